Context: an optimization exercise on an open-source flow, tuned for small area. The choices shown serve that exercise and are no tape-out recipe.
RTL that was checked went through simulation tests only; none was proved equivalent to the original.
The runs stand in the order in which they began. Some may have run side by side, so a run need not build on the results above it, and the first need not be the original design.
Some runs may be left out. An edit can pass the tests and still lose a function that they never use.
The RTL of runs 3 and 6 was laid out without a check of its function.
Power is estimated from default activity; no workload was simulated.

==> design.v <==
module alu_exec_top (
    input  logic        clk,
    input  logic        rst,             
    input  logic [31:0] immediate,
    input  logic [31:0] operandA,
    input  logic [31:0] operandB,
    input  logic [1:0]  sourceSelect,
    input  logic [1:0]  aluControl,
    output logic [31:0] result,
    output logic [1:0]  compareResult,
    output logic        overflow
);
logic [31:0] imm_q, opa_q, opb_q;
logic [1:0]  sel_q, ctl_q;
logic [31:0] selA, selB;
logic [31:0] alu_result;
logic [1:0]  alu_compare;
logic        alu_overflow;
always_ff @(posedge clk) begin
    if (rst) begin
        imm_q <= 32'h0;
        opa_q <= 32'h0;
        opb_q <= 32'h0;
        sel_q <= 2'b00;
        ctl_q <= 2'b00;
    end else begin
        imm_q <= immediate;
        opa_q <= operandA;
        opb_q <= operandB;
        sel_q <= sourceSelect;
        ctl_q <= aluControl;
    end
end
ALUSourceSelect aluss (
    .immediate(imm_q),
    .operandA(opa_q),
    .operandB(opb_q),
    .sourceSelect(sel_q),
    .resultA(selA),
    .resultB(selB)
);
ALU alu (
    .operandA(selA),
    .operandB(selB),
    .aluControl(ctl_q),
    .result(alu_result),
    .compareResult(alu_compare),
    .overflow(alu_overflow)
);
always_ff @(posedge clk) begin
    if (rst) begin
        result        <= 32'h0;
        overflow      <= 1'b0;
        compareResult <= 2'b00;
    end else if (ctl_q == 2'b10) begin
        compareResult <= alu_compare;
    end else begin
        result        <= alu_result;
        overflow      <= alu_overflow;
    end
end
endmodule

module ALUSourceSelect(
    input logic [31:0] immediate, 
    input logic [31:0] operandA, 
    input logic [31:0] operandB, 
    input logic [1:0] sourceSelect,
    output logic [31:0] resultA, 
     output logic [31:0] resultB
);
always_comb begin
    case (sourceSelect)
        2'b00:begin
           resultA = immediate;
           resultB = immediate;
        end
        2'b01:begin
           resultA = immediate;
           resultB = operandB;
        end
        2'b10:begin
           resultA = operandA;
           resultB = immediate;
        end
        2'b11:begin
           resultA = operandA;
           resultB = operandB;
        end
      endcase
      end
endmodule
module ALU (
    input logic [31:0] operandA,  
    input logic [31:0] operandB,  
    input logic [1:0] aluControl,  
    output logic [31:0] result,  
    output logic [1:0] compareResult,  
    output logic overflow  
);
always_comb begin
    result = 32'h00000000;
    overflow = 1'b0;
    compareResult = 2'b00;
    case (aluControl)
        2'b00: begin
            result = operandA + operandB;
            if ((operandA[31] == operandB[31]) && (result[31] != operandA[31]))
                overflow = 1'b1;
            else
                overflow = 1'b0;
            end
        2'b01: begin
            result = operandA - operandB;
            if ((operandA[31] != operandB[31]) && (result[31] != operandA[31]))
                overflow = 1'b1;
            else
                overflow = 1'b0;
            end
        2'b11: begin
           result = operandA * operandB;
           overflow = 1'b0;
           end
        2'b10: begin
           if (operandA > operandB) 
              compareResult = 2'b10;
           else if (operandA < operandB)
              compareResult = 2'b01;
           else if (operandA == operandB)
              compareResult = 2'b00;
           end       
    endcase
end
endmodule
==> run.sh <==
#!/bin/bash
# synth_recipe.tcl (not shown) runs the flow's synth.tcl, then flattens the netlist and writes it again
# the make line also repeats each setting of config.mk as NAME=value (left out here)
make -C /OpenROAD-flow-scripts/flow DESIGN_CONFIG=/design/flow/config.mk WORK_HOME=/design/flow/orfs CLKGATE_MAP_FILE= SYNTH_SCRIPT=/design/flow/synth_recipe.tcl finish
==> config.mk <==
export PLATFORM = sky130hd
export DESIGN_NAME = alu_exec_top
export DESIGN_NICKNAME = alu_exec_top
export VERILOG_FILES = /design/flow/design.v
export SDC_FILE = /design/flow/constraint.sdc
export NUM_CORES = 4
export LEC_CHECK = 0
export CAP_MARGIN = 20
export CORE_MARGIN = 2
export CORE_UTILIZATION = 40
export SLEW_MARGIN = 20
==> constraint.sdc <==
create_clock -name core_clock -period 9.0 [get_ports {clk}]
set_input_delay 1.8000 -clock core_clock [delete_from_list [all_inputs] [get_ports {clk}]]
set_output_delay 1.8000 -clock core_clock [all_outputs]
set_load 0.01 [all_outputs]
==> flow_summary.toml, run 1 <==
[status]
status = "timing/DRC/antenna clean"

[drt]
wl_per_cell_um = 24.1
vias = 19803
wirelength_um = 87400
met1_length_um = 34800
drtIter0Drc = 1514
drc = 0
ant_nets = 0
dr.pass1.iters = 8
top_layer = "met4"
viasPerCell = 5.45
dr_wl_met3_um = 6690
wl_met2_um = 40000

[floorplan]
io_pins = 137
core-area_mm2 = 0.0578
fp.dieW_um = 246
rows = 88
start_util_pct = 40.6
die_h_um = 246
dieArea_mm2 = 0.0606

[sta]
setup_tns_ns = 0
fin_crit_sh_pct = 95.0
clock_skew_ns = 0.0185
period_needed_ns = 8.55
timing.final.hold_violations = 0
tightest_slew_ns = 0.894
rsz0062_at_grt = "false"
slew_viol_final = 0
fin_ws_ns = 0.448
setup_viol = 0
fmax_mhz = 117
slew_headroom_pct = 39.8

[yosys]
synth.avg_cell_area_um2 = 8.67
syn-num-nets = 3404
ys_seq_area_share_pct = 11.5
muxShareOfSynthArea_pct = 4.33
synth_area_mm2 = 0.0235
synth_top_family_by_area = "adder cells"
yosys.area_share.simple_pct = 16.7
synth_compound_area_share_pct = 8.80
synth_cell_types = 78
yosys_warnings = 3
synth_cells = 2706
synthArstFlopShare_pct = 0
synth_edf_count = 0
synthXorXnorAreaFrac_pct = 3.97
synthAdderAreaFrac_pct = 44.9
synth_seq_cells = 135
synth-main-ff-cell = "dfxtp_1"

[setup_path]
slowest_delay_ns = 0.62
cpMostUsedCell = "fa_1"
r2r_slack_ns = 0.45
worst-path-max-fanout = 15
critPathLaunchType = "flop"
arrival_ns = 8.85
critPathKind = "reg -> reg"
slowest_stage = "dfxtp_2"
reg2reg_depth = 27
cp-end-kind = "flop"
crit_family = "adder cells"
r2r_end = "result[30]$_SDFFE_PP0P_"
reg2reg_from = "sel_q[1]$_SDFF_PP0_"
crit_buf_inv = 6
required_ns = 9.30

[placed_design]
dpl_cell_area_mm2 = 0.0261
place_inst = 3602
pre_cts_slack_ns = 0.504
dp_hpwl_um = 72400
port_buffers = 136
place.gp.congestion = 1.01

[global_routing]
grt_pass1_vias = 21355
grt_pass1_wl_um = 133000
grt.total_usage_pct = 29.7
grt-ovfl-total = 0
antenna_found_initial = 2
grt_max_degree = 100

[clock_network]
clk_pin_slew_ns = 0.06
htreeDepth = 4
cts_sinks = 135
cts_buffers = 17
clk_latency_ns = 0.45
cts_hold_repair.buffers = 0
cts_buffer_depth = 2
root_buffer = "clkbuf_16"
cts_tree = "built"

[power]
p_switching_mw = 2.93
p_per_area_mw_per_mm2 = 216
p_leak_nw = 12.3
pwr-share-seq_pct = 11.9
peakVddDrop_uv = 251
internal_power_mw = 2.84
p_comb_share_pct = 75.7
switching_share_pct = 50.8
clkPwrFrac_pct = 12.4

[layout]
syn2layout_area_growth_pct = 13.8
fin_nets = 3554
fin_cells = 3634
layout-drive-gt1-share_pct = 7.11
fillers = 5687
diodes = 0
layout_common_cells = "inv_1, fa_1, nor2_1"
layout_commonest_cell = "inv_1"
final_area_mm2 = 0.0267

[hold_path]
holdPathStages = 1
hold_path_end = "compareResult[0]$_SDFFE_PP0N_"
hp-class = "reg -> reg"
hold_start = "compareResult[0]$_SDFFE_PP0N_"

[job]
drv_cap = 0
worst register-to-register path: cells and delay by family, from the launching register on:
family | cells | cell delay (ns)
muxes | 1 | 0.30
AOI/OAI and AO/OA | 8 | 1.56
and+or+nand+nor | 1 | 0.38
buffers and inverters | 6 | 1.08
xor gates and xnor gates | 1 | 0.24
adders and majority gates | 10 | 4.25
DFF | 1 | 0.62
kinds of logic (layout without fill, tap and decap cells):
| group | Yosys count | count (layout) |
|---|---|---|
| AOI/OAI and AO/OA | 314 | 314 |
| and+or+nand+nor | 888 | 888 |
| xor gates and xnor gates | 104 | 104 |
| adders and majority gates | 596 | 596 |
| DFF | 135 | 135 |
| muxes | 82 | 82 |
| buffers and inverters | 587 | 750 |
state kept, by name, indices dropped and copies added (netlist names):
name and flops:
opb_q 32, ctl_q 2, sel_q 2, imm_q 32, result 32, opa_q 32, overflow 1, compareResult 2
cells in the mapped netlist, types with 20 or more instances:
cell type | number | area share, %
ha_1 | 186 | 9.9
mux2i_1 | 45 | 1.9
dfxtp_1 | 135 | 12
nor2_1 | 397 | 6.3
fa_1 | 410 | 35
a211oi_1 | 27 | 0.86
clkbuf_1 | 85 | 1.4
a21oi_1 | 93 | 2.0
a21o_1 | 20 | 0.64
inv_1 | 453 | 7.2
o21ai_0 | 48 | 1.0
nor3_1 | 33 | 0.70
nor2b_1 | 122 | 3.3
xnor2_1 | 87 | 3.2
nand2_1 | 243 | 3.9
per-layer routing:
metal,vias up,global-route usage [%]
met4,0,17.0
met5,-,0
met1,9862,37.7
met2,958,48.0
met3,264,4.80
li1,8719,-
per-stage QoR:
stage	total power, mW	hold slack (ns)	util [%]
floorplan	3.34	0.511	-
global route	6.14	0.531	46.2
finish	5.77	0.503	46.2
detailed placement	4.97	0.497	45.1
CTS	5.71	0.505	46.2
global placement	4.94	0.487	45.1
power groups by stage:
stage	Combinational [mW]	Sequential (mW)	Clock, mW
2_1_floorplan	2.65	0.696	0
3_3_place_gp	4.24	0.697	0
3_5_place_dp	4.27	0.698	0
4_1_cts	4.30	0.686	0.725
5_1_grt	4.69	0.689	0.752
6_report	4.37	0.685	0.716
timing repair:
item | in CTS | in global routing
setup buffers | 0 | 0
resized for setup | 0 | 1
endpoints found under the setup margin | 0 | 1
how the worst max path moves through the flow:
stage,startpoint,end,slack (ns),cells past startpoint
after global placement,sel_q[1]$_SDFF_PP0_,result[30]$_SDFFE_PP0P_,0.46,27
after detailed placement,sel_q[1]$_SDFF_PP0_,result[30]$_SDFFE_PP0P_,0.50,27
after global routing,sel_q[1]$_SDFF_PP0_,result[30]$_SDFFE_PP0P_,0.06,27
final,sel_q[1]$_SDFF_PP0_,result[30]$_SDFFE_PP0P_,0.45,27
after floorplan,sel_q[0]$_SDFF_PP0_,result[31]$_SDFFE_PP0P_,0.97,31
after CTS,sel_q[1]$_SDFF_PP0_,result[30]$_SDFFE_PP0P_,0.46,27
layout make-up:
class	count	area, um^2	area share [%]
clock buffers	17	425	1.59
repair buffers	238	2140	8.00
multi-input cells	1984	18500	69.3
well taps	765	957	3.58
flip-flops and latches	135	2710	10.1
inverters	480	1810	6.76
clock inverters	15	179	0.670
==> run 2: changes to the inputs <==
==> design.v (replaced) <==
module alu_exec_top (
    input  logic        clk,
    input  logic        rst,             
    input  logic [31:0] immediate,
    input  logic [31:0] operandA,
    input  logic [31:0] operandB,
    input  logic [1:0]  sourceSelect,
    input  logic [1:0]  aluControl,
    output logic [31:0] result,
    output logic [1:0]  compareResult,
    output logic        overflow
);
logic [31:0] imm_q, opa_q, opb_q;
logic [1:0]  sel_q, ctl_q;
logic [31:0] selA, selB;
logic [31:0] alu_result;
logic [1:0]  alu_compare;
logic        alu_overflow;
always_ff @(posedge clk) begin
    if (rst) begin
        imm_q <= 32'h0;
        opa_q <= 32'h0;
        opb_q <= 32'h0;
        sel_q <= 2'b00;
        ctl_q <= 2'b00;
    end else begin
        imm_q <= immediate;
        opa_q <= operandA;
        opb_q <= operandB;
        sel_q <= sourceSelect;
        ctl_q <= aluControl;
    end
end
ALUSourceSelect aluss (
    .immediate(imm_q),
    .operandA(opa_q),
    .operandB(opb_q),
    .sourceSelect(sel_q),
    .resultA(selA),
    .resultB(selB)
);
ALU alu (
    .operandA(selA),
    .operandB(selB),
    .aluControl(ctl_q),
    .result(alu_result),
    .compareResult(alu_compare),
    .overflow(alu_overflow)
);
always_ff @(posedge clk) begin
    if (rst) begin
        result        <= 32'h0;
        overflow      <= 1'b0;
        compareResult <= 2'b00;
    end else if (ctl_q == 2'b10) begin
        compareResult <= alu_compare;
    end else begin
        result        <= alu_result;
        overflow      <= alu_overflow;
    end
end
endmodule

module ALUSourceSelect(
    input logic [31:0] immediate, 
    input logic [31:0] operandA, 
    input logic [31:0] operandB, 
    input logic [1:0] sourceSelect,
    output logic [31:0] resultA, 
     output logic [31:0] resultB
);
always_comb begin
    case (sourceSelect)
        2'b00:begin
           resultA = immediate;
           resultB = immediate;
        end
        2'b01:begin
           resultA = immediate;
           resultB = operandB;
        end
        2'b10:begin
           resultA = operandA;
           resultB = immediate;
        end
        2'b11:begin
           resultA = operandA;
           resultB = operandB;
        end
      endcase
      end
endmodule
module ALU (
    input logic [31:0] operandA,
    input logic [31:0] operandB,
    input logic [1:0] aluControl,
    output logic [31:0] result,
    output logic [1:0] compareResult,
    output logic overflow
);
logic mul, sub, zero, lt;
logic one0, two0, neg0, one1, two1, neg1, one2, two2, neg2, one3, two3, neg3, one4, two4, neg4, one5, two5, neg5, one6, two6, neg6, one7, two7, neg7, one8, two8, neg8, one9, two9, neg9, one10, two10, neg10, one11, two11, neg11, one12, two12, neg12, one13, two13, neg13, one14, two14, neg14, one15, two15, neg15;
logic p1, q2, p3, p4, p5, p6, p7, p8, p9, p10, p11, p12, p13, p14, p15, p16;
logic p17, p18, p19, p20, p21, p22, p23, p24, p25, p26, p27, p28, p29, p30, p31, p32;
logic p33, v34, p35, q36, p37, p38, p39, p40, p41, p42, p43, p44, p45, p46, p47, p48;
logic p49, p50, p51, p52, p53, p54, p55, p56, p57, p58, p59, p60, p61, p62, p63, p64;
logic p65, p66, q67, p68, p69, p70, p71, p72, p73, p74, p75, p76, p77, p78, p79, p80;
logic p81, p82, p83, p84, p85, p86, p87, p88, p89, p90, p91, p92, p93, p94, p95, q96;
logic p97, p98, p99, p100, p101, p102, p103, p104, p105, p106, p107, p108, p109, p110, p111, p112;
logic p113, p114, p115, p116, p117, p118, p119, p120, p121, p122, q123, p124, p125, p126, p127, p128;
logic p129, p130, p131, p132, p133, p134, p135, p136, p137, p138, p139, p140, p141, p142, p143, p144;
logic p145, p146, p147, q148, p149, p150, p151, p152, p153, p154, p155, p156, p157, p158, p159, p160;
logic p161, p162, p163, p164, p165, p166, p167, p168, p169, p170, q171, p172, p173, p174, p175, p176;
logic p177, p178, p179, p180, p181, p182, p183, p184, p185, p186, p187, p188, p189, p190, p191, q192;
logic p193, p194, p195, p196, p197, p198, p199, p200, p201, p202, p203, p204, p205, p206, p207, p208;
logic p209, p210, q211, p212, p213, p214, p215, p216, p217, p218, p219, p220, p221, p222, p223, p224;
logic p225, p226, p227, q228, p229, p230, p231, p232, p233, p234, p235, p236, p237, p238, p239, p240;
logic p241, p242, q243, p244, p245, p246, p247, p248, p249, p250, p251, p252, p253, p254, p255, q256;
logic p257, p258, p259, p260, p261, p262, p263, p264, p265, p266, q267, p268, p269, p270, p271, p272;
logic p273, p274, p275, q276, p277, p278, p279, p280, p281, p282, q283, p284, p285, p286, p287, q288;
logic p289, p290, q291, p292, s293, c294, s295, c296, s297, c298, s299, c300, s301, c302, s303, c304;
logic s305, c306, s307, c308, s309, c310, s311, c312, s313, c314, s315, c316, s317, c318, s319, c320;
logic s321, c322, s323, c324, s325, c326, s327, c328, s329, c330, s331, c332, s333, c334, s335, c336;
logic s337, c338, s339, c340, s341, c342, s343, c344, s345, c346, s347, c348, s349, c350, s351, c352;
logic s353, c354, s355, c356, s357, c358, s359, c360, s361, c362, s363, c364, s365, c366, s367, c368;
logic s369, c370, s371, c372, s373, c374, s375, c376, s377, c378, s379, c380, s381, c382, s383, c384;
logic s385, c386, s387, c388, s389, c390, s391, c392, s393, c394, s395, c396, s397, c398, s399, c400;
logic s401, c402, s403, c404, s405, c406, s407, c408, s409, c410, s411, c412, s413, c414, s415, c416;
logic s417, c418, s419, c420, s421, c422, s423, c424, s425, c426, s427, c428, s429, c430, s431, c432;
logic s433, c434, s435, c436, s437, c438, s439, c440, s441, c442, s443, c444, s445, c446, s447, c448;
logic s449, c450, s451, c452, s453, c454, s455, c456, s457, c458, s459, c460, s461, c462, s463, c464;
logic s465, c466, s467, c468, s469, c470, s471, c472, s473, c474, s475, c476, s477, c478, s479, c480;
logic s481, c482, s483, c484, s485, c486, s487, c488, s489, c490, s491, c492, s493, c494, s495, c496;
logic s497, c498, s499, c500, s501, c502, s503, c504, s505, c506, s507, c508, s509, c510, s511, c512;
logic s513, c514, s515, c516, s517, c518, s519, c520, s521, c522, s523, c524, s525, c526, s527, c528;
logic s529, c530, s531, c532, s533, c534, s535, c536, s537, c538, s539, c540, s541, c542, s543, c544;
logic s545, c546, s547, c548, s549, c550, s551, c552, s553, c554, s555, c556, s557, c558, s559, c560;
logic s561, c562, s563, c564, s565, c566, s567, c568, s569, c570, s571, c572, s573, c574, s575, c576;
logic s577, c578, s579, c580, s581, c582, s583, c584, s585, c586, s587, c588, s589, c590, s591, c592;
logic s593, c594, s595, c596, s597, c598, s599, c600, s601, c602, s603, c604, s605, c606, s607, c608;
logic s609, c610, s611, c612, s613, c614, s615, c616, s617, c618, s619, c620, s621, c622, s623, c624;
logic s625, c626, s627, c628, s629, c630, s631, c632, s633, c634, s635, c636, s637, c638, s639, c640;
logic s641, c642, s643, c644, s645, c646, s647, c648, s649, c650, s651, c652, s653, c654, s655, c656;
logic s657, c658, s659, c660, s661, c662, s663, c664, s665, c666, s667, c668, s669, c670, s671, c672;
logic s673, c674, s675, c676, s677, c678, s679, c680, s681, c682, s683, c684, s685, c686, s687, c688;
logic s689, c690, s691, c692, s693, c694, s695, c696, s697, c698, s699, c700, s701, c702, s703, c704;
logic s705, c706, s707, c708, s709, c710, s711, c712, s713, c714, s715, c716, s717, c718, s719, c720;
logic s721, c722, s723, c724, s725, c726, s727, c728, s729, c730, s731, c732, s733, c734, x735, x736;
logic x737, x738, x739, x740, x741, x742, x743, x744, x745, x746, x747, x748, x749, x750, x751, x752;
logic x753, x754, x755, x756, x757, x758, x759, x760, x761, x762, x763, x764, g765, h766, g767, h768;
logic g769, h770, g771, h772, g773, h774, g775, h776, g777, h778, g779, h780, g781, h782, g783, h784;
logic g785, h786, g787, h788, G789, G790, P791, G792, P793, G794, P795, G796, P797, G798, P799, G800;
logic P801, G802, P803, G804, P805, G806, P807, G808, P809, G810, G811, P812, G813, P814, G815, P816;
logic G817, P818, G819, G820, P821, G822, G823, G824, G825, G826, G827, G828, G829, G830, G831, G832;
logic G833, G834, G835, G836, G837, G838, G839, G840, r841, r842, r843, r844, r845, r846, r847, r848;
logic r849, r850, r851, r852, r853, r854, r855, r856, r857, r858, r859, r860, r861, r862, r863;
assign mul = aluControl[1] & aluControl[0];
assign sub = aluControl[1] ^ aluControl[0];
assign one0 = ~mul | operandB[0];
assign two0 = mul & operandB[1] & ~operandB[0];
assign neg0 = mul & operandB[1];
assign p1 = one0 & operandA[0];
assign q2 = neg0 & ~p1;
assign p3 = ((one0 & operandA[1]) | (two0 & operandA[0])) ^ neg0;
assign p4 = ((one0 & operandA[2]) | (two0 & operandA[1])) ^ neg0;
assign p5 = ((one0 & operandA[3]) | (two0 & operandA[2])) ^ neg0;
assign p6 = ((one0 & operandA[4]) | (two0 & operandA[3])) ^ neg0;
assign p7 = ((one0 & operandA[5]) | (two0 & operandA[4])) ^ neg0;
assign p8 = ((one0 & operandA[6]) | (two0 & operandA[5])) ^ neg0;
assign p9 = ((one0 & operandA[7]) | (two0 & operandA[6])) ^ neg0;
assign p10 = ((one0 & operandA[8]) | (two0 & operandA[7])) ^ neg0;
assign p11 = ((one0 & operandA[9]) | (two0 & operandA[8])) ^ neg0;
assign p12 = ((one0 & operandA[10]) | (two0 & operandA[9])) ^ neg0;
assign p13 = ((one0 & operandA[11]) | (two0 & operandA[10])) ^ neg0;
assign p14 = ((one0 & operandA[12]) | (two0 & operandA[11])) ^ neg0;
assign p15 = ((one0 & operandA[13]) | (two0 & operandA[12])) ^ neg0;
assign p16 = ((one0 & operandA[14]) | (two0 & operandA[13])) ^ neg0;
assign p17 = ((one0 & operandA[15]) | (two0 & operandA[14])) ^ neg0;
assign p18 = ((one0 & operandA[16]) | (two0 & operandA[15])) ^ neg0;
assign p19 = ((one0 & operandA[17]) | (two0 & operandA[16])) ^ neg0;
assign p20 = ((one0 & operandA[18]) | (two0 & operandA[17])) ^ neg0;
assign p21 = ((one0 & operandA[19]) | (two0 & operandA[18])) ^ neg0;
assign p22 = ((one0 & operandA[20]) | (two0 & operandA[19])) ^ neg0;
assign p23 = ((one0 & operandA[21]) | (two0 & operandA[20])) ^ neg0;
assign p24 = ((one0 & operandA[22]) | (two0 & operandA[21])) ^ neg0;
assign p25 = ((one0 & operandA[23]) | (two0 & operandA[22])) ^ neg0;
assign p26 = ((one0 & operandA[24]) | (two0 & operandA[23])) ^ neg0;
assign p27 = ((one0 & operandA[25]) | (two0 & operandA[24])) ^ neg0;
assign p28 = ((one0 & operandA[26]) | (two0 & operandA[25])) ^ neg0;
assign p29 = ((one0 & operandA[27]) | (two0 & operandA[26])) ^ neg0;
assign p30 = ((one0 & operandA[28]) | (two0 & operandA[27])) ^ neg0;
assign p31 = ((one0 & operandA[29]) | (two0 & operandA[28])) ^ neg0;
assign p32 = ((one0 & operandA[30]) | (two0 & operandA[29])) ^ neg0;
assign p33 = ((one0 & operandA[31]) | (two0 & operandA[30])) ^ neg0;
assign one1 = mul & (operandB[2] ^ operandB[1]);
assign two1 = mul & ((operandB[3] & ~operandB[2] & ~operandB[1]) | (~operandB[3] & operandB[2] & operandB[1]));
assign neg1 = mul & operandB[3];
assign v34 = (one1 & operandA[0]) | (two1 & 1'b0) | (~mul & operandB[2]);
assign p35 = v34 ^ sub;
assign q36 = neg1 & ~v34;
assign p37 = ((one1 & operandA[1]) | (two1 & operandA[0]) | (~mul & operandB[3])) ^ (neg1 | sub);
assign p38 = ((one1 & operandA[2]) | (two1 & operandA[1]) | (~mul & operandB[4])) ^ (neg1 | sub);
assign p39 = ((one1 & operandA[3]) | (two1 & operandA[2]) | (~mul & operandB[5])) ^ (neg1 | sub);
assign p40 = ((one1 & operandA[4]) | (two1 & operandA[3]) | (~mul & operandB[6])) ^ (neg1 | sub);
assign p41 = ((one1 & operandA[5]) | (two1 & operandA[4]) | (~mul & operandB[7])) ^ (neg1 | sub);
assign p42 = ((one1 & operandA[6]) | (two1 & operandA[5]) | (~mul & operandB[8])) ^ (neg1 | sub);
assign p43 = ((one1 & operandA[7]) | (two1 & operandA[6]) | (~mul & operandB[9])) ^ (neg1 | sub);
assign p44 = ((one1 & operandA[8]) | (two1 & operandA[7]) | (~mul & operandB[10])) ^ (neg1 | sub);
assign p45 = ((one1 & operandA[9]) | (two1 & operandA[8]) | (~mul & operandB[11])) ^ (neg1 | sub);
assign p46 = ((one1 & operandA[10]) | (two1 & operandA[9]) | (~mul & operandB[12])) ^ (neg1 | sub);
assign p47 = ((one1 & operandA[11]) | (two1 & operandA[10]) | (~mul & operandB[13])) ^ (neg1 | sub);
assign p48 = ((one1 & operandA[12]) | (two1 & operandA[11]) | (~mul & operandB[14])) ^ (neg1 | sub);
assign p49 = ((one1 & operandA[13]) | (two1 & operandA[12]) | (~mul & operandB[15])) ^ (neg1 | sub);
assign p50 = ((one1 & operandA[14]) | (two1 & operandA[13]) | (~mul & operandB[16])) ^ (neg1 | sub);
assign p51 = ((one1 & operandA[15]) | (two1 & operandA[14]) | (~mul & operandB[17])) ^ (neg1 | sub);
assign p52 = ((one1 & operandA[16]) | (two1 & operandA[15]) | (~mul & operandB[18])) ^ (neg1 | sub);
assign p53 = ((one1 & operandA[17]) | (two1 & operandA[16]) | (~mul & operandB[19])) ^ (neg1 | sub);
assign p54 = ((one1 & operandA[18]) | (two1 & operandA[17]) | (~mul & operandB[20])) ^ (neg1 | sub);
assign p55 = ((one1 & operandA[19]) | (two1 & operandA[18]) | (~mul & operandB[21])) ^ (neg1 | sub);
assign p56 = ((one1 & operandA[20]) | (two1 & operandA[19]) | (~mul & operandB[22])) ^ (neg1 | sub);
assign p57 = ((one1 & operandA[21]) | (two1 & operandA[20]) | (~mul & operandB[23])) ^ (neg1 | sub);
assign p58 = ((one1 & operandA[22]) | (two1 & operandA[21]) | (~mul & operandB[24])) ^ (neg1 | sub);
assign p59 = ((one1 & operandA[23]) | (two1 & operandA[22]) | (~mul & operandB[25])) ^ (neg1 | sub);
assign p60 = ((one1 & operandA[24]) | (two1 & operandA[23]) | (~mul & operandB[26])) ^ (neg1 | sub);
assign p61 = ((one1 & operandA[25]) | (two1 & operandA[24]) | (~mul & operandB[27])) ^ (neg1 | sub);
assign p62 = ((one1 & operandA[26]) | (two1 & operandA[25]) | (~mul & operandB[28])) ^ (neg1 | sub);
assign p63 = ((one1 & operandA[27]) | (two1 & operandA[26]) | (~mul & operandB[29])) ^ (neg1 | sub);
assign p64 = ((one1 & operandA[28]) | (two1 & operandA[27]) | (~mul & operandB[30])) ^ (neg1 | sub);
assign p65 = ((one1 & operandA[29]) | (two1 & operandA[28]) | (~mul & operandB[31])) ^ (neg1 | sub);
assign one2 = mul & (operandB[4] ^ operandB[3]);
assign two2 = mul & ((operandB[5] & ~operandB[4] & ~operandB[3]) | (~operandB[5] & operandB[4] & operandB[3]));
assign neg2 = mul & operandB[5];
assign p66 = one2 & operandA[0];
assign q67 = neg2 & ~p66;
assign p68 = ((one2 & operandA[1]) | (two2 & operandA[0])) ^ neg2;
assign p69 = ((one2 & operandA[2]) | (two2 & operandA[1])) ^ neg2;
assign p70 = ((one2 & operandA[3]) | (two2 & operandA[2])) ^ neg2;
assign p71 = ((one2 & operandA[4]) | (two2 & operandA[3])) ^ neg2;
assign p72 = ((one2 & operandA[5]) | (two2 & operandA[4])) ^ neg2;
assign p73 = ((one2 & operandA[6]) | (two2 & operandA[5])) ^ neg2;
assign p74 = ((one2 & operandA[7]) | (two2 & operandA[6])) ^ neg2;
assign p75 = ((one2 & operandA[8]) | (two2 & operandA[7])) ^ neg2;
assign p76 = ((one2 & operandA[9]) | (two2 & operandA[8])) ^ neg2;
assign p77 = ((one2 & operandA[10]) | (two2 & operandA[9])) ^ neg2;
assign p78 = ((one2 & operandA[11]) | (two2 & operandA[10])) ^ neg2;
assign p79 = ((one2 & operandA[12]) | (two2 & operandA[11])) ^ neg2;
assign p80 = ((one2 & operandA[13]) | (two2 & operandA[12])) ^ neg2;
assign p81 = ((one2 & operandA[14]) | (two2 & operandA[13])) ^ neg2;
assign p82 = ((one2 & operandA[15]) | (two2 & operandA[14])) ^ neg2;
assign p83 = ((one2 & operandA[16]) | (two2 & operandA[15])) ^ neg2;
assign p84 = ((one2 & operandA[17]) | (two2 & operandA[16])) ^ neg2;
assign p85 = ((one2 & operandA[18]) | (two2 & operandA[17])) ^ neg2;
assign p86 = ((one2 & operandA[19]) | (two2 & operandA[18])) ^ neg2;
assign p87 = ((one2 & operandA[20]) | (two2 & operandA[19])) ^ neg2;
assign p88 = ((one2 & operandA[21]) | (two2 & operandA[20])) ^ neg2;
assign p89 = ((one2 & operandA[22]) | (two2 & operandA[21])) ^ neg2;
assign p90 = ((one2 & operandA[23]) | (two2 & operandA[22])) ^ neg2;
assign p91 = ((one2 & operandA[24]) | (two2 & operandA[23])) ^ neg2;
assign p92 = ((one2 & operandA[25]) | (two2 & operandA[24])) ^ neg2;
assign p93 = ((one2 & operandA[26]) | (two2 & operandA[25])) ^ neg2;
assign p94 = ((one2 & operandA[27]) | (two2 & operandA[26])) ^ neg2;
assign one3 = mul & (operandB[6] ^ operandB[5]);
assign two3 = mul & ((operandB[7] & ~operandB[6] & ~operandB[5]) | (~operandB[7] & operandB[6] & operandB[5]));
assign neg3 = mul & operandB[7];
assign p95 = one3 & operandA[0];
assign q96 = neg3 & ~p95;
assign p97 = ((one3 & operandA[1]) | (two3 & operandA[0])) ^ neg3;
assign p98 = ((one3 & operandA[2]) | (two3 & operandA[1])) ^ neg3;
assign p99 = ((one3 & operandA[3]) | (two3 & operandA[2])) ^ neg3;
assign p100 = ((one3 & operandA[4]) | (two3 & operandA[3])) ^ neg3;
assign p101 = ((one3 & operandA[5]) | (two3 & operandA[4])) ^ neg3;
assign p102 = ((one3 & operandA[6]) | (two3 & operandA[5])) ^ neg3;
assign p103 = ((one3 & operandA[7]) | (two3 & operandA[6])) ^ neg3;
assign p104 = ((one3 & operandA[8]) | (two3 & operandA[7])) ^ neg3;
assign p105 = ((one3 & operandA[9]) | (two3 & operandA[8])) ^ neg3;
assign p106 = ((one3 & operandA[10]) | (two3 & operandA[9])) ^ neg3;
assign p107 = ((one3 & operandA[11]) | (two3 & operandA[10])) ^ neg3;
assign p108 = ((one3 & operandA[12]) | (two3 & operandA[11])) ^ neg3;
assign p109 = ((one3 & operandA[13]) | (two3 & operandA[12])) ^ neg3;
assign p110 = ((one3 & operandA[14]) | (two3 & operandA[13])) ^ neg3;
assign p111 = ((one3 & operandA[15]) | (two3 & operandA[14])) ^ neg3;
assign p112 = ((one3 & operandA[16]) | (two3 & operandA[15])) ^ neg3;
assign p113 = ((one3 & operandA[17]) | (two3 & operandA[16])) ^ neg3;
assign p114 = ((one3 & operandA[18]) | (two3 & operandA[17])) ^ neg3;
assign p115 = ((one3 & operandA[19]) | (two3 & operandA[18])) ^ neg3;
assign p116 = ((one3 & operandA[20]) | (two3 & operandA[19])) ^ neg3;
assign p117 = ((one3 & operandA[21]) | (two3 & operandA[20])) ^ neg3;
assign p118 = ((one3 & operandA[22]) | (two3 & operandA[21])) ^ neg3;
assign p119 = ((one3 & operandA[23]) | (two3 & operandA[22])) ^ neg3;
assign p120 = ((one3 & operandA[24]) | (two3 & operandA[23])) ^ neg3;
assign p121 = ((one3 & operandA[25]) | (two3 & operandA[24])) ^ neg3;
assign one4 = mul & (operandB[8] ^ operandB[7]);
assign two4 = mul & ((operandB[9] & ~operandB[8] & ~operandB[7]) | (~operandB[9] & operandB[8] & operandB[7]));
assign neg4 = mul & operandB[9];
assign p122 = one4 & operandA[0];
assign q123 = neg4 & ~p122;
assign p124 = ((one4 & operandA[1]) | (two4 & operandA[0])) ^ neg4;
assign p125 = ((one4 & operandA[2]) | (two4 & operandA[1])) ^ neg4;
assign p126 = ((one4 & operandA[3]) | (two4 & operandA[2])) ^ neg4;
assign p127 = ((one4 & operandA[4]) | (two4 & operandA[3])) ^ neg4;
assign p128 = ((one4 & operandA[5]) | (two4 & operandA[4])) ^ neg4;
assign p129 = ((one4 & operandA[6]) | (two4 & operandA[5])) ^ neg4;
assign p130 = ((one4 & operandA[7]) | (two4 & operandA[6])) ^ neg4;
assign p131 = ((one4 & operandA[8]) | (two4 & operandA[7])) ^ neg4;
assign p132 = ((one4 & operandA[9]) | (two4 & operandA[8])) ^ neg4;
assign p133 = ((one4 & operandA[10]) | (two4 & operandA[9])) ^ neg4;
assign p134 = ((one4 & operandA[11]) | (two4 & operandA[10])) ^ neg4;
assign p135 = ((one4 & operandA[12]) | (two4 & operandA[11])) ^ neg4;
assign p136 = ((one4 & operandA[13]) | (two4 & operandA[12])) ^ neg4;
assign p137 = ((one4 & operandA[14]) | (two4 & operandA[13])) ^ neg4;
assign p138 = ((one4 & operandA[15]) | (two4 & operandA[14])) ^ neg4;
assign p139 = ((one4 & operandA[16]) | (two4 & operandA[15])) ^ neg4;
assign p140 = ((one4 & operandA[17]) | (two4 & operandA[16])) ^ neg4;
assign p141 = ((one4 & operandA[18]) | (two4 & operandA[17])) ^ neg4;
assign p142 = ((one4 & operandA[19]) | (two4 & operandA[18])) ^ neg4;
assign p143 = ((one4 & operandA[20]) | (two4 & operandA[19])) ^ neg4;
assign p144 = ((one4 & operandA[21]) | (two4 & operandA[20])) ^ neg4;
assign p145 = ((one4 & operandA[22]) | (two4 & operandA[21])) ^ neg4;
assign p146 = ((one4 & operandA[23]) | (two4 & operandA[22])) ^ neg4;
assign one5 = mul & (operandB[10] ^ operandB[9]);
assign two5 = mul & ((operandB[11] & ~operandB[10] & ~operandB[9]) | (~operandB[11] & operandB[10] & operandB[9]));
assign neg5 = mul & operandB[11];
assign p147 = one5 & operandA[0];
assign q148 = neg5 & ~p147;
assign p149 = ((one5 & operandA[1]) | (two5 & operandA[0])) ^ neg5;
assign p150 = ((one5 & operandA[2]) | (two5 & operandA[1])) ^ neg5;
assign p151 = ((one5 & operandA[3]) | (two5 & operandA[2])) ^ neg5;
assign p152 = ((one5 & operandA[4]) | (two5 & operandA[3])) ^ neg5;
assign p153 = ((one5 & operandA[5]) | (two5 & operandA[4])) ^ neg5;
assign p154 = ((one5 & operandA[6]) | (two5 & operandA[5])) ^ neg5;
assign p155 = ((one5 & operandA[7]) | (two5 & operandA[6])) ^ neg5;
assign p156 = ((one5 & operandA[8]) | (two5 & operandA[7])) ^ neg5;
assign p157 = ((one5 & operandA[9]) | (two5 & operandA[8])) ^ neg5;
assign p158 = ((one5 & operandA[10]) | (two5 & operandA[9])) ^ neg5;
assign p159 = ((one5 & operandA[11]) | (two5 & operandA[10])) ^ neg5;
assign p160 = ((one5 & operandA[12]) | (two5 & operandA[11])) ^ neg5;
assign p161 = ((one5 & operandA[13]) | (two5 & operandA[12])) ^ neg5;
assign p162 = ((one5 & operandA[14]) | (two5 & operandA[13])) ^ neg5;
assign p163 = ((one5 & operandA[15]) | (two5 & operandA[14])) ^ neg5;
assign p164 = ((one5 & operandA[16]) | (two5 & operandA[15])) ^ neg5;
assign p165 = ((one5 & operandA[17]) | (two5 & operandA[16])) ^ neg5;
assign p166 = ((one5 & operandA[18]) | (two5 & operandA[17])) ^ neg5;
assign p167 = ((one5 & operandA[19]) | (two5 & operandA[18])) ^ neg5;
assign p168 = ((one5 & operandA[20]) | (two5 & operandA[19])) ^ neg5;
assign p169 = ((one5 & operandA[21]) | (two5 & operandA[20])) ^ neg5;
assign one6 = mul & (operandB[12] ^ operandB[11]);
assign two6 = mul & ((operandB[13] & ~operandB[12] & ~operandB[11]) | (~operandB[13] & operandB[12] & operandB[11]));
assign neg6 = mul & operandB[13];
assign p170 = one6 & operandA[0];
assign q171 = neg6 & ~p170;
assign p172 = ((one6 & operandA[1]) | (two6 & operandA[0])) ^ neg6;
assign p173 = ((one6 & operandA[2]) | (two6 & operandA[1])) ^ neg6;
assign p174 = ((one6 & operandA[3]) | (two6 & operandA[2])) ^ neg6;
assign p175 = ((one6 & operandA[4]) | (two6 & operandA[3])) ^ neg6;
assign p176 = ((one6 & operandA[5]) | (two6 & operandA[4])) ^ neg6;
assign p177 = ((one6 & operandA[6]) | (two6 & operandA[5])) ^ neg6;
assign p178 = ((one6 & operandA[7]) | (two6 & operandA[6])) ^ neg6;
assign p179 = ((one6 & operandA[8]) | (two6 & operandA[7])) ^ neg6;
assign p180 = ((one6 & operandA[9]) | (two6 & operandA[8])) ^ neg6;
assign p181 = ((one6 & operandA[10]) | (two6 & operandA[9])) ^ neg6;
assign p182 = ((one6 & operandA[11]) | (two6 & operandA[10])) ^ neg6;
assign p183 = ((one6 & operandA[12]) | (two6 & operandA[11])) ^ neg6;
assign p184 = ((one6 & operandA[13]) | (two6 & operandA[12])) ^ neg6;
assign p185 = ((one6 & operandA[14]) | (two6 & operandA[13])) ^ neg6;
assign p186 = ((one6 & operandA[15]) | (two6 & operandA[14])) ^ neg6;
assign p187 = ((one6 & operandA[16]) | (two6 & operandA[15])) ^ neg6;
assign p188 = ((one6 & operandA[17]) | (two6 & operandA[16])) ^ neg6;
assign p189 = ((one6 & operandA[18]) | (two6 & operandA[17])) ^ neg6;
assign p190 = ((one6 & operandA[19]) | (two6 & operandA[18])) ^ neg6;
assign one7 = mul & (operandB[14] ^ operandB[13]);
assign two7 = mul & ((operandB[15] & ~operandB[14] & ~operandB[13]) | (~operandB[15] & operandB[14] & operandB[13]));
assign neg7 = mul & operandB[15];
assign p191 = one7 & operandA[0];
assign q192 = neg7 & ~p191;
assign p193 = ((one7 & operandA[1]) | (two7 & operandA[0])) ^ neg7;
assign p194 = ((one7 & operandA[2]) | (two7 & operandA[1])) ^ neg7;
assign p195 = ((one7 & operandA[3]) | (two7 & operandA[2])) ^ neg7;
assign p196 = ((one7 & operandA[4]) | (two7 & operandA[3])) ^ neg7;
assign p197 = ((one7 & operandA[5]) | (two7 & operandA[4])) ^ neg7;
assign p198 = ((one7 & operandA[6]) | (two7 & operandA[5])) ^ neg7;
assign p199 = ((one7 & operandA[7]) | (two7 & operandA[6])) ^ neg7;
assign p200 = ((one7 & operandA[8]) | (two7 & operandA[7])) ^ neg7;
assign p201 = ((one7 & operandA[9]) | (two7 & operandA[8])) ^ neg7;
assign p202 = ((one7 & operandA[10]) | (two7 & operandA[9])) ^ neg7;
assign p203 = ((one7 & operandA[11]) | (two7 & operandA[10])) ^ neg7;
assign p204 = ((one7 & operandA[12]) | (two7 & operandA[11])) ^ neg7;
assign p205 = ((one7 & operandA[13]) | (two7 & operandA[12])) ^ neg7;
assign p206 = ((one7 & operandA[14]) | (two7 & operandA[13])) ^ neg7;
assign p207 = ((one7 & operandA[15]) | (two7 & operandA[14])) ^ neg7;
assign p208 = ((one7 & operandA[16]) | (two7 & operandA[15])) ^ neg7;
assign p209 = ((one7 & operandA[17]) | (two7 & operandA[16])) ^ neg7;
assign one8 = mul & (operandB[16] ^ operandB[15]);
assign two8 = mul & ((operandB[17] & ~operandB[16] & ~operandB[15]) | (~operandB[17] & operandB[16] & operandB[15]));
assign neg8 = mul & operandB[17];
assign p210 = one8 & operandA[0];
assign q211 = neg8 & ~p210;
assign p212 = ((one8 & operandA[1]) | (two8 & operandA[0])) ^ neg8;
assign p213 = ((one8 & operandA[2]) | (two8 & operandA[1])) ^ neg8;
assign p214 = ((one8 & operandA[3]) | (two8 & operandA[2])) ^ neg8;
assign p215 = ((one8 & operandA[4]) | (two8 & operandA[3])) ^ neg8;
assign p216 = ((one8 & operandA[5]) | (two8 & operandA[4])) ^ neg8;
assign p217 = ((one8 & operandA[6]) | (two8 & operandA[5])) ^ neg8;
assign p218 = ((one8 & operandA[7]) | (two8 & operandA[6])) ^ neg8;
assign p219 = ((one8 & operandA[8]) | (two8 & operandA[7])) ^ neg8;
assign p220 = ((one8 & operandA[9]) | (two8 & operandA[8])) ^ neg8;
assign p221 = ((one8 & operandA[10]) | (two8 & operandA[9])) ^ neg8;
assign p222 = ((one8 & operandA[11]) | (two8 & operandA[10])) ^ neg8;
assign p223 = ((one8 & operandA[12]) | (two8 & operandA[11])) ^ neg8;
assign p224 = ((one8 & operandA[13]) | (two8 & operandA[12])) ^ neg8;
assign p225 = ((one8 & operandA[14]) | (two8 & operandA[13])) ^ neg8;
assign p226 = ((one8 & operandA[15]) | (two8 & operandA[14])) ^ neg8;
assign one9 = mul & (operandB[18] ^ operandB[17]);
assign two9 = mul & ((operandB[19] & ~operandB[18] & ~operandB[17]) | (~operandB[19] & operandB[18] & operandB[17]));
assign neg9 = mul & operandB[19];
assign p227 = one9 & operandA[0];
assign q228 = neg9 & ~p227;
assign p229 = ((one9 & operandA[1]) | (two9 & operandA[0])) ^ neg9;
assign p230 = ((one9 & operandA[2]) | (two9 & operandA[1])) ^ neg9;
assign p231 = ((one9 & operandA[3]) | (two9 & operandA[2])) ^ neg9;
assign p232 = ((one9 & operandA[4]) | (two9 & operandA[3])) ^ neg9;
assign p233 = ((one9 & operandA[5]) | (two9 & operandA[4])) ^ neg9;
assign p234 = ((one9 & operandA[6]) | (two9 & operandA[5])) ^ neg9;
assign p235 = ((one9 & operandA[7]) | (two9 & operandA[6])) ^ neg9;
assign p236 = ((one9 & operandA[8]) | (two9 & operandA[7])) ^ neg9;
assign p237 = ((one9 & operandA[9]) | (two9 & operandA[8])) ^ neg9;
assign p238 = ((one9 & operandA[10]) | (two9 & operandA[9])) ^ neg9;
assign p239 = ((one9 & operandA[11]) | (two9 & operandA[10])) ^ neg9;
assign p240 = ((one9 & operandA[12]) | (two9 & operandA[11])) ^ neg9;
assign p241 = ((one9 & operandA[13]) | (two9 & operandA[12])) ^ neg9;
assign one10 = mul & (operandB[20] ^ operandB[19]);
assign two10 = mul & ((operandB[21] & ~operandB[20] & ~operandB[19]) | (~operandB[21] & operandB[20] & operandB[19]));
assign neg10 = mul & operandB[21];
assign p242 = one10 & operandA[0];
assign q243 = neg10 & ~p242;
assign p244 = ((one10 & operandA[1]) | (two10 & operandA[0])) ^ neg10;
assign p245 = ((one10 & operandA[2]) | (two10 & operandA[1])) ^ neg10;
assign p246 = ((one10 & operandA[3]) | (two10 & operandA[2])) ^ neg10;
assign p247 = ((one10 & operandA[4]) | (two10 & operandA[3])) ^ neg10;
assign p248 = ((one10 & operandA[5]) | (two10 & operandA[4])) ^ neg10;
assign p249 = ((one10 & operandA[6]) | (two10 & operandA[5])) ^ neg10;
assign p250 = ((one10 & operandA[7]) | (two10 & operandA[6])) ^ neg10;
assign p251 = ((one10 & operandA[8]) | (two10 & operandA[7])) ^ neg10;
assign p252 = ((one10 & operandA[9]) | (two10 & operandA[8])) ^ neg10;
assign p253 = ((one10 & operandA[10]) | (two10 & operandA[9])) ^ neg10;
assign p254 = ((one10 & operandA[11]) | (two10 & operandA[10])) ^ neg10;
assign one11 = mul & (operandB[22] ^ operandB[21]);
assign two11 = mul & ((operandB[23] & ~operandB[22] & ~operandB[21]) | (~operandB[23] & operandB[22] & operandB[21]));
assign neg11 = mul & operandB[23];
assign p255 = one11 & operandA[0];
assign q256 = neg11 & ~p255;
assign p257 = ((one11 & operandA[1]) | (two11 & operandA[0])) ^ neg11;
assign p258 = ((one11 & operandA[2]) | (two11 & operandA[1])) ^ neg11;
assign p259 = ((one11 & operandA[3]) | (two11 & operandA[2])) ^ neg11;
assign p260 = ((one11 & operandA[4]) | (two11 & operandA[3])) ^ neg11;
assign p261 = ((one11 & operandA[5]) | (two11 & operandA[4])) ^ neg11;
assign p262 = ((one11 & operandA[6]) | (two11 & operandA[5])) ^ neg11;
assign p263 = ((one11 & operandA[7]) | (two11 & operandA[6])) ^ neg11;
assign p264 = ((one11 & operandA[8]) | (two11 & operandA[7])) ^ neg11;
assign p265 = ((one11 & operandA[9]) | (two11 & operandA[8])) ^ neg11;
assign one12 = mul & (operandB[24] ^ operandB[23]);
assign two12 = mul & ((operandB[25] & ~operandB[24] & ~operandB[23]) | (~operandB[25] & operandB[24] & operandB[23]));
assign neg12 = mul & operandB[25];
assign p266 = one12 & operandA[0];
assign q267 = neg12 & ~p266;
assign p268 = ((one12 & operandA[1]) | (two12 & operandA[0])) ^ neg12;
assign p269 = ((one12 & operandA[2]) | (two12 & operandA[1])) ^ neg12;
assign p270 = ((one12 & operandA[3]) | (two12 & operandA[2])) ^ neg12;
assign p271 = ((one12 & operandA[4]) | (two12 & operandA[3])) ^ neg12;
assign p272 = ((one12 & operandA[5]) | (two12 & operandA[4])) ^ neg12;
assign p273 = ((one12 & operandA[6]) | (two12 & operandA[5])) ^ neg12;
assign p274 = ((one12 & operandA[7]) | (two12 & operandA[6])) ^ neg12;
assign one13 = mul & (operandB[26] ^ operandB[25]);
assign two13 = mul & ((operandB[27] & ~operandB[26] & ~operandB[25]) | (~operandB[27] & operandB[26] & operandB[25]));
assign neg13 = mul & operandB[27];
assign p275 = one13 & operandA[0];
assign q276 = neg13 & ~p275;
assign p277 = ((one13 & operandA[1]) | (two13 & operandA[0])) ^ neg13;
assign p278 = ((one13 & operandA[2]) | (two13 & operandA[1])) ^ neg13;
assign p279 = ((one13 & operandA[3]) | (two13 & operandA[2])) ^ neg13;
assign p280 = ((one13 & operandA[4]) | (two13 & operandA[3])) ^ neg13;
assign p281 = ((one13 & operandA[5]) | (two13 & operandA[4])) ^ neg13;
assign one14 = mul & (operandB[28] ^ operandB[27]);
assign two14 = mul & ((operandB[29] & ~operandB[28] & ~operandB[27]) | (~operandB[29] & operandB[28] & operandB[27]));
assign neg14 = mul & operandB[29];
assign p282 = one14 & operandA[0];
assign q283 = neg14 & ~p282;
assign p284 = ((one14 & operandA[1]) | (two14 & operandA[0])) ^ neg14;
assign p285 = ((one14 & operandA[2]) | (two14 & operandA[1])) ^ neg14;
assign p286 = ((one14 & operandA[3]) | (two14 & operandA[2])) ^ neg14;
assign one15 = mul & (operandB[30] ^ operandB[29]);
assign two15 = mul & ((operandB[31] & ~operandB[30] & ~operandB[29]) | (~operandB[31] & operandB[30] & operandB[29]));
assign neg15 = mul & operandB[31];
assign p287 = one15 & operandA[0];
assign q288 = neg15 & ~p287;
assign p289 = ((one15 & operandA[1]) | (two15 & operandA[0])) ^ neg15;
assign p290 = ~mul & operandB[0];
assign q291 = sub & ~operandB[0];
assign p292 = ~mul & (operandB[1] ^ sub);
assign s293 = p1 ^ p290;
assign c294 = p1 & p290;
assign s295 = p292 ^ q2 ^ q291;
assign c296 = (p292 & q2) | (p292 & q291) | (q2 & q291);
assign s297 = c294 ^ p3 ^ s295;
assign c298 = (c294 & p3) | (c294 & s295) | (p3 & s295);
assign s299 = p35 ^ p4 ^ c296;
assign c300 = (p35 & p4) | (p35 & c296) | (p4 & c296);
assign s301 = c298 ^ s299;
assign c302 = c298 & s299;
assign s303 = q36 ^ p37 ^ p5;
assign c304 = (q36 & p37) | (q36 & p5) | (p37 & p5);
assign s305 = c300 ^ s303 ^ c302;
assign c306 = (c300 & s303) | (c300 & c302) | (s303 & c302);
assign s307 = p66 ^ p38 ^ p6;
assign c308 = (p66 & p38) | (p66 & p6) | (p38 & p6);
assign s309 = c304 ^ s307 ^ c306;
assign c310 = (c304 & s307) | (c304 & c306) | (s307 & c306);
assign s311 = q67 ^ p39 ^ p68;
assign c312 = (q67 & p39) | (q67 & p68) | (p39 & p68);
assign s313 = p7 ^ c308 ^ s311;
assign c314 = (p7 & c308) | (p7 & s311) | (c308 & s311);
assign s315 = s313 ^ c310;
assign c316 = s313 & c310;
assign s317 = p95 ^ p40 ^ p69;
assign c318 = (p95 & p40) | (p95 & p69) | (p40 & p69);
assign s319 = p8 ^ c312 ^ s317;
assign c320 = (p8 & c312) | (p8 & s317) | (c312 & s317);
assign s321 = c314 ^ s319 ^ c316;
assign c322 = (c314 & s319) | (c314 & c316) | (s319 & c316);
assign s323 = q96 ^ p41 ^ p70;
assign c324 = (q96 & p41) | (q96 & p70) | (p41 & p70);
assign s325 = p9 ^ p97 ^ c318;
assign c326 = (p9 & p97) | (p9 & c318) | (p97 & c318);
assign s327 = s323 ^ c320 ^ s325;
assign c328 = (s323 & c320) | (s323 & s325) | (c320 & s325);
assign s329 = s327 ^ c322;
assign c330 = s327 & c322;
assign s331 = p122 ^ p10 ^ p42;
assign c332 = (p122 & p10) | (p122 & p42) | (p10 & p42);
assign s333 = p71 ^ p98 ^ c324;
assign c334 = (p71 & p98) | (p71 & c324) | (p98 & c324);
assign s335 = s331 ^ c326 ^ s333;
assign c336 = (s331 & c326) | (s331 & s333) | (c326 & s333);
assign s337 = c328 ^ s335 ^ c330;
assign c338 = (c328 & s335) | (c328 & c330) | (s335 & c330);
assign s339 = q123 ^ p11 ^ p124;
assign c340 = (q123 & p11) | (q123 & p124) | (p11 & p124);
assign s341 = p43 ^ p72 ^ p99;
assign c342 = (p43 & p72) | (p43 & p99) | (p72 & p99);
assign s343 = c332 ^ s339 ^ s341;
assign c344 = (c332 & s339) | (c332 & s341) | (s339 & s341);
assign s345 = c334 ^ s343 ^ c336;
assign c346 = (c334 & s343) | (c334 & c336) | (s343 & c336);
assign s347 = p147 ^ p100 ^ p12;
assign c348 = (p147 & p100) | (p147 & p12) | (p100 & p12);
assign s349 = p125 ^ p44 ^ p73;
assign c350 = (p125 & p44) | (p125 & p73) | (p44 & p73);
assign s351 = c340 ^ c342 ^ s347;
assign c352 = (c340 & c342) | (c340 & s347) | (c342 & s347);
assign s353 = s349 ^ c344 ^ s351;
assign c354 = (s349 & c344) | (s349 & s351) | (c344 & s351);
assign s355 = q148 ^ p101 ^ p126;
assign c356 = (q148 & p101) | (q148 & p126) | (p101 & p126);
assign s357 = p13 ^ p149 ^ p45;
assign c358 = (p13 & p149) | (p13 & p45) | (p149 & p45);
assign s359 = p74 ^ c348 ^ c350;
assign c360 = (p74 & c348) | (p74 & c350) | (c348 & c350);
assign s361 = s355 ^ s357 ^ c352;
assign c362 = (s355 & s357) | (s355 & c352) | (s357 & c352);
assign s363 = s359 ^ c354 ^ s361;
assign c364 = (s359 & c354) | (s359 & s361) | (c354 & s361);
assign s365 = p170 ^ p102 ^ p127;
assign c366 = (p170 & p102) | (p170 & p127) | (p102 & p127);
assign s367 = p14 ^ p150 ^ p46;
assign c368 = (p14 & p150) | (p14 & p46) | (p150 & p46);
assign s369 = p75 ^ c356 ^ c358;
assign c370 = (p75 & c356) | (p75 & c358) | (c356 & c358);
assign s371 = s365 ^ s367 ^ c360;
assign c372 = (s365 & s367) | (s365 & c360) | (s367 & c360);
assign s373 = s369 ^ c362 ^ s371;
assign c374 = (s369 & c362) | (s369 & s371) | (c362 & s371);
assign s375 = q171 ^ p103 ^ p128;
assign c376 = (q171 & p103) | (q171 & p128) | (p103 & p128);
assign s377 = p15 ^ p151 ^ p172;
assign c378 = (p15 & p151) | (p15 & p172) | (p151 & p172);
assign s379 = p47 ^ p76 ^ c366;
assign c380 = (p47 & p76) | (p47 & c366) | (p76 & c366);
assign s381 = c368 ^ s375 ^ s377;
assign c382 = (c368 & s375) | (c368 & s377) | (s375 & s377);
assign s383 = c370 ^ s379 ^ s381;
assign c384 = (c370 & s379) | (c370 & s381) | (s379 & s381);
assign s385 = c372 ^ s383 ^ c374;
assign c386 = (c372 & s383) | (c372 & c374) | (s383 & c374);
assign s387 = p191 ^ p104 ^ p129;
assign c388 = (p191 & p104) | (p191 & p129) | (p104 & p129);
assign s389 = p152 ^ p16 ^ p173;
assign c390 = (p152 & p16) | (p152 & p173) | (p16 & p173);
assign s391 = p48 ^ p77 ^ c376;
assign c392 = (p48 & p77) | (p48 & c376) | (p77 & c376);
assign s393 = c378 ^ s387 ^ s389;
assign c394 = (c378 & s387) | (c378 & s389) | (s387 & s389);
assign s395 = c380 ^ c382 ^ s391;
assign c396 = (c380 & c382) | (c380 & s391) | (c382 & s391);
assign s397 = s393 ^ c384 ^ s395;
assign c398 = (s393 & c384) | (s393 & s395) | (c384 & s395);
assign s399 = q192 ^ p105 ^ p130;
assign c400 = (q192 & p105) | (q192 & p130) | (p105 & p130);
assign s401 = p153 ^ p17 ^ p174;
assign c402 = (p153 & p17) | (p153 & p174) | (p17 & p174);
assign s403 = p193 ^ p49 ^ p78;
assign c404 = (p193 & p49) | (p193 & p78) | (p49 & p78);
assign s405 = c388 ^ c390 ^ s399;
assign c406 = (c388 & c390) | (c388 & s399) | (c390 & s399);
assign s407 = s401 ^ s403 ^ c392;
assign c408 = (s401 & s403) | (s401 & c392) | (s403 & c392);
assign s409 = c394 ^ s405 ^ c396;
assign c410 = (c394 & s405) | (c394 & c396) | (s405 & c396);
assign s411 = s407 ^ c398 ^ s409;
assign c412 = (s407 & c398) | (s407 & s409) | (c398 & s409);
assign s413 = p210 ^ p106 ^ p131;
assign c414 = (p210 & p106) | (p210 & p131) | (p106 & p131);
assign s415 = p154 ^ p175 ^ p18;
assign c416 = (p154 & p175) | (p154 & p18) | (p175 & p18);
assign s417 = p194 ^ p50 ^ p79;
assign c418 = (p194 & p50) | (p194 & p79) | (p50 & p79);
assign s419 = c400 ^ c402 ^ c404;
assign c420 = (c400 & c402) | (c400 & c404) | (c402 & c404);
assign s421 = s413 ^ s415 ^ s417;
assign c422 = (s413 & s415) | (s413 & s417) | (s415 & s417);
assign s423 = c406 ^ s419 ^ s421;
assign c424 = (c406 & s419) | (c406 & s421) | (s419 & s421);
assign s425 = c408 ^ s423 ^ c410;
assign c426 = (c408 & s423) | (c408 & c410) | (s423 & c410);
assign s427 = q211 ^ p107 ^ p132;
assign c428 = (q211 & p107) | (q211 & p132) | (p107 & p132);
assign s429 = p155 ^ p176 ^ p19;
assign c430 = (p155 & p176) | (p155 & p19) | (p176 & p19);
assign s431 = p195 ^ p212 ^ p51;
assign c432 = (p195 & p212) | (p195 & p51) | (p212 & p51);
assign s433 = p80 ^ c414 ^ c416;
assign c434 = (p80 & c414) | (p80 & c416) | (c414 & c416);
assign s435 = c418 ^ s427 ^ s429;
assign c436 = (c418 & s427) | (c418 & s429) | (s427 & s429);
assign s437 = s431 ^ c420 ^ c422;
assign c438 = (s431 & c420) | (s431 & c422) | (c420 & c422);
assign s439 = s433 ^ s435 ^ c424;
assign c440 = (s433 & s435) | (s433 & c424) | (s435 & c424);
assign s441 = s437 ^ s439 ^ c426;
assign c442 = (s437 & s439) | (s437 & c426) | (s439 & c426);
assign s443 = p227 ^ p108 ^ p133;
assign c444 = (p227 & p108) | (p227 & p133) | (p108 & p133);
assign s445 = p156 ^ p177 ^ p196;
assign c446 = (p156 & p177) | (p156 & p196) | (p177 & p196);
assign s447 = p20 ^ p213 ^ p52;
assign c448 = (p20 & p213) | (p20 & p52) | (p213 & p52);
assign s449 = p81 ^ c428 ^ c430;
assign c450 = (p81 & c428) | (p81 & c430) | (c428 & c430);
assign s451 = c432 ^ s443 ^ s445;
assign c452 = (c432 & s443) | (c432 & s445) | (s443 & s445);
assign s453 = s447 ^ c434 ^ c436;
assign c454 = (s447 & c434) | (s447 & c436) | (c434 & c436);
assign s455 = s449 ^ s451 ^ c438;
assign c456 = (s449 & s451) | (s449 & c438) | (s451 & c438);
assign s457 = s453 ^ c440 ^ s455;
assign c458 = (s453 & c440) | (s453 & s455) | (c440 & s455);
assign s459 = q228 ^ p109 ^ p134;
assign c460 = (q228 & p109) | (q228 & p134) | (p109 & p134);
assign s461 = p157 ^ p178 ^ p197;
assign c462 = (p157 & p178) | (p157 & p197) | (p178 & p197);
assign s463 = p21 ^ p214 ^ p229;
assign c464 = (p21 & p214) | (p21 & p229) | (p214 & p229);
assign s465 = p53 ^ p82 ^ c444;
assign c466 = (p53 & p82) | (p53 & c444) | (p82 & c444);
assign s467 = c446 ^ c448 ^ s459;
assign c468 = (c446 & c448) | (c446 & s459) | (c448 & s459);
assign s469 = s461 ^ s463 ^ c450;
assign c470 = (s461 & s463) | (s461 & c450) | (s463 & c450);
assign s471 = c452 ^ s465 ^ s467;
assign c472 = (c452 & s465) | (c452 & s467) | (s465 & s467);
assign s473 = c454 ^ s469 ^ s471;
assign c474 = (c454 & s469) | (c454 & s471) | (s469 & s471);
assign s475 = c456 ^ s473 ^ c458;
assign c476 = (c456 & s473) | (c456 & c458) | (s473 & c458);
assign s477 = p242 ^ p110 ^ p135;
assign c478 = (p242 & p110) | (p242 & p135) | (p110 & p135);
assign s479 = p158 ^ p179 ^ p198;
assign c480 = (p158 & p179) | (p158 & p198) | (p179 & p198);
assign s481 = p215 ^ p22 ^ p230;
assign c482 = (p215 & p22) | (p215 & p230) | (p22 & p230);
assign s483 = p54 ^ p83 ^ c460;
assign c484 = (p54 & p83) | (p54 & c460) | (p83 & c460);
assign s485 = c462 ^ c464 ^ s477;
assign c486 = (c462 & c464) | (c462 & s477) | (c464 & s477);
assign s487 = s479 ^ s481 ^ c466;
assign c488 = (s479 & s481) | (s479 & c466) | (s481 & c466);
assign s489 = c468 ^ s483 ^ s485;
assign c490 = (c468 & s483) | (c468 & s485) | (s483 & s485);
assign s491 = c470 ^ s487 ^ c472;
assign c492 = (c470 & s487) | (c470 & c472) | (s487 & c472);
assign s493 = s489 ^ c474 ^ s491;
assign c494 = (s489 & c474) | (s489 & s491) | (c474 & s491);
assign s495 = q243 ^ p111 ^ p136;
assign c496 = (q243 & p111) | (q243 & p136) | (p111 & p136);
assign s497 = p159 ^ p180 ^ p199;
assign c498 = (p159 & p180) | (p159 & p199) | (p180 & p199);
assign s499 = p216 ^ p23 ^ p231;
assign c500 = (p216 & p23) | (p216 & p231) | (p23 & p231);
assign s501 = p244 ^ p55 ^ p84;
assign c502 = (p244 & p55) | (p244 & p84) | (p55 & p84);
assign s503 = c478 ^ c480 ^ c482;
assign c504 = (c478 & c480) | (c478 & c482) | (c480 & c482);
assign s505 = s495 ^ s497 ^ s499;
assign c506 = (s495 & s497) | (s495 & s499) | (s497 & s499);
assign s507 = s501 ^ c484 ^ c486;
assign c508 = (s501 & c484) | (s501 & c486) | (c484 & c486);
assign s509 = s503 ^ s505 ^ c488;
assign c510 = (s503 & s505) | (s503 & c488) | (s505 & c488);
assign s511 = c490 ^ s507 ^ s509;
assign c512 = (c490 & s507) | (c490 & s509) | (s507 & s509);
assign s513 = c492 ^ s511 ^ c494;
assign c514 = (c492 & s511) | (c492 & c494) | (s511 & c494);
assign s515 = p255 ^ p112 ^ p137;
assign c516 = (p255 & p112) | (p255 & p137) | (p112 & p137);
assign s517 = p160 ^ p181 ^ p200;
assign c518 = (p160 & p181) | (p160 & p200) | (p181 & p200);
assign s519 = p217 ^ p232 ^ p24;
assign c520 = (p217 & p232) | (p217 & p24) | (p232 & p24);
assign s521 = p245 ^ p56 ^ p85;
assign c522 = (p245 & p56) | (p245 & p85) | (p56 & p85);
assign s523 = c496 ^ c498 ^ c500;
assign c524 = (c496 & c498) | (c496 & c500) | (c498 & c500);
assign s525 = c502 ^ s515 ^ s517;
assign c526 = (c502 & s515) | (c502 & s517) | (s515 & s517);
assign s527 = s519 ^ s521 ^ c504;
assign c528 = (s519 & s521) | (s519 & c504) | (s521 & c504);
assign s529 = c506 ^ s523 ^ s525;
assign c530 = (c506 & s523) | (c506 & s525) | (s523 & s525);
assign s531 = c508 ^ s527 ^ c510;
assign c532 = (c508 & s527) | (c508 & c510) | (s527 & c510);
assign s533 = s529 ^ c512 ^ s531;
assign c534 = (s529 & c512) | (s529 & s531) | (c512 & s531);
assign s535 = q256 ^ p113 ^ p138;
assign c536 = (q256 & p113) | (q256 & p138) | (p113 & p138);
assign s537 = p161 ^ p182 ^ p201;
assign c538 = (p161 & p182) | (p161 & p201) | (p182 & p201);
assign s539 = p218 ^ p233 ^ p246;
assign c540 = (p218 & p233) | (p218 & p246) | (p233 & p246);
assign s541 = p25 ^ p257 ^ p57;
assign c542 = (p25 & p257) | (p25 & p57) | (p257 & p57);
assign s543 = p86 ^ c516 ^ c518;
assign c544 = (p86 & c516) | (p86 & c518) | (c516 & c518);
assign s545 = c520 ^ c522 ^ s535;
assign c546 = (c520 & c522) | (c520 & s535) | (c522 & s535);
assign s547 = s537 ^ s539 ^ s541;
assign c548 = (s537 & s539) | (s537 & s541) | (s539 & s541);
assign s549 = c524 ^ c526 ^ s543;
assign c550 = (c524 & c526) | (c524 & s543) | (c526 & s543);
assign s551 = s545 ^ s547 ^ c528;
assign c552 = (s545 & s547) | (s545 & c528) | (s547 & c528);
assign s553 = c530 ^ s549 ^ s551;
assign c554 = (c530 & s549) | (c530 & s551) | (s549 & s551);
assign s555 = c532 ^ s553 ^ c534;
assign c556 = (c532 & s553) | (c532 & c534) | (s553 & c534);
assign s557 = p266 ^ p114 ^ p139;
assign c558 = (p266 & p114) | (p266 & p139) | (p114 & p139);
assign s559 = p162 ^ p183 ^ p202;
assign c560 = (p162 & p183) | (p162 & p202) | (p183 & p202);
assign s561 = p219 ^ p234 ^ p247;
assign c562 = (p219 & p234) | (p219 & p247) | (p234 & p247);
assign s563 = p258 ^ p26 ^ p58;
assign c564 = (p258 & p26) | (p258 & p58) | (p26 & p58);
assign s565 = p87 ^ c536 ^ c538;
assign c566 = (p87 & c536) | (p87 & c538) | (c536 & c538);
assign s567 = c540 ^ c542 ^ s557;
assign c568 = (c540 & c542) | (c540 & s557) | (c542 & s557);
assign s569 = s559 ^ s561 ^ s563;
assign c570 = (s559 & s561) | (s559 & s563) | (s561 & s563);
assign s571 = c544 ^ c546 ^ c548;
assign c572 = (c544 & c546) | (c544 & c548) | (c546 & c548);
assign s573 = s565 ^ s567 ^ s569;
assign c574 = (s565 & s567) | (s565 & s569) | (s567 & s569);
assign s575 = c550 ^ s571 ^ c552;
assign c576 = (c550 & s571) | (c550 & c552) | (s571 & c552);
assign s577 = s573 ^ c554 ^ s575;
assign c578 = (s573 & c554) | (s573 & s575) | (c554 & s575);
assign s579 = q267 ^ p115 ^ p140;
assign c580 = (q267 & p115) | (q267 & p140) | (p115 & p140);
assign s581 = p163 ^ p184 ^ p203;
assign c582 = (p163 & p184) | (p163 & p203) | (p184 & p203);
assign s583 = p220 ^ p235 ^ p248;
assign c584 = (p220 & p235) | (p220 & p248) | (p235 & p248);
assign s585 = p259 ^ p268 ^ p27;
assign c586 = (p259 & p268) | (p259 & p27) | (p268 & p27);
assign s587 = p59 ^ p88 ^ c558;
assign c588 = (p59 & p88) | (p59 & c558) | (p88 & c558);
assign s589 = c560 ^ c562 ^ c564;
assign c590 = (c560 & c562) | (c560 & c564) | (c562 & c564);
assign s591 = s579 ^ s581 ^ s583;
assign c592 = (s579 & s581) | (s579 & s583) | (s581 & s583);
assign s593 = s585 ^ c566 ^ c568;
assign c594 = (s585 & c566) | (s585 & c568) | (c566 & c568);
assign s595 = c570 ^ s587 ^ s589;
assign c596 = (c570 & s587) | (c570 & s589) | (s587 & s589);
assign s597 = s591 ^ c572 ^ c574;
assign c598 = (s591 & c572) | (s591 & c574) | (c572 & c574);
assign s599 = s593 ^ s595 ^ c576;
assign c600 = (s593 & s595) | (s593 & c576) | (s595 & c576);
assign s601 = s597 ^ c578 ^ s599;
assign c602 = (s597 & c578) | (s597 & s599) | (c578 & s599);
assign s603 = p275 ^ p116 ^ p141;
assign c604 = (p275 & p116) | (p275 & p141) | (p116 & p141);
assign s605 = p164 ^ p185 ^ p204;
assign c606 = (p164 & p185) | (p164 & p204) | (p185 & p204);
assign s607 = p221 ^ p236 ^ p249;
assign c608 = (p221 & p236) | (p221 & p249) | (p236 & p249);
assign s609 = p260 ^ p269 ^ p28;
assign c610 = (p260 & p269) | (p260 & p28) | (p269 & p28);
assign s611 = p60 ^ p89 ^ c580;
assign c612 = (p60 & p89) | (p60 & c580) | (p89 & c580);
assign s613 = c582 ^ c584 ^ c586;
assign c614 = (c582 & c584) | (c582 & c586) | (c584 & c586);
assign s615 = s603 ^ s605 ^ s607;
assign c616 = (s603 & s605) | (s603 & s607) | (s605 & s607);
assign s617 = s609 ^ c588 ^ c590;
assign c618 = (s609 & c588) | (s609 & c590) | (c588 & c590);
assign s619 = c592 ^ s611 ^ s613;
assign c620 = (c592 & s611) | (c592 & s613) | (s611 & s613);
assign s621 = s615 ^ c594 ^ c596;
assign c622 = (s615 & c594) | (s615 & c596) | (c594 & c596);
assign s623 = s617 ^ s619 ^ c598;
assign c624 = (s617 & s619) | (s617 & c598) | (s619 & c598);
assign s625 = s621 ^ c600 ^ s623;
assign c626 = (s621 & c600) | (s621 & s623) | (c600 & s623);
assign s627 = q276 ^ p117 ^ p142;
assign c628 = (q276 & p117) | (q276 & p142) | (p117 & p142);
assign s629 = p165 ^ p186 ^ p205;
assign c630 = (p165 & p186) | (p165 & p205) | (p186 & p205);
assign s631 = p222 ^ p237 ^ p250;
assign c632 = (p222 & p237) | (p222 & p250) | (p237 & p250);
assign s633 = p261 ^ p270 ^ p277;
assign c634 = (p261 & p270) | (p261 & p277) | (p270 & p277);
assign s635 = p29 ^ p61 ^ p90;
assign c636 = (p29 & p61) | (p29 & p90) | (p61 & p90);
assign s637 = c604 ^ c606 ^ c608;
assign c638 = (c604 & c606) | (c604 & c608) | (c606 & c608);
assign s639 = c610 ^ s627 ^ s629;
assign c640 = (c610 & s627) | (c610 & s629) | (s627 & s629);
assign s641 = s631 ^ s633 ^ s635;
assign c642 = (s631 & s633) | (s631 & s635) | (s633 & s635);
assign s643 = c612 ^ c614 ^ c616;
assign c644 = (c612 & c614) | (c612 & c616) | (c614 & c616);
assign s645 = s637 ^ s639 ^ s641;
assign c646 = (s637 & s639) | (s637 & s641) | (s639 & s641);
assign s647 = c618 ^ c620 ^ s643;
assign c648 = (c618 & c620) | (c618 & s643) | (c620 & s643);
assign s649 = s645 ^ c622 ^ s647;
assign c650 = (s645 & c622) | (s645 & s647) | (c622 & s647);
assign s651 = c624 ^ s649 ^ c626;
assign c652 = (c624 & s649) | (c624 & c626) | (s649 & c626);
assign s653 = p282 ^ p118 ^ p143;
assign c654 = (p282 & p118) | (p282 & p143) | (p118 & p143);
assign s655 = p166 ^ p187 ^ p206;
assign c656 = (p166 & p187) | (p166 & p206) | (p187 & p206);
assign s657 = p223 ^ p238 ^ p251;
assign c658 = (p223 & p238) | (p223 & p251) | (p238 & p251);
assign s659 = p262 ^ p271 ^ p278;
assign c660 = (p262 & p271) | (p262 & p278) | (p271 & p278);
assign s661 = p30 ^ p62 ^ p91;
assign c662 = (p30 & p62) | (p30 & p91) | (p62 & p91);
assign s663 = c628 ^ c630 ^ c632;
assign c664 = (c628 & c630) | (c628 & c632) | (c630 & c632);
assign s665 = c634 ^ c636 ^ s653;
assign c666 = (c634 & c636) | (c634 & s653) | (c636 & s653);
assign s667 = s655 ^ s657 ^ s659;
assign c668 = (s655 & s657) | (s655 & s659) | (s657 & s659);
assign s669 = s661 ^ c638 ^ c640;
assign c670 = (s661 & c638) | (s661 & c640) | (c638 & c640);
assign s671 = c642 ^ s663 ^ s665;
assign c672 = (c642 & s663) | (c642 & s665) | (s663 & s665);
assign s673 = s667 ^ c644 ^ c646;
assign c674 = (s667 & c644) | (s667 & c646) | (c644 & c646);
assign s675 = s669 ^ s671 ^ c648;
assign c676 = (s669 & s671) | (s669 & c648) | (s671 & c648);
assign s677 = s673 ^ c650 ^ s675;
assign c678 = (s673 & c650) | (s673 & s675) | (c650 & s675);
assign s679 = q283 ^ p119 ^ p144;
assign c680 = (q283 & p119) | (q283 & p144) | (p119 & p144);
assign s681 = p167 ^ p188 ^ p207;
assign c682 = (p167 & p188) | (p167 & p207) | (p188 & p207);
assign s683 = p224 ^ p239 ^ p252;
assign c684 = (p224 & p239) | (p224 & p252) | (p239 & p252);
assign s685 = p263 ^ p272 ^ p279;
assign c686 = (p263 & p272) | (p263 & p279) | (p272 & p279);
assign s687 = p284 ^ p31 ^ p63;
assign c688 = (p284 & p31) | (p284 & p63) | (p31 & p63);
assign s689 = p92 ^ c654 ^ c656;
assign c690 = (p92 & c654) | (p92 & c656) | (c654 & c656);
assign s691 = c658 ^ c660 ^ c662;
assign c692 = (c658 & c660) | (c658 & c662) | (c660 & c662);
assign s693 = s679 ^ s681 ^ s683;
assign c694 = (s679 & s681) | (s679 & s683) | (s681 & s683);
assign s695 = s685 ^ s687 ^ c664;
assign c696 = (s685 & s687) | (s685 & c664) | (s687 & c664);
assign s697 = c666 ^ c668 ^ s689;
assign c698 = (c666 & c668) | (c666 & s689) | (c668 & s689);
assign s699 = s691 ^ s693 ^ c670;
assign c700 = (s691 & s693) | (s691 & c670) | (s693 & c670);
assign s701 = s695 ^ c672 ^ s697;
assign c702 = (s695 & c672) | (s695 & s697) | (c672 & s697);
assign s703 = c674 ^ s699 ^ s701;
assign c704 = (c674 & s699) | (c674 & s701) | (s699 & s701);
assign s705 = c676 ^ s703 ^ c678;
assign c706 = (c676 & s703) | (c676 & c678) | (s703 & c678);
assign s707 = p287 ^ p120 ^ p145;
assign c708 = (p287 & p120) | (p287 & p145) | (p120 & p145);
assign s709 = p168 ^ p189 ^ p208;
assign c710 = (p168 & p189) | (p168 & p208) | (p189 & p208);
assign s711 = p225 ^ p240 ^ p253;
assign c712 = (p225 & p240) | (p225 & p253) | (p240 & p253);
assign s713 = p264 ^ p273 ^ p280;
assign c714 = (p264 & p273) | (p264 & p280) | (p273 & p280);
assign s715 = p285 ^ p32 ^ p64;
assign c716 = (p285 & p32) | (p285 & p64) | (p32 & p64);
assign s717 = p93 ^ c680 ^ c682;
assign c718 = (p93 & c680) | (p93 & c682) | (c680 & c682);
assign s719 = c684 ^ c686 ^ c688;
assign c720 = (c684 & c686) | (c684 & c688) | (c686 & c688);
assign s721 = s707 ^ s709 ^ s711;
assign c722 = (s707 & s709) | (s707 & s711) | (s709 & s711);
assign s723 = s713 ^ s715 ^ c690;
assign c724 = (s713 & s715) | (s713 & c690) | (s715 & c690);
assign s725 = c692 ^ c694 ^ s717;
assign c726 = (c692 & c694) | (c692 & s717) | (c694 & s717);
assign s727 = s719 ^ s721 ^ c696;
assign c728 = (s719 & s721) | (s719 & c696) | (s721 & c696);
assign s729 = c698 ^ s723 ^ s725;
assign c730 = (c698 & s723) | (c698 & s725) | (s723 & s725);
assign s731 = c700 ^ s727 ^ c702;
assign c732 = (c700 & s727) | (c700 & c702) | (s727 & c702);
assign s733 = s729 ^ c704 ^ s731;
assign c734 = (s729 & c704) | (s729 & s731) | (c704 & s731);
assign x735 = q288 ^ p121;
assign x736 = p146 ^ p169;
assign x737 = p190 ^ p209;
assign x738 = p226 ^ p241;
assign x739 = p254 ^ p265;
assign x740 = p274 ^ p281;
assign x741 = p286 ^ p289;
assign x742 = p33 ^ p65;
assign x743 = p94 ^ x735;
assign x744 = x736 ^ x737;
assign x745 = x738 ^ x739;
assign x746 = x740 ^ x741;
assign x747 = x742 ^ c708;
assign x748 = c710 ^ c712;
assign x749 = c714 ^ c716;
assign x750 = x743 ^ x744;
assign x751 = x745 ^ x746;
assign x752 = x747 ^ x748;
assign x753 = x749 ^ x750;
assign x754 = x751 ^ c718;
assign x755 = c720 ^ x752;
assign x756 = x753 ^ c722;
assign x757 = x754 ^ x755;
assign x758 = c724 ^ x756;
assign x759 = x757 ^ c726;
assign x760 = x758 ^ c728;
assign x761 = x759 ^ x760;
assign x762 = c730 ^ x761;
assign x763 = x762 ^ c732;
assign x764 = x763 ^ c734;
assign g765 = s345 & c338;
assign h766 = s345 ^ c338;
assign g767 = s353 & c346;
assign h768 = s353 ^ c346;
assign g769 = c364 & s373;
assign h770 = c364 ^ s373;
assign g771 = s397 & c386;
assign h772 = s397 ^ c386;
assign g773 = c412 & s425;
assign h774 = c412 ^ s425;
assign g775 = s457 & c442;
assign h776 = s457 ^ c442;
assign g777 = s493 & c476;
assign h778 = s493 ^ c476;
assign g779 = s533 & c514;
assign h780 = s533 ^ c514;
assign g781 = s577 & c556;
assign h782 = s577 ^ c556;
assign g783 = c602 & s625;
assign h784 = c602 ^ s625;
assign g785 = s677 & c652;
assign h786 = s677 ^ c652;
assign g787 = s733 & c706;
assign h788 = s733 ^ c706;
assign G789 = g765 | (h766 & 1'b0);
assign G790 = 1'b0 | (s363 & g767);
assign P791 = s363 & h768;
assign G792 = 1'b0 | (s385 & g769);
assign P793 = s385 & h770;
assign G794 = 1'b0 | (s411 & g771);
assign P795 = s411 & h772;
assign G796 = 1'b0 | (s441 & g773);
assign P797 = s441 & h774;
assign G798 = 1'b0 | (s475 & g775);
assign P799 = s475 & h776;
assign G800 = 1'b0 | (s513 & g777);
assign P801 = s513 & h778;
assign G802 = 1'b0 | (s555 & g779);
assign P803 = s555 & h780;
assign G804 = 1'b0 | (s601 & g781);
assign P805 = s601 & h782;
assign G806 = 1'b0 | (s651 & g783);
assign P807 = s651 & h784;
assign G808 = 1'b0 | (s705 & g785);
assign P809 = s705 & h786;
assign G810 = G790 | (P791 & G789);
assign G811 = G794 | (P795 & G792);
assign P812 = P795 & P793;
assign G813 = G798 | (P799 & G796);
assign P814 = P799 & P797;
assign G815 = G802 | (P803 & G800);
assign P816 = P803 & P801;
assign G817 = G806 | (P807 & G804);
assign P818 = P807 & P805;
assign G819 = G811 | (P812 & G810);
assign G820 = G815 | (P816 & G813);
assign P821 = P816 & P814;
assign G822 = G820 | (P821 & G819);
assign G823 = G813 | (P814 & G819);
assign G824 = G817 | (P818 & G822);
assign G825 = G792 | (P793 & G810);
assign G826 = G796 | (P797 & G819);
assign G827 = G800 | (P801 & G823);
assign G828 = G804 | (P805 & G822);
assign G829 = G808 | (P809 & G824);
assign G830 = g767 | (h768 & G789);
assign G831 = g769 | (h770 & G810);
assign G832 = g771 | (h772 & G825);
assign G833 = g773 | (h774 & G819);
assign G834 = g775 | (h776 & G826);
assign G835 = g777 | (h778 & G823);
assign G836 = g779 | (h780 & G827);
assign G837 = g781 | (h782 & G822);
assign G838 = g783 | (h784 & G828);
assign G839 = g785 | (h786 & G824);
assign G840 = g787 | (h788 & G829);
assign r841 = h766 ^ 1'b0;
assign r842 = h768 ^ G789;
assign r843 = s363 ^ G830;
assign r844 = h770 ^ G810;
assign r845 = s385 ^ G831;
assign r846 = h772 ^ G825;
assign r847 = s411 ^ G832;
assign r848 = h774 ^ G819;
assign r849 = s441 ^ G833;
assign r850 = h776 ^ G826;
assign r851 = s475 ^ G834;
assign r852 = h778 ^ G823;
assign r853 = s513 ^ G835;
assign r854 = h780 ^ G827;
assign r855 = s555 ^ G836;
assign r856 = h782 ^ G822;
assign r857 = s601 ^ G837;
assign r858 = h784 ^ G828;
assign r859 = s651 ^ G838;
assign r860 = h786 ^ G824;
assign r861 = s705 ^ G839;
assign r862 = h788 ^ G829;
assign r863 = x764 ^ G840;
assign result = {r863, r862, r861, r860, r859, r858, r857, r856, r855, r854, r853, r852, r851, r850, r849, r848, r847, r846, r845, r844, r843, r842, r841, s337, s329, s321, s315, s309, s305, s301, s297, s293};
assign overflow = ~mul & ~(operandA[31] ^ operandB[31] ^ sub) & (result[31] ^ operandA[31]);
assign zero = ~|result;
assign lt = (operandA[31] ^ operandB[31]) ? operandB[31] : result[31];
assign compareResult = {~lt & ~zero, lt};
endmodule
==> run 2 against run 1 <==
Wire length is 24% lower. Critical path type unchanged. Via count down 21%. Design area shrank 17%. First-iteration DRC count rose by 4.8%. Global-route usage grew 0.50 points. Fmax decreased by 3.1%. Sequential power is 6.7% higher.
==> flow_summary.toml, run 2 <==
[status]
status = "timing/DRC/antenna clean"

[setup_path]
worst-path-max-fanout = 8
reg2reg_depth = 39
critPathKind = "reg -> reg"
required_ns = 9.38
r2r_slack_ns = 0.17
reg2reg_from = "sel_q[0]$_SDFF_PP0_"
cpMostUsedCell = "xnor2_2"
critPathLaunchType = "flop"
cp-end-kind = "flop"
slowest_stage = "fa_1"
arrival_ns = 9.21
r2r_end = "overflow$_SDFFE_PP0P_"
slowest_delay_ns = 0.53

[yosys]
synth-main-ff-cell = "dfxtp_1"
synth_edf_count = 0
ys_seq_area_share_pct = 15.7
yosysMostFrequentCell = "inv_1"
yosys.area.top_type = "fa_1"
yosysTopAreaCellShare_pct = 26.6
yosys_warnings = 2
synthArstFlopShare_pct = 0
syn-num-nets = 2283
netlist_top_cells_count = "inv_1, fa_1, o22ai_1"
synth_cells = 1936
synthTopCellsByArea = "fa_1, dfxtp_1, o22ai_1"
synth.avg_cell_area_um2 = 8.87
synth_area_mm2 = 0.0172
synth_seq_cells = 135
synth_cell_types = 65

[clock_network]
cts_sinks = 135
root_buffer = "clkbuf_16"
clk_latency_ns = 0.47
clk_pin_slew_ns = 0.07
cts_tree = "built"
cts_buffer_depth = 2
htreeDepth = 4
cts_buffers = 17

[layout]
diodes = 0
fin_nets = 2598
syn2layout_area_growth_pct = 28.3
layout_common_cells = "buf_4, inv_1, fa_1"
final_area_mm2 = 0.0220
layout_commonest_cell = "buf_4"
layout-drive-gt1-share_pct = 20.4

[power]
peakVddDrop_uv = 108
p_leak_nw = 8.87
clkPwrFrac_pct = 20.1
p_total_mw = 3.38
p_comb_share_pct = 58.2
switching_share_pct = 42.5
p_switching_mw = 1.44
p_per_area_mw_per_mm2 = 153
pwr-share-seq_pct = 21.6
internal_power_mw = 1.94

[hold_path]
hp-class = "reg -> reg"
hold_path_end = "overflow$_SDFFE_PP0P_"
hold_start = "overflow$_SDFFE_PP0P_"
holdPathStages = 2

[global_routing]
antenna_found_initial = 1
grt-ovfl-total = 0
grt_pass1_vias = 15497
grt_pass1_wl_um = 98400
grt_max_degree = 75
grt.total_usage_pct = 30.2

[sta]
fin_crit_sh_pct = 98.1
period_needed_ns = 8.83
slew_viol_final = 0
rsz0062_at_grt = "true"
tightest_slew_ns = 0.807
slew_headroom_pct = 44.6
clock_skew_ns = 0.0250
setup_viol = 0
fmax_mhz = 113
timing.final.hold_violations = 0

[placed_design]
port_buffers = 136
dpl_cell_area_mm2 = 0.0210
dp_hpwl_um = 54200
place.gp.congestion = 1.06

[drt]
vias = 15671
drtIter0Drc = 1587
wirelength_um = 66400
ant_nets = 0
viasPerCell = 5.59
dr.pass1.iters = 9
drc = 0
wl_per_cell_um = 23.7

[floorplan]
start_util_pct = 40.8
io_pins = 137
dieArea_mm2 = 0.0446
core-area_mm2 = 0.0421
rows = 75
die_h_um = 211
fp.dieW_um = 211

[job]
drv_cap = 0
==> run 2: power groups by stage <==
stage               combinational [mW]  sequential, mW  clock [mW]
global route                      2.14           0.740       0.722
global placement                  1.86           0.741           0
finish                            1.97           0.731       0.681
detailed placement                1.89           0.744           0
floorplan                         1.05           0.755           0
CTS                               1.90           0.731       0.701
==> run 2: layout make-up <==
class / count / area [um^2]
fill: 3909 / 20100
tap: 539 / 674
sequential: 135 / 2710
inverter: 255 / 957
multi-input combinational: 1401 / 13300
clock inverter: 14 / 129
clock buffer: 18 / 429
timing repair buffer: 441 / 3890
==> run 2: metal layers <==
| layer | wire [um] | track usage, % | part of all wire [%] | vias up |
|---|---|---|---|---|
| li1 | - | - | - | 7042 |
| met1 | 27900 | 40.5 | 42 | 7637 |
| met2 | 30200 | 48.4 | 45 | 841 |
| met3 | 5050 | 4.33 | 7.6 | 149 |
| met4 | 3270 | 13.6 | 4.9 | 2 |
| met5 | 13 | 0 | 0.020 | - |
==> run 2: stage by stage <==
step                utilization, %  hold slack (ns)  TNS (ns)  worst slack [ns]  cells
floorplan                        -            0.485         0            0.0186   1936
global placement              49.9            0.466    -0.143            -0.129   2759
detailed placement            49.9            0.473    -0.477            -0.245   2759
CTS                           51.4            0.485         0            0.0169   2794
global route                  52.3            0.492    -0.146            -0.146   2803
finish                        52.3            0.482         0             0.171   2803
==> run 2: worst max-delay path: cells and delay by family (launching register included) <==
kind / cells / cell delay [ns]
flops: 1 / 0.41
xor+xnor: 9 / 1.60
simple gates: 5 / 1.18
mux: 1 / 0.12
compound gates: 9 / 1.49
buf+inv: 7 / 0.79
fa+ha+maj: 8 / 3.14
==> run 2: kinds of logic after synthesis <==
group                    after synthesis  share of synthesized area (%)
XOR/XNOR                             271                           14.2
buffers and inverters                400                           9.21
AND/OR/NAND/NOR                      349                           10.2
flip-flops                           135                           15.7
multiplexers                         126                           7.96
adder cells (fa/ha/maj)              245                           27.8
AO/OA/AOI/OAI                        410                           14.8
==> run 2: timing repair <==
action                                  in CTS  in global routing
endpoints found under the setup margin       4                  4
pin swaps                                    6                 37
hold buffers                                 0                  0
buffers inserted                             2                  8
gates cloned                                 1                  1
gates resized for setup                      9                 72
endpoints found under the hold margin        0                  0
==> run 2: worst max-delay path by stage <==
| stage | startpoint | endpoint | slack, ns | depth (start not counted) |
|---|---|---|---|---|
| floorplan | ctl_q[0]$_SDFF_PP0_ | overflow$_SDFFE_PP0P_ | 0.02 | 43 |
| global placement | sel_q[0]$_SDFF_PP0_ | overflow$_SDFFE_PP0P_ | -0.13 | 39 |
| detailed placement | sel_q[0]$_SDFF_PP0_ | overflow$_SDFFE_PP0P_ | -0.24 | 39 |
| CTS | sel_q[0]$_SDFF_PP0_ | overflow$_SDFFE_PP0P_ | 0.02 | 39 |
| global route | sel_q[0]$_SDFF_PP0_ | overflow$_SDFFE_PP0P_ | -0.15 | 39 |
| finish | sel_q[0]$_SDFF_PP0_ | overflow$_SDFFE_PP0P_ | 0.17 | 39 |
==> run 3: changes to the inputs <==
--- a/design.v
+++ b/design.v
@@ -500,442 +500,225 @@
 assign c294 = p1 & p290;
-assign s295 = p292 ^ q2 ^ q291;
-assign c296 = (p292 & q2) | (p292 & q291) | (q2 & q291);
-assign s297 = c294 ^ p3 ^ s295;
-assign c298 = (c294 & p3) | (c294 & s295) | (p3 & s295);
-assign s299 = p35 ^ p4 ^ c296;
-assign c300 = (p35 & p4) | (p35 & c296) | (p4 & c296);
+FAm us295 (.a(p292), .b(q2), .c(q291), .s(s295), .co(c296));
+FAm us297 (.a(c294), .b(p3), .c(s295), .s(s297), .co(c298));
+FAm us299 (.a(p35), .b(p4), .c(c296), .s(s299), .co(c300));
 assign s301 = c298 ^ s299;
 assign c302 = c298 & s299;
-assign s303 = q36 ^ p37 ^ p5;
-assign c304 = (q36 & p37) | (q36 & p5) | (p37 & p5);
-assign s305 = c300 ^ s303 ^ c302;
-assign c306 = (c300 & s303) | (c300 & c302) | (s303 & c302);
-assign s307 = p66 ^ p38 ^ p6;
-assign c308 = (p66 & p38) | (p66 & p6) | (p38 & p6);
-assign s309 = c304 ^ s307 ^ c306;
-assign c310 = (c304 & s307) | (c304 & c306) | (s307 & c306);
-assign s311 = q67 ^ p39 ^ p68;
-assign c312 = (q67 & p39) | (q67 & p68) | (p39 & p68);
-assign s313 = p7 ^ c308 ^ s311;
-assign c314 = (p7 & c308) | (p7 & s311) | (c308 & s311);
+FAm us303 (.a(q36), .b(p37), .c(p5), .s(s303), .co(c304));
+FAm us305 (.a(c300), .b(s303), .c(c302), .s(s305), .co(c306));
+FAm us307 (.a(p66), .b(p38), .c(p6), .s(s307), .co(c308));
+FAm us309 (.a(c304), .b(s307), .c(c306), .s(s309), .co(c310));
+FAm us311 (.a(q67), .b(p39), .c(p68), .s(s311), .co(c312));
+FAm us313 (.a(p7), .b(c308), .c(s311), .s(s313), .co(c314));
 assign s315 = s313 ^ c310;
 assign c316 = s313 & c310;
-assign s317 = p95 ^ p40 ^ p69;
-assign c318 = (p95 & p40) | (p95 & p69) | (p40 & p69);
-assign s319 = p8 ^ c312 ^ s317;
-assign c320 = (p8 & c312) | (p8 & s317) | (c312 & s317);
-assign s321 = c314 ^ s319 ^ c316;
-assign c322 = (c314 & s319) | (c314 & c316) | (s319 & c316);
-assign s323 = q96 ^ p41 ^ p70;
-assign c324 = (q96 & p41) | (q96 & p70) | (p41 & p70);
-assign s325 = p9 ^ p97 ^ c318;
-assign c326 = (p9 & p97) | (p9 & c318) | (p97 & c318);
-assign s327 = s323 ^ c320 ^ s325;
-assign c328 = (s323 & c320) | (s323 & s325) | (c320 & s325);
+FAm us317 (.a(p95), .b(p40), .c(p69), .s(s317), .co(c318));
+FAm us319 (.a(p8), .b(c312), .c(s317), .s(s319), .co(c320));
+FAm us321 (.a(c314), .b(s319), .c(c316), .s(s321), .co(c322));
+FAm us323 (.a(q96), .b(p41), .c(p70), .s(s323), .co(c324));
+FAm us325 (.a(p9), .b(p97), .c(c318), .s(s325), .co(c326));
+FAm us327 (.a(s323), .b(c320), .c(s325), .s(s327), .co(c328));
 assign s329 = s327 ^ c322;
 assign c330 = s327 & c322;
-assign s331 = p122 ^ p10 ^ p42;
-assign c332 = (p122 & p10) | (p122 & p42) | (p10 & p42);
-assign s333 = p71 ^ p98 ^ c324;
-assign c334 = (p71 & p98) | (p71 & c324) | (p98 & c324);
-assign s335 = s331 ^ c326 ^ s333;
-assign c336 = (s331 & c326) | (s331 & s333) | (c326 & s333);
-assign s337 = c328 ^ s335 ^ c330;
-assign c338 = (c328 & s335) | (c328 & c330) | (s335 & c330);
-assign s339 = q123 ^ p11 ^ p124;
-assign c340 = (q123 & p11) | (q123 & p124) | (p11 & p124);
-assign s341 = p43 ^ p72 ^ p99;
-assign c342 = (p43 & p72) | (p43 & p99) | (p72 & p99);
-assign s343 = c332 ^ s339 ^ s341;
-assign c344 = (c332 & s339) | (c332 & s341) | (s339 & s341);
-assign s345 = c334 ^ s343 ^ c336;
-assign c346 = (c334 & s343) | (c334 & c336) | (s343 & c336);
-assign s347 = p147 ^ p100 ^ p12;
-assign c348 = (p147 & p100) | (p147 & p12) | (p100 & p12);
-assign s349 = p125 ^ p44 ^ p73;
-assign c350 = (p125 & p44) | (p125 & p73) | (p44 & p73);
-assign s351 = c340 ^ c342 ^ s347;
-assign c352 = (c340 & c342) | (c340 & s347) | (c342 & s347);
-assign s353 = s349 ^ c344 ^ s351;
-assign c354 = (s349 & c344) | (s349 & s351) | (c344 & s351);
-assign s355 = q148 ^ p101 ^ p126;
-assign c356 = (q148 & p101) | (q148 & p126) | (p101 & p126);
-assign s357 = p13 ^ p149 ^ p45;
-assign c358 = (p13 & p149) | (p13 & p45) | (p149 & p45);
-assign s359 = p74 ^ c348 ^ c350;
-assign c360 = (p74 & c348) | (p74 & c350) | (c348 & c350);
-assign s361 = s355 ^ s357 ^ c352;
-assign c362 = (s355 & s357) | (s355 & c352) | (s357 & c352);
-assign s363 = s359 ^ c354 ^ s361;
-assign c364 = (s359 & c354) | (s359 & s361) | (c354 & s361);
-assign s365 = p170 ^ p102 ^ p127;
-assign c366 = (p170 & p102) | (p170 & p127) | (p102 & p127);
-assign s367 = p14 ^ p150 ^ p46;
-assign c368 = (p14 & p150) | (p14 & p46) | (p150 & p46);
-assign s369 = p75 ^ c356 ^ c358;
-assign c370 = (p75 & c356) | (p75 & c358) | (c356 & c358);
-assign s371 = s365 ^ s367 ^ c360;
-assign c372 = (s365 & s367) | (s365 & c360) | (s367 & c360);
-assign s373 = s369 ^ c362 ^ s371;
-assign c374 = (s369 & c362) | (s369 & s371) | (c362 & s371);
-assign s375 = q171 ^ p103 ^ p128;
-assign c376 = (q171 & p103) | (q171 & p128) | (p103 & p128);
-assign s377 = p15 ^ p151 ^ p172;
-assign c378 = (p15 & p151) | (p15 & p172) | (p151 & p172);
-assign s379 = p47 ^ p76 ^ c366;
-assign c380 = (p47 & p76) | (p47 & c366) | (p76 & c366);
-assign s381 = c368 ^ s375 ^ s377;
-assign c382 = (c368 & s375) | (c368 & s377) | (s375 & s377);
-assign s383 = c370 ^ s379 ^ s381;
-assign c384 = (c370 & s379) | (c370 & s381) | (s379 & s381);
-assign s385 = c372 ^ s383 ^ c374;
-assign c386 = (c372 & s383) | (c372 & c374) | (s383 & c374);
-assign s387 = p191 ^ p104 ^ p129;
-assign c388 = (p191 & p104) | (p191 & p129) | (p104 & p129);
-assign s389 = p152 ^ p16 ^ p173;
-assign c390 = (p152 & p16) | (p152 & p173) | (p16 & p173);
-assign s391 = p48 ^ p77 ^ c376;
-assign c392 = (p48 & p77) | (p48 & c376) | (p77 & c376);
-assign s393 = c378 ^ s387 ^ s389;
-assign c394 = (c378 & s387) | (c378 & s389) | (s387 & s389);
-assign s395 = c380 ^ c382 ^ s391;
-assign c396 = (c380 & c382) | (c380 & s391) | (c382 & s391);
-assign s397 = s393 ^ c384 ^ s395;
-assign c398 = (s393 & c384) | (s393 & s395) | (c384 & s395);
-assign s399 = q192 ^ p105 ^ p130;
-assign c400 = (q192 & p105) | (q192 & p130) | (p105 & p130);
-assign s401 = p153 ^ p17 ^ p174;
-assign c402 = (p153 & p17) | (p153 & p174) | (p17 & p174);
-assign s403 = p193 ^ p49 ^ p78;
-assign c404 = (p193 & p49) | (p193 & p78) | (p49 & p78);
-assign s405 = c388 ^ c390 ^ s399;
-assign c406 = (c388 & c390) | (c388 & s399) | (c390 & s399);
-assign s407 = s401 ^ s403 ^ c392;
-assign c408 = (s401 & s403) | (s401 & c392) | (s403 & c392);
-assign s409 = c394 ^ s405 ^ c396;
-assign c410 = (c394 & s405) | (c394 & c396) | (s405 & c396);
-assign s411 = s407 ^ c398 ^ s409;
-assign c412 = (s407 & c398) | (s407 & s409) | (c398 & s409);
-assign s413 = p210 ^ p106 ^ p131;
-assign c414 = (p210 & p106) | (p210 & p131) | (p106 & p131);
-assign s415 = p154 ^ p175 ^ p18;
-assign c416 = (p154 & p175) | (p154 & p18) | (p175 & p18);
-assign s417 = p194 ^ p50 ^ p79;
-assign c418 = (p194 & p50) | (p194 & p79) | (p50 & p79);
-assign s419 = c400 ^ c402 ^ c404;
-assign c420 = (c400 & c402) | (c400 & c404) | (c402 & c404);
-assign s421 = s413 ^ s415 ^ s417;
-assign c422 = (s413 & s415) | (s413 & s417) | (s415 & s417);
-assign s423 = c406 ^ s419 ^ s421;
-assign c424 = (c406 & s419) | (c406 & s421) | (s419 & s421);
-assign s425 = c408 ^ s423 ^ c410;
-assign c426 = (c408 & s423) | (c408 & c410) | (s423 & c410);
-assign s427 = q211 ^ p107 ^ p132;
-assign c428 = (q211 & p107) | (q211 & p132) | (p107 & p132);
-assign s429 = p155 ^ p176 ^ p19;
-assign c430 = (p155 & p176) | (p155 & p19) | (p176 & p19);
-assign s431 = p195 ^ p212 ^ p51;
-assign c432 = (p195 & p212) | (p195 & p51) | (p212 & p51);
-assign s433 = p80 ^ c414 ^ c416;
-assign c434 = (p80 & c414) | (p80 & c416) | (c414 & c416);
-assign s435 = c418 ^ s427 ^ s429;
-assign c436 = (c418 & s427) | (c418 & s429) | (s427 & s429);
-assign s437 = s431 ^ c420 ^ c422;
-assign c438 = (s431 & c420) | (s431 & c422) | (c420 & c422);
-assign s439 = s433 ^ s435 ^ c424;
-assign c440 = (s433 & s435) | (s433 & c424) | (s435 & c424);
-assign s441 = s437 ^ s439 ^ c426;
-assign c442 = (s437 & s439) | (s437 & c426) | (s439 & c426);
-assign s443 = p227 ^ p108 ^ p133;
-assign c444 = (p227 & p108) | (p227 & p133) | (p108 & p133);
-assign s445 = p156 ^ p177 ^ p196;
-assign c446 = (p156 & p177) | (p156 & p196) | (p177 & p196);
-assign s447 = p20 ^ p213 ^ p52;
-assign c448 = (p20 & p213) | (p20 & p52) | (p213 & p52);
-assign s449 = p81 ^ c428 ^ c430;
-assign c450 = (p81 & c428) | (p81 & c430) | (c428 & c430);
-assign s451 = c432 ^ s443 ^ s445;
-assign c452 = (c432 & s443) | (c432 & s445) | (s443 & s445);
-assign s453 = s447 ^ c434 ^ c436;
-assign c454 = (s447 & c434) | (s447 & c436) | (c434 & c436);
-assign s455 = s449 ^ s451 ^ c438;
-assign c456 = (s449 & s451) | (s449 & c438) | (s451 & c438);
-assign s457 = s453 ^ c440 ^ s455;
-assign c458 = (s453 & c440) | (s453 & s455) | (c440 & s455);
-assign s459 = q228 ^ p109 ^ p134;
-assign c460 = (q228 & p109) | (q228 & p134) | (p109 & p134);
-assign s461 = p157 ^ p178 ^ p197;
-assign c462 = (p157 & p178) | (p157 & p197) | (p178 & p197);
-assign s463 = p21 ^ p214 ^ p229;
-assign c464 = (p21 & p214) | (p21 & p229) | (p214 & p229);
-assign s465 = p53 ^ p82 ^ c444;
-assign c466 = (p53 & p82) | (p53 & c444) | (p82 & c444);
-assign s467 = c446 ^ c448 ^ s459;
-assign c468 = (c446 & c448) | (c446 & s459) | (c448 & s459);
-assign s469 = s461 ^ s463 ^ c450;
-assign c470 = (s461 & s463) | (s461 & c450) | (s463 & c450);
-assign s471 = c452 ^ s465 ^ s467;
-assign c472 = (c452 & s465) | (c452 & s467) | (s465 & s467);
-assign s473 = c454 ^ s469 ^ s471;
-assign c474 = (c454 & s469) | (c454 & s471) | (s469 & s471);
-assign s475 = c456 ^ s473 ^ c458;
-assign c476 = (c456 & s473) | (c456 & c458) | (s473 & c458);
-assign s477 = p242 ^ p110 ^ p135;
-assign c478 = (p242 & p110) | (p242 & p135) | (p110 & p135);
-assign s479 = p158 ^ p179 ^ p198;
-assign c480 = (p158 & p179) | (p158 & p198) | (p179 & p198);
-assign s481 = p215 ^ p22 ^ p230;
-assign c482 = (p215 & p22) | (p215 & p230) | (p22 & p230);
-assign s483 = p54 ^ p83 ^ c460;
-assign c484 = (p54 & p83) | (p54 & c460) | (p83 & c460);
-assign s485 = c462 ^ c464 ^ s477;
-assign c486 = (c462 & c464) | (c462 & s477) | (c464 & s477);
-assign s487 = s479 ^ s481 ^ c466;
-assign c488 = (s479 & s481) | (s479 & c466) | (s481 & c466);
-assign s489 = c468 ^ s483 ^ s485;
-assign c490 = (c468 & s483) | (c468 & s485) | (s483 & s485);
-assign s491 = c470 ^ s487 ^ c472;
-assign c492 = (c470 & s487) | (c470 & c472) | (s487 & c472);
-assign s493 = s489 ^ c474 ^ s491;
-assign c494 = (s489 & c474) | (s489 & s491) | (c474 & s491);
-assign s495 = q243 ^ p111 ^ p136;
-assign c496 = (q243 & p111) | (q243 & p136) | (p111 & p136);
-assign s497 = p159 ^ p180 ^ p199;
-assign c498 = (p159 & p180) | (p159 & p199) | (p180 & p199);
-assign s499 = p216 ^ p23 ^ p231;
-assign c500 = (p216 & p23) | (p216 & p231) | (p23 & p231);
-assign s501 = p244 ^ p55 ^ p84;
-assign c502 = (p244 & p55) | (p244 & p84) | (p55 & p84);
-assign s503 = c478 ^ c480 ^ c482;
-assign c504 = (c478 & c480) | (c478 & c482) | (c480 & c482);
-assign s505 = s495 ^ s497 ^ s499;
-assign c506 = (s495 & s497) | (s495 & s499) | (s497 & s499);
-assign s507 = s501 ^ c484 ^ c486;
-assign c508 = (s501 & c484) | (s501 & c486) | (c484 & c486);
-assign s509 = s503 ^ s505 ^ c488;
-assign c510 = (s503 & s505) | (s503 & c488) | (s505 & c488);
-assign s511 = c490 ^ s507 ^ s509;
-assign c512 = (c490 & s507) | (c490 & s509) | (s507 & s509);
-assign s513 = c492 ^ s511 ^ c494;
-assign c514 = (c492 & s511) | (c492 & c494) | (s511 & c494);
-assign s515 = p255 ^ p112 ^ p137;
-assign c516 = (p255 & p112) | (p255 & p137) | (p112 & p137);
-assign s517 = p160 ^ p181 ^ p200;
-assign c518 = (p160 & p181) | (p160 & p200) | (p181 & p200);
-assign s519 = p217 ^ p232 ^ p24;
-assign c520 = (p217 & p232) | (p217 & p24) | (p232 & p24);
-assign s521 = p245 ^ p56 ^ p85;
-assign c522 = (p245 & p56) | (p245 & p85) | (p56 & p85);
-assign s523 = c496 ^ c498 ^ c500;
-assign c524 = (c496 & c498) | (c496 & c500) | (c498 & c500);
-assign s525 = c502 ^ s515 ^ s517;
-assign c526 = (c502 & s515) | (c502 & s517) | (s515 & s517);
-assign s527 = s519 ^ s521 ^ c504;
-assign c528 = (s519 & s521) | (s519 & c504) | (s521 & c504);
-assign s529 = c506 ^ s523 ^ s525;
-assign c530 = (c506 & s523) | (c506 & s525) | (s523 & s525);
-assign s531 = c508 ^ s527 ^ c510;
-assign c532 = (c508 & s527) | (c508 & c510) | (s527 & c510);
-assign s533 = s529 ^ c512 ^ s531;
-assign c534 = (s529 & c512) | (s529 & s531) | (c512 & s531);
-assign s535 = q256 ^ p113 ^ p138;
-assign c536 = (q256 & p113) | (q256 & p138) | (p113 & p138);
-assign s537 = p161 ^ p182 ^ p201;
-assign c538 = (p161 & p182) | (p161 & p201) | (p182 & p201);
-assign s539 = p218 ^ p233 ^ p246;
-assign c540 = (p218 & p233) | (p218 & p246) | (p233 & p246);
-assign s541 = p25 ^ p257 ^ p57;
-assign c542 = (p25 & p257) | (p25 & p57) | (p257 & p57);
-assign s543 = p86 ^ c516 ^ c518;
-assign c544 = (p86 & c516) | (p86 & c518) | (c516 & c518);
-assign s545 = c520 ^ c522 ^ s535;
-assign c546 = (c520 & c522) | (c520 & s535) | (c522 & s535);
-assign s547 = s537 ^ s539 ^ s541;
-assign c548 = (s537 & s539) | (s537 & s541) | (s539 & s541);
-assign s549 = c524 ^ c526 ^ s543;
-assign c550 = (c524 & c526) | (c524 & s543) | (c526 & s543);
-assign s551 = s545 ^ s547 ^ c528;
-assign c552 = (s545 & s547) | (s545 & c528) | (s547 & c528);
-assign s553 = c530 ^ s549 ^ s551;
-assign c554 = (c530 & s549) | (c530 & s551) | (s549 & s551);
-assign s555 = c532 ^ s553 ^ c534;
-assign c556 = (c532 & s553) | (c532 & c534) | (s553 & c534);
-assign s557 = p266 ^ p114 ^ p139;
-assign c558 = (p266 & p114) | (p266 & p139) | (p114 & p139);
-assign s559 = p162 ^ p183 ^ p202;
-assign c560 = (p162 & p183) | (p162 & p202) | (p183 & p202);
-assign s561 = p219 ^ p234 ^ p247;
-assign c562 = (p219 & p234) | (p219 & p247) | (p234 & p247);
-assign s563 = p258 ^ p26 ^ p58;
-assign c564 = (p258 & p26) | (p258 & p58) | (p26 & p58);
-assign s565 = p87 ^ c536 ^ c538;
-assign c566 = (p87 & c536) | (p87 & c538) | (c536 & c538);
-assign s567 = c540 ^ c542 ^ s557;
-assign c568 = (c540 & c542) | (c540 & s557) | (c542 & s557);
-assign s569 = s559 ^ s561 ^ s563;
-assign c570 = (s559 & s561) | (s559 & s563) | (s561 & s563);
-assign s571 = c544 ^ c546 ^ c548;
-assign c572 = (c544 & c546) | (c544 & c548) | (c546 & c548);
-assign s573 = s565 ^ s567 ^ s569;
-assign c574 = (s565 & s567) | (s565 & s569) | (s567 & s569);
-assign s575 = c550 ^ s571 ^ c552;
-assign c576 = (c550 & s571) | (c550 & c552) | (s571 & c552);
-assign s577 = s573 ^ c554 ^ s575;
-assign c578 = (s573 & c554) | (s573 & s575) | (c554 & s575);
-assign s579 = q267 ^ p115 ^ p140;
-assign c580 = (q267 & p115) | (q267 & p140) | (p115 & p140);
-assign s581 = p163 ^ p184 ^ p203;
-assign c582 = (p163 & p184) | (p163 & p203) | (p184 & p203);
-assign s583 = p220 ^ p235 ^ p248;
-assign c584 = (p220 & p235) | (p220 & p248) | (p235 & p248);
-assign s585 = p259 ^ p268 ^ p27;
-assign c586 = (p259 & p268) | (p259 & p27) | (p268 & p27);
-assign s587 = p59 ^ p88 ^ c558;
-assign c588 = (p59 & p88) | (p59 & c558) | (p88 & c558);
-assign s589 = c560 ^ c562 ^ c564;
-assign c590 = (c560 & c562) | (c560 & c564) | (c562 & c564);
-assign s591 = s579 ^ s581 ^ s583;
-assign c592 = (s579 & s581) | (s579 & s583) | (s581 & s583);
-assign s593 = s585 ^ c566 ^ c568;
-assign c594 = (s585 & c566) | (s585 & c568) | (c566 & c568);
-assign s595 = c570 ^ s587 ^ s589;
-assign c596 = (c570 & s587) | (c570 & s589) | (s587 & s589);
-assign s597 = s591 ^ c572 ^ c574;
-assign c598 = (s591 & c572) | (s591 & c574) | (c572 & c574);
-assign s599 = s593 ^ s595 ^ c576;
-assign c600 = (s593 & s595) | (s593 & c576) | (s595 & c576);
-assign s601 = s597 ^ c578 ^ s599;
-assign c602 = (s597 & c578) | (s597 & s599) | (c578 & s599);
-assign s603 = p275 ^ p116 ^ p141;
-assign c604 = (p275 & p116) | (p275 & p141) | (p116 & p141);
-assign s605 = p164 ^ p185 ^ p204;
-assign c606 = (p164 & p185) | (p164 & p204) | (p185 & p204);
-assign s607 = p221 ^ p236 ^ p249;
-assign c608 = (p221 & p236) | (p221 & p249) | (p236 & p249);
-assign s609 = p260 ^ p269 ^ p28;
-assign c610 = (p260 & p269) | (p260 & p28) | (p269 & p28);
-assign s611 = p60 ^ p89 ^ c580;
-assign c612 = (p60 & p89) | (p60 & c580) | (p89 & c580);
-assign s613 = c582 ^ c584 ^ c586;
-assign c614 = (c582 & c584) | (c582 & c586) | (c584 & c586);
-assign s615 = s603 ^ s605 ^ s607;
-assign c616 = (s603 & s605) | (s603 & s607) | (s605 & s607);
-assign s617 = s609 ^ c588 ^ c590;
-assign c618 = (s609 & c588) | (s609 & c590) | (c588 & c590);
-assign s619 = c592 ^ s611 ^ s613;
-assign c620 = (c592 & s611) | (c592 & s613) | (s611 & s613);
-assign s621 = s615 ^ c594 ^ c596;
-assign c622 = (s615 & c594) | (s615 & c596) | (c594 & c596);
-assign s623 = s617 ^ s619 ^ c598;
-assign c624 = (s617 & s619) | (s617 & c598) | (s619 & c598);
-assign s625 = s621 ^ c600 ^ s623;
-assign c626 = (s621 & c600) | (s621 & s623) | (c600 & s623);
-assign s627 = q276 ^ p117 ^ p142;
-assign c628 = (q276 & p117) | (q276 & p142) | (p117 & p142);
-assign s629 = p165 ^ p186 ^ p205;
-assign c630 = (p165 & p186) | (p165 & p205) | (p186 & p205);
-assign s631 = p222 ^ p237 ^ p250;
-assign c632 = (p222 & p237) | (p222 & p250) | (p237 & p250);
-assign s633 = p261 ^ p270 ^ p277;
-assign c634 = (p261 & p270) | (p261 & p277) | (p270 & p277);
-assign s635 = p29 ^ p61 ^ p90;
-assign c636 = (p29 & p61) | (p29 & p90) | (p61 & p90);
-assign s637 = c604 ^ c606 ^ c608;
-assign c638 = (c604 & c606) | (c604 & c608) | (c606 & c608);
-assign s639 = c610 ^ s627 ^ s629;
-assign c640 = (c610 & s627) | (c610 & s629) | (s627 & s629);
-assign s641 = s631 ^ s633 ^ s635;
-assign c642 = (s631 & s633) | (s631 & s635) | (s633 & s635);
-assign s643 = c612 ^ c614 ^ c616;
-assign c644 = (c612 & c614) | (c612 & c616) | (c614 & c616);
-assign s645 = s637 ^ s639 ^ s641;
-assign c646 = (s637 & s639) | (s637 & s641) | (s639 & s641);
-assign s647 = c618 ^ c620 ^ s643;
-assign c648 = (c618 & c620) | (c618 & s643) | (c620 & s643);
-assign s649 = s645 ^ c622 ^ s647;
-assign c650 = (s645 & c622) | (s645 & s647) | (c622 & s647);
-assign s651 = c624 ^ s649 ^ c626;
-assign c652 = (c624 & s649) | (c624 & c626) | (s649 & c626);
-assign s653 = p282 ^ p118 ^ p143;
-assign c654 = (p282 & p118) | (p282 & p143) | (p118 & p143);
-assign s655 = p166 ^ p187 ^ p206;
-assign c656 = (p166 & p187) | (p166 & p206) | (p187 & p206);
-assign s657 = p223 ^ p238 ^ p251;
-assign c658 = (p223 & p238) | (p223 & p251) | (p238 & p251);
-assign s659 = p262 ^ p271 ^ p278;
-assign c660 = (p262 & p271) | (p262 & p278) | (p271 & p278);
-assign s661 = p30 ^ p62 ^ p91;
-assign c662 = (p30 & p62) | (p30 & p91) | (p62 & p91);
-assign s663 = c628 ^ c630 ^ c632;
-assign c664 = (c628 & c630) | (c628 & c632) | (c630 & c632);
-assign s665 = c634 ^ c636 ^ s653;
-assign c666 = (c634 & c636) | (c634 & s653) | (c636 & s653);
-assign s667 = s655 ^ s657 ^ s659;
-assign c668 = (s655 & s657) | (s655 & s659) | (s657 & s659);
-assign s669 = s661 ^ c638 ^ c640;
-assign c670 = (s661 & c638) | (s661 & c640) | (c638 & c640);
-assign s671 = c642 ^ s663 ^ s665;
-assign c672 = (c642 & s663) | (c642 & s665) | (s663 & s665);
-assign s673 = s667 ^ c644 ^ c646;
-assign c674 = (s667 & c644) | (s667 & c646) | (c644 & c646);
-assign s675 = s669 ^ s671 ^ c648;
-assign c676 = (s669 & s671) | (s669 & c648) | (s671 & c648);
-assign s677 = s673 ^ c650 ^ s675;
-assign c678 = (s673 & c650) | (s673 & s675) | (c650 & s675);
-assign s679 = q283 ^ p119 ^ p144;
-assign c680 = (q283 & p119) | (q283 & p144) | (p119 & p144);
-assign s681 = p167 ^ p188 ^ p207;
-assign c682 = (p167 & p188) | (p167 & p207) | (p188 & p207);
-assign s683 = p224 ^ p239 ^ p252;
-assign c684 = (p224 & p239) | (p224 & p252) | (p239 & p252);
-assign s685 = p263 ^ p272 ^ p279;
-assign c686 = (p263 & p272) | (p263 & p279) | (p272 & p279);
-assign s687 = p284 ^ p31 ^ p63;
-assign c688 = (p284 & p31) | (p284 & p63) | (p31 & p63);
-assign s689 = p92 ^ c654 ^ c656;
-assign c690 = (p92 & c654) | (p92 & c656) | (c654 & c656);
-assign s691 = c658 ^ c660 ^ c662;
-assign c692 = (c658 & c660) | (c658 & c662) | (c660 & c662);
-assign s693 = s679 ^ s681 ^ s683;
-assign c694 = (s679 & s681) | (s679 & s683) | (s681 & s683);
-assign s695 = s685 ^ s687 ^ c664;
-assign c696 = (s685 & s687) | (s685 & c664) | (s687 & c664);
-assign s697 = c666 ^ c668 ^ s689;
-assign c698 = (c666 & c668) | (c666 & s689) | (c668 & s689);
-assign s699 = s691 ^ s693 ^ c670;
-assign c700 = (s691 & s693) | (s691 & c670) | (s693 & c670);
-assign s701 = s695 ^ c672 ^ s697;
-assign c702 = (s695 & c672) | (s695 & s697) | (c672 & s697);
-assign s703 = c674 ^ s699 ^ s701;
-assign c704 = (c674 & s699) | (c674 & s701) | (s699 & s701);
-assign s705 = c676 ^ s703 ^ c678;
-assign c706 = (c676 & s703) | (c676 & c678) | (s703 & c678);
-assign s707 = p287 ^ p120 ^ p145;
-assign c708 = (p287 & p120) | (p287 & p145) | (p120 & p145);
-assign s709 = p168 ^ p189 ^ p208;
-assign c710 = (p168 & p189) | (p168 & p208) | (p189 & p208);
-assign s711 = p225 ^ p240 ^ p253;
-assign c712 = (p225 & p240) | (p225 & p253) | (p240 & p253);
-assign s713 = p264 ^ p273 ^ p280;
-assign c714 = (p264 & p273) | (p264 & p280) | (p273 & p280);
-assign s715 = p285 ^ p32 ^ p64;
-assign c716 = (p285 & p32) | (p285 & p64) | (p32 & p64);
-assign s717 = p93 ^ c680 ^ c682;
-assign c718 = (p93 & c680) | (p93 & c682) | (c680 & c682);
-assign s719 = c684 ^ c686 ^ c688;
-assign c720 = (c684 & c686) | (c684 & c688) | (c686 & c688);
-assign s721 = s707 ^ s709 ^ s711;
-assign c722 = (s707 & s709) | (s707 & s711) | (s709 & s711);
-assign s723 = s713 ^ s715 ^ c690;
-assign c724 = (s713 & s715) | (s713 & c690) | (s715 & c690);
-assign s725 = c692 ^ c694 ^ s717;
-assign c726 = (c692 & c694) | (c692 & s717) | (c694 & s717);
-assign s727 = s719 ^ s721 ^ c696;
-assign c728 = (s719 & s721) | (s719 & c696) | (s721 & c696);
-assign s729 = c698 ^ s723 ^ s725;
-assign c730 = (c698 & s723) | (c698 & s725) | (s723 & s725);
-assign s731 = c700 ^ s727 ^ c702;
-assign c732 = (c700 & s727) | (c700 & c702) | (s727 & c702);
-assign s733 = s729 ^ c704 ^ s731;
-assign c734 = (s729 & c704) | (s729 & s731) | (c704 & s731);
+FAm us331 (.a(p122), .b(p10), .c(p42), .s(s331), .co(c332));
+FAm us333 (.a(p71), .b(p98), .c(c324), .s(s333), .co(c334));
+FAm us335 (.a(s331), .b(c326), .c(s333), .s(s335), .co(c336));
+FAm us337 (.a(c328), .b(s335), .c(c330), .s(s337), .co(c338));
+FAm us339 (.a(q123), .b(p11), .c(p124), .s(s339), .co(c340));
+FAm us341 (.a(p43), .b(p72), .c(p99), .s(s341), .co(c342));
+FAm us343 (.a(c332), .b(s339), .c(s341), .s(s343), .co(c344));
+FAm us345 (.a(c334), .b(s343), .c(c336), .s(s345), .co(c346));
+FAm us347 (.a(p147), .b(p100), .c(p12), .s(s347), .co(c348));
+FAm us349 (.a(p125), .b(p44), .c(p73), .s(s349), .co(c350));
+FAm us351 (.a(c340), .b(c342), .c(s347), .s(s351), .co(c352));
+FAm us353 (.a(s349), .b(c344), .c(s351), .s(s353), .co(c354));
+FAm us355 (.a(q148), .b(p101), .c(p126), .s(s355), .co(c356));
+FAm us357 (.a(p13), .b(p149), .c(p45), .s(s357), .co(c358));
+FAm us359 (.a(p74), .b(c348), .c(c350), .s(s359), .co(c360));
+FAm us361 (.a(s355), .b(s357), .c(c352), .s(s361), .co(c362));
+FAm us363 (.a(s359), .b(c354), .c(s361), .s(s363), .co(c364));
+FAm us365 (.a(p170), .b(p102), .c(p127), .s(s365), .co(c366));
+FAm us367 (.a(p14), .b(p150), .c(p46), .s(s367), .co(c368));
+FAm us369 (.a(p75), .b(c356), .c(c358), .s(s369), .co(c370));
+FAm us371 (.a(s365), .b(s367), .c(c360), .s(s371), .co(c372));
+FAm us373 (.a(s369), .b(c362), .c(s371), .s(s373), .co(c374));
+FAm us375 (.a(q171), .b(p103), .c(p128), .s(s375), .co(c376));
+FAm us377 (.a(p15), .b(p151), .c(p172), .s(s377), .co(c378));
+FAm us379 (.a(p47), .b(p76), .c(c366), .s(s379), .co(c380));
+FAm us381 (.a(c368), .b(s375), .c(s377), .s(s381), .co(c382));
+FAm us383 (.a(c370), .b(s379), .c(s381), .s(s383), .co(c384));
+FAm us385 (.a(c372), .b(s383), .c(c374), .s(s385), .co(c386));
+FAm us387 (.a(p191), .b(p104), .c(p129), .s(s387), .co(c388));
+FAm us389 (.a(p152), .b(p16), .c(p173), .s(s389), .co(c390));
+FAm us391 (.a(p48), .b(p77), .c(c376), .s(s391), .co(c392));
+FAm us393 (.a(c378), .b(s387), .c(s389), .s(s393), .co(c394));
+FAm us395 (.a(c380), .b(c382), .c(s391), .s(s395), .co(c396));
+FAm us397 (.a(s393), .b(c384), .c(s395), .s(s397), .co(c398));
+FAm us399 (.a(q192), .b(p105), .c(p130), .s(s399), .co(c400));
+FAm us401 (.a(p153), .b(p17), .c(p174), .s(s401), .co(c402));
+FAm us403 (.a(p193), .b(p49), .c(p78), .s(s403), .co(c404));
+FAm us405 (.a(c388), .b(c390), .c(s399), .s(s405), .co(c406));
+FAm us407 (.a(s401), .b(s403), .c(c392), .s(s407), .co(c408));
+FAm us409 (.a(c394), .b(s405), .c(c396), .s(s409), .co(c410));
+FAm us411 (.a(s407), .b(c398), .c(s409), .s(s411), .co(c412));
+FAm us413 (.a(p210), .b(p106), .c(p131), .s(s413), .co(c414));
+FAm us415 (.a(p154), .b(p175), .c(p18), .s(s415), .co(c416));
+FAm us417 (.a(p194), .b(p50), .c(p79), .s(s417), .co(c418));
+FAm us419 (.a(c400), .b(c402), .c(c404), .s(s419), .co(c420));
+FAm us421 (.a(s413), .b(s415), .c(s417), .s(s421), .co(c422));
+FAm us423 (.a(c406), .b(s419), .c(s421), .s(s423), .co(c424));
+FAm us425 (.a(c408), .b(s423), .c(c410), .s(s425), .co(c426));
+FAm us427 (.a(q211), .b(p107), .c(p132), .s(s427), .co(c428));
+FAm us429 (.a(p155), .b(p176), .c(p19), .s(s429), .co(c430));
+FAm us431 (.a(p195), .b(p212), .c(p51), .s(s431), .co(c432));
+FAm us433 (.a(p80), .b(c414), .c(c416), .s(s433), .co(c434));
+FAm us435 (.a(c418), .b(s427), .c(s429), .s(s435), .co(c436));
+FAm us437 (.a(s431), .b(c420), .c(c422), .s(s437), .co(c438));
+FAm us439 (.a(s433), .b(s435), .c(c424), .s(s439), .co(c440));
+FAm us441 (.a(s437), .b(s439), .c(c426), .s(s441), .co(c442));
+FAm us443 (.a(p227), .b(p108), .c(p133), .s(s443), .co(c444));
+FAm us445 (.a(p156), .b(p177), .c(p196), .s(s445), .co(c446));
+FAm us447 (.a(p20), .b(p213), .c(p52), .s(s447), .co(c448));
+FAm us449 (.a(p81), .b(c428), .c(c430), .s(s449), .co(c450));
+FAm us451 (.a(c432), .b(s443), .c(s445), .s(s451), .co(c452));
+FAm us453 (.a(s447), .b(c434), .c(c436), .s(s453), .co(c454));
+FAm us455 (.a(s449), .b(s451), .c(c438), .s(s455), .co(c456));
+FAm us457 (.a(s453), .b(c440), .c(s455), .s(s457), .co(c458));
+FAm us459 (.a(q228), .b(p109), .c(p134), .s(s459), .co(c460));
+FAm us461 (.a(p157), .b(p178), .c(p197), .s(s461), .co(c462));
+FAm us463 (.a(p21), .b(p214), .c(p229), .s(s463), .co(c464));
+FAm us465 (.a(p53), .b(p82), .c(c444), .s(s465), .co(c466));
+FAm us467 (.a(c446), .b(c448), .c(s459), .s(s467), .co(c468));
+FAm us469 (.a(s461), .b(s463), .c(c450), .s(s469), .co(c470));
+FAm us471 (.a(c452), .b(s465), .c(s467), .s(s471), .co(c472));
+FAm us473 (.a(c454), .b(s469), .c(s471), .s(s473), .co(c474));
+FAm us475 (.a(c456), .b(s473), .c(c458), .s(s475), .co(c476));
+FAm us477 (.a(p242), .b(p110), .c(p135), .s(s477), .co(c478));
+FAm us479 (.a(p158), .b(p179), .c(p198), .s(s479), .co(c480));
+FAm us481 (.a(p215), .b(p22), .c(p230), .s(s481), .co(c482));
+FAm us483 (.a(p54), .b(p83), .c(c460), .s(s483), .co(c484));
+FAm us485 (.a(c462), .b(c464), .c(s477), .s(s485), .co(c486));
+FAm us487 (.a(s479), .b(s481), .c(c466), .s(s487), .co(c488));
+FAm us489 (.a(c468), .b(s483), .c(s485), .s(s489), .co(c490));
+FAm us491 (.a(c470), .b(s487), .c(c472), .s(s491), .co(c492));
+FAm us493 (.a(s489), .b(c474), .c(s491), .s(s493), .co(c494));
+FAm us495 (.a(q243), .b(p111), .c(p136), .s(s495), .co(c496));
+FAm us497 (.a(p159), .b(p180), .c(p199), .s(s497), .co(c498));
+FAm us499 (.a(p216), .b(p23), .c(p231), .s(s499), .co(c500));
+FAm us501 (.a(p244), .b(p55), .c(p84), .s(s501), .co(c502));
+FAm us503 (.a(c478), .b(c480), .c(c482), .s(s503), .co(c504));
+FAm us505 (.a(s495), .b(s497), .c(s499), .s(s505), .co(c506));
+FAm us507 (.a(s501), .b(c484), .c(c486), .s(s507), .co(c508));
+FAm us509 (.a(s503), .b(s505), .c(c488), .s(s509), .co(c510));
+FAm us511 (.a(c490), .b(s507), .c(s509), .s(s511), .co(c512));
+FAm us513 (.a(c492), .b(s511), .c(c494), .s(s513), .co(c514));
+FAm us515 (.a(p255), .b(p112), .c(p137), .s(s515), .co(c516));
+FAm us517 (.a(p160), .b(p181), .c(p200), .s(s517), .co(c518));
+FAm us519 (.a(p217), .b(p232), .c(p24), .s(s519), .co(c520));
+FAm us521 (.a(p245), .b(p56), .c(p85), .s(s521), .co(c522));
+FAm us523 (.a(c496), .b(c498), .c(c500), .s(s523), .co(c524));
+FAm us525 (.a(c502), .b(s515), .c(s517), .s(s525), .co(c526));
+FAm us527 (.a(s519), .b(s521), .c(c504), .s(s527), .co(c528));
+FAm us529 (.a(c506), .b(s523), .c(s525), .s(s529), .co(c530));
+FAm us531 (.a(c508), .b(s527), .c(c510), .s(s531), .co(c532));
+FAm us533 (.a(s529), .b(c512), .c(s531), .s(s533), .co(c534));
+FAm us535 (.a(q256), .b(p113), .c(p138), .s(s535), .co(c536));
+FAm us537 (.a(p161), .b(p182), .c(p201), .s(s537), .co(c538));
+FAm us539 (.a(p218), .b(p233), .c(p246), .s(s539), .co(c540));
+FAm us541 (.a(p25), .b(p257), .c(p57), .s(s541), .co(c542));
+FAm us543 (.a(p86), .b(c516), .c(c518), .s(s543), .co(c544));
+FAm us545 (.a(c520), .b(c522), .c(s535), .s(s545), .co(c546));
+FAm us547 (.a(s537), .b(s539), .c(s541), .s(s547), .co(c548));
+FAm us549 (.a(c524), .b(c526), .c(s543), .s(s549), .co(c550));
+FAm us551 (.a(s545), .b(s547), .c(c528), .s(s551), .co(c552));
+FAm us553 (.a(c530), .b(s549), .c(s551), .s(s553), .co(c554));
+FAm us555 (.a(c532), .b(s553), .c(c534), .s(s555), .co(c556));
+FAm us557 (.a(p266), .b(p114), .c(p139), .s(s557), .co(c558));
+FAm us559 (.a(p162), .b(p183), .c(p202), .s(s559), .co(c560));
+FAm us561 (.a(p219), .b(p234), .c(p247), .s(s561), .co(c562));
+FAm us563 (.a(p258), .b(p26), .c(p58), .s(s563), .co(c564));
+FAm us565 (.a(p87), .b(c536), .c(c538), .s(s565), .co(c566));
+FAm us567 (.a(c540), .b(c542), .c(s557), .s(s567), .co(c568));
+FAm us569 (.a(s559), .b(s561), .c(s563), .s(s569), .co(c570));
+FAm us571 (.a(c544), .b(c546), .c(c548), .s(s571), .co(c572));
+FAm us573 (.a(s565), .b(s567), .c(s569), .s(s573), .co(c574));
+FAm us575 (.a(c550), .b(s571), .c(c552), .s(s575), .co(c576));
+FAm us577 (.a(s573), .b(c554), .c(s575), .s(s577), .co(c578));
+FAm us579 (.a(q267), .b(p115), .c(p140), .s(s579), .co(c580));
+FAm us581 (.a(p163), .b(p184), .c(p203), .s(s581), .co(c582));
+FAm us583 (.a(p220), .b(p235), .c(p248), .s(s583), .co(c584));
+FAm us585 (.a(p259), .b(p268), .c(p27), .s(s585), .co(c586));
+FAm us587 (.a(p59), .b(p88), .c(c558), .s(s587), .co(c588));
+FAm us589 (.a(c560), .b(c562), .c(c564), .s(s589), .co(c590));
+FAm us591 (.a(s579), .b(s581), .c(s583), .s(s591), .co(c592));
+FAm us593 (.a(s585), .b(c566), .c(c568), .s(s593), .co(c594));
+FAm us595 (.a(c570), .b(s587), .c(s589), .s(s595), .co(c596));
+FAm us597 (.a(s591), .b(c572), .c(c574), .s(s597), .co(c598));
+FAm us599 (.a(s593), .b(s595), .c(c576), .s(s599), .co(c600));
+FAm us601 (.a(s597), .b(c578), .c(s599), .s(s601), .co(c602));
+FAm us603 (.a(p275), .b(p116), .c(p141), .s(s603), .co(c604));
+FAm us605 (.a(p164), .b(p185), .c(p204), .s(s605), .co(c606));
+FAm us607 (.a(p221), .b(p236), .c(p249), .s(s607), .co(c608));
+FAm us609 (.a(p260), .b(p269), .c(p28), .s(s609), .co(c610));
+FAm us611 (.a(p60), .b(p89), .c(c580), .s(s611), .co(c612));
+FAm us613 (.a(c582), .b(c584), .c(c586), .s(s613), .co(c614));
+FAm us615 (.a(s603), .b(s605), .c(s607), .s(s615), .co(c616));
+FAm us617 (.a(s609), .b(c588), .c(c590), .s(s617), .co(c618));
+FAm us619 (.a(c592), .b(s611), .c(s613), .s(s619), .co(c620));
+FAm us621 (.a(s615), .b(c594), .c(c596), .s(s621), .co(c622));
+FAm us623 (.a(s617), .b(s619), .c(c598), .s(s623), .co(c624));
+FAm us625 (.a(s621), .b(c600), .c(s623), .s(s625), .co(c626));
+FAm us627 (.a(q276), .b(p117), .c(p142), .s(s627), .co(c628));
+FAm us629 (.a(p165), .b(p186), .c(p205), .s(s629), .co(c630));
+FAm us631 (.a(p222), .b(p237), .c(p250), .s(s631), .co(c632));
+FAm us633 (.a(p261), .b(p270), .c(p277), .s(s633), .co(c634));
+FAm us635 (.a(p29), .b(p61), .c(p90), .s(s635), .co(c636));
+FAm us637 (.a(c604), .b(c606), .c(c608), .s(s637), .co(c638));
+FAm us639 (.a(c610), .b(s627), .c(s629), .s(s639), .co(c640));
+FAm us641 (.a(s631), .b(s633), .c(s635), .s(s641), .co(c642));
+FAm us643 (.a(c612), .b(c614), .c(c616), .s(s643), .co(c644));
+FAm us645 (.a(s637), .b(s639), .c(s641), .s(s645), .co(c646));
+FAm us647 (.a(c618), .b(c620), .c(s643), .s(s647), .co(c648));
+FAm us649 (.a(s645), .b(c622), .c(s647), .s(s649), .co(c650));
+FAm us651 (.a(c624), .b(s649), .c(c626), .s(s651), .co(c652));
+FAm us653 (.a(p282), .b(p118), .c(p143), .s(s653), .co(c654));
+FAm us655 (.a(p166), .b(p187), .c(p206), .s(s655), .co(c656));
+FAm us657 (.a(p223), .b(p238), .c(p251), .s(s657), .co(c658));
+FAm us659 (.a(p262), .b(p271), .c(p278), .s(s659), .co(c660));
+FAm us661 (.a(p30), .b(p62), .c(p91), .s(s661), .co(c662));
+FAm us663 (.a(c628), .b(c630), .c(c632), .s(s663), .co(c664));
+FAm us665 (.a(c634), .b(c636), .c(s653), .s(s665), .co(c666));
+FAm us667 (.a(s655), .b(s657), .c(s659), .s(s667), .co(c668));
+FAm us669 (.a(s661), .b(c638), .c(c640), .s(s669), .co(c670));
+FAm us671 (.a(c642), .b(s663), .c(s665), .s(s671), .co(c672));
+FAm us673 (.a(s667), .b(c644), .c(c646), .s(s673), .co(c674));
+FAm us675 (.a(s669), .b(s671), .c(c648), .s(s675), .co(c676));
+FAm us677 (.a(s673), .b(c650), .c(s675), .s(s677), .co(c678));
+FAm us679 (.a(q283), .b(p119), .c(p144), .s(s679), .co(c680));
+FAm us681 (.a(p167), .b(p188), .c(p207), .s(s681), .co(c682));
+FAm us683 (.a(p224), .b(p239), .c(p252), .s(s683), .co(c684));
+FAm us685 (.a(p263), .b(p272), .c(p279), .s(s685), .co(c686));
+FAm us687 (.a(p284), .b(p31), .c(p63), .s(s687), .co(c688));
+FAm us689 (.a(p92), .b(c654), .c(c656), .s(s689), .co(c690));
+FAm us691 (.a(c658), .b(c660), .c(c662), .s(s691), .co(c692));
+FAm us693 (.a(s679), .b(s681), .c(s683), .s(s693), .co(c694));
+FAm us695 (.a(s685), .b(s687), .c(c664), .s(s695), .co(c696));
+FAm us697 (.a(c666), .b(c668), .c(s689), .s(s697), .co(c698));
+FAm us699 (.a(s691), .b(s693), .c(c670), .s(s699), .co(c700));
+FAm us701 (.a(s695), .b(c672), .c(s697), .s(s701), .co(c702));
+FAm us703 (.a(c674), .b(s699), .c(s701), .s(s703), .co(c704));
+FAm us705 (.a(c676), .b(s703), .c(c678), .s(s705), .co(c706));
+FAm us707 (.a(p287), .b(p120), .c(p145), .s(s707), .co(c708));
+FAm us709 (.a(p168), .b(p189), .c(p208), .s(s709), .co(c710));
+FAm us711 (.a(p225), .b(p240), .c(p253), .s(s711), .co(c712));
+FAm us713 (.a(p264), .b(p273), .c(p280), .s(s713), .co(c714));
+FAm us715 (.a(p285), .b(p32), .c(p64), .s(s715), .co(c716));
+FAm us717 (.a(p93), .b(c680), .c(c682), .s(s717), .co(c718));
+FAm us719 (.a(c684), .b(c686), .c(c688), .s(s719), .co(c720));
+FAm us721 (.a(s707), .b(s709), .c(s711), .s(s721), .co(c722));
+FAm us723 (.a(s713), .b(s715), .c(c690), .s(s723), .co(c724));
+FAm us725 (.a(c692), .b(c694), .c(s717), .s(s725), .co(c726));
+FAm us727 (.a(s719), .b(s721), .c(c696), .s(s727), .co(c728));
+FAm us729 (.a(c698), .b(s723), .c(s725), .s(s729), .co(c730));
+FAm us731 (.a(c700), .b(s727), .c(c702), .s(s731), .co(c732));
+FAm us733 (.a(s729), .b(c704), .c(s731), .s(s733), .co(c734));
 assign x735 = q288 ^ p121;
@@ -1075 +858,8 @@
 endmodule
+module FAm (
+    input logic a, b, c,
+    output logic s, co
+);
+assign s = a ^ b ^ c;
+assign co = (a & b) | (a & c) | (b & c);
+endmodule
--- a/config.mk
+++ b/config.mk
@@ -11 +11,2 @@
 export SLEW_MARGIN = 20
+export SYNTH_HIERARCHICAL = 1
==> run 3 against run 2 <==
Still clean on timing, DRC and antenna. Area after synthesis rose by 20%. Setup slack gained 0.32 ns. Register-to-register slack better by 0.32 ns. Cell count up 6.8%. Synthesized cell count up 25%. Non-clock buffer count fell by 233. Hold slack improved by 0.017 ns. Clock skew is 0.011 ns lower. Design area up 1.5%.
==> flow_summary.toml, run 3 <==
[status]
status = "timing/DRC/antenna clean"

[power]
p_switching_mw = 1.42
internal_power_mw = 1.91
pwr-share-seq_pct = 21.9
peakVddDrop_uv = 134
p_comb_share_pct = 55.7
clkPwrFrac_pct = 22.4
p_leak_nw = 8.10
switching_share_pct = 42.7
p_per_area_mw_per_mm2 = 149

[clock_network]
clk_latency_ns = 0.45
postCtsSetupBuffers = 0
cts.repair.resized = 0
cts_buffers = 17
root_buffer = "clkbuf_16"
cts_hold_repair.buffers = 0
cts_sinks = 135
cts_tree = "built"
htreeDepth = 4
cts_buffer_depth = 2
clk_pin_slew_ns = 0.07

[drt]
wl_per_cell_um = 24.0
ant_nets = 0
vias = 18574
wirelength_um = 71700
drc = 0
drtIter0Drc = 2423
dr.pass1.iters = 9
viasPerCell = 6.20

[yosys]
synth_edf_count = 0
syn-num-nets = 2766
yosys.area.top_type = "fa_1"
synth_cells = 2420
synthTopCellsByArea = "fa_1, dfxtp_1, o21ai_0"
synth_cell_types = 68
yosys_warnings = 8
synth_area_mm2 = 0.0206
yosysTopAreaCellShare_pct = 22.2
synth-main-ff-cell = "dfxtp_1"
yosysMostFrequentCell = "o21ai_0"
synth.avg_cell_area_um2 = 8.51
ys_seq_area_share_pct = 13.1
synthArstFlopShare_pct = 0
synth_seq_cells = 135
netlist_top_cells_count = "o21ai_0, fa_1, clkbuf_1"

[floorplan]
rows = 83
dieArea_mm2 = 0.0533
start_util_pct = 40.3
io_pins = 137
core-area_mm2 = 0.0511
fp.dieW_um = 231
die_h_um = 231

[layout]
diodes = 0
fin_nets = 2648
syn2layout_area_growth_pct = 8.67
layout-drive-gt1-share_pct = 9.55
layout_common_cells = "o21ai_0, fa_1, nand2_1"
finish.utilization_pct = 43.8
layout_commonest_cell = "o21ai_0"
fin_cells = 2995
fillers = 5010

[sta]
fin_crit_sh_pct = 94.5
holdWs_ns = 0.499
setup_tns_ns = 0
clock_skew_ns = 0.0139
timing.final.hold_violations = 0
tightest_slew_ns = 0.947
slew_viol_final = 0
fin_ws_ns = 0.491
setup_viol = 0
rsz0062_at_grt = "false"
fmax_mhz = 118
period_needed_ns = 8.51
slew_headroom_pct = 36.9

[placed_design]
pre_cts_slack_ns = 0.556
port_buffers = 136
place.gp.congestion = 0.977
place_inst = 2963
dp_hpwl_um = 52500

[global_routing]
grt_max_degree = 108
grt.total_usage_pct = 26.5
grt_pass1_vias = 17940
grt_pass1_wl_um = 108000
antenna_found_initial = 0
grt-ovfl-total = 0

[setup_path]
reg2reg_depth = 27
cp-end-kind = "flop"
r2r_slack_ns = 0.49
arrival_ns = 8.82
critPathLaunchType = "flop"
required_ns = 9.31
worst-path-max-fanout = 37
critPathKind = "reg -> reg"

[hold_path]
hp-class = "reg -> reg"
holdPathStages = 2

[job]
drv_cap = 0
run 3: cell types whose count changed after synthesis, moves of 78 or more:
| cell | delta |
|---|---|
| inv_1 | -227 |
| nand2_1 | +103 |
| clkbuf_1 | +113 |
| o21ai_0 | +220 |
| xnor2_1 | -83 |
| a22oi_1 | +90 |
| o22ai_1 | -191 |
| a21oi_1 | +78 |
run 3: final cells by class:
cell class | instances | area, um^2 | area share, %
multi-input combinational | 1908 | 16100 | 72.1
sequential | 135 | 2710 | 12.1
timing repair buffer | 208 | 1920 | 8.60
tap | 680 | 851 | 3.80
clock buffer | 17 | 425 | 1.90
clock inverter | 15 | 206 | 0.923
inverter | 32 | 123 | 0.548
run 3: worst paths after layout:
check | from | end
hold / removal | result[13]$_SDFFE_PP0P_ | result[13]$_SDFFE_PP0P_
setup reg to reg | sel_q[0]$_SDFF_PP0_ | compareResult[1]$_SDFFE_PP0N_
hold reg to reg | result[13]$_SDFFE_PP0P_ | result[13]$_SDFFE_PP0P_
setup / recovery | sel_q[0]$_SDFF_PP0_ | compareResult[1]$_SDFFE_PP0N_
run 3: cell families (layout without fill, tap and decap cells):
| group | after synthesis | after routing | share of synthesized area [%] |
|---|---|---|---|
| and+or+nand+nor | 599 | 599 | 16.0 |
| adders and majority gates | 316 | 316 | 26.7 |
| buffers and inverters | 377 | 272 | 8.61 |
| DFF | 135 | 135 | 13.1 |
| AOI/OAI and AO/OA | 763 | 763 | 23.8 |
| muxes | 82 | 82 | 5.47 |
| xor gates and xnor gates | 148 | 148 | 6.40 |
run 3: critical path: stages (launching register included):
cell and delay [ns]:
dfxtp_2 0.52, buf_12 0.26, mux2_4 0.49, and2_1 0.78
a22oi_1 0.20, a21oi_1 0.23, fa_1 0.46, fa_1 0.43
fa_1 0.43, fa_1 0.40, fa_1 0.40, fa_1 0.44
ha_1 0.32, a21oi_1 0.06, nor2b_1 0.16, nand4_1 0.14
a21o_1 0.18, a21boi_0 0.26, a21oi_1 0.15, o31ai_1 0.29
fa_1 0.50, nor4_1 0.20, nand4_1 0.20, or4_1 0.45
o22ai_1 0.12, mux2i_1 0.09, nand4bb_1 0.10, o21ai_1 0.06
run 3: modules after synthesis, one instance, submodules excluded:
module           flip-flops and latches  cells  area (um^2)
ALU                                   0   1763        10700
alu_exec_top                        135    368         4420
FAm                                   0      1         20.0
ALUSourceSelect                       0     72         1090
run 3: through the flow:
stage | instance area [um^2] | total power [mW]
detailed placement | 21700 | 2.57
finish | 22400 | 3.33
global placement | 21700 | 2.54
global route | 22400 | 3.53
CTS | 22400 | 3.33
floorplan | 20600 | 2.16
run 3: per-layer routing:
metal	track usage [%]	vias to the layer above	wire, um
li1	-	8259	-
met4	12.5	0	3400
met3	5.04	202	6900
met5	0	-	0
met1	35.2	9048	29300
met2	41.4	1065	32100
run 3: power groups by stage:
stage / clock network, mW / registers (mW) / logic (mW)
5_1_grt: 0.785 / 0.740 / 2.01
6_report: 0.745 / 0.729 / 1.86
4_1_cts: 0.762 / 0.731 / 1.84
3_3_place_gp: 0 / 0.742 / 1.79
3_5_place_dp: 0 / 0.743 / 1.83
2_1_floorplan: 0 / 0.758 / 1.40
==> run 4: changes to the inputs <==
==> design.v: back to that of run 2 <==
--- a/config.mk
+++ b/config.mk
@@ -7,6 +7,6 @@
 export LEC_CHECK = 0
-export CAP_MARGIN = 20
+export ABC_AREA = 1
+export CAP_MARGIN = 0
 export CORE_MARGIN = 2
-export CORE_UTILIZATION = 40
-export SLEW_MARGIN = 20
-export SYNTH_HIERARCHICAL = 1
+export CORE_UTILIZATION = 65
+export SLEW_MARGIN = 0
==> run 4 against run 3 <==
Now fails the layout checks on capacitance limit. Count of clock-buffer cells in the layout did not move. Critical path depth up 7. Cell count decreased by 6.6%. Sequential cell count unchanged. Sequential power down 2%. Area after synthesis down 15%.
==> flow_summary.toml, run 4 <==
[status]
status = "complete, but fails checks"
so.violations = "capacitance limit"

[layout]
multi_input_area_mm2 = 0.0123
layout_commonest_cell = "inv_1"
regArea_mm2 = 0.00271
syn2layout_area_growth_pct = 12.9
fin_nets = 2791
layout-drive-gt1-share_pct = 6.35
fillers = 2039
diodes = 0
layout_common_cells = "inv_1, nand2_1, fa_1"

[setup_path]
critPathKind = "reg -> reg"
required_ns = 9.31
cpMostUsedCell = "a21oi_1"
arrival_ns = 8.82
slowest_stage = "o21ai_0"
cp-end-kind = "flop"
slowest_delay_ns = 0.86
critPathLaunchType = "flop"
worst-path-max-fanout = 46

[power]
clkPwrFrac_pct = 24.2
switching_share_pct = 45.2
p_per_area_mw_per_mm2 = 154
pwr-share-seq_pct = 23.5
p_leak_nw = 9.51
internal_power_mw = 1.68
p_comb_share_pct = 52.3
peakVddDrop_uv = 131
p_switching_mw = 1.38

[floorplan]
rows = 60
fp.dieW_um = 168
core-area_mm2 = 0.0267
start_util_pct = 65.6
io_pins = 137
die_h_um = 168
dieArea_mm2 = 0.0283

[clock_network]
cts_buffer_depth = 2
clk_pin_slew_ns = 0.08
htreeDepth = 4
cts_tree = "built"
root_buffer = "clkbuf_16"
cts_buffers = 17
postCtsSetupBuffers = 0
clk_latency_ns = 0.44
cts_sinks = 135

[yosys]
synth_cells = 2361
synth_area_mm2 = 0.0175
ys_seq_area_share_pct = 15.4
yosysTopAreaCellShare_pct = 26.0
synth_edf_count = 0
synth.avg_cell_area_um2 = 7.43
syn-num-nets = 2708
yosys_warnings = 2
yosysMostFrequentCell = "inv_1"
synthArstFlopShare_pct = 0
synth_seq_cells = 135
synth-main-ff-cell = "dfxtp_1"
netlist_top_cells_count = "inv_1, nand2_1, fa_1"
synthTopCellsByArea = "fa_1, dfxtp_1, xor2_1"
yosys.area.top_type = "fa_1"
synth_cell_types = 41

[sta]
tightest_slew_ns = 1.50
period_needed_ns = 8.50
holdWs_ns = 0.458
timing.final.hold_violations = 0
rsz0062_at_grt = "false"
fmax_mhz = 118
setup_viol = 0
fin_crit_sh_pct = 94.5
setup_tns_ns = 0
clock_skew_ns = 0.0184
slew_viol_final = 1
slew_headroom_pct = -1.04

[drt]
drtIter0Drc = 2072
wirelength_um = 60000
drc = 0
dr.pass1.iters = 8
wl_per_cell_um = 21.4
viasPerCell = 5.91
ant_nets = 0
vias = 16547

[global_routing]
grt_pass1_vias = 16448
antenna_found_initial = 1
grt_pass1_wl_um = 92000
grt.total_usage_pct = 42.8
grt-ovfl-total = 0
grt_max_degree = 97

[placed_design]
port_buffers = 136
place.gp.congestion = 1.05
dp_hpwl_um = 45400

[hold_path]
hp-class = "reg -> reg"

[job]
drv_cap = 1
==> run 4: changes by cell type after synthesis, moves of 71 or more <==
cell | previous run | this run
nor2_1 | 102 | 221
a21oi_1 | 158 | 22
inv_1 | 27 | 507
o22ai_1 | 17 | 182
xor2_1 | 100 | 222
o21ai_0 | 267 | 74
nand2_1 | 176 | 351
maj3_1 | 71 | 0
a22oi_1 | 112 | 30
o311ai_0 | 71 | 0
nor2b_1 | 114 | 0
clkbuf_1 | 223 | 89
==> run 4: cell families after synthesis <==
| logic type | Yosys count | synth area share, % |
|---|---|---|
| and+or+nand+nor | 684 | 16.3 |
| buffers and inverters | 668 | 14.8 |
| AOI/OAI and AO/OA | 365 | 13.1 |
| xor gates and xnor gates | 264 | 13.2 |
| adders and majority gates | 245 | 27.2 |
| DFF | 135 | 15.4 |
==> run 4: layout make-up <==
| type | count | area share [%] |
|---|---|---|
| clock inverters | 15 | 0.928 |
| inverters | 538 | 10.2 |
| repair buffers | 194 | 9.06 |
| flip-flops and latches | 135 | 13.7 |
| multi-input cells | 1558 | 61.8 |
| well taps | 341 | 2.15 |
| clock buffers | 17 | 2.15 |
==> run 4: per-stage QoR <==
step                instance area [um^2]  power, mW  setup WS [ns]  cells  util (%)
floorplan                          17500       1.68           1.79   2361         -
global placement                   19200       2.23           1.04   2766      71.8
detailed placement                 19200       2.28          0.752   2766      71.8
CTS                                19800       3.02          0.738   2798      74.1
global route                       19800       3.20         0.0193   2798      74.1
finish                             19800       3.05          0.496   2798      74.1
==> run 4: power groups by stage <==
stage | clock network (mW) | logic, mW | registers, mW
finish | 0.739 | 1.60 | 0.717
global route | 0.760 | 1.72 | 0.726
CTS | 0.739 | 1.56 | 0.717
detailed placement | 0 | 1.55 | 0.731
global placement | 0 | 1.50 | 0.727
floorplan | 0 | 0.931 | 0.750
==> run 4: what timing repair did <==
item	in CTS	in global routing
setup endpoints to repair	0	1
endpoints found under the hold margin	0	0
hold buffers	0	0
resized for setup	0	2
==> run 4: worst paths after layout <==
kind / from / to / slack (ns) / cells after the start
max: sel_q[1]$_SDFF_PP0_ / compareResult[1]$_SDFFE_PP0N_ / 0.50 / 34
min: overflow$_SDFFE_PP0P_ / overflow$_SDFFE_PP0P_ / 0.46 / 2
max reg2reg: sel_q[1]$_SDFF_PP0_ / compareResult[1]$_SDFFE_PP0N_ / 0.50 / 34
min reg2reg: overflow$_SDFFE_PP0P_ / overflow$_SDFFE_PP0P_ / 0.46 / 2
==> run 4: worst max-delay path: cells and delay by family (launching register included) <==
kind            cells  cell delay, ns
fa+ha+maj           5            2.48
simple gates       16            2.14
compound gates      8            2.08
buf+inv             4            1.03
flops               1            0.43
xor+xnor            1            0.18
==> run 4: metal layers <==
layer / vias to the layer above / wire length [um] / track usage (%)
met1: 7661 / 21900 / 53.7
met4: 2 / 4460 / 25.3
li1: 7398 / - / -
met2: 1215 / 26000 / 66.6
met3: 271 / 7620 / 11.3
met5: - / 13 / 0
==> run 5: changes to the inputs <==
==> flow/run.sh (new file) <==
#!/bin/bash
# Own layout flow: the standard ORFS flow (standard.sh) with two changes:
#  - Yosys's synth runs without its quick "abc -fast" pre-mapping (SYNTH_ARGS=-noabc),
#    so the full adders that extract_fa finds keep the polarity the RTL gives them and
#    need no inverters between them (the final ABC mapping still runs as usual);
#  - ports are buffered with sky130_fd_sc_hd__buf_1 instead of the delay buffer
#    buffer_ports picks by default.
# Each step's full output goes to a log file in the folder this runs in.
set -euo pipefail
bash standard.sh SYNTH_ARGS=-noabc "BUFFER_PORTS_ARGS=-buffer_cell sky130_fd_sc_hd__buf_1" finish > flow_make.log 2>&1
==> standard.sh (new file) <==
#!/bin/bash
# synth_recipe.tcl (not shown) runs the flow's synth.tcl, then flattens the netlist and writes it again
# the make line also repeats each setting of config.mk as NAME=value (left out here)
make -C /OpenROAD-flow-scripts/flow DESIGN_CONFIG=/design/flow/config.mk WORK_HOME=/design/flow/orfs CLKGATE_MAP_FILE= SYNTH_SCRIPT=/design/flow/synth_recipe.tcl "${@:-finish}"
--- a/config.mk
+++ b/config.mk
@@ -7,3 +7,2 @@
 export LEC_CHECK = 0
-export ABC_AREA = 1
 export CAP_MARGIN = 0
removed: run.sh
==> run 5 against run 4 <==
The run now finishes clean. Utilization is 1.5 points higher. Die area shrank 8.2%. Count of clock-buffer cells in the layout did not move. Non-clock buffer count is 84 higher. Critical endpoint is now overflow$_SDFFE_PP0P_. Largest cell class unchanged. Largest power group unchanged.
==> flow_summary.toml, run 5 <==
[placed_design]
place_inst = 2105
dpl_cell_area_mm2 = 0.0175
place.gp.congestion = 1.01
dp_hpwl_um = 42500
pre_cts_slack_ns = -0.101
port_buffers = 136

[drt]
drc = 0
viasPerCell = 6.63
wl_per_cell_um = 25.7
ant_nets = 0
dr.pass1.iters = 9
vias = 14200
wirelength_um = 55100
drtIter0Drc = 1974

[sta]
holdWs_ns = 0.485
timing.final.hold_violations = 0
tightest_slew_ns = 1.15
fin_crit_sh_pct = 96.9
setup_viol = 0
clock_skew_ns = 0.0150
period_needed_ns = 8.72
slew_viol_final = 0
fmax_mhz = 115
setup_tns_ns = 0
slew_headroom_pct = 23.1
fin_ws_ns = 0.280

[setup_path]
crit_family = "adder cells"
slowest_delay_ns = 0.52
r2r_slack_ns = 0.28
cpMostUsedCell = "fa_1"
slowest_stage = "fa_1"
worst-path-max-fanout = 24
critPathKind = "reg -> reg"
crit_buf_inv = 3
required_ns = 9.35
arrival_ns = 9.07
critPathLaunchType = "flop"
cp-end-kind = "flop"

[job]
drv_cap = 0

[yosys]
yosys.area.top_type = "fa_1"
synth_top_family_by_area = "adder cells"
syn-num-nets = 1997
synth_edf_count = 0
yosysMostFrequentCell = "xnor2_1"
netlist_top_cells_count = "xnor2_1, fa_1, o22ai_1"
yosys_warnings = 2
yosys.area_share.simple_pct = 10.3
ys_seq_area_share_pct = 16.8
synthArstFlopShare_pct = 0
synth_cells = 1650
synthTopCellsByArea = "fa_1, dfxtp_1, xnor2_1"
yosysTopAreaCellShare_pct = 28.4
synthAdderAreaFrac_pct = 29.8
synth-main-ff-cell = "dfxtp_1"
synthXorXnorAreaFrac_pct = 15.0
synth_compound_area_share_pct = 15.3
synth.avg_cell_area_um2 = 9.74
synth_seq_cells = 135
synth_cell_types = 67
synth_area_mm2 = 0.0161
muxShareOfSynthArea_pct = 8.75

[clock_network]
root_buffer = "clkbuf_16"
clk_latency_ns = 0.43
cts_tree = "built"
htreeDepth = 4
clk_pin_slew_ns = 0.07
cts_sinks = 135
cts_buffers = 17
cts_buffer_depth = 2
cts_hold_repair.buffers = 0

[floorplan]
start_util_pct = 66.1
die_h_um = 161
fp.dieW_um = 161
rows = 57
io_pins = 137
core-area_mm2 = 0.0243
dieArea_mm2 = 0.0260

[layout]
fillers = 1812
fin_nets = 2153
multi_input_area_mm2 = 0.0129
fin_cells = 2143
finish.utilization_pct = 75.7
layout_common_cells = "xnor2_1, fa_1, o22ai_1"
layout_commonest_cell = "xnor2_1"
syn2layout_area_growth_pct = 14.5
diodes = 0
layout-drive-gt1-share_pct = 15.1
regArea_mm2 = 0.00271
final_area_mm2 = 0.0184

[global_routing]
grt_max_degree = 76
grt_pass1_vias = 14197
top_usage_layer = "met2"
grtUsageMet1_pct = 54.1
antenna_found_initial = 0
grt_pass1_wl_um = 83600
grt.total_usage_pct = 42.8
grt-ovfl-total = 0
met2_usage_pct = 68.3
grt_util_met3_pct = 11.4

[power]
p_leak_nw = 7.26
peakVddDrop_uv = 182
p_total_mw = 3.09
p_per_area_mw_per_mm2 = 168

[status]
status = "timing/DRC/antenna clean"

[hold_path]
hp-class = "reg -> reg"
==> run 5: cell count changes after synthesis, moves of 38 or more <==
cell / delta
a21oi_1: +57
nand3_1: -38
xnor2_1: +188
nand2_1: -305
nor2_1: -117
inv_1: -494
xor2_1: -184
nor2b_1: +113
o21ai_0: -53
mux2i_1: +86
==> run 5: worst paths after layout <==
| check | cells past startpoint | endpoint | from |
|---|---|---|---|
| max reg2reg | 33 | overflow$_SDFFE_PP0P_ | sel_q[0]$_SDFF_PP0_ |
| min | 2 | compareResult[1]$_SDFFE_PP0N_ | compareResult[1]$_SDFFE_PP0N_ |
| max | 33 | overflow$_SDFFE_PP0P_ | sel_q[0]$_SDFF_PP0_ |
| min reg2reg | 2 | compareResult[1]$_SDFFE_PP0N_ | compareResult[1]$_SDFFE_PP0N_ |
==> run 5: cells by family (layout without fill, tap and decap cells) <==
family                   count (synthesis)  after routing
buffers and inverters                  155            324
AND/OR/NAND/NOR                        327            327
flip-flops                             135            135
multiplexers                           128            128
XOR/XNOR                               271            271
AO/OA/AOI/OAI                          388            388
adder cells (fa/ha/maj)                246            246
==> run 5: final cells by class <==
cell class | instances | area share (%)
clock buffers | 17 | 2.31
clock inverters | 15 | 1.08
inverters | 14 | 0.286
multi-input cells | 1360 | 70.2
flip-flops and latches | 135 | 14.7
well taps | 324 | 2.20
repair buffers | 278 | 9.18
==> run 5: what timing repair did <==
item,4_1_cts,5_1_grt
gates resized for setup,5,50
endpoints found under the setup margin,2,4
setup buffers,0,6
pin swaps,2,11
cloned,0,0
==> run 5: tightest hold or removal path, cell delays in order (launching register included) <==
cell	delay [ns]
dfxtp_1	0.31
nor2_1	0.09
nor3_1	0.05
==> run 5: routing by layer <==
metal	share of wire (%)	vias up
li1	-	6051
met1	37	6811
met2	45	1083
met3	12	255
met4	6.2	0
met5	0	-
==> run 5: report_power, final <==
| group | internal, mW | switching (mW) | leakage, nW |
|---|---|---|---|
| combinational | 0.687 | 0.967 | 5.83 |
| clock | 0.380 | 0.326 | 0.301 |
| sequential | 0.679 | 0.0494 | 1.13 |
==> run 6: changes to the inputs <==
--- a/design.v
+++ b/design.v
@@ -147,11 +147,14 @@
 logic s705, c706, s707, c708, s709, c710, s711, c712, s713, c714, s715, c716, s717, c718, s719, c720;
-logic s721, c722, s723, c724, s725, c726, s727, c728, s729, c730, s731, c732, s733, c734, x735, x736;
+logic s721, c722, s723, c724, s725, c726, x727, x728, x729, x730, x731, x732, x733, x734, x735, x736;
 logic x737, x738, x739, x740, x741, x742, x743, x744, x745, x746, x747, x748, x749, x750, x751, x752;
-logic x753, x754, x755, x756, x757, x758, x759, x760, x761, x762, x763, x764, g765, h766, g767, h768;
+logic x753, x754, x755, x756, g757, h758, g759, h760, g761, h762, g763, h764, g765, h766, g767, h768;
 logic g769, h770, g771, h772, g773, h774, g775, h776, g777, h778, g779, h780, g781, h782, g783, h784;
-logic g785, h786, g787, h788, G789, G790, P791, G792, P793, G794, P795, G796, P797, G798, P799, G800;
-logic P801, G802, P803, G804, P805, G806, P807, G808, P809, G810, G811, P812, G813, P814, G815, P816;
-logic G817, P818, G819, G820, P821, G822, G823, G824, G825, G826, G827, G828, G829, G830, G831, G832;
-logic G833, G834, G835, G836, G837, G838, G839, G840, r841, r842, r843, r844, r845, r846, r847, r848;
-logic r849, r850, r851, r852, r853, r854, r855, r856, r857, r858, r859, r860, r861, r862, r863;
+logic G785, G786, P787, G788, P789, G790, P791, G792, P793, G794, P795, G796, P797, G798, P799, G800;
+logic P801, G802, P803, G804, P805, G806, P807, G808, P809, G810, G811, G812, P813, G814, P815, G816;
+logic P817, G818, P819, G820, P821, G822, P823, G824, P825, G826, P827, G828, P829, G830, P831, G832;
+logic P833, G834, G835, G836, G837, G838, P839, G840, P841, G842, P843, G844, P845, G846, P847, G848;
+logic P849, G850, P851, G852, P853, G854, G855, G856, G857, G858, G859, G860, G861, G862, P863, G864;
+logic P865, G866, P867, G868, G869, G870, G871, G872, G873, G874, G875, G876, G877, G878, r879, r880;
+logic r881, r882, r883, r884, r885, r886, r887, r888, r889, r890, r891, r892, r893, r894, r895, r896;
+logic r897, r898, r899, r900, r901, r902, r903, r904, r905;
 assign mul = aluControl[1] & aluControl[0];
@@ -510,4 +513,4 @@
 assign c304 = (q36 & p37) | (q36 & p5) | (p37 & p5);
-assign s305 = c300 ^ s303 ^ c302;
-assign c306 = (c300 & s303) | (c300 & c302) | (s303 & c302);
+assign s305 = s303 ^ c300 ^ c302;
+assign c306 = (s303 & c300) | (s303 & c302) | (c300 & c302);
 assign s307 = p66 ^ p38 ^ p6;
@@ -520,552 +523,594 @@
 assign c314 = (p7 & c308) | (p7 & s311) | (c308 & s311);
-assign s315 = s313 ^ c310;
-assign c316 = s313 & c310;
-assign s317 = p95 ^ p40 ^ p69;
-assign c318 = (p95 & p40) | (p95 & p69) | (p40 & p69);
-assign s319 = p8 ^ c312 ^ s317;
-assign c320 = (p8 & c312) | (p8 & s317) | (c312 & s317);
-assign s321 = c314 ^ s319 ^ c316;
-assign c322 = (c314 & s319) | (c314 & c316) | (s319 & c316);
-assign s323 = q96 ^ p41 ^ p70;
-assign c324 = (q96 & p41) | (q96 & p70) | (p41 & p70);
-assign s325 = p9 ^ p97 ^ c318;
-assign c326 = (p9 & p97) | (p9 & c318) | (p97 & c318);
-assign s327 = s323 ^ c320 ^ s325;
-assign c328 = (s323 & c320) | (s323 & s325) | (c320 & s325);
-assign s329 = s327 ^ c322;
-assign c330 = s327 & c322;
-assign s331 = p122 ^ p10 ^ p42;
-assign c332 = (p122 & p10) | (p122 & p42) | (p10 & p42);
-assign s333 = p71 ^ p98 ^ c324;
-assign c334 = (p71 & p98) | (p71 & c324) | (p98 & c324);
-assign s335 = s331 ^ c326 ^ s333;
-assign c336 = (s331 & c326) | (s331 & s333) | (c326 & s333);
+assign s315 = p95 ^ p40 ^ p69;
+assign c316 = (p95 & p40) | (p95 & p69) | (p40 & p69);
+assign s317 = p8 ^ c312 ^ s315;
+assign c318 = (p8 & c312) | (p8 & s315) | (c312 & s315);
+assign s319 = q96 ^ p41 ^ p70;
+assign c320 = (q96 & p41) | (q96 & p70) | (p41 & p70);
+assign s321 = p9 ^ p97 ^ c316;
+assign c322 = (p9 & p97) | (p9 & c316) | (p97 & c316);
+assign s323 = s319 ^ c318 ^ s321;
+assign c324 = (s319 & c318) | (s319 & s321) | (c318 & s321);
+assign s325 = p122 ^ p10 ^ p42;
+assign c326 = (p122 & p10) | (p122 & p42) | (p10 & p42);
+assign s327 = p71 ^ p98 ^ c320;
+assign c328 = (p71 & p98) | (p71 & c320) | (p98 & c320);
+assign s329 = s325 ^ c322 ^ s327;
+assign c330 = (s325 & c322) | (s325 & s327) | (c322 & s327);
+assign s331 = q123 ^ p11 ^ p124;
+assign c332 = (q123 & p11) | (q123 & p124) | (p11 & p124);
+assign s333 = p43 ^ p72 ^ p99;
+assign c334 = (p43 & p72) | (p43 & p99) | (p72 & p99);
+assign s335 = c326 ^ s331 ^ s333;
+assign c336 = (c326 & s331) | (c326 & s333) | (s331 & s333);
 assign s337 = c328 ^ s335 ^ c330;
 assign c338 = (c328 & s335) | (c328 & c330) | (s335 & c330);
-assign s339 = q123 ^ p11 ^ p124;
-assign c340 = (q123 & p11) | (q123 & p124) | (p11 & p124);
-assign s341 = p43 ^ p72 ^ p99;
-assign c342 = (p43 & p72) | (p43 & p99) | (p72 & p99);
-assign s343 = c332 ^ s339 ^ s341;
-assign c344 = (c332 & s339) | (c332 & s341) | (s339 & s341);
-assign s345 = c334 ^ s343 ^ c336;
-assign c346 = (c334 & s343) | (c334 & c336) | (s343 & c336);
-assign s347 = p147 ^ p100 ^ p12;
-assign c348 = (p147 & p100) | (p147 & p12) | (p100 & p12);
-assign s349 = p125 ^ p44 ^ p73;
-assign c350 = (p125 & p44) | (p125 & p73) | (p44 & p73);
-assign s351 = c340 ^ c342 ^ s347;
-assign c352 = (c340 & c342) | (c340 & s347) | (c342 & s347);
-assign s353 = s349 ^ c344 ^ s351;
-assign c354 = (s349 & c344) | (s349 & s351) | (c344 & s351);
-assign s355 = q148 ^ p101 ^ p126;
-assign c356 = (q148 & p101) | (q148 & p126) | (p101 & p126);
-assign s357 = p13 ^ p149 ^ p45;
-assign c358 = (p13 & p149) | (p13 & p45) | (p149 & p45);
-assign s359 = p74 ^ c348 ^ c350;
-assign c360 = (p74 & c348) | (p74 & c350) | (c348 & c350);
-assign s361 = s355 ^ s357 ^ c352;
-assign c362 = (s355 & s357) | (s355 & c352) | (s357 & c352);
-assign s363 = s359 ^ c354 ^ s361;
-assign c364 = (s359 & c354) | (s359 & s361) | (c354 & s361);
-assign s365 = p170 ^ p102 ^ p127;
-assign c366 = (p170 & p102) | (p170 & p127) | (p102 & p127);
-assign s367 = p14 ^ p150 ^ p46;
-assign c368 = (p14 & p150) | (p14 & p46) | (p150 & p46);
-assign s369 = p75 ^ c356 ^ c358;
-assign c370 = (p75 & c356) | (p75 & c358) | (c356 & c358);
-assign s371 = s365 ^ s367 ^ c360;
-assign c372 = (s365 & s367) | (s365 & c360) | (s367 & c360);
-assign s373 = s369 ^ c362 ^ s371;
-assign c374 = (s369 & c362) | (s369 & s371) | (c362 & s371);
-assign s375 = q171 ^ p103 ^ p128;
-assign c376 = (q171 & p103) | (q171 & p128) | (p103 & p128);
-assign s377 = p15 ^ p151 ^ p172;
-assign c378 = (p15 & p151) | (p15 & p172) | (p151 & p172);
-assign s379 = p47 ^ p76 ^ c366;
-assign c380 = (p47 & p76) | (p47 & c366) | (p76 & c366);
-assign s381 = c368 ^ s375 ^ s377;
-assign c382 = (c368 & s375) | (c368 & s377) | (s375 & s377);
-assign s383 = c370 ^ s379 ^ s381;
-assign c384 = (c370 & s379) | (c370 & s381) | (s379 & s381);
-assign s385 = c372 ^ s383 ^ c374;
-assign c386 = (c372 & s383) | (c372 & c374) | (s383 & c374);
-assign s387 = p191 ^ p104 ^ p129;
-assign c388 = (p191 & p104) | (p191 & p129) | (p104 & p129);
-assign s389 = p152 ^ p16 ^ p173;
-assign c390 = (p152 & p16) | (p152 & p173) | (p16 & p173);
-assign s391 = p48 ^ p77 ^ c376;
-assign c392 = (p48 & p77) | (p48 & c376) | (p77 & c376);
-assign s393 = c378 ^ s387 ^ s389;
-assign c394 = (c378 & s387) | (c378 & s389) | (s387 & s389);
-assign s395 = c380 ^ c382 ^ s391;
-assign c396 = (c380 & c382) | (c380 & s391) | (c382 & s391);
-assign s397 = s393 ^ c384 ^ s395;
-assign c398 = (s393 & c384) | (s393 & s395) | (c384 & s395);
-assign s399 = q192 ^ p105 ^ p130;
-assign c400 = (q192 & p105) | (q192 & p130) | (p105 & p130);
-assign s401 = p153 ^ p17 ^ p174;
-assign c402 = (p153 & p17) | (p153 & p174) | (p17 & p174);
-assign s403 = p193 ^ p49 ^ p78;
-assign c404 = (p193 & p49) | (p193 & p78) | (p49 & p78);
-assign s405 = c388 ^ c390 ^ s399;
-assign c406 = (c388 & c390) | (c388 & s399) | (c390 & s399);
-assign s407 = s401 ^ s403 ^ c392;
-assign c408 = (s401 & s403) | (s401 & c392) | (s403 & c392);
-assign s409 = c394 ^ s405 ^ c396;
-assign c410 = (c394 & s405) | (c394 & c396) | (s405 & c396);
-assign s411 = s407 ^ c398 ^ s409;
-assign c412 = (s407 & c398) | (s407 & s409) | (c398 & s409);
-assign s413 = p210 ^ p106 ^ p131;
-assign c414 = (p210 & p106) | (p210 & p131) | (p106 & p131);
-assign s415 = p154 ^ p175 ^ p18;
-assign c416 = (p154 & p175) | (p154 & p18) | (p175 & p18);
-assign s417 = p194 ^ p50 ^ p79;
-assign c418 = (p194 & p50) | (p194 & p79) | (p50 & p79);
-assign s419 = c400 ^ c402 ^ c404;
-assign c420 = (c400 & c402) | (c400 & c404) | (c402 & c404);
-assign s421 = s413 ^ s415 ^ s417;
-assign c422 = (s413 & s415) | (s413 & s417) | (s415 & s417);
-assign s423 = c406 ^ s419 ^ s421;
-assign c424 = (c406 & s419) | (c406 & s421) | (s419 & s421);
-assign s425 = c408 ^ s423 ^ c410;
-assign c426 = (c408 & s423) | (c408 & c410) | (s423 & c410);
-assign s427 = q211 ^ p107 ^ p132;
-assign c428 = (q211 & p107) | (q211 & p132) | (p107 & p132);
-assign s429 = p155 ^ p176 ^ p19;
-assign c430 = (p155 & p176) | (p155 & p19) | (p176 & p19);
-assign s431 = p195 ^ p212 ^ p51;
-assign c432 = (p195 & p212) | (p195 & p51) | (p212 & p51);
-assign s433 = p80 ^ c414 ^ c416;
-assign c434 = (p80 & c414) | (p80 & c416) | (c414 & c416);
-assign s435 = c418 ^ s427 ^ s429;
-assign c436 = (c418 & s427) | (c418 & s429) | (s427 & s429);
-assign s437 = s431 ^ c420 ^ c422;
-assign c438 = (s431 & c420) | (s431 & c422) | (c420 & c422);
-assign s439 = s433 ^ s435 ^ c424;
-assign c440 = (s433 & s435) | (s433 & c424) | (s435 & c424);
-assign s441 = s437 ^ s439 ^ c426;
-assign c442 = (s437 & s439) | (s437 & c426) | (s439 & c426);
-assign s443 = p227 ^ p108 ^ p133;
-assign c444 = (p227 & p108) | (p227 & p133) | (p108 & p133);
-assign s445 = p156 ^ p177 ^ p196;
-assign c446 = (p156 & p177) | (p156 & p196) | (p177 & p196);
-assign s447 = p20 ^ p213 ^ p52;
-assign c448 = (p20 & p213) | (p20 & p52) | (p213 & p52);
-assign s449 = p81 ^ c428 ^ c430;
-assign c450 = (p81 & c428) | (p81 & c430) | (c428 & c430);
-assign s451 = c432 ^ s443 ^ s445;
-assign c452 = (c432 & s443) | (c432 & s445) | (s443 & s445);
-assign s453 = s447 ^ c434 ^ c436;
-assign c454 = (s447 & c434) | (s447 & c436) | (c434 & c436);
-assign s455 = s449 ^ s451 ^ c438;
-assign c456 = (s449 & s451) | (s449 & c438) | (s451 & c438);
-assign s457 = s453 ^ c440 ^ s455;
-assign c458 = (s453 & c440) | (s453 & s455) | (c440 & s455);
-assign s459 = q228 ^ p109 ^ p134;
-assign c460 = (q228 & p109) | (q228 & p134) | (p109 & p134);
-assign s461 = p157 ^ p178 ^ p197;
-assign c462 = (p157 & p178) | (p157 & p197) | (p178 & p197);
-assign s463 = p21 ^ p214 ^ p229;
-assign c464 = (p21 & p214) | (p21 & p229) | (p214 & p229);
-assign s465 = p53 ^ p82 ^ c444;
-assign c466 = (p53 & p82) | (p53 & c444) | (p82 & c444);
-assign s467 = c446 ^ c448 ^ s459;
-assign c468 = (c446 & c448) | (c446 & s459) | (c448 & s459);
-assign s469 = s461 ^ s463 ^ c450;
-assign c470 = (s461 & s463) | (s461 & c450) | (s463 & c450);
-assign s471 = c452 ^ s465 ^ s467;
-assign c472 = (c452 & s465) | (c452 & s467) | (s465 & s467);
-assign s473 = c454 ^ s469 ^ s471;
-assign c474 = (c454 & s469) | (c454 & s471) | (s469 & s471);
-assign s475 = c456 ^ s473 ^ c458;
-assign c476 = (c456 & s473) | (c456 & c458) | (s473 & c458);
-assign s477 = p242 ^ p110 ^ p135;
-assign c478 = (p242 & p110) | (p242 & p135) | (p110 & p135);
-assign s479 = p158 ^ p179 ^ p198;
-assign c480 = (p158 & p179) | (p158 & p198) | (p179 & p198);
-assign s481 = p215 ^ p22 ^ p230;
-assign c482 = (p215 & p22) | (p215 & p230) | (p22 & p230);
-assign s483 = p54 ^ p83 ^ c460;
-assign c484 = (p54 & p83) | (p54 & c460) | (p83 & c460);
-assign s485 = c462 ^ c464 ^ s477;
-assign c486 = (c462 & c464) | (c462 & s477) | (c464 & s477);
-assign s487 = s479 ^ s481 ^ c466;
-assign c488 = (s479 & s481) | (s479 & c466) | (s481 & c466);
-assign s489 = c468 ^ s483 ^ s485;
-assign c490 = (c468 & s483) | (c468 & s485) | (s483 & s485);
-assign s491 = c470 ^ s487 ^ c472;
-assign c492 = (c470 & s487) | (c470 & c472) | (s487 & c472);
-assign s493 = s489 ^ c474 ^ s491;
-assign c494 = (s489 & c474) | (s489 & s491) | (c474 & s491);
-assign s495 = q243 ^ p111 ^ p136;
-assign c496 = (q243 & p111) | (q243 & p136) | (p111 & p136);
-assign s497 = p159 ^ p180 ^ p199;
-assign c498 = (p159 & p180) | (p159 & p199) | (p180 & p199);
-assign s499 = p216 ^ p23 ^ p231;
-assign c500 = (p216 & p23) | (p216 & p231) | (p23 & p231);
-assign s501 = p244 ^ p55 ^ p84;
-assign c502 = (p244 & p55) | (p244 & p84) | (p55 & p84);
-assign s503 = c478 ^ c480 ^ c482;
-assign c504 = (c478 & c480) | (c478 & c482) | (c480 & c482);
-assign s505 = s495 ^ s497 ^ s499;
-assign c506 = (s495 & s497) | (s495 & s499) | (s497 & s499);
-assign s507 = s501 ^ c484 ^ c486;
-assign c508 = (s501 & c484) | (s501 & c486) | (c484 & c486);
-assign s509 = s503 ^ s505 ^ c488;
-assign c510 = (s503 & s505) | (s503 & c488) | (s505 & c488);
-assign s511 = c490 ^ s507 ^ s509;
-assign c512 = (c490 & s507) | (c490 & s509) | (s507 & s509);
-assign s513 = c492 ^ s511 ^ c494;
-assign c514 = (c492 & s511) | (c492 & c494) | (s511 & c494);
-assign s515 = p255 ^ p112 ^ p137;
-assign c516 = (p255 & p112) | (p255 & p137) | (p112 & p137);
-assign s517 = p160 ^ p181 ^ p200;
-assign c518 = (p160 & p181) | (p160 & p200) | (p181 & p200);
-assign s519 = p217 ^ p232 ^ p24;
-assign c520 = (p217 & p232) | (p217 & p24) | (p232 & p24);
-assign s521 = p245 ^ p56 ^ p85;
-assign c522 = (p245 & p56) | (p245 & p85) | (p56 & p85);
-assign s523 = c496 ^ c498 ^ c500;
-assign c524 = (c496 & c498) | (c496 & c500) | (c498 & c500);
-assign s525 = c502 ^ s515 ^ s517;
-assign c526 = (c502 & s515) | (c502 & s517) | (s515 & s517);
-assign s527 = s519 ^ s521 ^ c504;
-assign c528 = (s519 & s521) | (s519 & c504) | (s521 & c504);
-assign s529 = c506 ^ s523 ^ s525;
-assign c530 = (c506 & s523) | (c506 & s525) | (s523 & s525);
-assign s531 = c508 ^ s527 ^ c510;
-assign c532 = (c508 & s527) | (c508 & c510) | (s527 & c510);
-assign s533 = s529 ^ c512 ^ s531;
-assign c534 = (s529 & c512) | (s529 & s531) | (c512 & s531);
-assign s535 = q256 ^ p113 ^ p138;
-assign c536 = (q256 & p113) | (q256 & p138) | (p113 & p138);
-assign s537 = p161 ^ p182 ^ p201;
-assign c538 = (p161 & p182) | (p161 & p201) | (p182 & p201);
-assign s539 = p218 ^ p233 ^ p246;
-assign c540 = (p218 & p233) | (p218 & p246) | (p233 & p246);
-assign s541 = p25 ^ p257 ^ p57;
-assign c542 = (p25 & p257) | (p25 & p57) | (p257 & p57);
-assign s543 = p86 ^ c516 ^ c518;
-assign c544 = (p86 & c516) | (p86 & c518) | (c516 & c518);
-assign s545 = c520 ^ c522 ^ s535;
-assign c546 = (c520 & c522) | (c520 & s535) | (c522 & s535);
-assign s547 = s537 ^ s539 ^ s541;
-assign c548 = (s537 & s539) | (s537 & s541) | (s539 & s541);
-assign s549 = c524 ^ c526 ^ s543;
-assign c550 = (c524 & c526) | (c524 & s543) | (c526 & s543);
-assign s551 = s545 ^ s547 ^ c528;
-assign c552 = (s545 & s547) | (s545 & c528) | (s547 & c528);
-assign s553 = c530 ^ s549 ^ s551;
-assign c554 = (c530 & s549) | (c530 & s551) | (s549 & s551);
-assign s555 = c532 ^ s553 ^ c534;
-assign c556 = (c532 & s553) | (c532 & c534) | (s553 & c534);
-assign s557 = p266 ^ p114 ^ p139;
-assign c558 = (p266 & p114) | (p266 & p139) | (p114 & p139);
-assign s559 = p162 ^ p183 ^ p202;
-assign c560 = (p162 & p183) | (p162 & p202) | (p183 & p202);
-assign s561 = p219 ^ p234 ^ p247;
-assign c562 = (p219 & p234) | (p219 & p247) | (p234 & p247);
-assign s563 = p258 ^ p26 ^ p58;
-assign c564 = (p258 & p26) | (p258 & p58) | (p26 & p58);
-assign s565 = p87 ^ c536 ^ c538;
-assign c566 = (p87 & c536) | (p87 & c538) | (c536 & c538);
-assign s567 = c540 ^ c542 ^ s557;
-assign c568 = (c540 & c542) | (c540 & s557) | (c542 & s557);
-assign s569 = s559 ^ s561 ^ s563;
-assign c570 = (s559 & s561) | (s559 & s563) | (s561 & s563);
-assign s571 = c544 ^ c546 ^ c548;
-assign c572 = (c544 & c546) | (c544 & c548) | (c546 & c548);
-assign s573 = s565 ^ s567 ^ s569;
-assign c574 = (s565 & s567) | (s565 & s569) | (s567 & s569);
-assign s575 = c550 ^ s571 ^ c552;
-assign c576 = (c550 & s571) | (c550 & c552) | (s571 & c552);
-assign s577 = s573 ^ c554 ^ s575;
-assign c578 = (s573 & c554) | (s573 & s575) | (c554 & s575);
-assign s579 = q267 ^ p115 ^ p140;
-assign c580 = (q267 & p115) | (q267 & p140) | (p115 & p140);
-assign s581 = p163 ^ p184 ^ p203;
-assign c582 = (p163 & p184) | (p163 & p203) | (p184 & p203);
-assign s583 = p220 ^ p235 ^ p248;
-assign c584 = (p220 & p235) | (p220 & p248) | (p235 & p248);
-assign s585 = p259 ^ p268 ^ p27;
-assign c586 = (p259 & p268) | (p259 & p27) | (p268 & p27);
-assign s587 = p59 ^ p88 ^ c558;
-assign c588 = (p59 & p88) | (p59 & c558) | (p88 & c558);
-assign s589 = c560 ^ c562 ^ c564;
-assign c590 = (c560 & c562) | (c560 & c564) | (c562 & c564);
-assign s591 = s579 ^ s581 ^ s583;
-assign c592 = (s579 & s581) | (s579 & s583) | (s581 & s583);
-assign s593 = s585 ^ c566 ^ c568;
-assign c594 = (s585 & c566) | (s585 & c568) | (c566 & c568);
-assign s595 = c570 ^ s587 ^ s589;
-assign c596 = (c570 & s587) | (c570 & s589) | (s587 & s589);
-assign s597 = s591 ^ c572 ^ c574;
-assign c598 = (s591 & c572) | (s591 & c574) | (c572 & c574);
-assign s599 = s593 ^ s595 ^ c576;
-assign c600 = (s593 & s595) | (s593 & c576) | (s595 & c576);
-assign s601 = s597 ^ c578 ^ s599;
-assign c602 = (s597 & c578) | (s597 & s599) | (c578 & s599);
-assign s603 = p275 ^ p116 ^ p141;
-assign c604 = (p275 & p116) | (p275 & p141) | (p116 & p141);
-assign s605 = p164 ^ p185 ^ p204;
-assign c606 = (p164 & p185) | (p164 & p204) | (p185 & p204);
-assign s607 = p221 ^ p236 ^ p249;
-assign c608 = (p221 & p236) | (p221 & p249) | (p236 & p249);
-assign s609 = p260 ^ p269 ^ p28;
-assign c610 = (p260 & p269) | (p260 & p28) | (p269 & p28);
-assign s611 = p60 ^ p89 ^ c580;
-assign c612 = (p60 & p89) | (p60 & c580) | (p89 & c580);
-assign s613 = c582 ^ c584 ^ c586;
-assign c614 = (c582 & c584) | (c582 & c586) | (c584 & c586);
-assign s615 = s603 ^ s605 ^ s607;
-assign c616 = (s603 & s605) | (s603 & s607) | (s605 & s607);
-assign s617 = s609 ^ c588 ^ c590;
-assign c618 = (s609 & c588) | (s609 & c590) | (c588 & c590);
-assign s619 = c592 ^ s611 ^ s613;
-assign c620 = (c592 & s611) | (c592 & s613) | (s611 & s613);
-assign s621 = s615 ^ c594 ^ c596;
-assign c622 = (s615 & c594) | (s615 & c596) | (c594 & c596);
-assign s623 = s617 ^ s619 ^ c598;
-assign c624 = (s617 & s619) | (s617 & c598) | (s619 & c598);
-assign s625 = s621 ^ c600 ^ s623;
-assign c626 = (s621 & c600) | (s621 & s623) | (c600 & s623);
-assign s627 = q276 ^ p117 ^ p142;
-assign c628 = (q276 & p117) | (q276 & p142) | (p117 & p142);
-assign s629 = p165 ^ p186 ^ p205;
-assign c630 = (p165 & p186) | (p165 & p205) | (p186 & p205);
-assign s631 = p222 ^ p237 ^ p250;
-assign c632 = (p222 & p237) | (p222 & p250) | (p237 & p250);
-assign s633 = p261 ^ p270 ^ p277;
-assign c634 = (p261 & p270) | (p261 & p277) | (p270 & p277);
-assign s635 = p29 ^ p61 ^ p90;
-assign c636 = (p29 & p61) | (p29 & p90) | (p61 & p90);
-assign s637 = c604 ^ c606 ^ c608;
-assign c638 = (c604 & c606) | (c604 & c608) | (c606 & c608);
-assign s639 = c610 ^ s627 ^ s629;
-assign c640 = (c610 & s627) | (c610 & s629) | (s627 & s629);
-assign s641 = s631 ^ s633 ^ s635;
-assign c642 = (s631 & s633) | (s631 & s635) | (s633 & s635);
-assign s643 = c612 ^ c614 ^ c616;
-assign c644 = (c612 & c614) | (c612 & c616) | (c614 & c616);
-assign s645 = s637 ^ s639 ^ s641;
-assign c646 = (s637 & s639) | (s637 & s641) | (s639 & s641);
-assign s647 = c618 ^ c620 ^ s643;
-assign c648 = (c618 & c620) | (c618 & s643) | (c620 & s643);
-assign s649 = s645 ^ c622 ^ s647;
-assign c650 = (s645 & c622) | (s645 & s647) | (c622 & s647);
-assign s651 = c624 ^ s649 ^ c626;
-assign c652 = (c624 & s649) | (c624 & c626) | (s649 & c626);
-assign s653 = p282 ^ p118 ^ p143;
-assign c654 = (p282 & p118) | (p282 & p143) | (p118 & p143);
-assign s655 = p166 ^ p187 ^ p206;
-assign c656 = (p166 & p187) | (p166 & p206) | (p187 & p206);
-assign s657 = p223 ^ p238 ^ p251;
-assign c658 = (p223 & p238) | (p223 & p251) | (p238 & p251);
-assign s659 = p262 ^ p271 ^ p278;
-assign c660 = (p262 & p271) | (p262 & p278) | (p271 & p278);
-assign s661 = p30 ^ p62 ^ p91;
-assign c662 = (p30 & p62) | (p30 & p91) | (p62 & p91);
-assign s663 = c628 ^ c630 ^ c632;
-assign c664 = (c628 & c630) | (c628 & c632) | (c630 & c632);
-assign s665 = c634 ^ c636 ^ s653;
-assign c666 = (c634 & c636) | (c634 & s653) | (c636 & s653);
-assign s667 = s655 ^ s657 ^ s659;
-assign c668 = (s655 & s657) | (s655 & s659) | (s657 & s659);
-assign s669 = s661 ^ c638 ^ c640;
-assign c670 = (s661 & c638) | (s661 & c640) | (c638 & c640);
-assign s671 = c642 ^ s663 ^ s665;
-assign c672 = (c642 & s663) | (c642 & s665) | (s663 & s665);
-assign s673 = s667 ^ c644 ^ c646;
-assign c674 = (s667 & c644) | (s667 & c646) | (c644 & c646);
-assign s675 = s669 ^ s671 ^ c648;
-assign c676 = (s669 & s671) | (s669 & c648) | (s671 & c648);
-assign s677 = s673 ^ c650 ^ s675;
-assign c678 = (s673 & c650) | (s673 & s675) | (c650 & s675);
-assign s679 = q283 ^ p119 ^ p144;
-assign c680 = (q283 & p119) | (q283 & p144) | (p119 & p144);
-assign s681 = p167 ^ p188 ^ p207;
-assign c682 = (p167 & p188) | (p167 & p207) | (p188 & p207);
-assign s683 = p224 ^ p239 ^ p252;
-assign c684 = (p224 & p239) | (p224 & p252) | (p239 & p252);
-assign s685 = p263 ^ p272 ^ p279;
-assign c686 = (p263 & p272) | (p263 & p279) | (p272 & p279);
-assign s687 = p284 ^ p31 ^ p63;
-assign c688 = (p284 & p31) | (p284 & p63) | (p31 & p63);
-assign s689 = p92 ^ c654 ^ c656;
-assign c690 = (p92 & c654) | (p92 & c656) | (c654 & c656);
-assign s691 = c658 ^ c660 ^ c662;
-assign c692 = (c658 & c660) | (c658 & c662) | (c660 & c662);
-assign s693 = s679 ^ s681 ^ s683;
-assign c694 = (s679 & s681) | (s679 & s683) | (s681 & s683);
-assign s695 = s685 ^ s687 ^ c664;
-assign c696 = (s685 & s687) | (s685 & c664) | (s687 & c664);
-assign s697 = c666 ^ c668 ^ s689;
-assign c698 = (c666 & c668) | (c666 & s689) | (c668 & s689);
-assign s699 = s691 ^ s693 ^ c670;
-assign c700 = (s691 & s693) | (s691 & c670) | (s693 & c670);
-assign s701 = s695 ^ c672 ^ s697;
-assign c702 = (s695 & c672) | (s695 & s697) | (c672 & s697);
-assign s703 = c674 ^ s699 ^ s701;
-assign c704 = (c674 & s699) | (c674 & s701) | (s699 & s701);
-assign s705 = c676 ^ s703 ^ c678;
-assign c706 = (c676 & s703) | (c676 & c678) | (s703 & c678);
-assign s707 = p287 ^ p120 ^ p145;
-assign c708 = (p287 & p120) | (p287 & p145) | (p120 & p145);
-assign s709 = p168 ^ p189 ^ p208;
-assign c710 = (p168 & p189) | (p168 & p208) | (p189 & p208);
-assign s711 = p225 ^ p240 ^ p253;
-assign c712 = (p225 & p240) | (p225 & p253) | (p240 & p253);
-assign s713 = p264 ^ p273 ^ p280;
-assign c714 = (p264 & p273) | (p264 & p280) | (p273 & p280);
-assign s715 = p285 ^ p32 ^ p64;
-assign c716 = (p285 & p32) | (p285 & p64) | (p32 & p64);
-assign s717 = p93 ^ c680 ^ c682;
-assign c718 = (p93 & c680) | (p93 & c682) | (c680 & c682);
-assign s719 = c684 ^ c686 ^ c688;
-assign c720 = (c684 & c686) | (c684 & c688) | (c686 & c688);
-assign s721 = s707 ^ s709 ^ s711;
-assign c722 = (s707 & s709) | (s707 & s711) | (s709 & s711);
-assign s723 = s713 ^ s715 ^ c690;
-assign c724 = (s713 & s715) | (s713 & c690) | (s715 & c690);
-assign s725 = c692 ^ c694 ^ s717;
-assign c726 = (c692 & c694) | (c692 & s717) | (c694 & s717);
-assign s727 = s719 ^ s721 ^ c696;
-assign c728 = (s719 & s721) | (s719 & c696) | (s721 & c696);
-assign s729 = c698 ^ s723 ^ s725;
-assign c730 = (c698 & s723) | (c698 & s725) | (s723 & s725);
-assign s731 = c700 ^ s727 ^ c702;
-assign c732 = (c700 & s727) | (c700 & c702) | (s727 & c702);
-assign s733 = s729 ^ c704 ^ s731;
-assign c734 = (s729 & c704) | (s729 & s731) | (c704 & s731);
-assign x735 = q288 ^ p121;
-assign x736 = p146 ^ p169;
-assign x737 = p190 ^ p209;
-assign x738 = p226 ^ p241;
-assign x739 = p254 ^ p265;
-assign x740 = p274 ^ p281;
-assign x741 = p286 ^ p289;
-assign x742 = p33 ^ p65;
-assign x743 = p94 ^ x735;
-assign x744 = x736 ^ x737;
-assign x745 = x738 ^ x739;
-assign x746 = x740 ^ x741;
-assign x747 = x742 ^ c708;
-assign x748 = c710 ^ c712;
-assign x749 = c714 ^ c716;
-assign x750 = x743 ^ x744;
-assign x751 = x745 ^ x746;
-assign x752 = x747 ^ x748;
-assign x753 = x749 ^ x750;
-assign x754 = x751 ^ c718;
-assign x755 = c720 ^ x752;
-assign x756 = x753 ^ c722;
-assign x757 = x754 ^ x755;
-assign x758 = c724 ^ x756;
-assign x759 = x757 ^ c726;
-assign x760 = x758 ^ c728;
-assign x761 = x759 ^ x760;
-assign x762 = c730 ^ x761;
-assign x763 = x762 ^ c732;
-assign x764 = x763 ^ c734;
-assign g765 = s345 & c338;
-assign h766 = s345 ^ c338;
-assign g767 = s353 & c346;
-assign h768 = s353 ^ c346;
-assign g769 = c364 & s373;
-assign h770 = c364 ^ s373;
-assign g771 = s397 & c386;
-assign h772 = s397 ^ c386;
-assign g773 = c412 & s425;
-assign h774 = c412 ^ s425;
-assign g775 = s457 & c442;
-assign h776 = s457 ^ c442;
-assign g777 = s493 & c476;
-assign h778 = s493 ^ c476;
-assign g779 = s533 & c514;
-assign h780 = s533 ^ c514;
-assign g781 = s577 & c556;
-assign h782 = s577 ^ c556;
-assign g783 = c602 & s625;
-assign h784 = c602 ^ s625;
-assign g785 = s677 & c652;
-assign h786 = s677 ^ c652;
-assign g787 = s733 & c706;
-assign h788 = s733 ^ c706;
-assign G789 = g765 | (h766 & 1'b0);
-assign G790 = 1'b0 | (s363 & g767);
-assign P791 = s363 & h768;
-assign G792 = 1'b0 | (s385 & g769);
-assign P793 = s385 & h770;
-assign G794 = 1'b0 | (s411 & g771);
-assign P795 = s411 & h772;
-assign G796 = 1'b0 | (s441 & g773);
-assign P797 = s441 & h774;
-assign G798 = 1'b0 | (s475 & g775);
-assign P799 = s475 & h776;
-assign G800 = 1'b0 | (s513 & g777);
-assign P801 = s513 & h778;
-assign G802 = 1'b0 | (s555 & g779);
-assign P803 = s555 & h780;
-assign G804 = 1'b0 | (s601 & g781);
-assign P805 = s601 & h782;
-assign G806 = 1'b0 | (s651 & g783);
-assign P807 = s651 & h784;
-assign G808 = 1'b0 | (s705 & g785);
-assign P809 = s705 & h786;
-assign G810 = G790 | (P791 & G789);
-assign G811 = G794 | (P795 & G792);
-assign P812 = P795 & P793;
-assign G813 = G798 | (P799 & G796);
-assign P814 = P799 & P797;
-assign G815 = G802 | (P803 & G800);
-assign P816 = P803 & P801;
-assign G817 = G806 | (P807 & G804);
-assign P818 = P807 & P805;
-assign G819 = G811 | (P812 & G810);
-assign G820 = G815 | (P816 & G813);
-assign P821 = P816 & P814;
-assign G822 = G820 | (P821 & G819);
-assign G823 = G813 | (P814 & G819);
-assign G824 = G817 | (P818 & G822);
-assign G825 = G792 | (P793 & G810);
-assign G826 = G796 | (P797 & G819);
-assign G827 = G800 | (P801 & G823);
-assign G828 = G804 | (P805 & G822);
-assign G829 = G808 | (P809 & G824);
-assign G830 = g767 | (h768 & G789);
-assign G831 = g769 | (h770 & G810);
-assign G832 = g771 | (h772 & G825);
-assign G833 = g773 | (h774 & G819);
-assign G834 = g775 | (h776 & G826);
-assign G835 = g777 | (h778 & G823);
-assign G836 = g779 | (h780 & G827);
-assign G837 = g781 | (h782 & G822);
-assign G838 = g783 | (h784 & G828);
-assign G839 = g785 | (h786 & G824);
-assign G840 = g787 | (h788 & G829);
-assign r841 = h766 ^ 1'b0;
-assign r842 = h768 ^ G789;
-assign r843 = s363 ^ G830;
-assign r844 = h770 ^ G810;
-assign r845 = s385 ^ G831;
-assign r846 = h772 ^ G825;
-assign r847 = s411 ^ G832;
-assign r848 = h774 ^ G819;
-assign r849 = s441 ^ G833;
-assign r850 = h776 ^ G826;
-assign r851 = s475 ^ G834;
-assign r852 = h778 ^ G823;
-assign r853 = s513 ^ G835;
-assign r854 = h780 ^ G827;
-assign r855 = s555 ^ G836;
-assign r856 = h782 ^ G822;
-assign r857 = s601 ^ G837;
-assign r858 = h784 ^ G828;
-assign r859 = s651 ^ G838;
-assign r860 = h786 ^ G824;
-assign r861 = s705 ^ G839;
-assign r862 = h788 ^ G829;
-assign r863 = x764 ^ G840;
-assign result = {r863, r862, r861, r860, r859, r858, r857, r856, r855, r854, r853, r852, r851, r850, r849, r848, r847, r846, r845, r844, r843, r842, r841, s337, s329, s321, s315, s309, s305, s301, s297, s293};
+assign s339 = p147 ^ p100 ^ p12;
+assign c340 = (p147 & p100) | (p147 & p12) | (p100 & p12);
+assign s341 = p125 ^ p44 ^ p73;
+assign c342 = (p125 & p44) | (p125 & p73) | (p44 & p73);
+assign s343 = c332 ^ c334 ^ s339;
+assign c344 = (c332 & c334) | (c332 & s339) | (c334 & s339);
+assign s345 = s341 ^ c336 ^ s343;
+assign c346 = (s341 & c336) | (s341 & s343) | (c336 & s343);
+assign s347 = q148 ^ p101 ^ p126;
+assign c348 = (q148 & p101) | (q148 & p126) | (p101 & p126);
+assign s349 = p13 ^ p149 ^ p45;
+assign c350 = (p13 & p149) | (p13 & p45) | (p149 & p45);
+assign s351 = p74 ^ c340 ^ c342;
+assign c352 = (p74 & c340) | (p74 & c342) | (c340 & c342);
+assign s353 = s347 ^ s349 ^ c344;
+assign c354 = (s347 & s349) | (s347 & c344) | (s349 & c344);
+assign s355 = s351 ^ c346 ^ s353;
+assign c356 = (s351 & c346) | (s351 & s353) | (c346 & s353);
+assign s357 = p170 ^ p102 ^ p127;
+assign c358 = (p170 & p102) | (p170 & p127) | (p102 & p127);
+assign s359 = p14 ^ p150 ^ p46;
+assign c360 = (p14 & p150) | (p14 & p46) | (p150 & p46);
+assign s361 = p75 ^ c348 ^ c350;
+assign c362 = (p75 & c348) | (p75 & c350) | (c348 & c350);
+assign s363 = s357 ^ s359 ^ c352;
+assign c364 = (s357 & s359) | (s357 & c352) | (s359 & c352);
+assign s365 = s361 ^ c354 ^ s363;
+assign c366 = (s361 & c354) | (s361 & s363) | (c354 & s363);
+assign s367 = q171 ^ p103 ^ p128;
+assign c368 = (q171 & p103) | (q171 & p128) | (p103 & p128);
+assign s369 = p15 ^ p151 ^ p172;
+assign c370 = (p15 & p151) | (p15 & p172) | (p151 & p172);
+assign s371 = p47 ^ p76 ^ c358;
+assign c372 = (p47 & p76) | (p47 & c358) | (p76 & c358);
+assign s373 = c360 ^ s367 ^ s369;
+assign c374 = (c360 & s367) | (c360 & s369) | (s367 & s369);
+assign s375 = c362 ^ s371 ^ s373;
+assign c376 = (c362 & s371) | (c362 & s373) | (s371 & s373);
+assign s377 = c364 ^ s375 ^ c366;
+assign c378 = (c364 & s375) | (c364 & c366) | (s375 & c366);
+assign s379 = p191 ^ p104 ^ p129;
+assign c380 = (p191 & p104) | (p191 & p129) | (p104 & p129);
+assign s381 = p152 ^ p16 ^ p173;
+assign c382 = (p152 & p16) | (p152 & p173) | (p16 & p173);
+assign s383 = p48 ^ p77 ^ c368;
+assign c384 = (p48 & p77) | (p48 & c368) | (p77 & c368);
+assign s385 = c370 ^ s379 ^ s381;
+assign c386 = (c370 & s379) | (c370 & s381) | (s379 & s381);
+assign s387 = c372 ^ c374 ^ s383;
+assign c388 = (c372 & c374) | (c372 & s383) | (c374 & s383);
+assign s389 = s385 ^ c376 ^ s387;
+assign c390 = (s385 & c376) | (s385 & s387) | (c376 & s387);
+assign s391 = q192 ^ p105 ^ p130;
+assign c392 = (q192 & p105) | (q192 & p130) | (p105 & p130);
+assign s393 = p153 ^ p17 ^ p174;
+assign c394 = (p153 & p17) | (p153 & p174) | (p17 & p174);
+assign s395 = p193 ^ p49 ^ p78;
+assign c396 = (p193 & p49) | (p193 & p78) | (p49 & p78);
+assign s397 = c380 ^ c382 ^ s391;
+assign c398 = (c380 & c382) | (c380 & s391) | (c382 & s391);
+assign s399 = s393 ^ s395 ^ c384;
+assign c400 = (s393 & s395) | (s393 & c384) | (s395 & c384);
+assign s401 = c386 ^ s397 ^ c388;
+assign c402 = (c386 & s397) | (c386 & c388) | (s397 & c388);
+assign s403 = s399 ^ c390 ^ s401;
+assign c404 = (s399 & c390) | (s399 & s401) | (c390 & s401);
+assign s405 = p210 ^ p106 ^ p131;
+assign c406 = (p210 & p106) | (p210 & p131) | (p106 & p131);
+assign s407 = p154 ^ p175 ^ p18;
+assign c408 = (p154 & p175) | (p154 & p18) | (p175 & p18);
+assign s409 = p194 ^ p50 ^ p79;
+assign c410 = (p194 & p50) | (p194 & p79) | (p50 & p79);
+assign s411 = c392 ^ c394 ^ c396;
+assign c412 = (c392 & c394) | (c392 & c396) | (c394 & c396);
+assign s413 = s405 ^ s407 ^ s409;
+assign c414 = (s405 & s407) | (s405 & s409) | (s407 & s409);
+assign s415 = c398 ^ s411 ^ s413;
+assign c416 = (c398 & s411) | (c398 & s413) | (s411 & s413);
+assign s417 = c400 ^ s415 ^ c402;
+assign c418 = (c400 & s415) | (c400 & c402) | (s415 & c402);
+assign s419 = q211 ^ p107 ^ p132;
+assign c420 = (q211 & p107) | (q211 & p132) | (p107 & p132);
+assign s421 = p155 ^ p176 ^ p19;
+assign c422 = (p155 & p176) | (p155 & p19) | (p176 & p19);
+assign s423 = p195 ^ p212 ^ p51;
+assign c424 = (p195 & p212) | (p195 & p51) | (p212 & p51);
+assign s425 = p80 ^ c406 ^ c408;
+assign c426 = (p80 & c406) | (p80 & c408) | (c406 & c408);
+assign s427 = c410 ^ s419 ^ s421;
+assign c428 = (c410 & s419) | (c410 & s421) | (s419 & s421);
+assign s429 = s423 ^ c412 ^ c414;
+assign c430 = (s423 & c412) | (s423 & c414) | (c412 & c414);
+assign s431 = s425 ^ s427 ^ c416;
+assign c432 = (s425 & s427) | (s425 & c416) | (s427 & c416);
+assign s433 = s429 ^ s431 ^ c418;
+assign c434 = (s429 & s431) | (s429 & c418) | (s431 & c418);
+assign s435 = p227 ^ p108 ^ p133;
+assign c436 = (p227 & p108) | (p227 & p133) | (p108 & p133);
+assign s437 = p156 ^ p177 ^ p196;
+assign c438 = (p156 & p177) | (p156 & p196) | (p177 & p196);
+assign s439 = p20 ^ p213 ^ p52;
+assign c440 = (p20 & p213) | (p20 & p52) | (p213 & p52);
+assign s441 = p81 ^ c420 ^ c422;
+assign c442 = (p81 & c420) | (p81 & c422) | (c420 & c422);
+assign s443 = c424 ^ s435 ^ s437;
+assign c444 = (c424 & s435) | (c424 & s437) | (s435 & s437);
+assign s445 = s439 ^ c426 ^ c428;
+assign c446 = (s439 & c426) | (s439 & c428) | (c426 & c428);
+assign s447 = s441 ^ s443 ^ c430;
+assign c448 = (s441 & s443) | (s441 & c430) | (s443 & c430);
+assign s449 = s445 ^ c432 ^ s447;
+assign c450 = (s445 & c432) | (s445 & s447) | (c432 & s447);
+assign s451 = q228 ^ p109 ^ p134;
+assign c452 = (q228 & p109) | (q228 & p134) | (p109 & p134);
+assign s453 = p157 ^ p178 ^ p197;
+assign c454 = (p157 & p178) | (p157 & p197) | (p178 & p197);
+assign s455 = p21 ^ p214 ^ p229;
+assign c456 = (p21 & p214) | (p21 & p229) | (p214 & p229);
+assign s457 = p53 ^ p82 ^ c436;
+assign c458 = (p53 & p82) | (p53 & c436) | (p82 & c436);
+assign s459 = c438 ^ c440 ^ s451;
+assign c460 = (c438 & c440) | (c438 & s451) | (c440 & s451);
+assign s461 = s453 ^ s455 ^ c442;
+assign c462 = (s453 & s455) | (s453 & c442) | (s455 & c442);
+assign s463 = c444 ^ s457 ^ s459;
+assign c464 = (c444 & s457) | (c444 & s459) | (s457 & s459);
+assign s465 = c446 ^ s461 ^ s463;
+assign c466 = (c446 & s461) | (c446 & s463) | (s461 & s463);
+assign s467 = c448 ^ s465 ^ c450;
+assign c468 = (c448 & s465) | (c448 & c450) | (s465 & c450);
+assign s469 = p242 ^ p110 ^ p135;
+assign c470 = (p242 & p110) | (p242 & p135) | (p110 & p135);
+assign s471 = p158 ^ p179 ^ p198;
+assign c472 = (p158 & p179) | (p158 & p198) | (p179 & p198);
+assign s473 = p215 ^ p22 ^ p230;
+assign c474 = (p215 & p22) | (p215 & p230) | (p22 & p230);
+assign s475 = p54 ^ p83 ^ c452;
+assign c476 = (p54 & p83) | (p54 & c452) | (p83 & c452);
+assign s477 = c454 ^ c456 ^ s469;
+assign c478 = (c454 & c456) | (c454 & s469) | (c456 & s469);
+assign s479 = s471 ^ s473 ^ c458;
+assign c480 = (s471 & s473) | (s471 & c458) | (s473 & c458);
+assign s481 = c460 ^ s475 ^ s477;
+assign c482 = (c460 & s475) | (c460 & s477) | (s475 & s477);
+assign s483 = c462 ^ s479 ^ c464;
+assign c484 = (c462 & s479) | (c462 & c464) | (s479 & c464);
+assign s485 = s481 ^ c466 ^ s483;
+assign c486 = (s481 & c466) | (s481 & s483) | (c466 & s483);
+assign s487 = q243 ^ p111 ^ p136;
+assign c488 = (q243 & p111) | (q243 & p136) | (p111 & p136);
+assign s489 = p159 ^ p180 ^ p199;
+assign c490 = (p159 & p180) | (p159 & p199) | (p180 & p199);
+assign s491 = p216 ^ p23 ^ p231;
+assign c492 = (p216 & p23) | (p216 & p231) | (p23 & p231);
+assign s493 = p244 ^ p55 ^ p84;
+assign c494 = (p244 & p55) | (p244 & p84) | (p55 & p84);
+assign s495 = c470 ^ c472 ^ c474;
+assign c496 = (c470 & c472) | (c470 & c474) | (c472 & c474);
+assign s497 = s487 ^ s489 ^ s491;
+assign c498 = (s487 & s489) | (s487 & s491) | (s489 & s491);
+assign s499 = s493 ^ c476 ^ c478;
+assign c500 = (s493 & c476) | (s493 & c478) | (c476 & c478);
+assign s501 = s495 ^ s497 ^ c480;
+assign c502 = (s495 & s497) | (s495 & c480) | (s497 & c480);
+assign s503 = c482 ^ s499 ^ s501;
+assign c504 = (c482 & s499) | (c482 & s501) | (s499 & s501);
+assign s505 = c484 ^ s503 ^ c486;
+assign c506 = (c484 & s503) | (c484 & c486) | (s503 & c486);
+assign s507 = p255 ^ p112 ^ p137;
+assign c508 = (p255 & p112) | (p255 & p137) | (p112 & p137);
+assign s509 = p160 ^ p181 ^ p200;
+assign c510 = (p160 & p181) | (p160 & p200) | (p181 & p200);
+assign s511 = p217 ^ p232 ^ p24;
+assign c512 = (p217 & p232) | (p217 & p24) | (p232 & p24);
+assign s513 = p245 ^ p56 ^ p85;
+assign c514 = (p245 & p56) | (p245 & p85) | (p56 & p85);
+assign s515 = c488 ^ c490 ^ c492;
+assign c516 = (c488 & c490) | (c488 & c492) | (c490 & c492);
+assign s517 = c494 ^ s507 ^ s509;
+assign c518 = (c494 & s507) | (c494 & s509) | (s507 & s509);
+assign s519 = s511 ^ s513 ^ c496;
+assign c520 = (s511 & s513) | (s511 & c496) | (s513 & c496);
+assign s521 = c498 ^ s515 ^ s517;
+assign c522 = (c498 & s515) | (c498 & s517) | (s515 & s517);
+assign s523 = c500 ^ s519 ^ s521;
+assign c524 = (c500 & s519) | (c500 & s521) | (s519 & s521);
+assign s525 = c502 ^ s523 ^ c504;
+assign c526 = (c502 & s523) | (c502 & c504) | (s523 & c504);
+assign s527 = q256 ^ p113 ^ p138;
+assign c528 = (q256 & p113) | (q256 & p138) | (p113 & p138);
+assign s529 = p161 ^ p182 ^ p201;
+assign c530 = (p161 & p182) | (p161 & p201) | (p182 & p201);
+assign s531 = p218 ^ p233 ^ p246;
+assign c532 = (p218 & p233) | (p218 & p246) | (p233 & p246);
+assign s533 = p25 ^ p257 ^ p57;
+assign c534 = (p25 & p257) | (p25 & p57) | (p257 & p57);
+assign s535 = p86 ^ c508 ^ c510;
+assign c536 = (p86 & c508) | (p86 & c510) | (c508 & c510);
+assign s537 = c512 ^ c514 ^ s527;
+assign c538 = (c512 & c514) | (c512 & s527) | (c514 & s527);
+assign s539 = s529 ^ s531 ^ s533;
+assign c540 = (s529 & s531) | (s529 & s533) | (s531 & s533);
+assign s541 = c516 ^ c518 ^ s535;
+assign c542 = (c516 & c518) | (c516 & s535) | (c518 & s535);
+assign s543 = s537 ^ s539 ^ c520;
+assign c544 = (s537 & s539) | (s537 & c520) | (s539 & c520);
+assign s545 = c522 ^ s541 ^ s543;
+assign c546 = (c522 & s541) | (c522 & s543) | (s541 & s543);
+assign s547 = c524 ^ s545 ^ c526;
+assign c548 = (c524 & s545) | (c524 & c526) | (s545 & c526);
+assign s549 = p266 ^ p114 ^ p139;
+assign c550 = (p266 & p114) | (p266 & p139) | (p114 & p139);
+assign s551 = p162 ^ p183 ^ p202;
+assign c552 = (p162 & p183) | (p162 & p202) | (p183 & p202);
+assign s553 = p219 ^ p234 ^ p247;
+assign c554 = (p219 & p234) | (p219 & p247) | (p234 & p247);
+assign s555 = p258 ^ p26 ^ p58;
+assign c556 = (p258 & p26) | (p258 & p58) | (p26 & p58);
+assign s557 = p87 ^ c528 ^ c530;
+assign c558 = (p87 & c528) | (p87 & c530) | (c528 & c530);
+assign s559 = c532 ^ c534 ^ s549;
+assign c560 = (c532 & c534) | (c532 & s549) | (c534 & s549);
+assign s561 = s551 ^ s553 ^ s555;
+assign c562 = (s551 & s553) | (s551 & s555) | (s553 & s555);
+assign s563 = c536 ^ c538 ^ c540;
+assign c564 = (c536 & c538) | (c536 & c540) | (c538 & c540);
+assign s565 = s557 ^ s559 ^ s561;
+assign c566 = (s557 & s559) | (s557 & s561) | (s559 & s561);
+assign s567 = c542 ^ s563 ^ s565;
+assign c568 = (c542 & s563) | (c542 & s565) | (s563 & s565);
+assign s569 = c544 ^ s567 ^ c546;
+assign c570 = (c544 & s567) | (c544 & c546) | (s567 & c546);
+assign s571 = q267 ^ p115 ^ p140;
+assign c572 = (q267 & p115) | (q267 & p140) | (p115 & p140);
+assign s573 = p163 ^ p184 ^ p203;
+assign c574 = (p163 & p184) | (p163 & p203) | (p184 & p203);
+assign s575 = p220 ^ p235 ^ p248;
+assign c576 = (p220 & p235) | (p220 & p248) | (p235 & p248);
+assign s577 = p259 ^ p268 ^ p27;
+assign c578 = (p259 & p268) | (p259 & p27) | (p268 & p27);
+assign s579 = p59 ^ p88 ^ c550;
+assign c580 = (p59 & p88) | (p59 & c550) | (p88 & c550);
+assign s581 = c552 ^ c554 ^ c556;
+assign c582 = (c552 & c554) | (c552 & c556) | (c554 & c556);
+assign s583 = s571 ^ s573 ^ s575;
+assign c584 = (s571 & s573) | (s571 & s575) | (s573 & s575);
+assign s585 = s577 ^ c558 ^ c560;
+assign c586 = (s577 & c558) | (s577 & c560) | (c558 & c560);
+assign s587 = c562 ^ s579 ^ s581;
+assign c588 = (c562 & s579) | (c562 & s581) | (s579 & s581);
+assign s589 = s583 ^ c564 ^ c566;
+assign c590 = (s583 & c564) | (s583 & c566) | (c564 & c566);
+assign s591 = s585 ^ s587 ^ c568;
+assign c592 = (s585 & s587) | (s585 & c568) | (s587 & c568);
+assign s593 = s589 ^ s591 ^ c570;
+assign c594 = (s589 & s591) | (s589 & c570) | (s591 & c570);
+assign s595 = p275 ^ p116 ^ p141;
+assign c596 = (p275 & p116) | (p275 & p141) | (p116 & p141);
+assign s597 = p164 ^ p185 ^ p204;
+assign c598 = (p164 & p185) | (p164 & p204) | (p185 & p204);
+assign s599 = p221 ^ p236 ^ p249;
+assign c600 = (p221 & p236) | (p221 & p249) | (p236 & p249);
+assign s601 = p260 ^ p269 ^ p28;
+assign c602 = (p260 & p269) | (p260 & p28) | (p269 & p28);
+assign s603 = p60 ^ p89 ^ c572;
+assign c604 = (p60 & p89) | (p60 & c572) | (p89 & c572);
+assign s605 = c574 ^ c576 ^ c578;
+assign c606 = (c574 & c576) | (c574 & c578) | (c576 & c578);
+assign s607 = s595 ^ s597 ^ s599;
+assign c608 = (s595 & s597) | (s595 & s599) | (s597 & s599);
+assign s609 = s601 ^ c580 ^ c582;
+assign c610 = (s601 & c580) | (s601 & c582) | (c580 & c582);
+assign s611 = c584 ^ s603 ^ s605;
+assign c612 = (c584 & s603) | (c584 & s605) | (s603 & s605);
+assign s613 = s607 ^ c586 ^ c588;
+assign c614 = (s607 & c586) | (s607 & c588) | (c586 & c588);
+assign s615 = s609 ^ s611 ^ c590;
+assign c616 = (s609 & s611) | (s609 & c590) | (s611 & c590);
+assign s617 = s613 ^ s615 ^ c592;
+assign c618 = (s613 & s615) | (s613 & c592) | (s615 & c592);
+assign s619 = q276 ^ p117 ^ p142;
+assign c620 = (q276 & p117) | (q276 & p142) | (p117 & p142);
+assign s621 = p165 ^ p186 ^ p205;
+assign c622 = (p165 & p186) | (p165 & p205) | (p186 & p205);
+assign s623 = p222 ^ p237 ^ p250;
+assign c624 = (p222 & p237) | (p222 & p250) | (p237 & p250);
+assign s625 = p261 ^ p270 ^ p277;
+assign c626 = (p261 & p270) | (p261 & p277) | (p270 & p277);
+assign s627 = p29 ^ p61 ^ p90;
+assign c628 = (p29 & p61) | (p29 & p90) | (p61 & p90);
+assign s629 = c596 ^ c598 ^ c600;
+assign c630 = (c596 & c598) | (c596 & c600) | (c598 & c600);
+assign s631 = c602 ^ s619 ^ s621;
+assign c632 = (c602 & s619) | (c602 & s621) | (s619 & s621);
+assign s633 = s623 ^ s625 ^ s627;
+assign c634 = (s623 & s625) | (s623 & s627) | (s625 & s627);
+assign s635 = c604 ^ c606 ^ c608;
+assign c636 = (c604 & c606) | (c604 & c608) | (c606 & c608);
+assign s637 = s629 ^ s631 ^ s633;
+assign c638 = (s629 & s631) | (s629 & s633) | (s631 & s633);
+assign s639 = c610 ^ c612 ^ s635;
+assign c640 = (c610 & c612) | (c610 & s635) | (c612 & s635);
+assign s641 = s637 ^ c614 ^ s639;
+assign c642 = (s637 & c614) | (s637 & s639) | (c614 & s639);
+assign s643 = c616 ^ s641 ^ c618;
+assign c644 = (c616 & s641) | (c616 & c618) | (s641 & c618);
+assign s645 = p282 ^ p118 ^ p143;
+assign c646 = (p282 & p118) | (p282 & p143) | (p118 & p143);
+assign s647 = p166 ^ p187 ^ p206;
+assign c648 = (p166 & p187) | (p166 & p206) | (p187 & p206);
+assign s649 = p223 ^ p238 ^ p251;
+assign c650 = (p223 & p238) | (p223 & p251) | (p238 & p251);
+assign s651 = p262 ^ p271 ^ p278;
+assign c652 = (p262 & p271) | (p262 & p278) | (p271 & p278);
+assign s653 = p30 ^ p62 ^ p91;
+assign c654 = (p30 & p62) | (p30 & p91) | (p62 & p91);
+assign s655 = c620 ^ c622 ^ c624;
+assign c656 = (c620 & c622) | (c620 & c624) | (c622 & c624);
+assign s657 = c626 ^ c628 ^ s645;
+assign c658 = (c626 & c628) | (c626 & s645) | (c628 & s645);
+assign s659 = s647 ^ s649 ^ s651;
+assign c660 = (s647 & s649) | (s647 & s651) | (s649 & s651);
+assign s661 = s653 ^ c630 ^ c632;
+assign c662 = (s653 & c630) | (s653 & c632) | (c630 & c632);
+assign s663 = c634 ^ s655 ^ s657;
+assign c664 = (c634 & s655) | (c634 & s657) | (s655 & s657);
+assign s665 = s659 ^ c636 ^ c638;
+assign c666 = (s659 & c636) | (s659 & c638) | (c636 & c638);
+assign s667 = s661 ^ s663 ^ c640;
+assign c668 = (s661 & s663) | (s661 & c640) | (s663 & c640);
+assign s669 = s665 ^ s667 ^ c642;
+assign c670 = (s665 & s667) | (s665 & c642) | (s667 & c642);
+assign s671 = q283 ^ p119 ^ p144;
+assign c672 = (q283 & p119) | (q283 & p144) | (p119 & p144);
+assign s673 = p167 ^ p188 ^ p207;
+assign c674 = (p167 & p188) | (p167 & p207) | (p188 & p207);
+assign s675 = p224 ^ p239 ^ p252;
+assign c676 = (p224 & p239) | (p224 & p252) | (p239 & p252);
+assign s677 = p263 ^ p272 ^ p279;
+assign c678 = (p263 & p272) | (p263 & p279) | (p272 & p279);
+assign s679 = p284 ^ p31 ^ p63;
+assign c680 = (p284 & p31) | (p284 & p63) | (p31 & p63);
+assign s681 = p92 ^ c646 ^ c648;
+assign c682 = (p92 & c646) | (p92 & c648) | (c646 & c648);
+assign s683 = c650 ^ c652 ^ c654;
+assign c684 = (c650 & c652) | (c650 & c654) | (c652 & c654);
+assign s685 = s671 ^ s673 ^ s675;
+assign c686 = (s671 & s673) | (s671 & s675) | (s673 & s675);
+assign s687 = s677 ^ s679 ^ c656;
+assign c688 = (s677 & s679) | (s677 & c656) | (s679 & c656);
+assign s689 = c658 ^ c660 ^ s681;
+assign c690 = (c658 & c660) | (c658 & s681) | (c660 & s681);
+assign s691 = s683 ^ s685 ^ c662;
+assign c692 = (s683 & s685) | (s683 & c662) | (s685 & c662);
+assign s693 = s687 ^ c664 ^ s689;
+assign c694 = (s687 & c664) | (s687 & s689) | (c664 & s689);
+assign s695 = c666 ^ s691 ^ s693;
+assign c696 = (c666 & s691) | (c666 & s693) | (s691 & s693);
+assign s697 = c668 ^ s695 ^ c670;
+assign c698 = (c668 & s695) | (c668 & c670) | (s695 & c670);
+assign s699 = p287 ^ p120 ^ p145;
+assign c700 = (p287 & p120) | (p287 & p145) | (p120 & p145);
+assign s701 = p168 ^ p189 ^ p208;
+assign c702 = (p168 & p189) | (p168 & p208) | (p189 & p208);
+assign s703 = p225 ^ p240 ^ p253;
+assign c704 = (p225 & p240) | (p225 & p253) | (p240 & p253);
+assign s705 = p264 ^ p273 ^ p280;
+assign c706 = (p264 & p273) | (p264 & p280) | (p273 & p280);
+assign s707 = p285 ^ p32 ^ p64;
+assign c708 = (p285 & p32) | (p285 & p64) | (p32 & p64);
+assign s709 = p93 ^ c672 ^ c674;
+assign c710 = (p93 & c672) | (p93 & c674) | (c672 & c674);
+assign s711 = c676 ^ c678 ^ c680;
+assign c712 = (c676 & c678) | (c676 & c680) | (c678 & c680);
+assign s713 = s699 ^ s701 ^ s703;
+assign c714 = (s699 & s701) | (s699 & s703) | (s701 & s703);
+assign s715 = s705 ^ s707 ^ c682;
+assign c716 = (s705 & s707) | (s705 & c682) | (s707 & c682);
+assign s717 = c684 ^ c686 ^ s709;
+assign c718 = (c684 & c686) | (c684 & s709) | (c686 & s709);
+assign s719 = s711 ^ s713 ^ c688;
+assign c720 = (s711 & s713) | (s711 & c688) | (s713 & c688);
+assign s721 = c690 ^ s715 ^ s717;
+assign c722 = (c690 & s715) | (c690 & s717) | (s715 & s717);
+assign s723 = c692 ^ s719 ^ c694;
+assign c724 = (c692 & s719) | (c692 & c694) | (s719 & c694);
+assign s725 = s721 ^ s723 ^ c696;
+assign c726 = (s721 & s723) | (s721 & c696) | (s723 & c696);
+assign x727 = q288 ^ p121;
+assign x728 = p146 ^ p169;
+assign x729 = p190 ^ p209;
+assign x730 = p226 ^ p241;
+assign x731 = p254 ^ p265;
+assign x732 = p274 ^ p281;
+assign x733 = p286 ^ p289;
+assign x734 = p33 ^ p65;
+assign x735 = p94 ^ x727;
+assign x736 = x728 ^ x729;
+assign x737 = x730 ^ x731;
+assign x738 = x732 ^ x733;
+assign x739 = x734 ^ x735;
+assign x740 = x736 ^ x737;
+assign x741 = x738 ^ c700;
+assign x742 = c702 ^ c704;
+assign x743 = c706 ^ c708;
+assign x744 = x739 ^ x740;
+assign x745 = x741 ^ x742;
+assign x746 = x743 ^ x744;
+assign x747 = x745 ^ c710;
+assign x748 = c712 ^ x746;
+assign x749 = c714 ^ x747;
+assign x750 = x748 ^ x749;
+assign x751 = c716 ^ c718;
+assign x752 = x750 ^ x751;
+assign x753 = x752 ^ c720;
+assign x754 = c722 ^ x753;
+assign x755 = x754 ^ c724;
+assign x756 = x755 ^ c726;
+assign g757 = s313 & c310;
+assign h758 = s313 ^ c310;
+assign g759 = c314 & s317;
+assign h760 = c314 ^ s317;
+assign g761 = c324 & s329;
+assign h762 = c324 ^ s329;
+assign g763 = s345 & c338;
+assign h764 = s345 ^ c338;
+assign g765 = c356 & s365;
+assign h766 = c356 ^ s365;
+assign g767 = s389 & c378;
+assign h768 = s389 ^ c378;
+assign g769 = c404 & s417;
+assign h770 = c404 ^ s417;
+assign g771 = s449 & c434;
+assign h772 = s449 ^ c434;
+assign g773 = s485 & c468;
+assign h774 = s485 ^ c468;
+assign g775 = s525 & c506;
+assign h776 = s525 ^ c506;
+assign g777 = s569 & c548;
+assign h778 = s569 ^ c548;
+assign g779 = s617 & c594;
+assign h780 = s617 ^ c594;
+assign g781 = s669 & c644;
+assign h782 = s669 ^ c644;
+assign g783 = s725 & c698;
+assign h784 = s725 ^ c698;
+assign G785 = g757 | (h758 & 1'b0);
+assign G786 = 1'b0 | (s323 & g759);
+assign P787 = s323 & h760;
+assign G788 = 1'b0 | (s337 & g761);
+assign P789 = s337 & h762;
+assign G790 = 1'b0 | (s355 & g763);
+assign P791 = s355 & h764;
+assign G792 = 1'b0 | (s377 & g765);
+assign P793 = s377 & h766;
+assign G794 = 1'b0 | (s403 & g767);
+assign P795 = s403 & h768;
+assign G796 = 1'b0 | (s433 & g769);
+assign P797 = s433 & h770;
+assign G798 = 1'b0 | (s467 & g771);
+assign P799 = s467 & h772;
+assign G800 = 1'b0 | (s505 & g773);
+assign P801 = s505 & h774;
+assign G802 = 1'b0 | (s547 & g775);
+assign P803 = s547 & h776;
+assign G804 = 1'b0 | (s593 & g777);
+assign P805 = s593 & h778;
+assign G806 = 1'b0 | (s643 & g779);
+assign P807 = s643 & h780;
+assign G808 = 1'b0 | (s697 & g781);
+assign P809 = s697 & h782;
+assign G810 = g759 | (h760 & G785);
+assign G811 = G786 | (P787 & G785);
+assign G812 = g763 | (h764 & G788);
+assign P813 = h764 & P789;
+assign G814 = G790 | (P791 & G788);
+assign P815 = P791 & P789;
+assign G816 = g767 | (h768 & G792);
+assign P817 = h768 & P793;
+assign G818 = G794 | (P795 & G792);
+assign P819 = P795 & P793;
+assign G820 = g771 | (h772 & G796);
+assign P821 = h772 & P797;
+assign G822 = G798 | (P799 & G796);
+assign P823 = P799 & P797;
+assign G824 = g775 | (h776 & G800);
+assign P825 = h776 & P801;
+assign G826 = G802 | (P803 & G800);
+assign P827 = P803 & P801;
+assign G828 = g779 | (h780 & G804);
+assign P829 = h780 & P805;
+assign G830 = G806 | (P807 & G804);
+assign P831 = P807 & P805;
+assign G832 = g783 | (h784 & G808);
+assign P833 = h784 & P809;
+assign G834 = g761 | (h762 & G811);
+assign G835 = G788 | (P789 & G811);
+assign G836 = G812 | (P813 & G811);
+assign G837 = G814 | (P815 & G811);
+assign G838 = g769 | (h770 & G818);
+assign P839 = h770 & P819;
+assign G840 = G796 | (P797 & G818);
+assign P841 = P797 & P819;
+assign G842 = G820 | (P821 & G818);
+assign P843 = P821 & P819;
+assign G844 = G822 | (P823 & G818);
+assign P845 = P823 & P819;
+assign G846 = g777 | (h778 & G826);
+assign P847 = h778 & P827;
+assign G848 = G804 | (P805 & G826);
+assign P849 = P805 & P827;
+assign G850 = G828 | (P829 & G826);
+assign P851 = P829 & P827;
+assign G852 = G830 | (P831 & G826);
+assign P853 = P831 & P827;
+assign G854 = g765 | (h766 & G837);
+assign G855 = G792 | (P793 & G837);
+assign G856 = G816 | (P817 & G837);
+assign G857 = G818 | (P819 & G837);
+assign G858 = G838 | (P839 & G837);
+assign G859 = G840 | (P841 & G837);
+assign G860 = G842 | (P843 & G837);
+assign G861 = G844 | (P845 & G837);
+assign G862 = g781 | (h782 & G852);
+assign P863 = h782 & P853;
+assign G864 = G808 | (P809 & G852);
+assign P865 = P809 & P853;
+assign G866 = G832 | (P833 & G852);
+assign P867 = P833 & P853;
+assign G868 = g773 | (h774 & G861);
+assign G869 = G800 | (P801 & G861);
+assign G870 = G824 | (P825 & G861);
+assign G871 = G826 | (P827 & G861);
+assign G872 = G846 | (P847 & G861);
+assign G873 = G848 | (P849 & G861);
+assign G874 = G850 | (P851 & G861);
+assign G875 = G852 | (P853 & G861);
+assign G876 = G862 | (P863 & G861);
+assign G877 = G864 | (P865 & G861);
+assign G878 = G866 | (P867 & G861);
+assign r879 = h758 ^ 1'b0;
+assign r880 = h760 ^ G785;
+assign r881 = s323 ^ G810;
+assign r882 = h762 ^ G811;
+assign r883 = s337 ^ G834;
+assign r884 = h764 ^ G835;
+assign r885 = s355 ^ G836;
+assign r886 = h766 ^ G837;
+assign r887 = s377 ^ G854;
+assign r888 = h768 ^ G855;
+assign r889 = s403 ^ G856;
+assign r890 = h770 ^ G857;
+assign r891 = s433 ^ G858;
+assign r892 = h772 ^ G859;
+assign r893 = s467 ^ G860;
+assign r894 = h774 ^ G861;
+assign r895 = s505 ^ G868;
+assign r896 = h776 ^ G869;
+assign r897 = s547 ^ G870;
+assign r898 = h778 ^ G871;
+assign r899 = s593 ^ G872;
+assign r900 = h780 ^ G873;
+assign r901 = s643 ^ G874;
+assign r902 = h782 ^ G875;
+assign r903 = s697 ^ G876;
+assign r904 = h784 ^ G877;
+assign r905 = x756 ^ G878;
+assign result = {r905, r904, r903, r902, r901, r900, r899, r898, r897, r896, r895, r894, r893, r892, r891, r890, r889, r888, r887, r886, r885, r884, r883, r882, r881, r880, r879, s309, s305, s301, s297, s293};
 assign overflow = ~mul & ~(operandA[31] ^ operandB[31] ^ sub) & (result[31] ^ operandA[31]);
--- a/config.mk
+++ b/config.mk
@@ -7,5 +7,7 @@
 export LEC_CHECK = 0
-export CAP_MARGIN = 0
+export CAP_MARGIN = 10
 export CORE_MARGIN = 2
-export CORE_UTILIZATION = 65
-export SLEW_MARGIN = 0
+export CORE_UTILIZATION = 60
+export CTS_BUF_LIST = sky130_fd_sc_hd__clkbuf_8 sky130_fd_sc_hd__clkbuf_16
+export GPL_TIMING_DRIVEN = 0
+export SLEW_MARGIN = 10
==> run 6 against run 5 <==
Design area decreased by 0.60%. Highest routed layer is now met5. Hold slack got worse by 0.0015 ns. Still clean on timing, DRC and antenna. Non-clock buffer count increased by 8. Largest cell class unchanged. Sequential power decreased by 0.7%. Count of clock-buffer cells in the layout unchanged. Die area increased by 9.6%.
==> flow_summary.toml, run 6 <==
[drt]
wl_per_cell_um = 29.7
drc = 0
wirelength_um = 65400
ant_nets = 0
drtIter0Drc = 2371
dr.pass1.iters = 8
viasPerCell = 6.78
vias = 14950

[layout]
syn2layout_area_growth_pct = 12.3
layout-drive-gt1-share_pct = 10.9
finish.utilization_pct = 68.3
diodes = 0
layout_common_cells = "fa_1, xor2_1, a22oi_1"
fin_cells = 2204
layout_commonest_cell = "fa_1"
fillers = 2172
fin_nets = 2189

[yosys]
synth.avg_cell_area_um2 = 9.68
yosysMostFrequentCell = "fa_1"
synth_compound_area_share_pct = 17.0
yosys.area.top_type = "fa_1"
synthTopCellsByArea = "fa_1, dfxtp_1, xor2_1"
ys_seq_area_share_pct = 16.6
muxShareOfSynthArea_pct = 8.10
synth_edf_count = 0
yosysTopAreaCellShare_pct = 26.9
yosys_warnings = 2
synthAdderAreaFrac_pct = 28.3
synth_area_mm2 = 0.0163
synthArstFlopShare_pct = 0
synth-main-ff-cell = "dfxtp_1"
syn-num-nets = 2022
synth_cell_types = 72
netlist_top_cells_count = "fa_1, xor2_1, a22oi_1"
synth_cells = 1683
synth_seq_cells = 135
yosys.area_share.simple_pct = 10.7
synth_top_family_by_area = "adder cells"
synthXorXnorAreaFrac_pct = 15.6

[sta]
slew_viol_final = 0
rsz0062_at_grt = "false"
fin_crit_sh_pct = 97.5
period_needed_ns = 8.77
setup_viol = 0
fin_ws_ns = 0.228
fmax_mhz = 114
clock_skew_ns = 0.0171
tightest_slew_ns = 1.28
timing.final.hold_violations = 0
slew_headroom_pct = 12.5

[global_routing]
grt_pass1_vias = 14611
grt_max_degree = 18
antenna_found_initial = 1
grt-ovfl-total = 0
grt.total_usage_pct = 46.1
grt_pass1_wl_um = 95100

[floorplan]
dieArea_mm2 = 0.0285
io_pins = 137
die_h_um = 169
core-area_mm2 = 0.0268
rows = 60
start_util_pct = 60.8
fp.dieW_um = 169

[hold_path]
hp-class = "reg -> reg"
hold_start = "overflow$_SDFFE_PP0P_"
holdPathStages = 2

[job]
drv_cap = 0

[placed_design]
pre_cts_slack_ns = -1.36
dp_hpwl_um = 50700
place.gp.congestion = 1.05
port_buffers = 135
place_inst = 2161

[clock_network]
htreeDepth = 4
clk_pin_slew_ns = 0.08
cts_tree = "built"
cts_hold_repair.buffers = 0
clk_latency_ns = 0.45
root_buffer = "clkbuf_16"
cts_buffers = 17
cts_buffer_depth = 2
cts_sinks = 135

[power]
p_per_area_mw_per_mm2 = 174
peakVddDrop_uv = 114
p_leak_nw = 6.84

[setup_path]
required_ns = 9.31
reg2reg_depth = 28
startpoint = "ctl_q[1]$_SDFF_PP0_"
worst-path-max-fanout = 10
slowest_delay_ns = 0.58
cpMostUsedCell = "fa_1"
critPathLaunchType = "flop"
critPathKind = "reg -> reg"
reg2reg_from = "ctl_q[1]$_SDFF_PP0_"
crit_buf_inv = 5
crit_family = "adder cells"
cp_num_cells = 28
slowest_stage = "fa_2"
cp-end-kind = "flop"
arrival_ns = 9.08

[status]
status = "timing/DRC/antenna clean"
## run 6: cell count changes after synthesis, moves of 21 or more
cell | previous run | this run
a22oi_1 | 28 | 163
a21oi_1 | 79 | 100
xor2_1 | 38 | 169
o22ai_1 | 215 | 80
nor2_1 | 104 | 138
xnor2_1 | 230 | 108
## run 6: cell type report
type	count	area, um^2	area share [%]
Buffer	133	611	3.34
Clock buffer	17	425	2.33
Clock inverter	15	180	0.985
Inverter	12	45.0	0.246
Multi-Input combinational cell	1398	13200	72.3
Sequential cell	135	2700	14.8
Tap cell	341	427	2.33
Timing Repair Buffer	153	671	3.67
## run 6: per-stage QoR
step	instance area, um^2	setup TNS, ns	power [mW]	hold WS [ns]
after floorplan	16300	0	1.86	0.490
after global placement	17200	-4.52	2.29	0.459
after detailed placement	17300	-4.46	2.35	0.468
after CTS	18100	0	3.11	0.483
after global routing	18300	0	3.32	0.509
final	18300	0	3.18	0.483
## run 6: cell families (layout without fill, tap and decap cells)
logic type               count (synthesis)  after routing
AO/OA/AOI/OAI                          411            411
AND/OR/NAND/NOR                        348            348
XOR/XNOR                               282            282
adder cells (fa/ha/maj)                237            237
buffers and inverters                  150            330
flip-flops                             135            135
multiplexers                           120            120
## run 6: power by group
| part | switching [mW] | total [mW] | internal, mW |
|---|---|---|---|
| Combinational | 1.04 | 1.70 | 0.661 |
| Sequential | 0.0439 | 0.723 | 0.679 |
| Clock | 0.383 | 0.760 | 0.377 |
## run 6: routing by layer
| layer | track usage [%] | share of wire, % | vias to the layer above |
|---|---|---|---|
| met2 | 69.9 | 43 | 1256 |
| li1 | - | - | 6182 |
| met5 | 0 | 0.024 | - |
| met1 | 58.9 | 37 | 7212 |
| met3 | 13.3 | 13 | 298 |
| met4 | 27.4 | 6.9 | 2 |
## run 6: path summary, 6_finish.rpt
kind | end | slack (ns)
worst min-delay path | overflow$_SDFFE_PP0P_ | 0.48
worst max register to register | compareResult[1]$_SDFFE_PP0N_ | 0.23
worst min register to register | overflow$_SDFFE_PP0P_ | 0.48
worst max-delay path | compareResult[1]$_SDFFE_PP0N_ | 0.23
## run 6: worst min-delay path, stage by stage (launching register included)
cell and delay (ns):
dfxtp_1 0.31, nand2_1 0.06, o22ai_1 0.07
## run 6: timing repair
item | in CTS | in global routing
pin swaps | 2 | 9
gates resized for setup | 53 | 43
endpoints found under the hold margin | 0 | 0
setup endpoints to repair | 7 | 2
setup buffers | 5 | 11
cloned | 0 | 0
==> run 7: changes to the inputs <==
--- a/design.v
+++ b/design.v
@@ -152,9 +152,8 @@
 logic G785, G786, P787, G788, P789, G790, P791, G792, P793, G794, P795, G796, P797, G798, P799, G800;
-logic P801, G802, P803, G804, P805, G806, P807, G808, P809, G810, G811, G812, P813, G814, P815, G816;
-logic P817, G818, P819, G820, P821, G822, P823, G824, P825, G826, P827, G828, P829, G830, P831, G832;
-logic P833, G834, G835, G836, G837, G838, P839, G840, P841, G842, P843, G844, P845, G846, P847, G848;
-logic P849, G850, P851, G852, P853, G854, G855, G856, G857, G858, G859, G860, G861, G862, P863, G864;
-logic P865, G866, P867, G868, G869, G870, G871, G872, G873, G874, G875, G876, G877, G878, r879, r880;
-logic r881, r882, r883, r884, r885, r886, r887, r888, r889, r890, r891, r892, r893, r894, r895, r896;
-logic r897, r898, r899, r900, r901, r902, r903, r904, r905;
+logic P801, G802, P803, G804, P805, G806, P807, G808, P809, G810, P811, G812, G813, P814, G815, P816;
+logic G817, P818, G819, P820, G821, P822, G823, P824, G825, G826, P827, G828, P829, G830, G831, G832;
+logic G833, G834, G835, G836, G837, G838, G839, G840, G841, G842, G843, G844, G845, G846, G847, G848;
+logic G849, G850, G851, G852, G853, r854, r855, r856, r857, r858, r859, r860, r861, r862, r863, r864;
+logic r865, r866, r867, r868, r869, r870, r871, r872, r873, r874, r875, r876, r877, r878, r879, r880;
+logic r881;
 assign mul = aluControl[1] & aluControl[0];
@@ -993,124 +992,100 @@
 assign h784 = s725 ^ c698;
-assign G785 = g757 | (h758 & 1'b0);
-assign G786 = 1'b0 | (s323 & g759);
-assign P787 = s323 & h760;
-assign G788 = 1'b0 | (s337 & g761);
-assign P789 = s337 & h762;
-assign G790 = 1'b0 | (s355 & g763);
-assign P791 = s355 & h764;
-assign G792 = 1'b0 | (s377 & g765);
-assign P793 = s377 & h766;
-assign G794 = 1'b0 | (s403 & g767);
-assign P795 = s403 & h768;
-assign G796 = 1'b0 | (s433 & g769);
-assign P797 = s433 & h770;
-assign G798 = 1'b0 | (s467 & g771);
-assign P799 = s467 & h772;
-assign G800 = 1'b0 | (s505 & g773);
-assign P801 = s505 & h774;
-assign G802 = 1'b0 | (s547 & g775);
-assign P803 = s547 & h776;
-assign G804 = 1'b0 | (s593 & g777);
-assign P805 = s593 & h778;
-assign G806 = 1'b0 | (s643 & g779);
-assign P807 = s643 & h780;
-assign G808 = 1'b0 | (s697 & g781);
-assign P809 = s697 & h782;
-assign G810 = g759 | (h760 & G785);
-assign G811 = G786 | (P787 & G785);
-assign G812 = g763 | (h764 & G788);
-assign P813 = h764 & P789;
-assign G814 = G790 | (P791 & G788);
-assign P815 = P791 & P789;
-assign G816 = g767 | (h768 & G792);
-assign P817 = h768 & P793;
-assign G818 = G794 | (P795 & G792);
-assign P819 = P795 & P793;
-assign G820 = g771 | (h772 & G796);
-assign P821 = h772 & P797;
-assign G822 = G798 | (P799 & G796);
-assign P823 = P799 & P797;
-assign G824 = g775 | (h776 & G800);
-assign P825 = h776 & P801;
-assign G826 = G802 | (P803 & G800);
-assign P827 = P803 & P801;
-assign G828 = g779 | (h780 & G804);
-assign P829 = h780 & P805;
-assign G830 = G806 | (P807 & G804);
-assign P831 = P807 & P805;
-assign G832 = g783 | (h784 & G808);
-assign P833 = h784 & P809;
-assign G834 = g761 | (h762 & G811);
-assign G835 = G788 | (P789 & G811);
-assign G836 = G812 | (P813 & G811);
-assign G837 = G814 | (P815 & G811);
-assign G838 = g769 | (h770 & G818);
-assign P839 = h770 & P819;
-assign G840 = G796 | (P797 & G818);
-assign P841 = P797 & P819;
-assign G842 = G820 | (P821 & G818);
-assign P843 = P821 & P819;
-assign G844 = G822 | (P823 & G818);
-assign P845 = P823 & P819;
-assign G846 = g777 | (h778 & G826);
-assign P847 = h778 & P827;
-assign G848 = G804 | (P805 & G826);
-assign P849 = P805 & P827;
-assign G850 = G828 | (P829 & G826);
-assign P851 = P829 & P827;
-assign G852 = G830 | (P831 & G826);
-assign P853 = P831 & P827;
-assign G854 = g765 | (h766 & G837);
-assign G855 = G792 | (P793 & G837);
-assign G856 = G816 | (P817 & G837);
-assign G857 = G818 | (P819 & G837);
-assign G858 = G838 | (P839 & G837);
-assign G859 = G840 | (P841 & G837);
-assign G860 = G842 | (P843 & G837);
-assign G861 = G844 | (P845 & G837);
-assign G862 = g781 | (h782 & G852);
-assign P863 = h782 & P853;
-assign G864 = G808 | (P809 & G852);
-assign P865 = P809 & P853;
-assign G866 = G832 | (P833 & G852);
-assign P867 = P833 & P853;
-assign G868 = g773 | (h774 & G861);
-assign G869 = G800 | (P801 & G861);
-assign G870 = G824 | (P825 & G861);
-assign G871 = G826 | (P827 & G861);
-assign G872 = G846 | (P847 & G861);
-assign G873 = G848 | (P849 & G861);
-assign G874 = G850 | (P851 & G861);
-assign G875 = G852 | (P853 & G861);
-assign G876 = G862 | (P863 & G861);
-assign G877 = G864 | (P865 & G861);
-assign G878 = G866 | (P867 & G861);
-assign r879 = h758 ^ 1'b0;
-assign r880 = h760 ^ G785;
-assign r881 = s323 ^ G810;
-assign r882 = h762 ^ G811;
-assign r883 = s337 ^ G834;
-assign r884 = h764 ^ G835;
-assign r885 = s355 ^ G836;
-assign r886 = h766 ^ G837;
-assign r887 = s377 ^ G854;
-assign r888 = h768 ^ G855;
-assign r889 = s403 ^ G856;
-assign r890 = h770 ^ G857;
-assign r891 = s433 ^ G858;
-assign r892 = h772 ^ G859;
-assign r893 = s467 ^ G860;
-assign r894 = h774 ^ G861;
-assign r895 = s505 ^ G868;
-assign r896 = h776 ^ G869;
-assign r897 = s547 ^ G870;
-assign r898 = h778 ^ G871;
-assign r899 = s593 ^ G872;
-assign r900 = h780 ^ G873;
-assign r901 = s643 ^ G874;
-assign r902 = h782 ^ G875;
-assign r903 = s697 ^ G876;
-assign r904 = h784 ^ G877;
-assign r905 = x756 ^ G878;
-assign result = {r905, r904, r903, r902, r901, r900, r899, r898, r897, r896, r895, r894, r893, r892, r891, r890, r889, r888, r887, r886, r885, r884, r883, r882, r881, r880, r879, s309, s305, s301, s297, s293};
+assign G785 = 1'b0 | (s309 & 1'b0);
+assign G786 = g759 | (h760 & g757);
+assign P787 = h760 & h758;
+assign G788 = g761 | (h762 & 1'b0);
+assign P789 = h762 & s323;
+assign G790 = g763 | (h764 & 1'b0);
+assign P791 = h764 & s337;
+assign G792 = g765 | (h766 & 1'b0);
+assign P793 = h766 & s355;
+assign G794 = g767 | (h768 & 1'b0);
+assign P795 = h768 & s377;
+assign G796 = g769 | (h770 & 1'b0);
+assign P797 = h770 & s403;
+assign G798 = g771 | (h772 & 1'b0);
+assign P799 = h772 & s433;
+assign G800 = g773 | (h774 & 1'b0);
+assign P801 = h774 & s467;
+assign G802 = g775 | (h776 & 1'b0);
+assign P803 = h776 & s505;
+assign G804 = g777 | (h778 & 1'b0);
+assign P805 = h778 & s547;
+assign G806 = g779 | (h780 & 1'b0);
+assign P807 = h780 & s593;
+assign G808 = g781 | (h782 & 1'b0);
+assign P809 = h782 & s643;
+assign G810 = g783 | (h784 & 1'b0);
+assign P811 = h784 & s697;
+assign G812 = G786 | (P787 & G785);
+assign G813 = G790 | (P791 & G788);
+assign P814 = P791 & P789;
+assign G815 = G794 | (P795 & G792);
+assign P816 = P795 & P793;
+assign G817 = G798 | (P799 & G796);
+assign P818 = P799 & P797;
+assign G819 = G802 | (P803 & G800);
+assign P820 = P803 & P801;
+assign G821 = G806 | (P807 & G804);
+assign P822 = P807 & P805;
+assign G823 = G810 | (P811 & G808);
+assign P824 = P811 & P809;
+assign G825 = G813 | (P814 & G812);
+assign G826 = G817 | (P818 & G815);
+assign P827 = P818 & P816;
+assign G828 = G821 | (P822 & G819);
+assign P829 = P822 & P820;
+assign G830 = G826 | (P827 & G825);
+assign G831 = G828 | (P829 & G830);
+assign G832 = G815 | (P816 & G825);
+assign G833 = G819 | (P820 & G830);
+assign G834 = G823 | (P824 & G831);
+assign G835 = G788 | (P789 & G812);
+assign G836 = G792 | (P793 & G825);
+assign G837 = G796 | (P797 & G832);
+assign G838 = G800 | (P801 & G830);
+assign G839 = G804 | (P805 & G833);
+assign G840 = G808 | (P809 & G831);
+assign G841 = g757 | (h758 & G785);
+assign G842 = 1'b0 | (s323 & G812);
+assign G843 = 1'b0 | (s337 & G835);
+assign G844 = 1'b0 | (s355 & G825);
+assign G845 = 1'b0 | (s377 & G836);
+assign G846 = 1'b0 | (s403 & G832);
+assign G847 = 1'b0 | (s433 & G837);
+assign G848 = 1'b0 | (s467 & G830);
+assign G849 = 1'b0 | (s505 & G838);
+assign G850 = 1'b0 | (s547 & G833);
+assign G851 = 1'b0 | (s593 & G839);
+assign G852 = 1'b0 | (s643 & G831);
+assign G853 = 1'b0 | (s697 & G840);
+assign r854 = s309 ^ 1'b0;
+assign r855 = h758 ^ G785;
+assign r856 = h760 ^ G841;
+assign r857 = s323 ^ G812;
+assign r858 = h762 ^ G842;
+assign r859 = s337 ^ G835;
+assign r860 = h764 ^ G843;
+assign r861 = s355 ^ G825;
+assign r862 = h766 ^ G844;
+assign r863 = s377 ^ G836;
+assign r864 = h768 ^ G845;
+assign r865 = s403 ^ G832;
+assign r866 = h770 ^ G846;
+assign r867 = s433 ^ G837;
+assign r868 = h772 ^ G847;
+assign r869 = s467 ^ G830;
+assign r870 = h774 ^ G848;
+assign r871 = s505 ^ G838;
+assign r872 = h776 ^ G849;
+assign r873 = s547 ^ G833;
+assign r874 = h778 ^ G850;
+assign r875 = s593 ^ G839;
+assign r876 = h780 ^ G851;
+assign r877 = s643 ^ G831;
+assign r878 = h782 ^ G852;
+assign r879 = s697 ^ G840;
+assign r880 = h784 ^ G853;
+assign r881 = x756 ^ G834;
+assign result = {r881, r880, r879, r878, r877, r876, r875, r874, r873, r872, r871, r870, r869, r868, r867, r866, r865, r864, r863, r862, r861, r860, r859, r858, r857, r856, r855, r854, s305, s301, s297, s293};
 assign overflow = ~mul & ~(operandA[31] ^ operandB[31] ^ sub) & (result[31] ^ operandA[31]);
==> flow/run.sh (replaced) <==
#!/bin/bash
# Own layout flow: the standard ORFS flow (standard.sh) with these changes:
#  - Yosys's synth runs without its quick "abc -fast" pre-mapping (SYNTH_ARGS=-noabc),
#    so the full adders that extract_fa finds keep the polarity the RTL gives them and
#    need no inverters between them;
#  - the final ABC mapping uses flow/abc_area_nf.script (one area-recovering &nf
#    mapping pass) instead of ORFS's abc_speed.script; flow/synth_abc.tcl is
#    synth_recipe.tcl with that one substitution;
#  - ports are buffered with sky130_fd_sc_hd__buf_1 instead of the delay buffer
#    buffer_ports picks by default.
# Each step's full output goes to a log file in the folder this runs in.
set -euo pipefail
W=$PWD
bash standard.sh SYNTH_ARGS=-noabc SYNTH_SCRIPT=$W/flow/synth_abc.tcl \
  ABC_SCRIPT_OVERRIDE=$W/flow/abc_area_nf.script \
  "BUFFER_PORTS_ARGS=-buffer_cell sky130_fd_sc_hd__buf_1" finish > flow_make.log 2>&1
==> flow/abc_area_nf.script (new file) <==
&get -n
&st
&dch
&nf -p -R 1000
&put
buffer -c
topo
stime -c
upsize -c
dnsize -c
==> flow/synth_abc.tcl (new file) <==
# The standard synthesis script (synth_recipe.tcl), with the final ABC mapping
# run with the script named by ABC_SCRIPT_OVERRIDE instead of ORFS's abc_speed.script.
proc synth {args} { yosys synth -nofsm -noshare {*}$args }
proc abc {args} {
  set i [lsearch -exact $args -script]
  if { $i >= 0 && [info exists ::env(ABC_SCRIPT_OVERRIDE)] } {
    lset args [expr { $i + 1 }] $::env(ABC_SCRIPT_OVERRIDE)
  }
  yosys abc {*}$args
}
source $::env(SCRIPTS_DIR)/synth.tcl
# left out here: clear keep_hierarchy, flatten, clean up, hide names made inside functions, write 1_2_yosys.v
--- a/config.mk
+++ b/config.mk
@@ -11,3 +11,2 @@
 export CTS_BUF_LIST = sky130_fd_sc_hd__clkbuf_8 sky130_fd_sc_hd__clkbuf_16
-export GPL_TIMING_DRIVEN = 0
 export SLEW_MARGIN = 10
==> run 7 against run 6 <==
Critical endpoint unchanged. Synthesized cell count decreased by 8.9%. Critical path depth decreased by 2. First-iteration DRC count decreased by 39%. Setup slack improved by 0.37 ns. Hold slack got worse by 0.0074 ns. Clock skew increased by 0.0031 ns. Utilization decreased by 1.2 points. Register-to-register slack improved by 0.37 ns. Still clean. Die area decreased by 4.7%. Sequential share of layout area increased by 1.2 points. Via count decreased by 18%. Fmax increased by 4.4%.
==> flow_summary.toml, run 7 <==
[status]
status = "timing/DRC/antenna clean"

[global_routing]
met2_usage_pct = 54.5
grt_pass1_wl_um = 72300
grt-ovfl-total = 0
grt.total_usage_pct = 35.8
grtUsageMet1_pct = 49.8
grt_util_met3_pct = 7.03
grt_max_degree = 89
grt_pass1_vias = 12221
top_usage_layer = "met2"
antenna_found_initial = 0

[drt]
viasPerCell = 6.27
wl_per_cell_um = 24.3
vias = 12190
dr.pass1.iters = 6
wirelength_um = 47400
drc = 0
drtIter0Drc = 1446
ant_nets = 0

[layout]
fillers = 2094
diodes = 0
fin_nets = 1949
layout_common_cells = "xor2_1, a22oi_1, fa_1"
fin_cells = 1945
final_area_mm2 = 0.0169
syn2layout_area_growth_pct = 9.09
layout-drive-gt1-share_pct = 8.42
finish.utilization_pct = 67.0
layout_commonest_cell = "xor2_1"

[floorplan]
io_pins = 137
dieArea_mm2 = 0.0272
start_util_pct = 61.4
core-area_mm2 = 0.0253
fp.dieW_um = 165
rows = 58
die_h_um = 165

[yosys]
yosysTopAreaCellShare_pct = 27.9
yosys.area.top_type = "fa_1"
ys_seq_area_share_pct = 17.4
syn-num-nets = 1880
synth_cell_types = 42
synth_cells = 1533
synth-main-ff-cell = "dfxtp_1"
synth_seq_cells = 135
synth_edf_count = 0
netlist_top_cells_count = "xor2_1, a22oi_1, fa_1"
synthTopCellsByArea = "fa_1, dfxtp_1, xor2_1"
synthArstFlopShare_pct = 0
yosysMostFrequentCell = "xor2_1"
synth_area_mm2 = 0.0155
synth.avg_cell_area_um2 = 10.1
yosys_warnings = 2

[sta]
period_needed_ns = 8.40
setup_viol = 0
rsz0062_at_grt = "false"
fin_crit_sh_pct = 93.3
tightest_slew_ns = 1.08
fmax_mhz = 119
clock_skew_ns = 0.0202
timing.final.hold_violations = 0
slew_headroom_pct = 27.3
holdWs_ns = 0.476
setup_tns_ns = 0
slew_viol_final = 0
fin_ws_ns = 0.601

[setup_path]
worst-path-max-fanout = 13
critPathKind = "reg -> reg"
slowest_stage = "mux2i_1"
critPathLaunchType = "flop"
cp-end-kind = "flop"
crit_buf_inv = 1
slowest_delay_ns = 0.76
arrival_ns = 8.69
required_ns = 9.29
crit_family = "adder cells"

[clock_network]
postCtsSetupBuffers = 0
cts_sinks = 135
cts_buffers = 17
cts_hold_repair.buffers = 0
clk_latency_ns = 0.44
cts_buffer_depth = 2
htreeDepth = 4
cts.repair.resized = 0
root_buffer = "clkbuf_16"
clk_pin_slew_ns = 0.08
cts_tree = "built"

[power]
p_total_mw = 2.82
p_leak_nw = 6.46
peakVddDrop_uv = 174
p_per_area_mw_per_mm2 = 166

[placed_design]
place_inst = 1913
dp_hpwl_um = 36600
place.gp.congestion = 1.00
port_buffers = 136
pre_cts_slack_ns = 0.653
dpl_cell_area_mm2 = 0.0163

[hold_path]
hp-class = "reg -> reg"

[job]
drv_cap = 0
## run 7: area by class of cell
cell class / instances / area, um^2 / area share [%]
Multi-Input combinational cell: 1241 / 12200 / 72.3
Sequential cell: 135 / 2700 / 16.0
Timing Repair Buffer: 193 / 942 / 5.57
Clock buffer: 18 / 439 / 2.60
Tap cell: 330 / 413 / 2.44
Clock inverter: 14 / 135 / 0.798
Inverter: 14 / 52.6 / 0.311
## run 7: worst register-to-register path, cell delays in order (launching register included)
cell and delay [ns]:
dfxtp_2 0.56, buf_4 0.28, mux2i_1 0.76, xor2_1 0.23, and2_1 0.50, a22oi_1 0.20, xor2_1 0.19, fa_1 0.50
fa_1 0.46, fa_1 0.45, fa_1 0.43, fa_1 0.42, fa_1 0.39, ha_1 0.32, a31o_1 0.20, a31o_1 0.24
a31o_1 0.24, a31o_1 0.26, a31o_1 0.25, a31o_1 0.26, ha_1 0.33, nor4_1 0.27, nand4_1 0.11, nor2_1 0.12
nand4_1 0.10, nand3_1 0.10, a21oi_1 0.08
## run 7: worst paths after layout
path                                                     from                            end  slack, ns  cells after the start
worst min-delay path            compareResult[1]$_SDFFE_PP0N_  compareResult[1]$_SDFFE_PP0N_       0.48                      2
worst max register to register            sel_q[0]$_SDFF_PP0_  compareResult[1]$_SDFFE_PP0N_       0.60                     26
worst min register to register  compareResult[1]$_SDFFE_PP0N_  compareResult[1]$_SDFFE_PP0N_       0.48                      2
worst max-delay path                      sel_q[0]$_SDFF_PP0_  compareResult[1]$_SDFFE_PP0N_       0.60                     26
## run 7: cells by family (layout without fill, tap and decap cells)
family          Yosys count  after routing  share of synthesized area, %
compound gates          305            305                          15.0
xor+xnor                316            316                          17.9
fa+ha+maj               246            246                          30.3
buf+inv                 157            239                          3.86
flops                   135            135                          17.4
mux                      88             88                          5.93
simple gates            286            286                          9.62
## run 7: report_power, final
part	switching [mW]	internal, mW	total (mW)
registers	0.0393	0.682	0.721
logic	0.831	0.566	1.40
clock network	0.324	0.374	0.698
total	1.19	1.62	2.82
## run 7: per-layer routing
layer / share of wire, % / wire (um)
met4: 4.5 / 2140
met3: 9.2 / 4380
met1: 42 / 19900
met2: 44 / 20900
met5: 0 / 0
==> run 8: changes to the inputs <==
--- a/config.mk
+++ b/config.mk
@@ -9,3 +9,3 @@
 export CORE_MARGIN = 2
-export CORE_UTILIZATION = 60
+export CORE_UTILIZATION = 70
 export CTS_BUF_LIST = sky130_fd_sc_hd__clkbuf_8 sky130_fd_sc_hd__clkbuf_16
==> run 8 against run 7 <==
Sequential share of layout area is essentially flat. Count of clock-buffer cells in the layout is the same. Critical endpoint unchanged. Critical path depth grew 1. Largest cell class unchanged. Design area shrank 0.15%.
==> flow_summary.toml, run 8 <==
[clock_network]
cts_tree = "built"
cts_sinks = 135
postCtsSetupBuffers = 0
clk_pin_slew_ns = 0.07
cts_buffers = 17
cts.repair.resized = 0
root_buffer = "clkbuf_16"
cts_buffer_depth = 2
cts_hold_repair.buffers = 0
htreeDepth = 4
clk_latency_ns = 0.43

[yosys]
yosys.area.top_type = "fa_1"
synth_edf_count = 0
ys_seq_area_share_pct = 17.4
synth_area_mm2 = 0.0155
netlist_top_cells_count = "xor2_1, a22oi_1, fa_1"
yosysMostFrequentCell = "xor2_1"
synth_cell_types = 42
synth_seq_cells = 135
synth-main-ff-cell = "dfxtp_1"
synthTopCellsByArea = "fa_1, dfxtp_1, xor2_1"
synthArstFlopShare_pct = 0
synth.avg_cell_area_um2 = 10.1
yosys_warnings = 2
syn-num-nets = 1880
yosysTopAreaCellShare_pct = 27.9
synth_cells = 1533

[global_routing]
grt.total_usage_pct = 40.7
grt_pass1_wl_um = 73100
grt-ovfl-total = 0
grt_pass1_vias = 12703
grt_max_degree = 94
antenna_found_initial = 0

[setup_path]
critPathLaunchType = "flop"
required_ns = 9.28
critPathKind = "reg -> reg"
worst-path-max-fanout = 15
cp-end-kind = "flop"
arrival_ns = 8.82

[drt]
dr.pass1.iters = 6
wirelength_um = 47300
ant_nets = 0
drtIter0Drc = 1700
viasPerCell = 6.63
drc = 0
wl_per_cell_um = 24.9
vias = 12567

[floorplan]
die_h_um = 153
core-area_mm2 = 0.0218
fp.dieW_um = 153
io_pins = 137
rows = 54
dieArea_mm2 = 0.0234
start_util_pct = 71.3

[sta]
fin_crit_sh_pct = 94.9
setup_viol = 0
fmax_mhz = 117
timing.final.hold_violations = 0
clock_skew_ns = 0.0125
slew_viol_final = 0
setup_tns_ns = 0
rsz0062_at_grt = "false"
slew_headroom_pct = 30.3
tightest_slew_ns = 1.05
period_needed_ns = 8.54

[job]
drv_cap = 0

[layout]
finish.utilization_pct = 77.7
layout_commonest_cell = "xor2_1"
layout-drive-gt1-share_pct = 8.54
fin_cells = 1896
syn2layout_area_growth_pct = 8.92
layout_common_cells = "xor2_1, a22oi_1, fa_1"
diodes = 0
fin_nets = 1950

[placed_design]
port_buffers = 136
place_inst = 1864
place.gp.congestion = 1.00
dp_hpwl_um = 36000

[hold_path]
hp-class = "reg -> reg"

[power]
peakVddDrop_uv = 141
p_leak_nw = 6.48
p_per_area_mw_per_mm2 = 170

[status]
status = "timing/DRC/antenna clean"
run 8: per-stage QoR:
stage,power (mW),hold WS [ns],setup slack (ns),area (um^2)
after floorplan,1.68,0.490,0.902,15500
after global placement,2.08,0.470,0.742,16300
after detailed placement,2.13,0.483,0.547,16300
after CTS,2.86,0.501,0.510,16900
after global routing,3.01,0.521,0.173,16900
final,2.87,0.502,0.459,16900
run 8: per-layer routing:
metal	wire length, um	track usage [%]
met3	5090	9.50
met5	0	0
met1	18200	54.4
met2	21300	62.9
met4	2690	19.7
run 8: final timing paths:
kind | startpoint | endpoint | slack [ns] | cells after the start
min reg2reg | result[10]$_SDFFE_PP0P_ | result[10]$_SDFFE_PP0P_ | 0.50 | 2
min | result[10]$_SDFFE_PP0P_ | result[10]$_SDFFE_PP0P_ | 0.50 | 2
max | sel_q[0]$_SDFF_PP0_ | compareResult[1]$_SDFFE_PP0N_ | 0.46 | 27
max reg2reg | sel_q[0]$_SDFF_PP0_ | compareResult[1]$_SDFFE_PP0N_ | 0.46 | 27
run 8: power breakdown:
group          switching [mW]  total [mW]  leakage [nW]  internal, mW
sequential             0.0429       0.725          1.12         0.682
clock                   0.319       0.721         0.294         0.402
combinational           0.856        1.42          5.07         0.566
total                    1.22        2.87          6.48          1.65
run 8: logic make-up after synthesis:
family                     after synthesis  synth area share [%]
muxes                                   88                  5.93
adders and majority gates              246                  30.3
AOI/OAI and AO/OA                      305                  15.0
buffers and inverters                  157                  3.86
DFF                                    135                  17.4
and+or+nand+nor                        286                  9.62
xor gates and xnor gates               316                  17.9
run 8: critical path, cell delays in order, from the launching register on:
cell      delay, ns
dfxtp_2        0.50
buf_4          0.36
mux2_2         0.43
or3_1          0.35
a21boi_1       0.71
a22oi_1        0.17
xor2_1         0.21
fa_1           0.45
fa_1           0.43
fa_1           0.47
fa_1           0.48
fa_1           0.40
ha_1           0.31
a31o_1         0.21
a31o_1         0.24
a31o_1         0.24
a31o_1         0.24
a31o_1         0.25
a31o_1         0.25
a31o_1         0.26
a31o_1         0.28
ha_1           0.35
nor4_1         0.27
nand4_1        0.11
nor2_1         0.12
nand4_1        0.10
nand3_1        0.10
a21oi_1        0.08
run 8: area by class of cell:
type | count | area [um^2]
Clock inverter | 14 | 159
Timing Repair Buffer | 194 | 950
Sequential cell | 135 | 2700
Clock buffer | 18 | 439
Tap cell | 280 | 350
Inverter | 14 | 52.6
Multi-Input combinational cell | 1241 | 12200
Fill cell | 1499 | 4860
==> run 9: changes to the inputs <==
--- a/config.mk
+++ b/config.mk
@@ -7,6 +7,6 @@
 export LEC_CHECK = 0
-export CAP_MARGIN = 10
+export CAP_MARGIN = 0
 export CORE_MARGIN = 2
-export CORE_UTILIZATION = 70
+export CORE_UTILIZATION = 60
 export CTS_BUF_LIST = sky130_fd_sc_hd__clkbuf_8 sky130_fd_sc_hd__clkbuf_16
-export SLEW_MARGIN = 10
+export SLEW_MARGIN = 0
==> run 9 against run 8 <==
Still clean on timing, DRC and antenna. Hold slack worse by 0.026 ns. Global-route usage is 4.8 points lower. Wire length up 0.19%. Clock power shrank 3.2%. Via count is 3.0% lower. Power fell by 1.8%. Sequential share of layout area barely moved. Sequential cell count unchanged. Register-to-register slack improved by 0.14 ns. Critical path type unchanged. Critical endpoint unchanged. Largest power group unchanged.
==> flow_summary.toml, run 9 <==
[yosys]
yosys.area.top_type = "fa_1"
synth_cells = 1533
synth_area_mm2 = 0.0155
yosys_warnings = 2
synthArstFlopShare_pct = 0
netlist_top_cells_count = "xor2_1, a22oi_1, fa_1"
synth-main-ff-cell = "dfxtp_1"
synth_seq_cells = 135
yosysTopAreaCellShare_pct = 27.9
synth_cell_types = 42
yosysMostFrequentCell = "xor2_1"
syn-num-nets = 1880
synth.avg_cell_area_um2 = 10.1
ys_seq_area_share_pct = 17.4
synth_edf_count = 0
synthTopCellsByArea = "fa_1, dfxtp_1, xor2_1"

[sta]
tightest_slew_ns = 1.08
fin_crit_sh_pct = 93.3
setup_tns_ns = 0
slew_headroom_pct = 27.3
slew_viol_final = 0
rsz0062_at_grt = "false"
fin_ws_ns = 0.601
period_needed_ns = 8.40
setup_viol = 0
fmax_mhz = 119
clock_skew_ns = 0.0202
timing.final.hold_violations = 0

[drt]
ant_nets = 0
dr.pass1.iters = 6
vias = 12190
wirelength_um = 47400
drtIter0Drc = 1446
viasPerCell = 6.27
drc = 0
wl_per_cell_um = 24.3

[job]
drv_cap = 0

[clock_network]
cts_sinks = 135
root_buffer = "clkbuf_16"
htreeDepth = 4
cts_tree = "built"
postCtsSetupBuffers = 0
cts_hold_repair.buffers = 0
cts.repair.resized = 0
cts_buffers = 17
clk_pin_slew_ns = 0.08
cts_buffer_depth = 2
clk_latency_ns = 0.44

[layout]
regArea_mm2 = 0.00270
diodes = 0
layout_common_cells = "xor2_1, a22oi_1, fa_1"
multi_input_area_mm2 = 0.0122
layout_commonest_cell = "xor2_1"
finish.utilization_pct = 67.0
fillers = 2094
layout-drive-gt1-share_pct = 8.42
fin_nets = 1949
syn2layout_area_growth_pct = 9.09

[floorplan]
start_util_pct = 61.4
io_pins = 137
fp.dieW_um = 165
dieArea_mm2 = 0.0272
die_h_um = 165
rows = 58
core-area_mm2 = 0.0253

[power]
p_leak_nw = 6.46
peakVddDrop_uv = 174
p_per_area_mw_per_mm2 = 166
p_total_mw = 2.82

[setup_path]
slowest_stage = "mux2i_1"
cp_num_cells = 26
crit_family = "adder cells"
required_ns = 9.29
critPathKind = "reg -> reg"
slowest_delay_ns = 0.76
worst-path-max-fanout = 13
critPathLaunchType = "flop"
arrival_ns = 8.69
reg2reg_depth = 26
crit_buf_inv = 1
cp-end-kind = "flop"

[global_routing]
grt.total_usage_pct = 35.8
top_usage_layer = "met2"
grt_pass1_wl_um = 72300
grt_max_degree = 89
grtUsageMet1_pct = 49.8
grt_pass1_vias = 12221
grt_util_met3_pct = 7.03
antenna_found_initial = 0
grt-ovfl-total = 0
met2_usage_pct = 54.5

[hold_path]
hp-class = "reg -> reg"
holdPathStages = 2

[placed_design]
dp_hpwl_um = 36600
place.gp.congestion = 1.00
port_buffers = 136
pre_cts_slack_ns = 0.653

[status]
status = "timing/DRC/antenna clean"
==> run 9: cell counts after synthesis <==
Identical to the previous run, type by type.
==> run 9: layer usage <==
metal | routed length, um | share of wire, % | up-vias
li1 | - | - | 5389
met1 | 19900 | 42 | 5947
met5 | 0 | 0 | -
met2 | 20900 | 44 | 730
met3 | 4380 | 9.2 | 124
met4 | 2140 | 4.5 | 0
==> run 9: power breakdown <==
part	total (mW)	internal [mW]	leakage [nW]	switching (mW)
Combinational	1.40	0.566	5.06	0.831
Sequential	0.721	0.682	1.12	0.0393
Clock	0.698	0.374	0.282	0.324
Total	2.82	1.62	6.46	1.19
==> run 9: worst reg2reg max path, stage by stage, from the launching register on <==
cell     delay (ns)
dfxtp_2        0.56
buf_4          0.28
mux2i_1        0.76
xor2_1         0.23
and2_1         0.50
a22oi_1        0.20
xor2_1         0.19
fa_1           0.50
fa_1           0.46
fa_1           0.45
fa_1           0.43
fa_1           0.42
fa_1           0.39
ha_1           0.32
a31o_1         0.20
a31o_1         0.24
a31o_1         0.24
a31o_1         0.26
a31o_1         0.25
a31o_1         0.26
ha_1           0.33
nor4_1         0.27
nand4_1        0.11
nor2_1         0.12
nand4_1        0.10
nand3_1        0.10
a21oi_1        0.08
==> run 9: final timing paths <==
kind                                      start                       endpoint  slack [ns]
setup / recovery            sel_q[0]$_SDFF_PP0_  compareResult[1]$_SDFFE_PP0N_        0.60
hold / removal    compareResult[1]$_SDFFE_PP0N_  compareResult[1]$_SDFFE_PP0N_        0.48
setup reg to reg            sel_q[0]$_SDFF_PP0_  compareResult[1]$_SDFFE_PP0N_        0.60
hold reg to reg   compareResult[1]$_SDFFE_PP0N_  compareResult[1]$_SDFFE_PP0N_        0.48
==> run 9: through the flow <==
| step | hold slack [ns] | cells | cell area (um^2) |
|---|---|---|---|
| floorplan | 0.490 | 1533 | 15500 |
| global placement | 0.471 | 1913 | 16300 |
| detailed placement | 0.464 | 1913 | 16300 |
| CTS | 0.475 | 1945 | 16900 |
| global route | 0.495 | 1945 | 16900 |
| finish | 0.476 | 1945 | 16900 |
==> run 9: cell type report <==
| type | instances | share of cell area (%) |
|---|---|---|
| Inverter | 14 | 0.311 |
| Multi-Input combinational cell | 1241 | 72.3 |
| Sequential cell | 135 | 16.0 |
| Clock buffer | 18 | 2.60 |
| Tap cell | 330 | 2.44 |
| Clock inverter | 14 | 0.798 |
| Timing Repair Buffer | 193 | 5.57 |
==> run 9: cell families (layout without fill, tap and decap cells) <==
family          after synthesis  after routing  synth area share, %
xor+xnor                    316            316                 17.9
compound gates              305            305                 15.0
simple gates                286            286                 9.62
fa+ha+maj                   246            246                 30.3
buf+inv                     157            239                 3.86
flops                       135            135                 17.4
mux                          88             88                 5.93
==> run 10: changes to the inputs <==
--- a/flow/run.sh
+++ b/flow/run.sh
@@ -8,2 +8,4 @@
 #    synth_recipe.tcl with that one substitution;
+#  - after global routing, ORFS's power recovery (RECOVER_POWER=100) downsizes gates
+#    on paths with positive slack;
 #  - ports are buffered with sky130_fd_sc_hd__buf_1 instead of the delay buffer
@@ -15,2 +17,2 @@
   ABC_SCRIPT_OVERRIDE=$W/flow/abc_area_nf.script \
-  "BUFFER_PORTS_ARGS=-buffer_cell sky130_fd_sc_hd__buf_1" finish > flow_make.log 2>&1
+  "BUFFER_PORTS_ARGS=-buffer_cell sky130_fd_sc_hd__buf_1" RECOVER_POWER=100 finish > flow_make.log 2>&1
--- a/config.mk
+++ b/config.mk
@@ -7,3 +7,3 @@
 export LEC_CHECK = 0
-export CAP_MARGIN = 0
+export CAP_MARGIN = 10
 export CORE_MARGIN = 2
@@ -11,2 +11,2 @@
 export CTS_BUF_LIST = sky130_fd_sc_hd__clkbuf_8 sky130_fd_sc_hd__clkbuf_16
-export SLEW_MARGIN = 0
+export SLEW_MARGIN = 10
==> run 10 against run 9 <==
The layout now fails its checks (capacitance limit, slew limit). Sequential power is essentially flat. Sequential share of layout area about the same. Cell count unchanged. Combinational power hardly changed. Design area is essentially flat. Synthesized cell count did not move. Count of clock-buffer cells in the layout stayed put. Area after synthesis did not move. Critical path depth down 1. Clock skew is essentially flat. Setup slack worse by 0.036 ns.
==> flow_summary.toml, run 10 <==
[status]
status = "complete, but fails checks"
so.violations = "capacitance limit, slew limit"

[floorplan]
start_util_pct = 61.4
rows = 58
die_h_um = 165
fp.dieW_um = 165
core-area_mm2 = 0.0253
dieArea_mm2 = 0.0272
io_pins = 137

[sta]
period_needed_ns = 8.43
clock_skew_ns = 0.0204
fin_ws_ns = 0.566
fmax_mhz = 119
tightest_slew_ns = 1.73
rsz0062_at_grt = "false"
fin_crit_sh_pct = 93.7
slew_headroom_pct = -15.6
timing.final.hold_violations = 0
setup_viol = 0
setup_tns_ns = 0
slew_viol_final = 49

[layout]
layout_common_cells = "xor2_1, a22oi_1, fa_1"
fillers = 2097
diodes = 0
syn2layout_area_growth_pct = 9.01
layout-drive-gt1-share_pct = 8.24
regArea_mm2 = 0.00270
fin_nets = 1949
layout_commonest_cell = "xor2_1"
multi_input_area_mm2 = 0.0122

[setup_path]
arrival_ns = 8.73
critPathLaunchType = "flop"
critPathKind = "reg -> reg"
reg2reg_depth = 25
required_ns = 9.29
reg2reg_from = "sel_q[0]$_SDFF_PP0_"
cp-end-kind = "flop"
worst-path-max-fanout = 13
r2r_slack_ns = 0.57
r2r_end = "compareResult[1]$_SDFFE_PP0N_"

[yosys]
yosysMostFrequentCell = "xor2_1"
synthXorXnorAreaFrac_pct = 17.9
synthArstFlopShare_pct = 0
synth-main-ff-cell = "dfxtp_1"
syn-num-nets = 1880
netlist_top_cells_count = "xor2_1, a22oi_1, fa_1"
synth.avg_cell_area_um2 = 10.1
synth_cell_types = 42
yosysTopAreaCellShare_pct = 27.9
synth_area_mm2 = 0.0155
synthAdderAreaFrac_pct = 30.3
synth_cells = 1533
yosys.area.top_type = "fa_1"
synthTopCellsByArea = "fa_1, dfxtp_1, xor2_1"
yosys.area_share.simple_pct = 9.62
muxShareOfSynthArea_pct = 5.93
synth_edf_count = 0
synth_top_family_by_area = "adder cells"
synth_compound_area_share_pct = 15.0
yosys_warnings = 2
ys_seq_area_share_pct = 17.4
synth_seq_cells = 135

[drt]
viasPerCell = 6.26
wl_per_cell_um = 24.3
drtIter0Drc = 1441
drc = 0
ant_nets = 0
vias = 12174
dr.pass1.iters = 6
wirelength_um = 47300

[clock_network]
root_buffer = "clkbuf_16"
postCtsSetupBuffers = 0
cts_tree = "built"
cts.repair.resized = 0
cts_buffers = 17
cts_sinks = 135
clk_latency_ns = 0.44
clk_pin_slew_ns = 0.08
cts_hold_repair.buffers = 0
htreeDepth = 4
cts_buffer_depth = 2

[job]
drv_cap = 1

[global_routing]
grt_pass1_vias = 12221
grt.total_usage_pct = 35.8
grt_pass1_wl_um = 72300
grt_max_degree = 89
antenna_found_initial = 0
grt-ovfl-total = 0

[hold_path]
hp-class = "reg -> reg"
hold_path_end = "compareResult[1]$_SDFFE_PP0N_"
hold_start = "compareResult[1]$_SDFFE_PP0N_"
holdPathStages = 2

[placed_design]
dp_hpwl_um = 36600
port_buffers = 136
place.gp.congestion = 1.00
pre_cts_slack_ns = 0.653

[power]
p_total_mw = 2.81
p_leak_nw = 6.46
peakVddDrop_uv = 174
p_per_area_mw_per_mm2 = 166
## run 10: cell counts after synthesis
No cell type changed its count.
## run 10: worst max-delay path by stage
stage / start / end / slack, ns / cells past startpoint
6_report: sel_q[0]$_SDFF_PP0_ / compareResult[1]$_SDFFE_PP0N_ / 0.57 / 25
5_1_grt: sel_q[0]$_SDFF_PP0_ / compareResult[1]$_SDFFE_PP0N_ / 0.17 / 29
4_1_cts: sel_q[0]$_SDFF_PP0_ / compareResult[1]$_SDFFE_PP0N_ / 0.65 / 26
3_5_place_dp: sel_q[0]$_SDFF_PP0_ / compareResult[1]$_SDFFE_PP0N_ / 0.65 / 29
3_3_place_gp: sel_q[0]$_SDFF_PP0_ / compareResult[1]$_SDFFE_PP0N_ / 0.76 / 26
2_1_floorplan: sel_q[0]$_SDFF_PP0_ / compareResult[1]$_SDFFE_PP0N_ / 0.90 / 32
## run 10: final cells by class
type                            count  area share, %
Timing Repair Buffer              193           5.55
Sequential cell                   135           16.0
Inverter                           14          0.311
Multi-Input combinational cell   1241           72.3
Tap cell                          330           2.44
Clock buffer                       18           2.60
Clock inverter                     14          0.799
## run 10: cell families after synthesis
kind of cell               after synthesis
DFF                                    135
adders and majority gates              246
AOI/OAI and AO/OA                      305
and+or+nand+nor                        286
muxes                                   88
buffers and inverters                  157
xor gates and xnor gates               316
## run 10: where the power goes
group / total, mW / switching (mW) / internal, mW
logic: 1.39 / 0.829 / 0.562
clock network: 0.698 / 0.325 / 0.374
registers: 0.721 / 0.0392 / 0.682
total: 2.81 / 1.19 / 1.62
## run 10: metrics by stage
stage | utilization [%] | hold slack (ns) | instance area (um^2) | instances
floorplan | - | 0.490 | 15500 | 1533
global placement | 64.7 | 0.471 | 16300 | 1913
detailed placement | 64.7 | 0.464 | 16300 | 1913
CTS | 67.0 | 0.475 | 16900 | 1945
global route | 67.0 | 0.495 | 16900 | 1945
finish | 67.0 | 0.476 | 16900 | 1945
## run 10: routing by layer
| layer | vias up | part of all wire [%] | global-route usage, % |
|---|---|---|---|
| li1 | 5386 | - | - |
| met5 | - | 0 | 0 |
| met3 | 127 | 9.4 | 7.03 |
| met4 | 0 | 4.6 | 15.8 |
| met1 | 5912 | 42 | 49.8 |
| met2 | 749 | 44 | 54.5 |
## run 10: worst max-delay path, stage by stage (launching register included)
cell and delay (ns):
dfxtp_2 0.57, buf_4 0.28, mux2i_1 0.77, xor2_1 0.22, and2_1 0.50, a22oi_1 0.20
xor2_1 0.19, fa_1 0.50, fa_1 0.46, fa_1 0.45, fa_1 0.43, fa_1 0.42
fa_1 0.39, ha_1 0.32, a31o_1 0.20, a31o_1 0.24, a31o_1 0.24, a31o_1 0.26
a31o_1 0.25, a31o_1 0.26, a31oi_4 0.19, xor2_1 0.31, inv_2 0.06, maj3_1 0.39
nand3_1 0.10, a21oi_1 0.08
==> run 11: changes to the inputs <==
--- a/flow/run.sh
+++ b/flow/run.sh
@@ -8,4 +8,2 @@
 #    synth_recipe.tcl with that one substitution;
-#  - after global routing, ORFS's power recovery (RECOVER_POWER=100) downsizes gates
-#    on paths with positive slack;
 #  - ports are buffered with sky130_fd_sc_hd__buf_1 instead of the delay buffer
@@ -17,2 +15,2 @@
   ABC_SCRIPT_OVERRIDE=$W/flow/abc_area_nf.script \
-  "BUFFER_PORTS_ARGS=-buffer_cell sky130_fd_sc_hd__buf_1" RECOVER_POWER=100 finish > flow_make.log 2>&1
+  "BUFFER_PORTS_ARGS=-buffer_cell sky130_fd_sc_hd__buf_1" finish > flow_make.log 2>&1
--- a/config.mk
+++ b/config.mk
@@ -9,4 +9,4 @@
 export CORE_MARGIN = 2
-export CORE_UTILIZATION = 60
-export CTS_BUF_LIST = sky130_fd_sc_hd__clkbuf_8 sky130_fd_sc_hd__clkbuf_16
+export CORE_UTILIZATION = 70
+export CTS_BUF_LIST = sky130_fd_sc_hd__clkbuf_8
 export SLEW_MARGIN = 10
==> run 11 against run 10 <==
Now clean on timing, DRC and antenna. Cell count fell by 2.5%. Utilization grew 9.8 points. Highest routed layer unchanged. Hold slack gained 0.026 ns. Wire length shrank 1.2%. First-iteration DRC count up 9.9%. Area after synthesis did not move. Global-route usage rose by 4.3 points. Register-to-register slack got worse by 0.09 ns. Largest power group unchanged. Clock skew increased by 0.0067 ns. Critical path depth grew 2. Combinational power about the same. Die area fell by 14%.
==> flow_summary.toml, run 11 <==
[clock_network]
postCtsSetupBuffers = 0
cts_hold_repair.buffers = 0
clk_latency_ns = 0.47
root_buffer = "clkbuf_8"
htreeDepth = 4
cts_buffer_depth = 2
clk_pin_slew_ns = 0.10
cts.repair.resized = 0
cts_tree = "built"
cts_sinks = 135
cts_buffers = 17

[sta]
fmax_mhz = 117
clock_skew_ns = 0.0271
setup_viol = 0
period_needed_ns = 8.52
tightest_slew_ns = 1.04
holdWs_ns = 0.502
slew_headroom_pct = 30.7
rsz0062_at_grt = "false"
slew_viol_final = 0
setup_tns_ns = 0
timing.final.hold_violations = 0
fin_crit_sh_pct = 94.7

[layout]
layout_commonest_cell = "xor2_1"
layout_common_cells = "xor2_1, a22oi_1, fa_1"
final_area_mm2 = 0.0167
fillers = 1538
diodes = 0
syn2layout_area_growth_pct = 7.69
layout-drive-gt1-share_pct = 8.54
fin_nets = 1950

[job]
drv_cap = 0

[status]
status = "timing/DRC/antenna clean"

[hold_path]
hp-class = "reg -> reg"

[yosys]
synthTopCellsByArea = "fa_1, dfxtp_1, xor2_1"
synth_edf_count = 0
yosys_warnings = 2
synth_area_mm2 = 0.0155
synth-main-ff-cell = "dfxtp_1"
yosys.area.top_type = "fa_1"
netlist_top_cells_count = "xor2_1, a22oi_1, fa_1"
ys_seq_area_share_pct = 17.4
synth_seq_cells = 135
synth_cell_types = 42
yosysTopAreaCellShare_pct = 27.9
syn-num-nets = 1880
synth_cells = 1533
synth.avg_cell_area_um2 = 10.1
yosysMostFrequentCell = "xor2_1"
synthArstFlopShare_pct = 0

[floorplan]
core-area_mm2 = 0.0218
rows = 54
dieArea_mm2 = 0.0234
fp.dieW_um = 153
io_pins = 137
die_h_um = 153
start_util_pct = 71.3

[power]
p_per_area_mw_per_mm2 = 160
p_leak_nw = 6.40
peakVddDrop_uv = 131

[drt]
wirelength_um = 46700
ant_nets = 0
drc = 0
dr.pass1.iters = 6
vias = 12491
wl_per_cell_um = 24.6
drtIter0Drc = 1584
viasPerCell = 6.59

[placed_design]
dp_hpwl_um = 36000
dpl_cell_area_mm2 = 0.0163
place.gp.congestion = 1.00
port_buffers = 136

[global_routing]
grt_max_degree = 94
antenna_found_initial = 0
grt_pass1_vias = 12620
grt_pass1_wl_um = 72200
grt.total_usage_pct = 40.2
grt-ovfl-total = 0

[setup_path]
required_ns = 9.32
worst-path-max-fanout = 15
critPathKind = "reg -> reg"
critPathLaunchType = "flop"
cp-end-kind = "flop"
arrival_ns = 8.84
## run 11: cell counts after synthesis
No cell type changed its count.
## run 11: final cells by class
type / instances / area (um^2) / share of cell area, %
multi-input cells: 1241 / 12200 / 73.3
flip-flops and latches: 135 / 2700 / 16.2
repair buffers: 194 / 950 / 5.68
well taps: 280 / 350 / 2.10
clock buffers: 18 / 248 / 1.48
clock inverters: 14 / 159 / 0.951
inverters: 14 / 52.6 / 0.315
## run 11: path summary, 6_finish.rpt
check	cells past startpoint	to	startpoint	slack [ns]
max	27	compareResult[1]$_SDFFE_PP0N_	sel_q[0]$_SDFF_PP0_	0.48
min	2	compareResult[1]$_SDFFE_PP0N_	compareResult[1]$_SDFFE_PP0N_	0.50
max reg2reg	27	compareResult[1]$_SDFFE_PP0N_	sel_q[0]$_SDFF_PP0_	0.48
min reg2reg	2	compareResult[1]$_SDFFE_PP0N_	compareResult[1]$_SDFFE_PP0N_	0.50
## run 11: metrics by stage
| stage | util (%) | total power [mW] | cells | setup slack, ns |
|---|---|---|---|---|
| 5_1_grt | 76.8 | 2.82 | 1896 | 0.161 |
| 4_1_cts | 76.8 | 2.66 | 1896 | 0.550 |
| 2_1_floorplan | - | 1.68 | 1533 | 0.902 |
| 3_5_place_dp | 74.9 | 2.13 | 1864 | 0.547 |
| 6_report | 76.8 | 2.67 | 1896 | 0.476 |
| 3_3_place_gp | 74.9 | 2.08 | 1864 | 0.742 |
## run 11: layer usage
metal	up-vias	track usage, %	share of wire, %
met3	194	9.87	11
met2	874	62.1	45
met1	6028	54.0	38
met5	-	0	0
li1	5395	-	-
met4	0	18.5	5.6
## run 11: cell families (layout without fill, tap and decap cells)
kind of cell | count (synthesis) | in the layout | share of synthesized area (%)
buffers and inverters | 157 | 240 | 3.86
adders and majority gates | 246 | 246 | 30.3
AOI/OAI and AO/OA | 305 | 305 | 15.0
DFF | 135 | 135 | 17.4
muxes | 88 | 88 | 5.93
xor gates and xnor gates | 316 | 316 | 17.9
and+or+nand+nor | 286 | 286 | 9.62
## run 11: worst max-delay path: stages (launching register included)
cell and delay (ns):
dfxtp_2 0.50, buf_4 0.36, mux2_2 0.43, or3_1 0.35, a21boi_1 0.72, a22oi_1 0.17, xor2_1 0.21, fa_1 0.46
fa_1 0.43, fa_1 0.47, fa_1 0.48, fa_1 0.40, ha_1 0.31, a31o_1 0.21, a31o_1 0.24, a31o_1 0.24
a31o_1 0.24, a31o_1 0.26, a31o_1 0.26, a31o_1 0.25, a31o_1 0.28, ha_1 0.34, nor4_1 0.27, nand4_1 0.11
nor2_1 0.12, nand4_1 0.10, nand3_1 0.10, a21oi_1 0.08
## run 11: power by group
part	internal (mW)	total (mW)	switching (mW)
registers	0.681	0.724	0.0426
logic	0.565	1.41	0.848
clock network	0.240	0.532	0.292
total	1.49	2.67	1.18
==> run 12: changes to the inputs <==
--- a/config.mk
+++ b/config.mk
@@ -9,3 +9,3 @@
 export CORE_MARGIN = 2
-export CORE_UTILIZATION = 70
+export CORE_UTILIZATION = 80
 export CTS_BUF_LIST = sky130_fd_sc_hd__clkbuf_8
==> run 12 against run 11 <==
Design area shrank 0.55%. Still clean. Largest cell class unchanged. Clock skew shrank 0.0074 ns. Critical path type unchanged. Largest power group unchanged. Setup slack lost 0.25 ns. Non-clock buffer count shrank 9. Count of clock-buffer cells in the layout shrank 1. Critical endpoint unchanged. Synthesized cell count is the same. Area after synthesis is the same. Fmax shrank 2.9%.
==> flow_summary.toml, run 12 <==
[setup_path]
reg2reg_from = "sel_q[0]$_SDFF_PP0_"
r2r_end = "compareResult[1]$_SDFFE_PP0N_"
required_ns = 9.33
critPathKind = "reg -> reg"
cp-end-kind = "flop"
critPathCapture = "compareResult[1]$_SDFFE_PP0N_"
reg2reg_depth = 26
arrival_ns = 9.11
critPathLaunchType = "flop"
r2r_slack_ns = 0.22
startpoint = "sel_q[0]$_SDFF_PP0_"
worst-path-max-fanout = 25

[drt]
drc = 0
viasPerCell = 7.33
vias = 13690
drtIter0Drc = 2578
wl_per_cell_um = 28.1
wirelength_um = 52400
ant_nets = 0
dr.pass1.iters = 12

[placed_design]
dpl_cell_area_mm2 = 0.0162
place.gp.congestion = 1.05
port_buffers = 136
place_inst = 1835
dp_hpwl_um = 36800

[clock_network]
clk_latency_ns = 0.48
cts_sinks = 135
clk_pin_slew_ns = 0.09
cts_buffer_depth = 2
root_buffer = "clkbuf_8"
cts_buffers = 17
cts_hold_repair.buffers = 0
cts_tree = "built"
htreeDepth = 4

[sta]
slew_viol_final = 0
fin_crit_sh_pct = 97.5
slew_headroom_pct = 26.8
timing.final.hold_violations = 0
period_needed_ns = 8.78
clock_skew_ns = 0.0198
rsz0062_at_grt = "false"
setup_tns_ns = 0
setup_viol = 0
holdWs_ns = 0.503
tightest_slew_ns = 1.10
fmax_mhz = 114

[global_routing]
grt_pass1_vias = 14064
antenna_found_initial = 0
grt_max_degree = 94
met2_usage_pct = 78.5
grt_pass1_wl_um = 80100
grt_util_met3_pct = 21.0
grtUsageMet1_pct = 62.4
top_usage_layer = "met2"
grt-ovfl-total = 0
grt.total_usage_pct = 52.4

[power]
peakVddDrop_uv = 218
p_per_area_mw_per_mm2 = 166
p_leak_nw = 6.34

[layout]
layout_common_cells = "xor2_1, a22oi_1, fa_1"
final_area_mm2 = 0.0166
layout_commonest_cell = "xor2_1"
diodes = 0
fin_cells = 1867
fin_nets = 1941
layout-drive-gt1-share_pct = 8.03
syn2layout_area_growth_pct = 7.09

[floorplan]
start_util_pct = 82.1
io_pins = 137
die_h_um = 143
fp.dieW_um = 143
core-area_mm2 = 0.0189
rows = 50
dieArea_mm2 = 0.0205

[yosys]
ys_seq_area_share_pct = 17.4
netlist_top_cells_count = "xor2_1, a22oi_1, fa_1"
synth_cell_types = 42
yosysTopAreaCellShare_pct = 27.9
synthArstFlopShare_pct = 0
synth_area_mm2 = 0.0155
yosys_warnings = 2
synth_edf_count = 0
yosysMostFrequentCell = "xor2_1"
synth_seq_cells = 135
synth-main-ff-cell = "dfxtp_1"
synthTopCellsByArea = "fa_1, dfxtp_1, xor2_1"
yosys.area.top_type = "fa_1"
synth.avg_cell_area_um2 = 10.1
synth_cells = 1533
syn-num-nets = 1880

[hold_path]
hold_start = "result[12]$_SDFFE_PP0P_"
hp-class = "reg -> reg"

[job]
drv_cap = 0

[status]
status = "timing/DRC/antenna clean"
run 12: cell counts after synthesis:
No cell type changed its count.
run 12: area by class of cell:
| class | count | area [um^2] |
|---|---|---|
| Clock buffer | 17 | 234 |
| Clock inverter | 15 | 161 |
| Fill cell | 912 | 2280 |
| Inverter | 14 | 52.6 |
| Multi-Input combinational cell | 1241 | 12200 |
| Sequential cell | 135 | 2700 |
| Tap cell | 260 | 325 |
| Timing Repair Buffer | 185 | 895 |
run 12: how the worst min path moves through the flow:
stage,endpoint,slack (ns),depth (start not counted)
2_1_floorplan,compareResult[1]$_SDFFE_PP0N_,0.49,2
3_3_place_gp,overflow$_SDFFE_PP0P_,0.47,2
3_5_place_dp,result[12]$_SDFFE_PP0P_,0.48,2
4_1_cts,result[12]$_SDFFE_PP0P_,0.50,2
5_1_grt,result[12]$_SDFFE_PP0P_,0.52,2
6_report,result[12]$_SDFFE_PP0P_,0.50,2
run 12: what timing repair did:
item                                    in CTS  in global routing
buffers inserted                             0                  0
endpoints found under the setup margin       0                  1
resized for setup                            0                  1
run 12: per-stage QoR:
stage          total power [mW]  utilization, %  setup WS, ns
2_1_floorplan              1.68               -         0.902
3_3_place_gp               2.05            85.8         0.965
3_5_place_dp               2.14            85.8         0.506
4_1_cts                    2.67            87.9         0.402
5_1_grt                    2.87            87.9         0.113
6_report                   2.76            87.9         0.222
run 12: per-layer routing:
| metal | part of all wire [%] | wire length, um | vias to the layer above |
|---|---|---|---|
| met3 | 15 | 7850 | 455 |
| met4 | 9.5 | 5000 | 0 |
| met2 | 43 | 22400 | 1468 |
| met5 | 0 | 0 | - |
| met1 | 33 | 17200 | 6398 |
| li1 | - | - | 5369 |
run 12: kinds of logic after synthesis:
kind of cell | synth area share, %
compound gates | 15.0
xor+xnor | 17.9
fa+ha+maj | 30.3
buf+inv | 3.86
flops | 17.4
mux | 5.93
simple gates | 9.62
run 12: power breakdown:
part | total [mW] | internal (mW) | switching (mW)
sequential | 0.728 | 0.682 | 0.0469
combinational | 1.50 | 0.573 | 0.925
clock | 0.530 | 0.230 | 0.300
total | 2.76 | 1.48 | 1.27
run 12: critical path, stage by stage, from the launching register on:
cell and delay (ns):
dfxtp_2 0.55, buf_4 0.28, mux2i_1 0.75, nand3_1 0.22, a21boi_1 0.18, buf_4 0.36
a22oi_1 0.16, xor2_1 0.21, fa_1 0.73, fa_1 0.66, fa_1 0.50, fa_1 0.40
fa_1 0.40, fa_1 0.43, ha_1 0.32, a31o_1 0.20, a31o_1 0.25, a31o_1 0.24
a31o_1 0.24, a31o_1 0.27, ha_1 0.33, nor4_1 0.31, nand4_1 0.16, nor2_1 0.14
nand4_1 0.10, nand3_1 0.11, a21oi_1 0.08

==> afterwards: timing with drivers on the ports <==
How much do the figures lean on ideal ports? The routed layouts below were timed once more, with nothing changed but the port constraints. Step 1 assumes that a clkbuf_16 drives the clock port and a buf_2 every other input. Step 2 times the ports against the registers' clock, not the clock port: input delays grow and output delays shrink by t, the midpoint of the rising clock arrivals with the driver on. a / b / c = no drivers / after step 1 / after step 2; a / b = the first two.
| run | t, ns | slack for setup (ns) | clock arrival spread, ns | worst register clock-pin slew, ns |
|---|---|---|---|---|
| run 1 | 0.490 | 0.448 / 0.448 / 0.448 | 0.018 / 0.019 | 0.07 / 0.07 |
| run 2 | 0.512 | 0.171 / 0.171 / 0.171 | 0.028 / 0.028 | 0.08 / 0.08 |
| run 3 | 0.505 | 0.491 / 0.491 / 0.491 | 0.014 / 0.014 | 0.07 / 0.07 |
| run 4 | 0.482 | 0.496 / 0.496 / 0.496 | 0.018 / 0.019 | 0.08 / 0.08 |
| run 5 | 0.470 | 0.280 / 0.280 / 0.280 | 0.015 / 0.015 | 0.07 / 0.07 |
| run 6 | 0.496 | 0.228 / 0.228 / 0.228 | 0.017 / 0.017 | 0.08 / 0.08 |
| run 7 | 0.477 | 0.601 / 0.601 / 0.601 | 0.020 / 0.020 | 0.08 / 0.08 |
| run 8 | 0.475 | 0.459 / 0.459 / 0.459 | 0.012 / 0.012 | 0.07 / 0.07 |
| run 9 | 0.477 | 0.601 / 0.601 / 0.601 | 0.020 / 0.020 | 0.08 / 0.08 |
| run 10 | 0.477 | 0.566 / 0.566 / 0.566 | 0.020 / 0.020 | 0.08 / 0.08 |
| run 11 | 0.499 | 0.476 / 0.476 / 0.476 | 0.028 / 0.027 | 0.11 / 0.11 |
| run 12 | 0.516 | 0.222 / 0.222 / 0.222 | 0.020 / 0.021 | 0.10 / 0.10 |
